This design comes from an exercise in tuning for small area, a short achievable clock period and few clock cycles per item on the open sky130 flow, not from production work.
At most, simulation tests tie the RTL to the original design; equivalence was not proved.
Runs are listed by start time; runs that overlapped did not see each other's results, and the first one shown may already differ from the original design.
The series may have gaps, and a smaller design here may also do less where the tests do not look.
The RTL of runs 3, 5 to 7, 17, 20 and 27 was laid out without a check of its function.
Power is estimated from default activity; no workload was simulated.

<file path="design.v">
`timescale 1ns / 1ps
module mux2x1 #(
	parameter size = 8)(
    input sel,
    input [size*2-1:0] inputVal,
    output reg [size-1:0] y
    );
	always @(sel, inputVal) begin
		case(sel)
			1'b0: y = inputVal[size-1:0];
			1'b1: y = inputVal[(size*2)-1:size];
		endcase
	end
endmodule
`timescale 1ns / 1ps
module DataRAM #(
    parameter width = 8,
    parameter length = 8) (
    input writeEnable, readEnable, clr, clk,
    input [length-1:0] addr, readAddr,
    input [width-1:0] writeData,
    output dataReady,
    output reg [width-1:0] readData
	);
    wire [width*(2**length)-1:0] words;
    assign dataReady = clr & ~writeEnable & readEnable;
    genvar g;
    generate
        for(g=0; g<2**length; g=g+1) begin : word
            reg [width-1:0] q;
            assign words[g*width +: width] = q;
            always @(posedge clk) begin
                if(clr == 0) q <= 0;
                else if(writeEnable == 1 && addr == g) q <= writeData;
            end
        end
    endgenerate
    always @(posedge clk) begin
        if(clr == 1 && writeEnable == 0 && readEnable == 1)
            readData <= words[readAddr*width +: width];
    end
endmodule
`timescale 1ns / 1ps
module DMCache(rst, cntrl, clk, addr, dataIn, dataOut, isHit, isClean, dataOutRAM, addrOutRAM, isDirtyWrite);
	parameter blocksize = 1;
	parameter ramWidth = 8;  
	parameter addrWidth = 8;
	parameter lineSize = 14;  
	parameter blockAddrBits = 4;
	input [1:0] cntrl;
	input clk, rst, isDirtyWrite;
	input [ramWidth-1:0] dataIn;  
	input [addrWidth-1:0] addr;
	output [ramWidth-1:0] dataOut;
	output reg isHit, isClean;
	output reg [ramWidth-1:0] dataOutRAM;
	output reg [addrWidth-1:0] addrOutRAM;
	localparam [lineSize-1:0] clearLine = {1'b1, 1'b0, {(lineSize-2){1'b1}}};
	reg [ramWidth-1:0] dataOutReg;
	wire [lineSize*(2**blockAddrBits)-1:0] lines;
	wire [lineSize-1:0] curLine = lines[addr[blockAddrBits-1:0]*lineSize +: lineSize];
	assign dataOut = (cntrl == 2'b10) ? curLine[ramWidth-1:0] : dataOutReg;
	genvar g;
	generate
		for(g=0; g<2**blockAddrBits; g=g+1) begin : line
			reg [lineSize-1:0] q;
			assign lines[g*lineSize +: lineSize] = q;
			always @(posedge clk) begin
				if(rst || cntrl == 2'b00) q <= clearLine;  
				else if(cntrl == 2'b11 && addr[blockAddrBits-1:0] == g)  
					q <= {1'b0, isDirtyWrite, addr[addrWidth-1:blockAddrBits], dataIn};
			end
		end
	endgenerate
	always @(posedge clk) begin
		dataOutReg <= dataOut;
		if(cntrl == 2'b01) begin  
			if((curLine[lineSize-3:ramWidth] == addr[addrWidth-1:blockAddrBits]) && (curLine[lineSize-1] != 1'b1) ) begin  
				isHit <= 1'b1;
			end
			else begin  
				isHit <= 1'b0;
			end
			isClean <= ~curLine[lineSize-2];
			addrOutRAM <= {curLine[lineSize-3:ramWidth], addr[blockAddrBits-1:0]};
			dataOutRAM <= curLine[ramWidth-1:0];
		end
	end
endmodule
`timescale 1ns / 1ps
module CacheController #(
	parameter ramWidth = 8,
	parameter addrSize = 8)(
    input clk, rst, isClean, isHit, indirect, dataReady,
	input [1:0] ctrl,
	input [addrSize-1:0] addr,
	input [ramWidth-1:0] dataIn,
    output reg dataInSel, RAMreadEnable, RAMwriteEnable, outputReady, addrSel,
    output reg [1:0] cacheIn,
	output reg [addrSize-1:0] cacheAddr,
	output reg [ramWidth-1:0] lockedDataIn
	);
    parameter start            = 19'b1000000000000000000,
              clrState         = 19'b0100000000000000000,
              read             = 19'b0010000000000000000,
              checkReadStatus  = 19'b0001000000000000000,
              r_writeRAM       = 19'b0000100000000000000,
              r_fetchRAM       = 19'b0000010000000000000,
              r_cacheWrite     = 19'b0000001000000000000,
              cacheRead        = 19'b0000000100000000000,
              write            = 19'b0000000010000000000,
              checkWriteStatus = 19'b0000000001000000000,
              w_writeRAM       = 19'b0000000000100000000,
              cacheWrite       = 19'b0000000000010000000,
              indCheckStatus   = 19'b0000000000001000000,
              indWriteCache    = 19'b0000000000000100000,
              indWriteRAM      = 19'b0000000000000010000,
              indReadRAM       = 19'b0000000000000001000,
              indRead          = 19'b0000000000000000100,
			  indirectAddr	   = 19'b0000000000000000010,
              indirectCheck    = 19'b0000000000000000001;
    reg [18:0] currState, nextState;
    always @(currState, isClean, isHit, indirect, ctrl, dataReady) begin
        case(currState)
            start: begin
                case(ctrl)
                    2'b00: nextState = clrState;
					2'b01: nextState = start;
                    2'b10: nextState = indirectCheck;
                    2'b11: nextState = indirectCheck;
					default: nextState = start;
                endcase
			end
            indirectCheck:
                if(indirect == 1) nextState = indCheckStatus;
                else
                    case(ctrl)
                        2'b00: nextState = clrState;
                        2'b01: nextState = start;
                        2'b10: nextState = read;
                        2'b11: nextState = write;
						default: nextState = start;
                    endcase
            indCheckStatus:
                case({isHit,isClean})
                    2'b00: nextState = indWriteRAM;
                    2'b01: nextState = indReadRAM;
                    2'b10: nextState = indRead;
                    2'b11: nextState = indRead;
					default: nextState = start;
                endcase
            indWriteRAM: nextState = indReadRAM;
            indReadRAM: nextState = indWriteCache;
            indWriteCache: nextState = indRead;
            indRead: nextState = indirectAddr;
			indirectAddr:
                case(ctrl)
                    2'b00: nextState = clrState;
                    2'b01: nextState = start;
                    2'b10: nextState = read;
                    2'b11: nextState = write;
					default: nextState = start;
                endcase
            clrState: nextState = start;
            read: nextState = checkReadStatus;
            checkReadStatus:
                case({isHit,isClean})
                    2'b00: nextState = r_writeRAM;
                    2'b01: nextState = r_fetchRAM;
                    2'b10: nextState = cacheRead;
                    2'b11: nextState = cacheRead;
					default: nextState = start;
                endcase
            r_writeRAM: nextState = r_fetchRAM;
            r_fetchRAM:
                if(dataReady == 0) nextState = r_fetchRAM;
			    else nextState = r_cacheWrite;
            r_cacheWrite: nextState = cacheRead;
            cacheRead: nextState = start;
            write: nextState = checkWriteStatus;
            checkWriteStatus:begin
                case({isHit,isClean})
                    2'b00: nextState = w_writeRAM;
                    2'b01: nextState = cacheWrite;
                    2'b10: nextState = cacheWrite;
                    2'b11: nextState = cacheWrite;
					default: nextState = start;
                endcase
			end
            w_writeRAM: nextState = cacheWrite;
            cacheWrite: nextState = start;
			default: nextState = start;
        endcase
    end
    always @(posedge clk) begin
		if(currState == start || currState == indirectAddr) 	cacheAddr <= addr;
		else	cacheAddr <= cacheAddr;
		if(currState == start) lockedDataIn <= dataIn;
		else lockedDataIn <= lockedDataIn;
        if(rst) currState <= start;
        else currState <= nextState;
    end
    always @(currState, addr, ctrl) begin
        case(currState)
            start: begin
                cacheIn = 2'b10;
                dataInSel = ctrl[0];
                RAMreadEnable = 1'b0;
                RAMwriteEnable = 1'b0;
				outputReady = 1'b0;
				addrSel = 1'b0;
            end
            clrState: begin
                cacheIn = 2'b00;
                dataInSel = ctrl[0];
                RAMreadEnable = 1'b0;
                RAMwriteEnable = 1'b0;
				outputReady = 1'b0;
				addrSel = 1'b0;
            end
            indirectCheck: begin
                cacheIn = 2'b01;
                dataInSel = ctrl[0];
                RAMreadEnable = 1'b0;
                RAMwriteEnable = 1'b0;
				outputReady = 1'b0;
				addrSel = 1'b0;
            end
            read: begin
                cacheIn = 2'b01;
                dataInSel = ctrl[0];
                RAMreadEnable = 1'b0;
                RAMwriteEnable = 1'b0;
				outputReady = 1'b0;
				addrSel = 1'b0;
            end
            checkReadStatus: begin
                cacheIn = 2'b10;
                dataInSel = ctrl[0];
                RAMreadEnable = 1'b0;
                RAMwriteEnable = 1'b0;
				outputReady = 1'b0;
				addrSel = 1'b0;
            end
            r_writeRAM: begin
                cacheIn = 2'b10;
                dataInSel = ctrl[0];
                RAMreadEnable = 1'b0;
                RAMwriteEnable = 1'b1;
				outputReady = 1'b0;
				addrSel = 1'b0;
            end
            r_fetchRAM: begin
                cacheIn = 2'b10;
                dataInSel = ctrl[0];
                RAMreadEnable = 1'b1;
                RAMwriteEnable = 1'b0;
				outputReady = 1'b0;
				addrSel = 1'b0;
            end
            r_cacheWrite: begin
                cacheIn = 2'b11;
                dataInSel = ctrl[0];
                RAMreadEnable = 1'b0;
                RAMwriteEnable = 1'b0;
                outputReady = 1'b0;
				addrSel = 1'b0;
            end
            cacheRead: begin
                cacheIn = 2'b10;
                dataInSel = ctrl[0];
                RAMreadEnable = 1'b0;
                RAMwriteEnable = 1'b0;
				outputReady = 1'b1;
				addrSel = 1'b0;
            end
            write: begin
                cacheIn = 2'b01;
                dataInSel = ctrl[0];
                RAMreadEnable = 1'b0;
                RAMwriteEnable = 1'b0;
				outputReady = 1'b0;
				addrSel = 1'b0;
            end
            checkWriteStatus: begin
                cacheIn = 2'b10;
                dataInSel = ctrl[0];
                RAMreadEnable = 1'b0;
                RAMwriteEnable = 1'b0;
				outputReady = 1'b0;
				addrSel = 1'b0;
            end
            w_writeRAM: begin
                cacheIn = 2'b10;
                dataInSel = ctrl[0];
                RAMreadEnable = 1'b0;
                RAMwriteEnable = 1'b1;
				outputReady = 1'b0;
				addrSel = 1'b0;
            end
            cacheWrite: begin
                cacheIn = 2'b11;
                dataInSel = ctrl[0];
                RAMreadEnable = 1'b0;
                RAMwriteEnable = 1'b0;
				outputReady = 1'b1;
				addrSel = 1'b0;
            end
            indCheckStatus: begin
                cacheIn = 2'b10;
                dataInSel = ctrl[0];
                RAMreadEnable = 1'b0;
                RAMwriteEnable = 1'b0;
				outputReady = 1'b0;
				addrSel = 1'b0;
            end
            indWriteRAM: begin
                cacheIn = 2'b10;
                dataInSel = ctrl[0];
                RAMreadEnable = 1'b0;
                RAMwriteEnable = 1'b1;
				outputReady = 1'b0;
				addrSel = 1'b0;
            end
            indReadRAM: begin
                cacheIn = 2'b10;
                dataInSel = ctrl[0];
                RAMreadEnable = 1'b1;
                RAMwriteEnable = 1'b0;
				outputReady = 1'b0;
				addrSel = 1'b0;
            end
            indWriteCache: begin
                cacheIn = 2'b11;
                dataInSel = 1'b0;  
                RAMreadEnable = 1'b0;
                RAMwriteEnable = 1'b0;
                outputReady = 1'b0;
				addrSel = 1'b0;
            end
            indRead: begin
                cacheIn = 2'b10;
                dataInSel = ctrl[0];
                RAMreadEnable = 1'b0;
                RAMwriteEnable = 1'b0;
				outputReady = 1'b0;
				addrSel = 1'b1;
            end
			indirectAddr: begin
				cacheIn = 2'b01;
                dataInSel = ctrl[0];
                RAMreadEnable = 1'b0;
                RAMwriteEnable = 1'b0;
				outputReady = 1'b0;
				addrSel = 1'b1;
			end
            default: begin
                cacheIn = 2'b10;
                dataInSel = ctrl[0];
                RAMreadEnable = 1'b0;
                RAMwriteEnable = 1'b0;
				outputReady = 1'b0;
				addrSel = 1'b0;
            end
        endcase
    end
endmodule
`timescale 1ns / 1ps
module memoryModule #(
	parameter ramWidth = 8,
	parameter addrSize = 8) (
	input clk, rst, isIndirect,
	input [1:0] cntrl,
	input [addrSize-1:0] addr,
	input [ramWidth-1:0] dataIn,
	output [ramWidth-1:0] dataOut,
	output dataReady
    );
	wire [ramWidth-1:0] wDataRAM;
	wire [addrSize-1:0] wAddrRAM, wCacheToRAMaddr,  wAddr;
	wire [ramWidth-1:0] wRAMOut; 
	wire [ramWidth-1:0] wCacheDataIn;
	wire [ramWidth-1:0] wLockedDataIn;
	wire wRAMDataReady;
	wire wIsHit, wIsClean;
	wire [1:0] wCacheCntrl;
	wire wWriteEnRAM, wReadEnRAM;
	wire wDataInSel;
	wire [addrSize-1:0] wCacheAddr;
	wire wAddrInSel, wRAMAddrInSel;
	DMCache #(.blocksize(1), .ramWidth(ramWidth), .addrWidth(addrSize), .lineSize(ramWidth+6), .blockAddrBits(4)) cache(  
		.rst(rst),
		.cntrl(wCacheCntrl),
		.clk(clk), 
		.addr(wCacheAddr), 
		.dataIn(wCacheDataIn), 
		.dataOut(dataOut), 
		.isHit(wIsHit), 
		.isClean(wIsClean), 
		.dataOutRAM(wDataRAM), 
		.addrOutRAM(wAddrRAM),
		.isDirtyWrite(~wAddrInSel)
	);
	DataRAM #(.width(ramWidth), .length(addrSize)) RAM(
		.writeEnable(wWriteEnRAM), 
		.readEnable(wReadEnRAM), 
		.clr(~rst), 
		.clk(clk), 
		.addr(wAddrRAM),
		.readAddr(wCacheAddr),
		.writeData(wDataRAM), 
		.dataReady(wRAMDataReady), 
		.readData(wRAMOut)
	);
	CacheController #(.ramWidth(ramWidth), .addrSize(addrSize)) controller(	
		.rst(rst),
		.dataIn(dataIn),
		.dataReady(wRAMDataReady),
		.ctrl(cntrl),
		.clk(clk),
		.isClean(wIsClean),
		.isHit(wIsHit),
		.indirect(isIndirect),
		.addr(wAddr),
		.dataInSel(wDataInSel),
		.RAMreadEnable(wReadEnRAM),
		.RAMwriteEnable(wWriteEnRAM),
		.cacheIn(wCacheCntrl),
		.outputReady(dataReady),
		.cacheAddr(wCacheAddr),
		.addrSel(wAddrInSel),
		.lockedDataIn(wLockedDataIn)
	);
	mux2x1 #(.size(ramWidth)) dataInSelector (
		.sel(wDataInSel),
		.inputVal({wLockedDataIn, wRAMOut}),
		.y(wCacheDataIn)
	);
	mux2x1 #(.size(addrSize)) addrSelector (
		.sel(wAddrInSel),
		.inputVal({dataOut[addrSize-1:0], addr}),
		.y(wAddr)
	);
endmodule
</file>
<file path="run.sh">
#!/bin/bash
# synth_recipe.tcl (not shown) runs the flow's synth.tcl, then flattens the netlist and writes it again
# the make line also repeats each setting of config.mk as NAME=value (left out here)
make -C /OpenROAD-flow-scripts/flow DESIGN_CONFIG=/design/flow/config.mk WORK_HOME=/design/flow/orfs CLKGATE_MAP_FILE= SYNTH_SCRIPT=/design/flow/synth_recipe.tcl finish
</file>
<file path="config.mk">
export PLATFORM = sky130hd
export DESIGN_NAME = memoryModule
export DESIGN_NICKNAME = memoryModule
export VERILOG_FILES = /design/flow/design.v
export SDC_FILE = /design/flow/constraint.sdc
export NUM_CORES = 4
export LEC_CHECK = 0
export CAP_MARGIN = 20
export CORE_MARGIN = 2
export CORE_UTILIZATION = 40
export SLEW_MARGIN = 20
</file>
<file path="constraint.sdc">
create_clock -name core_clock -period 6.0 [get_ports {clk}]
set_input_delay 1.2000 -clock core_clock [delete_from_list [all_inputs] [get_ports {clk}]]
set_output_delay 1.2000 -clock core_clock [all_outputs]
set_load 0.01 [all_outputs]
</file>
==> flow_summary.ini, run 1 <==
[run_status]
status = timing/DRC/antenna clean

[sta]
clock_skew_ns = 0.06430
finalHoldViolCount = 0
slew_viol_final = 0
rsz0062_at_grt = false
fin_setup_tns_ns = 0
fmax_ghz = 0.1880
relSlewSlack = 0.1811
period_share = 0.8865
min_period_ns = 5.319
fin_ws_ns = 0.6812
tightest_slew_ns = 1.197
setup_violations = 0

[placement]
placed_area_um2 = 110800
dp_cells = 12811
place_ws_ns = 1.229
io_buffers = 29
dp_hpwl_mm = 207.3
gp_congestion = 0.8669

[setup_path]
cp_cell_sequence = nor3_1, nand4_1, or4_1, nand4_1, nor2_1, mux2_2, clkdlybuf4s50_1
r2r_cells = 8
r2r_start = controller.cacheAddr[1]$_DFFE_PP_
slowest_delay_ns = 0.66
timing.rr.end = RAM.readData[6]$_DFFE_PP_
arrival_ns = 4.12
timing.critical_path.mode_cell = nand4_1
critical_path_class = flop to primary output
critPathMaxFanout = 9
cp.required_ns = 4.80
crit_path_start_kind = flop
reg2reg_slack_ns = 1.10
critPathSlowestCell = nor3_1
cp-end-kind = primary output

[routing]
wl_per_cell_um = 25.23
drt-pass1-iter-count = 6
final_antenna_net_count = 0
via_per_inst = 5.732
drc = 0
wl_mm = 334.6
vias = 76026
drt_iter0_drc = 7893

[power_and_ir_drop]
worst_ir_drop_vdd_mv = 0.2860
power_leakage_nw = 55.46
p_per_area_nw_per_um2 = 286.5

[global_routing]
track_usage = 0.2397
overflow = 0
grt_start_max_net_pins = 251
grt_pass1_wl_mm = 496.6
antenna_found_initial = 15
grt_pass1_vias = 73606

[final_layout]
fin_nets = 9528
design_area_um2 = 119400
layout.cells.non_filler = 13263
drive_gt1_frac = 0.1475
area_growth_pct = 11.21

[synth]
synth.top_cell.area_share = 0.4289
synth_cells = 9862
avgSynthCellArea_um2 = 10.88
ys_seq_area_frac = 0.4406
synthArstFlopShare = 0
synth_area_um2 = 107300
synth.net_count = 9883
yosys_register_bits = 2341
yosysTopAreaCell = dfxtp_1
synth_area_leaders = dfxtp_1 43%, mux2i_1 23%, mux4_2 9.9%, nor2_1 8.2%, o31ai_4 4.1%
synth_edf_count = 42
ys.warnings.count = 4
yosysUniqueCellTypes = 79
synth_flop_cell = dfxtp_1

[floorplan]
dieHeight_um = 522.0
io_pins = 30
die_x_um = 522.0
rows = 190
core_area_um2 = 267400
initial_core_util = 0.4013
die-area_um2 = 272500

[clock_network]
clock_latency_ns = 0.90
cts_root_buffer = clkbuf_16
path_clk_slew_ns = 0.06
hold_buffers = 0
cts_tree = done
htreeDepth = 4
clock_sinks = 2341
cts_buffers = 241
cts_setup_buffers = 0
clockBufferDepth = 3
ctsResizeCount = 0

[worst_hold_path]
hp-start = RAM.word[226].q[7]$_SDFFE_PP0P_
hold_path_class = flop to flop
hold_depth = 2
hold_end = RAM.word[226].q[7]$_SDFFE_PP0P_

[job]
max-cap-violations = 0
-- layout by cell type (no fill, tap or decap), drive strengths merged, types with 14 or more instances in the layout --
cell type	count
o31ai	259
nand3	56
buf	236
mux4	472
inv	27
edfxtp	42
bufinv	23
nand2b	14
clkbuf	362
clkinv	52
o211ai	19
a221oi	25
a21oi	59
dfxtp	2299
nor2b	27
nor2	2345
o221ai	51
mux2i	2507
nand2	339
nor3	26
o21a	19
clkdlybuf4s50	28
o22ai	50
a2111oi	14
nand4	26
o21ai	88
a22oi	25
mux2	43
a211oi	31
-- worst max-delay path by stage --
stage / cells past startpoint / startpoint / slack, ns / endpoint
after floorplan: 8 / controller.cacheAddr[1]$_DFFE_PP_ / 2.15 / dataOut[0]
after global placement: 8 / controller.cacheAddr[1]$_DFFE_PP_ / 1.14 / RAM.readData[6]$_DFFE_PP_
after detailed placement: 8 / controller.cacheAddr[1]$_DFFE_PP_ / 1.23 / RAM.readData[6]$_DFFE_PP_
after CTS: 7 / controller.currState[0]$_SDFF_PP0_ / 0.71 / dataOut[5]
after global routing: 7 / controller.currState[7]$_SDFF_PP0_ / 0.49 / dataOut[5]
final: 7 / controller.currState[7]$_SDFF_PP0_ / 0.68 / dataOut[5]
-- critical path: cells and delay by family (launching register included) --
kind	cells	cell delay [ns]
buffers and inverters	1	0.57
DFF	1	0.36
muxes	1	0.29
and+or+nand+nor	5	2.04
-- registers in the layout, summed over array words and instances, names as in the netlist, 8 cells and up --
name	flops
cache.dataOutReg	8
RAM.readData	8
cache.dataOutRAM	8
controller.currState	19
controller.cacheAddr	8
RAM.word.q	2048
cache.addrOutRAM	8
controller.lockedDataIn	8
cache.line.q	224
-- cell type report --
cell class,instances,area [um2]
Clock buffer,362,7141
Fill cell,24528,148100
Sequential cell,2341,47290
Tap cell,3552,4444
Inverter,25,101.3
Timing Repair Buffer,264,2809
Antenna cell,4,10.01
Multi-Input combinational cell,6634,56410
Clock inverter,81,1159
-- Yosys cell counts, drive strengths merged (19+ instances only) --
| cell type | number |
|---|---|
| mux2i | 2507 |
| nor2 | 2345 |
| dfxtp | 2299 |
| clkbuf | 587 |
| mux4 | 472 |
| nand2 | 339 |
| buf | 275 |
| o31ai | 259 |
| o21ai | 88 |
| a21oi | 59 |
| nand3 | 56 |
| o221ai | 51 |
| o22ai | 50 |
| mux2 | 43 |
| edfxtp | 42 |
| a211oi | 31 |
| nor2b | 27 |
| nand4 | 26 |
| nor3 | 26 |
| a221oi | 25 |
| a22oi | 25 |
| inv | 24 |
| o211ai | 19 |
| o21a | 19 |
-- power breakdown --
part | total [mW] | internal, mW | switching, mW
combinational | 2.87 | 0.816 | 2.05
sequential | 15.7 | 15.6 | 0.0371
clock | 15.7 | 9.17 | 6.51
-- through the flow --
step	power, mW	utilization	hold WS, ns
floorplan	17.66	-	0.4206
global placement	18.81	0.4136	0.4359
detailed placement	18.82	0.4145	0.4453
CTS	34.35	0.4455	0.4535
global route	35.08	0.4463	0.4683
finish	34.20	0.4463	0.4543
-- kinds of logic (layout without fill, tap and decap cells) --
group | count (synthesis) | after routing | synth area share
AOI/OAI and AO/OA | 712 | 712 | 0.07835
and+or+nand+nor | 2892 | 2892 | 0.1060
buffers and inverters | 887 | 732 | 0.03696
muxes | 3022 | 3022 | 0.3374
DFF | 2341 | 2341 | 0.4406
other | 0 | 4 | 0
xor gates and xnor gates | 8 | 8 | 0.0006529
-- layer usage --
layer / global-route usage / routed length, um / vias to the layer above
met4: 0.08742 / 12830 / 6
met5: 0 / 30 / -
li1: - / - / 34235
met2: 0.3800 / 152700 / 2767
met1: 0.3289 / 144700 / 38402
met3: 0.03772 / 24370 / 616
Testbench counts, summed over its fixed seeds: cycles 49,551, items 6,400.
==> run 2: changes to the inputs <==
==> design.v (replaced) <==
`timescale 1ns / 1ps
module memoryModule #(
	parameter ramWidth = 8,
	parameter addrSize = 8) (
	input clk, rst, isIndirect,
	input [1:0] cntrl,
	input [addrSize-1:0] addr,
	input [ramWidth-1:0] dataIn,
	output [ramWidth-1:0] dataOut,
	output dataReady
	);
	reg ph;                        
	reg [addrSize-1:0] ptr;        
	wire [addrSize-1:0] eff = ph ? ptr : addr;
	wire [ramWidth-1:0] rdata;
	assign dataReady = cntrl[1] & (ph | ~isIndirect);
	assign dataOut = rdata;
	wire we = rst | (cntrl == 2'b11 && (ph || !isIndirect));
	wire [ramWidth-1:0] wdata = rst ? {ramWidth{1'b0}} : dataIn;
	wire [ramWidth*(2**addrSize)-1:0] words;
	genvar g;
	generate
		for (g = 0; g < 2**addrSize; g = g + 1) begin : word
			reg [ramWidth-1:0] q;
			assign words[g*ramWidth +: ramWidth] = q;
			always @(posedge clk)
				if (rst || (we && eff == g)) q <= wdata;
		end
	endgenerate
	assign rdata = words[eff*ramWidth +: ramWidth];
	always @(posedge clk) begin
		if (rst) ph <= 1'b0;
		else ph <= cntrl[1] & isIndirect & ~ph;
		if (!ph) ptr <= rdata;
	end
endmodule
==> run 2 against run 1 <==
Effect of this change: now fails the layout checks on negative setup slack; global-route usage down 3.9 points; routed wire length down 38%; utilization up 2.4 points; maximum frequency down 12%; combinational power up about 20%; largest power group unchanged; highest routed layer is now met4.
==> flow_summary.ini, run 2 <==
[run_status]
status = failed layout checks
so_faults = negative setup slack

[power_and_ir_drop]
p_per_area_nw_per_um2 = 345.4
combPwrFrac = 0.106
p_int_mw = 24.83
worst_ir_drop_vdd_mv = 0.2894
power_leakage_nw = 33.17
p_clk_frac = 0.369
p_switching_mw = 7.590
netSwitchingFraction = 0.2341
seq_power_share = 0.525

[global_routing]
antenna_found_initial = 3
grt_start_max_net_pins = 216
overflow = 0
grt_pass1_wl_mm = 295.1
grt_pass1_vias = 40526
track_usage = 0.2002

[clock_network]
cts_root_buffer = clkbuf_16
clock_sinks = 2057
htreeDepth = 4
path_clk_slew_ns = 0.06
cts_buffers = 203
clock_latency_ns = 0.84
clockBufferDepth = 3
cts_tree = done

[setup_path]
crit_path_start_kind = primary input
crit_cells = 12
crit_buf_inv = 5
critPathMaxFanout = 17
critPathLaunch = addr[5]
cp.required_ns = 4.80
r2r_start = ph$_SDFF_PP0_
slowest_delay_ns = 0.73
critical_path_class = primary input to primary output
arrival_ns = 4.85
cp_top_family = compound AO/OA/AOI/OAI gates
reg2reg_slack_ns = 2.05
cp-end-kind = primary output
r2r_cells = 11
critPathSlowestCell = a221oi_1
timing.critical_path.mode_cell = buf_4
cp_cell_sequence = clkdlybuf4s50_1, buf_4, or3b_1, and2_1, or2_1, buf_12, a221oi_1, a22oi_1, a41oi_1, buf_4, or4_4, dlygate4sd2_1

[floorplan]
dieHeight_um = 452.0
core_area_um2 = 199700
rows = 164
io_pins = 30
initial_core_util = 0.4021
die_x_um = 452.0
die-area_um2 = 204300

[final_layout]
final_common_cell = edfxtp_1
fin_nets = 4198
area_growth_pct = 16.94
drive_gt1_frac = 0.2853
largest_reg_flops = 2048
fin_util = 0.4702
largestRegisters = word.q x2048, ptr x8, ph x1
final_cell_mix = 2056 x edfxtp_1, 432 x mux4_2, 319 x buf_4
regMostFlops = word.q

[sta]
fmax_ghz = 0.1652
slew_viol_final = 0
clock_skew_ns = 0.03678
fin_setup_tns_ns = -0.07489
finalHoldViolCount = 0
setup_violations = 2
relSlewSlack = 0.1635
tightest_slew_ns = 1.255
min_period_ns = 6.052
period_share = 1.009
fin_ws_ns = -0.05189

[synth]
synth_area_leaders = edfxtp_1 77%, mux4_2 12%, mux2i_1 2.0%, a21o_1 2.0%, a22oi_1 1.9%
synthArstFlopShare = 0
ys.warnings.count = 1
synth_commonest_cells = 2056 x edfxtp_1, 432 x mux4_2, 209 x a21o_1
synth_area_um2 = 80270
synth.net_count = 3794
synth_flop_cell = edfxtp_1
avgSynthCellArea_um2 = 21.28
synth_edf_count = 2056
synth.top_cell.area_share = 0.7691
yosysUniqueCellTypes = 43
ys_seq_area_frac = 0.7694
yosysMostFrequentCell = edfxtp_1
yosys_register_bits = 2057
synth_cells = 3773
yosysTopAreaCell = edfxtp_1

[job]
max-cap-violations = 0

[placement]
dp_hpwl_mm = 128.0
gp_congestion = 0.8630
place_ws_ns = -1.047
io_buffers = 29

[routing]
drt_iter0_drc = 4556
wl_per_cell_um = 29.56
wl_mm = 206.5
via_per_inst = 5.770
drc = 0
final_antenna_net_count = 0
drt-pass1-iter-count = 5
vias = 40305

[worst_hold_path]
hold_depth = 2
hp-start = ph$_SDFF_PP0_
hold_path_class = flop to flop
==> run 2: cell count changes after synthesis, moves of 205 or more <==
cell / change
edfxtp_1: +2014
clkbuf_1: -470
mux2i_1: -2343
dfxtp_1: -2298
a21o_1: +207
nor2_1: -2316
o31ai_4: -205
nand2_1: -245
==> run 2: cells by family (layout without fill, tap and decap cells) <==
logic type / count (synthesis) / count (layout) / synth area share
other: 0 / 3 / 0
buffers and inverters: 249 / 802 / 0.01414
AO/OA/AOI/OAI: 605 / 605 / 0.05775
AND/OR/NAND/NOR: 262 / 262 / 0.01652
flip-flops: 2057 / 2057 / 0.7694
multiplexers: 600 / 600 / 0.1422
==> run 2: power by group through the flow <==
stage / combinational [mW] / sequential [mW] / clock, mW
finish: 3.43 / 17.0 / 12.0
global route: 3.60 / 17.1 / 12.7
CTS: 3.44 / 17.0 / 12.2
detailed placement: 3.35 / 17.3 / 0
global placement: 3.31 / 17.3 / 0
floorplan: 1.91 / 17.3 / 0
==> run 2: metrics by stage <==
step / power, mW / instance area [um2] / instances / hold slack (ns)
2_1_floorplan: 19.17 / 80290 / 3773 / 1.013
3_3_place_gp: 20.59 / 86930 / 6604 / 0.8107
3_5_place_dp: 20.67 / 86990 / 6606 / 0.8112
4_1_cts: 32.63 / 93700 / 6972 / 0.6822
5_1_grt: 33.40 / 93870 / 6984 / 0.7302
6_report: 32.42 / 93870 / 6985 / 0.6780
==> run 2: final cells by class <==
cell class | instances | area, um2
clock buffer | 254 | 5293
inverter | 4 | 15.01
antenna | 3 | 7.507
tap | 2656 | 3323
clock inverter | 100 | 882.1
multi-input combinational | 1467 | 17960
fill | 16349 | 105800
sequential | 2057 | 61760
timing repair buffer | 444 | 4632
==> run 2: path summary, 6_finish.rpt <==
check	to
max	dataOut[3]
min	ph$_SDFF_PP0_
max reg2reg	ptr[4]$_DFFE_PN_
min reg2reg	ph$_SDFF_PP0_
==> run 2: tightest hold or removal path: stages, from the launching register on <==
cell and delay [ns]:
dfxtp_2 0.44, nand2b_1 0.15, nor3b_1 0.05
==> run 2: repair_timing <==
item / in CTS / in global routing
setup buffers: 9 / 9
endpoints found under the setup margin: 8 / 3
gates cloned: 3 / 0
hold buffers: 0 / 0
resized for setup: 84 / 10
pin swaps: 15 / 3
==> run 2: per-layer routing <==
metal / global-route usage / share of wire / routed length, um / vias up
met5: 0 / 0 / 0 / -
met4: 0.06543 / 0.031 / 6406 / 0
met3: 0.03327 / 0.066 / 13730 / 282
met2: 0.3196 / 0.48 / 100100 / 1552
met1: 0.2812 / 0.42 / 86260 / 21542
li1: - / - / - / 16929
Testbench counts for the RTL of run 2, summed over its fixed seeds: cycles 7,680, items 6,400.
==> run 3: changes to the inputs <==
--- a/design.v
+++ b/design.v
@@ -25,8 +25,22 @@
 			assign words[g*ramWidth +: ramWidth] = q;
 			always @(posedge clk)
-				if (rst || (we && eff == g)) q <= wdata;
+				if (rst || (we && row[g])) q <= wdata;
 		end
 	endgenerate
-	assign rdata = words[eff*ramWidth +: ramWidth];
+	wire [2**addrSize-1:0] row;
+	wire [ramWidth*(2**addrSize)-1:0] masked;
+	generate
+		for (g = 0; g < 2**addrSize; g = g + 1) begin : sel
+			assign row[g] = (eff == g);
+			assign masked[g*ramWidth +: ramWidth] = words[g*ramWidth +: ramWidth] & {ramWidth{row[g]}};
+		end
+	endgenerate
+	integer k;
+	reg [ramWidth-1:0] acc;
+	always @* begin
+		acc = {ramWidth{1'b0}};
+		for (k = 0; k < 2**addrSize; k = k + 1) acc = acc | masked[k*ramWidth +: ramWidth];
+	end
+	assign rdata = acc;
 	always @(posedge clk) begin
 		if (rst) ph <= 1'b0;
--- a/config.mk
+++ b/config.mk
@@ -6,6 +6,8 @@
 export NUM_CORES = 4
 export LEC_CHECK = 0
+export ABC_CLOCK_PERIOD_IN_PS = 4000
 export CAP_MARGIN = 20
 export CORE_MARGIN = 2
-export CORE_UTILIZATION = 40
+export CORE_UTILIZATION = 60
+export SETUP_SLACK_MARGIN = 1.5
 export SLEW_MARGIN = 20
==> run 3 against run 2 <==
Effect of this change: still fails the layout checks on negative setup slack; flip-flop and latch count unchanged; utilization grew 30 points; sequential share of layout area shrank 4.4 points; critical endpoint unchanged; total power is 0.54% higher.
==> flow_summary.ini, run 3 <==
[routing]
wl_per_cell_um = 47.70
drt_iter0_drc = 14276
highest_layer = met5
drt-pass1-iter-count = 10
final_antenna_net_count = 0
drt-met1-wl_mm = 119.5
met2_length_mm = 143.0
via_per_inst = 7.911
drc = 0
vias = 61087
wl_mm = 368.4
dr_wl_met3_mm = 73.33

[synth]
synth-xor-area-share = 0
avgSynthCellArea_um2 = 17.05
yosysUniqueCellTypes = 61
yosysMostFrequentCell = edfxtp_1
synth_edf_count = 2056
ys_seq_area_frac = 0.7765
yosys_register_bits = 2057
synth_commonest_cells = 2056 x edfxtp_1, 433 x a22oi_1, 304 x a32oi_1
synth_area_um2 = 79540
synth_compound_area_frac = 0.1273
synth_flop_cell = edfxtp_1
synth_area_leaders = edfxtp_1 78%, a22oi_1 4.1%, a32oi_1 3.3%, a21o_1 1.6%, nand3_1 1.6%
synth_mux_area_frac = 0
synthArstFlopShare = 0
synth_cells = 4665
ys.warnings.count = 1
synth_top_family_by_area = compound AO/OA/AOI/OAI gates
yosysTopAreaCell = edfxtp_1
synth.top_cell.area_share = 0.7763
synth.net_count = 4686
synthSimpleGateAreaFrac = 0.07683
synthAdderAreaFrac = 0

[setup_path]
r2r_start = ph$_SDFF_PP0_
timing.rr.end = ptr[3]$_DFFE_PN_
cp.required_ns = 4.80
critical_path_class = flop to primary output
crit_path_start_kind = flop
reg2reg_slack_ns = 1.78
r2r_cells = 14
cp-end-kind = primary output
critPathMaxFanout = 10
slowest_delay_ns = 0.74
critPathSlowestCell = nor4_4
arrival_ns = 4.94
cp_cell_sequence = buf_8, or3b_4, buf_16, buf_4, a22oi_2, buf_12, and2_4, buf_4, a22oi_1, nand4_1, nor4_4, buf_6, nand4_1, buf_4, buf_6
cp_top_family = simple AND/OR/NAND/NOR gates
crit_buf_inv = 8
timing.critical_path.mode_cell = buf_4

[final_layout]
design_area_um2 = 100700
fin_util = 0.7659
fin_nets = 5787
regMostFlops = word.q
largestRegisters = word.q x2048, ptr x8, ph x1
final_cell_mix = 2056 x edfxtp_1, 983 x buf_4, 369 x a22oi_1
area_growth_pct = 26.59
layout.cells.non_filler = 7722
drive_gt1_frac = 0.3316
largest_reg_flops = 2048
final_common_cell = edfxtp_1

[sta]
period_share = 1.023
fin_ws_ns = -0.1360
fin_setup_tns_ns = -0.2778
tightest_slew_ns = 1.252
finalHoldViolCount = 0
holdWs_ns = 0.9279
clock_skew_ns = 0.05421
setup_violations = 4
slew_viol_final = 0
min_period_ns = 6.136
fmax_ghz = 0.1630
rsz0062_at_grt = true
relSlewSlack = 0.1652

[run_status]
so_faults = negative setup slack
status = failed layout checks

[floorplan]
io_pins = 30
rows = 133
die-area_um2 = 135500
initial_core_util = 0.6050
die_x_um = 368.1
core_area_um2 = 131500
dieHeight_um = 368.1

[placement]
dp_cells = 7198
dp_hpwl_mm = 257.3
place_ws_ns = -1.810
placed_area_um2 = 91240
io_buffers = 29
gp_congestion = 1.079

[power_and_ir_drop]
p_total_mw = 32.60
p_per_area_nw_per_um2 = 323.8
worst_ir_drop_vdd_mv = 0.4015
power_leakage_nw = 38.08

[job]
max-cap-violations = 0

[clock_network]
clockBufferDepth = 3
htreeDepth = 4
clock_latency_ns = 0.90
cts_buffers = 202
cts_root_buffer = clkbuf_16
path_clk_slew_ns = 0.06
cts_tree = done
clock_sinks = 2057

[global_routing]
antenna_found_initial = 23
overflow = 0
grt_pass1_wl_mm = 482.0
grt_pass1_vias = 55234
grt_start_max_net_pins = 178
track_usage = 0.5385

[worst_hold_path]
hold_path_class = primary input to flop
hold_end = ph$_SDFF_PP0_
hp-start = rst
hold_depth = 2
==> run 3: cell families (layout without fill, tap and decap cells) <==
logic type	count (synthesis)	in the layout
compound gates	1236	1236
buf+inv	354	1629
flops	2057	2057
other cells	0	26
simple gates	1018	1019
==> run 3: how the worst max path moves through the flow <==
stage / from / depth (start not counted) / end
floorplan: rst / 2 / word[0].q[0]$_DFFE_PP_
global placement: addr[7] / 16 / dataOut[0]
detailed placement: addr[7] / 16 / dataOut[0]
CTS: ph$_SDFF_PP0_ / 17 / dataOut[0]
global route: ph$_SDFF_PP0_ / 15 / dataOut[3]
finish: ph$_SDFF_PP0_ / 15 / dataOut[3]
==> run 3: layout make-up <==
cell class,count,area [um2]
antenna,26,65.06
clock buffer,245,5238
clock inverter,134,1267
fill,7606,30780
inverter,2,7.507
multi-input combinational,2255,18200
sequential,2057,61760
tap,1755,2196
timing repair buffer,1248,11950
==> run 3: timing repair <==
item / in CTS / in global routing
setup endpoints to repair: 16 / 8
hold buffers: 0 / 0
gates resized for setup: 402 / 86
pin swaps: 97 / 40
gates cloned: 3 / 1
buffers inserted: 93 / 22
==> run 3: routing by layer <==
layer	track usage	vias to the layer above
li1	-	22125
met1	0.6963	30023
met2	0.6989	7330
met3	0.2943	1585
met4	0.3407	24
met5	0.03348	-
==> run 3: power by group <==
| group | switching, mW | internal [mW] |
|---|---|---|
| Combinational | 1.97 | 0.802 |
| Sequential | 0.325 | 16.8 |
| Clock | 5.67 | 7.02 |
==> run 4: changes to the inputs <==
--- a/design.v
+++ b/design.v
@@ -25,22 +25,8 @@
 			assign words[g*ramWidth +: ramWidth] = q;
 			always @(posedge clk)
-				if (rst || (we && row[g])) q <= wdata;
+				if (rst || (we && eff == g)) q <= wdata;
 		end
 	endgenerate
-	wire [2**addrSize-1:0] row;
-	wire [ramWidth*(2**addrSize)-1:0] masked;
-	generate
-		for (g = 0; g < 2**addrSize; g = g + 1) begin : sel
-			assign row[g] = (eff == g);
-			assign masked[g*ramWidth +: ramWidth] = words[g*ramWidth +: ramWidth] & {ramWidth{row[g]}};
-		end
-	endgenerate
-	integer k;
-	reg [ramWidth-1:0] acc;
-	always @* begin
-		acc = {ramWidth{1'b0}};
-		for (k = 0; k < 2**addrSize; k = k + 1) acc = acc | masked[k*ramWidth +: ramWidth];
-	end
-	assign rdata = acc;
+	assign rdata = words[eff*ramWidth +: ramWidth];
 	always @(posedge clk) begin
 		if (rst) ph <= 1'b0;
==> run 4 against run 3 <==
Effect of this change: the run now finishes clean; utilization down 5.9 points; non-clock buffer count down 791; maximum frequency up 10%; clock power down 5%; area after synthesis up 0.93%; die area up 0.92%; sequential share of layout area up 4.3 points; critical path depth down 1; synthesized cell count down 19%; critical path type is now primary input to primary output.
==> flow_summary.ini, run 4 <==
[sta]
relSlewSlack = 0.1043
period_share = 0.9259
fmax_ghz = 0.1800
finalHoldViolCount = 0
fin_ws_ns = 0.4448
slew_viol_final = 0
rsz0062_at_grt = true
min_period_ns = 5.555
clock_skew_ns = 0.02189
tightest_slew_ns = 1.344
setup_violations = 0
holdWs_ns = 0.5963

[final_layout]
final_cell_mix = 2056 x edfxtp_1, 432 x mux4_2, 299 x buf_4
largest_reg_flops = 2048
area_growth_pct = 17.27
fin_nets = 4208
largestRegisters = word.q x2048, ptr x8, ph x1
fin_util = 0.7071
regMostFlops = word.q
layout.cells.non_filler = 6108
final_common_cell = edfxtp_1
drive_gt1_frac = 0.3164
diodes = 0
fillers = 8012

[placement]
place_ws_ns = -0.8410
io_buffers = 29
dp_hpwl_mm = 127.3
gp_congestion = 0.9118
dp_cells = 5678

[power_and_ir_drop]
worst_ir_drop_vdd_mv = 0.2829
p_per_area_nw_per_um2 = 349.3
netSwitchingFraction = 0.2282
combPwrFrac = 0.112
p_switching_mw = 7.502
p_clk_frac = 0.369
power_leakage_nw = 33.58
p_int_mw = 25.38
seq_power_share = 0.519

[routing]
drt-met1-wl_mm = 83.68
highest_layer = met5
wl_mm = 208.7
wl_per_cell_um = 34.17
dr_wl_met3_mm = 18.46
final_antenna_net_count = 0
via_per_inst = 6.775
vias = 41380
drc = 0
met2_length_mm = 100.6
drt_iter0_drc = 5166
drt-pass1-iter-count = 5

[job]
max-cap-violations = 0

[run_status]
status = timing/DRC/antenna clean

[global_routing]
track_usage = 0.3100
overflow = 0
antenna_found_initial = 3
grt_pass1_wl_mm = 299.5
grt_start_max_net_pins = 206
grt_pass1_vias = 41529

[clock_network]
cts_root_buffer = clkbuf_16
htreeDepth = 4
path_clk_slew_ns = 0.06
clock_latency_ns = 0.81
cts_tree = done
clockBufferDepth = 3
clock_sinks = 2057
cts_buffers = 198

[setup_path]
critical_path_class = primary input to primary output
r2r_start = ptr[0]$_DFFE_PN_
cp.required_ns = 4.80
crit_path_start_kind = primary input
reg2reg_slack_ns = 2.16
cp-end-kind = primary output
critPathMaxFanout = 9
critPathLaunch = addr[4]
arrival_ns = 4.36

[synth]
yosys_register_bits = 2057
synth_commonest_cells = 2056 x edfxtp_1, 432 x mux4_2, 209 x a21o_1
synth_cells = 3773
ys_seq_area_frac = 0.7694
ys.warnings.count = 1
yosysUniqueCellTypes = 43
synth_edf_count = 2056
synth.top_cell.area_share = 0.7691
synth.net_count = 3794
avgSynthCellArea_um2 = 21.28
synth_area_um2 = 80270
yosysMostFrequentCell = edfxtp_1
synthArstFlopShare = 0
synth_area_leaders = edfxtp_1 77%, mux4_2 12%, mux2i_1 2.0%, a21o_1 2.0%, a22oi_1 1.9%
synth_flop_cell = edfxtp_1
yosysTopAreaCell = edfxtp_1

[worst_hold_path]
hold_path_class = flop to flop
hp-start = ph$_SDFF_PP0_

[floorplan]
die_x_um = 369.8
io_pins = 30
core_area_um2 = 133100
rows = 134
initial_core_util = 0.6030
dieHeight_um = 369.8
die-area_um2 = 136700
[run 4: changes by cell type in the layout (fill, tap and decap cells not counted), sizes merged, moves of 92 or more]
| cell | before | now |
|---|---|---|
| nand4 | 149 | 16 |
| a22oi | 439 | 200 |
| and3 | 170 | 1 |
| mux2i | 0 | 164 |
| mux4 | 0 | 432 |
| and2 | 99 | 7 |
| buf | 1229 | 432 |
| a32oi | 304 | 1 |
| nand3 | 258 | 58 |
[run 4: layer usage]
metal / up-vias / GRT usage
li1: 16984 / -
met1: 22007 / 0.4581
met2: 2052 / 0.4824
met3: 333 / 0.05575
met4: 4 / 0.09365
met5: - / 0
[run 4: power groups by stage]
stage / clock network, mW / registers (mW) / logic [mW]
6_report: 12.1 / 17.1 / 3.67
5_1_grt: 12.8 / 17.1 / 3.85
4_1_cts: 12.3 / 17.0 / 3.62
3_5_place_dp: 0 / 17.3 / 3.24
2_1_floorplan: 0 / 17.2 / 1.91
3_3_place_gp: 0 / 17.3 / 3.18
[run 4: worst max-delay path, stage by stage]
cell	delay [ns]
clkdlybuf4s50_1	0.41
buf_4	0.18
or3_1	0.48
buf_4	0.19
nand2_1	0.09
nand2_1	0.11
buf_12	0.18
buf_4	0.19
a221oi_1	0.49
buf_4	0.20
a22oi_1	0.09
a41oi_1	0.23
or4_4	0.20
buf_6	0.11
[run 4: path summary, 6_finish.rpt]
check,to,cells after the start
max,dataOut[6],14
min,ph$_SDFF_PP0_,2
max reg2reg,word[72].q[2]$_DFFE_PP_,8
min reg2reg,ph$_SDFF_PP0_,2
[run 4: layout make-up]
class	count	area (um2)	share of cell area
Tap cell	1768	2212	0.02350
Inverter	4	15.01	0.0001595
Sequential cell	2057	61760	0.6561
Clock inverter	110	1026	0.01090
Clock buffer	243	5230	0.05556
Timing Repair Buffer	457	5066	0.05382
Multi-Input combinational cell	1469	18820	0.2000
[run 4: cell families after synthesis]
| family | count (synthesis) | synth area share |
|---|---|---|
| AO/OA/AOI/OAI | 605 | 0.05775 |
| multiplexers | 600 | 0.1422 |
| AND/OR/NAND/NOR | 262 | 0.01652 |
| flip-flops | 2057 | 0.7694 |
| buffers and inverters | 249 | 0.01414 |
[run 4: stage by stage]
step | power (mW) | setup TNS, ns | instance area (um2)
after global routing | 33.78 | 0 | 94140
after global placement | 20.45 | -4.935 | 85370
final | 32.88 | 0 | 94140
after floorplan | 19.15 | -126.11 | 80290
after CTS | 32.94 | 0 | 93800
after detailed placement | 20.58 | -4.913 | 85370
[run 4: repair_timing]
item	in CTS	in global routing
setup buffers	54	6
hold endpoints to repair	0	0
endpoints found under the setup margin	9	8
pin swaps	62	19
gates cloned	13	1
hold buffers	0	0
resized for setup	302	40
Testbench counts for the RTL of run 4, summed over its fixed seeds: cycles 7,680, items 6,400.
==> run 5: changes to the inputs <==
==> design.v (replaced) <==
`timescale 1ns / 1ps
module memoryModule #(
	parameter ramWidth = 8,
	parameter addrSize = 8) (
	input clk, rst, isIndirect,
	input [1:0] cntrl,
	input [addrSize-1:0] addr,
	input [ramWidth-1:0] dataIn,
	output [ramWidth-1:0] dataOut,
	output dataReady
	);
	reg ph;                  
	reg [15:0] ptrH, ptrL;   
	wire [7:0] rdata;
	wire startInd = cntrl[1] & isIndirect & ~ph;
	assign dataReady = cntrl[1] & (ph | ~isIndirect);
	assign dataOut = rdata;
	wire we = cntrl == 2'b11 && (ph || !isIndirect);
	wire [7:0] wdata = rst ? 8'd0 : we ? dataIn : rdata;
	wire [7:0] lt = addr & {8{~ph}};
	wire [7:0] lf = ~addr & {8{~ph}};
	wire [15:0] Hn, Ln;
	genvar g, b;
	generate
		for (g = 0; g < 16; g = g + 1) begin : dec
			g_a41oi uh (.a1(g[3] ? lt[7] : lf[7]), .a2(g[2] ? lt[6] : lf[6]),
			            .a3(g[1] ? lt[5] : lf[5]), .a4(g[0] ? lt[4] : lf[4]),
			            .b1(ptrH[g] | rst), .y(Hn[g]));
			g_a41oi ul (.a1(g[3] ? lt[3] : lf[3]), .a2(g[2] ? lt[2] : lf[2]),
			            .a3(g[1] ? lt[1] : lf[1]), .a4(g[0] ? lt[0] : lf[0]),
			            .b1(ptrL[g] | rst), .y(Ln[g]));
		end
	endgenerate
	wire [255:0] row;
	wire [2047:0] words;
	generate
		for (g = 0; g < 256; g = g + 1) begin : word
			reg [7:0] q;
			g_nor2 ur (.a(Hn[g/16]), .b(Ln[g%16]), .y(row[g]));
			assign words[g*8 +: 8] = q;
			always @(posedge clk)
				if (row[g]) q <= wdata;
		end
	endgenerate
	generate
		for (b = 0; b < 8; b = b + 1) begin : rbit
			wire [85:0] grp;
			wire [21:0] s1;
			wire [10:0] s2;
			wire [3:0] s3;
			wire [1:0] s4;
			for (g = 0; g < 84; g = g + 1) begin : ga
				g_aoi222 u (.a0(row[3*g]), .b0(words[(3*g)*8+b]),
				            .a1(row[3*g+1]), .b1(words[(3*g+1)*8+b]),
				            .a2(row[3*g+2]), .b2(words[(3*g+2)*8+b]),
				            .y(grp[g]));
			end
			for (g = 0; g < 2; g = g + 1) begin : gb
				g_aoi22 u (.a0(row[252+2*g]), .b0(words[(252+2*g)*8+b]),
				           .a1(row[253+2*g]), .b1(words[(253+2*g)*8+b]),
				           .y(grp[84+g]));
			end
			for (g = 0; g < 21; g = g + 1) begin : t1
				g_nand4 u (.a(grp[4*g]), .b(grp[4*g+1]), .c(grp[4*g+2]), .d(grp[4*g+3]), .y(s1[g]));
			end
			g_nand2 t1x (.a(grp[84]), .b(grp[85]), .y(s1[21]));
			for (g = 0; g < 11; g = g + 1) begin : t2
				g_nor2 u (.a(s1[2*g]), .b(s1[2*g+1]), .y(s2[g]));
			end
			g_nand3 t3a (.a(s2[0]), .b(s2[1]), .c(s2[2]), .y(s3[0]));
			g_nand3 t3b (.a(s2[3]), .b(s2[4]), .c(s2[5]), .y(s3[1]));
			g_nand3 t3c (.a(s2[6]), .b(s2[7]), .c(s2[8]), .y(s3[2]));
			g_nand2 t3d (.a(s2[9]), .b(s2[10]), .y(s3[3]));
			g_nor2 t4a (.a(s3[0]), .b(s3[1]), .y(s4[0]));
			g_nor2 t4b (.a(s3[2]), .b(s3[3]), .y(s4[1]));
			g_nand2 t5 (.a(s4[0]), .b(s4[1]), .y(rdata[b]));
		end
	endgenerate
	integer m;
	always @(posedge clk) begin
		if (rst) ph <= 1'b0;
		else ph <= startInd;
		for (m = 0; m < 16; m = m + 1) begin
			ptrH[m] <= ~rst & startInd & (rdata[7:4] == m);
			ptrL[m] <= ~rst & startInd & (rdata[3:0] == m);
		end
	end
endmodule
module g_a41oi (input a1, a2, a3, a4, b1, output y);
	assign y = ~((a1 & a2 & a3 & a4) | b1);
endmodule
module g_aoi222 (input a0, b0, a1, b1, a2, b2, output y);
	assign y = ~((a0 & b0) | (a1 & b1) | (a2 & b2));
endmodule
module g_aoi22 (input a0, b0, a1, b1, output y);
	assign y = ~((a0 & b0) | (a1 & b1));
endmodule
module g_nand4 (input a, b, c, d, output y);
	assign y = ~(a & b & c & d);
endmodule
module g_nand3 (input a, b, c, output y);
	assign y = ~(a & b & c);
endmodule
module g_nand2 (input a, b, output y);
	assign y = ~(a & b);
endmodule
module g_nor2 (input a, b, output y);
	assign y = ~(a | b);
endmodule
--- a/config.mk
+++ b/config.mk
@@ -6,8 +6,10 @@
 export NUM_CORES = 4
 export LEC_CHECK = 0
-export ABC_CLOCK_PERIOD_IN_PS = 4000
 export CAP_MARGIN = 20
 export CORE_MARGIN = 2
 export CORE_UTILIZATION = 60
-export SETUP_SLACK_MARGIN = 1.5
+export SETUP_SLACK_MARGIN = 1.0
 export SLEW_MARGIN = 20
+export SYNTH_HIERARCHICAL = 1
+export SYNTH_MINIMUM_KEEP_SIZE = 0
+export TNS_END_PERCENT = 5
==> run 5 against run 4 <==
Effect of this change: register-to-register slack got worse by 1.1 ns; first-iteration DRC count rose by 52%; critical endpoint unchanged; via count rose by 8.4%; count of clock-buffer cells in the layout rose by 3; combinational power fell by 12%; final area rose by 1.1%; utilization rose by 8.4 points; highest routed layer is now met4; non-clock buffer count rose by 926; sequential share of layout area fell by 0.30 points.
==> flow_summary.ini, run 5 <==
[final_layout]
largest_reg_flops = 2048
layout.cells.non_filler = 6853
fin_util = 0.7912
fillers = 6451
largestRegisters = word.q x2048, ptrH x16, ptrL x16
fin_nets = 5101
seqCellArea_um2 = 62160
diodes = 0
final_common_cell = edfxtp_1
final_cell_mix = 2048 x edfxtp_1, 1131 x buf_4, 672 x a222oi_1
area_growth_pct = 30.39
multi_input_area_um2 = 12020
design_area_um2 = 95180
drive_gt1_frac = 0.3591
regMostFlops = word.q

[power_and_ir_drop]
p_clk_frac = 0.372
netSwitchingFraction = 0.2234
p_int_mw = 25.12
combPwrFrac = 0.100
seq_power_share = 0.528
worst_ir_drop_vdd_mv = 0.3738
power_leakage_nw = 33.36
p_switching_mw = 7.225
p_per_area_nw_per_um2 = 339.8

[sta]
fin_ws_ns = 0.3727
fmax_ghz = 0.1777
finalHoldViolCount = 0
min_period_ns = 5.627
clock_skew_ns = 0.03229
tightest_slew_ns = 1.181
slew_viol_final = 0
period_share = 0.9379
setup_violations = 0
rsz0062_at_grt = true
relSlewSlack = 0.2129

[synth]
synth_area_um2 = 72990
synth.net_count = 3528
synthAdderAreaFrac = 0
yosys_register_bits = 2081
synth_compound_area_frac = 0.1020
yosysTopAreaCell = edfxtp_1
yosysUniqueCellTypes = 25
synth_top_family_by_area = compound AO/OA/AOI/OAI gates
synth-xor-area-share = 0
ys.warnings.count = 7
synth_commonest_cells = 2048 x edfxtp_1, 672 x a222oi_1, 392 x nor2_1
synth_cells = 3507
yosysMostFrequentCell = edfxtp_1
synth_area_leaders = edfxtp_1 84%, a222oi_1 9.2%, nor2_1 2.0%, nand4_1 1.4%, dfxtp_1 0.91%
synthSimpleGateAreaFrac = 0.04472
synth.top_cell.area_share = 0.8426
synthArstFlopShare = 0
synth_flop_cell = edfxtp_1
avgSynthCellArea_um2 = 20.81
synth_mux_area_frac = 0.001097
ys_seq_area_frac = 0.8516
synth_edf_count = 2048

[floorplan]
die-area_um2 = 124500
die_x_um = 352.8
dieHeight_um = 352.8
io_pins = 30
initial_core_util = 0.6068
core_area_um2 = 120300
rows = 127

[setup_path]
arrival_ns = 4.43
critPathMaxFanout = 12
cp.required_ns = 4.80
crit_path_start_kind = primary input
critical_path_class = primary input to primary output
cp-end-kind = primary output

[routing]
vias = 44866
via_per_inst = 6.547
drt-pass1-iter-count = 10
drc = 0
wl_mm = 194.9
final_antenna_net_count = 0
wl_per_cell_um = 28.44
drt_iter0_drc = 7848

[clock_network]
hold_buffers = 0
htreeDepth = 4
cts_tree = done
clock_sinks = 2081
clockBufferDepth = 3
cts_buffers = 196
path_clk_slew_ns = 0.06
cts_root_buffer = clkbuf_16
clock_latency_ns = 0.82

[job]
max-cap-violations = 0

[global_routing]
overflow = 0
antenna_found_initial = 1
grt_pass1_wl_mm = 286.5
grt_pass1_vias = 44844
track_usage = 0.3121
grt_start_max_net_pins = 97

[worst_hold_path]
hold_path_class = flop to flop

[placement]
gp_congestion = 0.8838
dp_cells = 6379
place_ws_ns = -0.9923
dp_hpwl_mm = 124.5
io_buffers = 29
placed_area_um2 = 86440

[run_status]
status = timing/DRC/antenna clean
==> run 5: repair_timing <==
item | in CTS | in global routing
endpoints found under the setup margin | 2068 | 265
resized for setup | 334 | 76
pin swaps | 168 | 93
cloned | 6 | 0
buffers inserted | 80 | 29
==> run 5: per-stage QoR <==
| step | power, mW | TNS, ns | hold slack [ns] |
|---|---|---|---|
| 4_1_cts | 32.41 | 0 | 0.9779 |
| 2_1_floorplan | 18.49 | -2235.89 | 0.7460 |
| 3_3_place_gp | 20.21 | -432.99 | 0.9604 |
| 3_5_place_dp | 20.35 | -625.28 | 0.9588 |
| 6_report | 32.34 | 0 | 1.005 |
| 5_1_grt | 33.26 | 0 | 1.022 |
==> run 5: modules after synthesis, one instance, submodules excluded <==
module / times used / cells / cell area [um2]
g_a41oi: 32 / 1 / 16.27
g_aoi22: 16 / 1 / 12.51
g_aoi222: 672 / 1 / 10.01
g_nand2: 24 / 1 / 3.754
g_nand3: 24 / 1 / 5.005
g_nand4: 168 / 1 / 6.256
g_nor2: 360 / 1 / 3.754
memoryModule: 1 / 2211 / 62930
==> run 5: logic make-up (layout without fill, tap and decap cells) <==
logic type / Yosys count / count (layout)
multiplexers: 8 / 8
AO/OA/AOI/OAI: 720 / 720
AND/OR/NAND/NOR: 690 / 690
buffers and inverters: 8 / 1742
flip-flops: 2081 / 2081
==> run 5: power by group through the flow <==
stage | Sequential (mW) | Clock (mW) | Combinational [mW]
2_1_floorplan | 17.4 | 0 | 1.14
3_3_place_gp | 17.3 | 0 | 2.88
3_5_place_dp | 17.4 | 0 | 2.98
4_1_cts | 17.1 | 12.2 | 3.15
5_1_grt | 17.1 | 12.7 | 3.40
6_report | 17.1 | 12.0 | 3.22
==> run 5: area by class of cell <==
cell class	count	share of cell area
clock buffer	246	0.05483
timing repair buffer	1383	0.1337
clock inverter	113	0.01077
multi-input combinational	1418	0.1263
sequential	2081	0.6531
tap	1612	0.02119
==> run 5: worst paths after layout <==
| path | end | slack [ns] | from | depth (start not counted) |
|---|---|---|---|---|
| max | dataOut[6] | 0.37 | rst | 19 |
| min | word[120].q[3]$_DFFE_PP_ | 1.01 | ptrH[7]$_DFF_P_ | 5 |
| max reg2reg | word[150].q[0]$_DFFE_PP_ | 1.08 | ph$_SDFF_PP0_ | 22 |
| min reg2reg | word[120].q[3]$_DFFE_PP_ | 1.01 | ptrH[7]$_DFF_P_ | 5 |
==> run 5: routing by layer <==
metal | GRT usage | routed length (um) | vias to the layer above
met1 | 0.4378 | 76580 | 22900
li1 | - | - | 19230
met2 | 0.4837 | 91710 | 2429
met5 | 0 | 0 | -
met3 | 0.08408 | 20760 | 307
met4 | 0.1009 | 5869 | 0
==> run 5: worst max-delay path: stages <==
cell and delay, ns:
buf_16 0.14, buf_16 0.14, or2_2 0.31, a41oi_4 0.22, buf_12 0.17, buf_12 0.10, buf_4 0.11, nor2_1 0.05
buf_4 0.15, buf_12 0.14, a222oi_1 0.51, nand4_1 0.20, nor2_2 0.24, nand2_4 0.16, nor2_4 0.14, buf_6 0.12
nand2_2 0.06, buf_6 0.13, buf_6 0.11
==> run 6: changes to the inputs <==
--- a/config.mk
+++ b/config.mk
@@ -9,4 +9,7 @@
 export CORE_MARGIN = 2
 export CORE_UTILIZATION = 60
+export CTS_BUF_LIST = sky130_fd_sc_hd__clkbuf_4 sky130_fd_sc_hd__clkbuf_8
+export CTS_CLUSTER_SIZE = 20
+export GPL_TIMING_DRIVEN = 0
 export SETUP_SLACK_MARGIN = 1.0
 export SLEW_MARGIN = 20
==> run 6 against run 5 <==
Effect of this change: highest routed layer unchanged; global-route usage shrank 3.0 points; total power fell by 4.3%; critical path type unchanged; via count down 7.6%; combinational power decreased by 16%; clock power down 7%.
==> flow_summary.ini, run 6 <==
[setup_path]
slowest_delay_ns = 0.56
r2r_start = ph$_SDFF_PP0_
critPathSlowestCell = a222oi_1
crit_path_start_kind = primary input
timing.rr.end = word[5].q[1]$_DFFE_PP_
critical_path_class = primary input to primary output
cp_top_family = simple AND/OR/NAND/NOR gates
critPathMaxFanout = 13
r2r_cells = 20
critPathLaunch = addr[4]
crit_buf_inv = 7
cp-end-kind = primary output
reg2reg_slack_ns = 1.16
cp.required_ns = 4.80
arrival_ns = 4.36
crit_cells = 16
cp_cell_sequence = dlygate4sd2_1, nor2b_4, buf_12, a41oi_4, buf_12, buf_12, buf_16, buf_4, nor2_4, a222oi_1, nand4_1, nor2_4, nand3_4, nor2_4, nand2_4, buf_6

[synth]
synth.top_cell.area_share = 0.8426
yosysTopAreaCell = edfxtp_1
avgSynthCellArea_um2 = 20.81
synth_mux_area_frac = 0.001097
synth_top_family_by_area = compound AO/OA/AOI/OAI gates
synthAdderAreaFrac = 0
yosys_register_bits = 2081
synth-xor-area-share = 0
yosysMostFrequentCell = edfxtp_1
synthSimpleGateAreaFrac = 0.04472
yosysUniqueCellTypes = 25
ys_seq_area_frac = 0.8516
synth.net_count = 3528
synth_area_um2 = 72990
synth_commonest_cells = 2048 x edfxtp_1, 672 x a222oi_1, 392 x nor2_1
synth_compound_area_frac = 0.1020
synth_cells = 3507
synth_flop_cell = edfxtp_1
ys.warnings.count = 7
synth_edf_count = 2048
synthArstFlopShare = 0
synth_area_leaders = edfxtp_1 84%, a222oi_1 9.2%, nor2_1 2.0%, nand4_1 1.4%, dfxtp_1 0.91%

[power_and_ir_drop]
worst_ir_drop_vdd_mv = 0.2761
p_per_area_nw_per_um2 = 344.5
power_leakage_nw = 29.11

[final_layout]
final_common_cell = edfxtp_1
layout.cells.non_filler = 6096
largestRegisters = word.q x2048, ptrH x16, ptrL x16
regMostFlops = word.q
fin_nets = 4274
largest_reg_flops = 2048
final_cell_mix = 2048 x edfxtp_1, 672 x a222oi_1, 338 x clkbuf_8
drive_gt1_frac = 0.2973
area_growth_pct = 23.08

[worst_hold_path]
hold_end = ph$_SDFF_PP0_
hp-start = rst
hold_depth = 3
hold_path_class = primary input to flop

[clock_network]
cts_tree = done
cts_root_buffer = clkbuf_8
clock_sinks = 2081
cts_buffers = 331
path_clk_slew_ns = 0.07
clock_latency_ns = 0.98
clockBufferDepth = 4
htreeDepth = 5
hold_buffers = 0

[routing]
wl_mm = 178.0
final_antenna_net_count = 0
wl_per_cell_um = 29.20
vias = 41439
drc = 0
drt_iter0_drc = 6751
via_per_inst = 6.798
drt-pass1-iter-count = 9

[placement]
dp_cells = 5269
io_buffers = 29
dp_hpwl_mm = 108.1
gp_congestion = 0.8137
place_ws_ns = -2.279

[sta]
tightest_slew_ns = 0.8671
clock_skew_ns = 0.04996
fmax_ghz = 0.1799
fin_ws_ns = 0.4422
finalHoldViolCount = 0
min_period_ns = 5.558
setup_violations = 0
rsz0062_at_grt = true
relSlewSlack = 0.4213
slew_viol_final = 0
period_share = 0.9263

[floorplan]
die-area_um2 = 124500
rows = 127
core_area_um2 = 120300
initial_core_util = 0.6068
io_pins = 30
die_x_um = 352.8
dieHeight_um = 352.8

[run_status]
status = timing/DRC/antenna clean

[global_routing]
overflow = 0
grt_start_max_net_pins = 33
grt_pass1_wl_mm = 258.5
grt_pass1_vias = 40142
track_usage = 0.2818
antenna_found_initial = 2

[job]
max-cap-violations = 0
run 6: cell counts after synthesis:
Identical to the previous run, type by type.
run 6: cell families (layout without fill, tap and decap cells):
logic type             count (synthesis)  in the layout
other                                  0              1
buffers and inverters                  8            980
AO/OA/AOI/OAI                        720            720
AND/OR/NAND/NOR                      690            693
flip-flops                          2081           2081
multiplexers                           8              9
run 6: layout make-up:
cell class	instances	area [um2]
Antenna cell	1	2.502
Sequential cell	2081	62160
Multi-Input combinational cell	1422	13650
Tap cell	1612	2017
Clock inverter	124	666.9
Fill cell	6767	30450
Buffer	8	103.9
Timing Repair Buffer	409	5823
Clock buffer	439	5404
run 6: worst register-to-register path: stages (launching register included):
cell      delay [ns]
dfxtp_4         0.38
buf_12          0.17
nor2_4          0.44
a41oi_4         0.18
buf_12          0.18
buf_16          0.16
nor2_2          0.57
a222oi_1        0.25
nand4_1         0.29
nor2_4          0.10
nand3_4         0.14
nor2_4          0.06
nand2_4         0.09
buf_4           0.19
nand2b_1        0.12
mux2i_4         0.31
buf_8           0.25
buf_16          0.20
buf_16          0.17
buf_8           0.19
buf_8           0.22
run 6: worst max path at each step:
stage                               to  slack (ns)
2_1_floorplan   word[0].q[0]$_DFFE_PP_       -1.13
3_3_place_gp   word[18].q[0]$_DFFE_PP_       -7.45
3_5_place_dp                dataOut[7]       -2.28
4_1_cts                     dataOut[4]        0.56
5_1_grt                     dataOut[4]        0.45
6_report                    dataOut[0]        0.44
run 6: per-layer routing:
layer / track usage / vias to the layer above / routed length, um / share of wire
met5: 0 / - / 0 / 0
met4: 0.1128 / 0 / 6369 / 0.036
met3: 0.05618 / 377 / 15640 / 0.088
met2: 0.4205 / 2215 / 82460 / 0.46
met1: 0.4161 / 21202 / 73560 / 0.41
li1: - / 17645 / - / -
run 6: per-module statistics from Yosys (local to each module, per instance), excerpt:
module        copies in the design  area [um2]
g_nand2                         24       3.754
g_nand4                        168       6.256
g_aoi22                         16       12.51
g_aoi222                       672       10.01
g_nand3                         24       5.005
memoryModule                     1       62930
g_nor2                         360       3.754
run 6: power by group:
part / switching [mW] / internal (mW) / total [mW]
Combinational: 1.78 / 0.930 / 2.71
Sequential: 0.178 / 16.9 / 17.1
Clock: 5.10 / 6.07 / 11.2
run 6: through the flow:
| stage | cell area [um2] | setup TNS [ns] | hold WS, ns | util | total power, mW |
|---|---|---|---|---|---|
| floorplan | 73140 | -2235.89 | 0.7460 | - | 18.49 |
| detailed placement | 78650 | -3119.77 | 0.8913 | 0.6538 | 19.62 |
| global route | 89830 | 0 | 0.6995 | 0.7468 | 32.00 |
| global placement | 75450 | - | 0.8567 | 0.6272 | 19.24 |
| CTS | 89310 | 0 | 0.6536 | 0.7424 | 31.09 |
| finish | 89830 | 0 | 0.7518 | 0.7468 | 30.95 |
run 6: timing repair:
action                                  in CTS  in global routing
pin swaps                                  191                 72
setup buffers                              227                 29
gates cloned                                 5                  2
resized for setup                          636                 65
endpoints found under the setup margin    2088                196
==> run 7: changes to the inputs <==
--- a/config.mk
+++ b/config.mk
@@ -8,5 +8,5 @@
 export CAP_MARGIN = 20
 export CORE_MARGIN = 2
-export CORE_UTILIZATION = 60
+export CORE_UTILIZATION = 75
 export CTS_BUF_LIST = sky130_fd_sc_hd__clkbuf_4 sky130_fd_sc_hd__clkbuf_8
 export CTS_CLUSTER_SIZE = 20
==> run 7 against run 6 <==
Effect of this change: the layout now fails its checks (negative setup slack); area after synthesis unchanged; final area down 0.37%; combinational power up about 10%; flip-flop and latch count unchanged; clock power about the same; utilization up 18 points; critical endpoint unchanged; largest cell class unchanged; largest power group unchanged.
==> flow_summary.ini, run 7 <==
[run_status]
status = failed layout checks
so_faults = negative setup slack

[floorplan]
dieHeight_um = 316.0
initial_core_util = 0.7559
io_pins = 30
rows = 114
die_x_um = 316.0
die-area_um2 = 99830
core_area_um2 = 96570

[sta]
rsz0062_at_grt = true
fmax_ghz = 0.1501
slew_viol_final = 0
finalHoldViolCount = 0
clock_skew_ns = 0.09421
period_share = 1.110
holdWs_ns = 0.8046
tightest_slew_ns = 1.200
relSlewSlack = 0.2002
min_period_ns = 6.660
fin_ws_ns = -0.6603
setup_violations = 38

[final_layout]
seqCellArea_um2 = 62160
drive_gt1_frac = 0.3012
layout.cells.non_filler = 5784
fillers = 2445
final_common_cell = edfxtp_1
area_growth_pct = 22.62
regMostFlops = word.q
largestRegisters = word.q x2048, ptrH x16, ptrL x16
final_cell_mix = 2048 x edfxtp_1, 672 x a222oi_1, 324 x clkbuf_8
largest_reg_flops = 2048
multi_input_area_um2 = 13830
fin_nets = 4314

[synth]
synth_cells = 3507
synth_area_leaders = edfxtp_1 84%, a222oi_1 9.2%, nor2_1 2.0%, nand4_1 1.4%, dfxtp_1 0.91%
yosysUniqueCellTypes = 25
synth_edf_count = 2048
synth.top_cell.area_share = 0.8426
ys.warnings.count = 7
yosysTopAreaCell = edfxtp_1
yosysMostFrequentCell = edfxtp_1
avgSynthCellArea_um2 = 20.81
synth_area_um2 = 72990
yosys_register_bits = 2081
synth_flop_cell = edfxtp_1
synth_commonest_cells = 2048 x edfxtp_1, 672 x a222oi_1, 392 x nor2_1
synth.net_count = 3528
ys_seq_area_frac = 0.8516
synthArstFlopShare = 0

[placement]
dp_hpwl_mm = 104.9
io_buffers = 29
gp_congestion = 0.8341
dp_cells = 4926

[job]
max-cap-violations = 0

[setup_path]
cp.required_ns = 4.80
cp_cell_sequence = buf_8, buf_2, or2_2, a41oi_4, buf_6, nor2_2, a222oi_1, nand4_1, nor2_2, nand3_1, nor2_4, nand2_4, dlymetal6s2s_1
critical_path_class = primary input to primary output
critPathSlowestCell = a222oi_1
timing.critical_path.mode_cell = nor2_2
crit_path_start_kind = primary input
arrival_ns = 5.46
r2r_cells = 22
cp-end-kind = primary output
slowest_delay_ns = 0.55
critPathMaxFanout = 16
cp_top_family = simple AND/OR/NAND/NOR gates
crit_cells = 13
crit_buf_inv = 4

[routing]
drc = 0
wl_mm = 229.8
final_antenna_net_count = 0
wl_per_cell_um = 39.74
vias = 47687
via_per_inst = 8.245
drt-pass1-iter-count = 22
drt_iter0_drc = 13674

[power_and_ir_drop]
worst_ir_drop_vdd_mv = 0.3264
p_per_area_nw_per_um2 = 350.6
power_leakage_nw = 29.11

[clock_network]
cts_tree = done
htreeDepth = 5
path_clk_slew_ns = 0.06
hold_buffers = 0
clock_latency_ns = 1.03
cts_buffers = 320
cts_root_buffer = clkbuf_8
clockBufferDepth = 4
clock_sinks = 2081

[global_routing]
grt_pass1_wl_mm = 278.3
overflow = 0
grt_pass1_vias = 42404
track_usage = 0.3886
grt_start_max_net_pins = 36
antenna_found_initial = 4

[worst_hold_path]
hold_depth = 3
hold_path_class = primary input to flop
## run 7: cell counts after synthesis
No cell type changed its count.
## run 7: cell families after synthesis
family,Yosys count,share of synthesized area
and+or+nand+nor,690,0.04472
muxes,8,0.001097
DFF,2081,0.8516
buffers and inverters,8,0.0005486
AOI/OAI and AO/OA,720,0.1020
## run 7: through the flow
stage / instance area, um2 / TNS [ns] / power (mW) / setup WS, ns / utilization
after detailed placement: 78230 / -2819.99 / 19.59 / -2.018 / 0.8101
after floorplan: 73140 / -2235.89 / 18.49 / -1.134 / -
after global routing: 89490 / -1.004 / 31.90 / -0.3508 / 0.9267
after CTS: 86960 / -1.156 / 30.27 / -0.3120 / 0.9006
after global placement: 75030 / - / 19.18 / -6.852 / 0.7770
final: 89500 / -3.743 / 31.38 / -0.6603 / 0.9268
## run 7: per-layer routing
layer  vias up  global-route usage  share of wire
li1      17716                   -              -
met1     22934              0.5463           0.30
met2      5770              0.5803           0.45
met3      1261              0.1001           0.17
met4         6              0.1961          0.079
met5         -                   0        0.00064
## run 7: modules after synthesis (local to each module, per instance)
module        cell area (um2)  cells inside  flip-flops and latches
g_a41oi                 16.27             1                       0
g_nand3                 5.005             1                       0
memoryModule            62930          2211                    2081
g_nand4                 6.256             1                       0
g_nand2                 3.754             1                       0
g_aoi22                 12.51             1                       0
g_nor2                  3.754             1                       0
g_aoi222                10.01             1                       0
## run 7: report_power, final
| group | total [mW] | switching, mW | internal [mW] | leakage [nW] |
|---|---|---|---|---|
| logic | 2.99 | 2.04 | 0.951 | 6.39 |
| registers | 17.2 | 0.276 | 16.9 | 19.8 |
| clock network | 11.2 | 5.68 | 5.54 | 2.97 |
## run 7: timing repair
action,in CTS,in global routing
resized for setup,482,232
cloned,2,7
setup endpoints to repair,2088,1307
pin swaps,54,178
buffers inserted,123,189
## run 7: area by class of cell
type / instances / area share
antenna: 6 / 0.0001678
buffer: 8 / 0.001118
clock buffer: 412 / 0.05714
clock inverter: 119 / 0.005885
multi-input combinational: 1423 / 0.1545
sequential: 2081 / 0.6946
tap: 1276 / 0.01784
timing repair buffer: 459 / 0.06878
## run 7: worst paths after layout
kind | start | end | slack [ns]
max | rst | dataOut[0] | -0.66
min | rst | ph$_SDFF_PP0_ | 0.80
max reg2reg | ph$_SDFF_PP0_ | word[49].q[7]$_DFFE_PP_ | 0.09
min reg2reg | ph$_SDFF_PP0_ | ph$_SDFF_PP0_ | 0.91
## run 7: worst min-delay path, cell delays in order
cell	delay, ns
buf_8	0.13
and4bb_1	0.26
buf_6	0.16
==> run 8: changes to the inputs <==
==> design.v (replaced) <==
`timescale 1ns / 1ps
module memoryModule #(
	parameter ramWidth = 8,
	parameter addrSize = 8) (
	input clk, rst, isIndirect,
	input [1:0] cntrl,
	input [addrSize-1:0] addr,
	input [ramWidth-1:0] dataIn,
	output [ramWidth-1:0] dataOut,
	output dataReady
	);
	reg ph;                  
	reg [15:0] ptrH, ptrL;   
	wire [7:0] rdata;
	wire startInd = cntrl[1] & isIndirect & ~ph;
	assign dataReady = cntrl[1] & (ph | ~isIndirect);
	assign dataOut = rdata;
	wire we = cntrl == 2'b11 && (ph || !isIndirect);
	wire [7:0] wdata = rst ? 8'd0 : we ? dataIn : rdata;
	wire [7:0] lt = addr & {8{~ph}};
	wire [7:0] lf = ~addr & {8{~ph}};
	wire [15:0] Hn, Ln;
	genvar g, b;
	generate
		for (g = 0; g < 16; g = g + 1) begin : dec
			g_a41oi uh (.a1(g[3] ? lt[7] : lf[7]), .a2(g[2] ? lt[6] : lf[6]),
			            .a3(g[1] ? lt[5] : lf[5]), .a4(g[0] ? lt[4] : lf[4]),
			            .b1(ptrH[g]), .y(Hn[g]));
			g_a41oi ul (.a1(g[3] ? lt[3] : lf[3]), .a2(g[2] ? lt[2] : lf[2]),
			            .a3(g[1] ? lt[1] : lf[1]), .a4(g[0] ? lt[0] : lf[0]),
			            .b1(ptrL[g]), .y(Ln[g]));
		end
	endgenerate
	wire [255:0] row;
	wire [2047:0] words;
	generate
		for (g = 0; g < 256; g = g + 1) begin : word
			reg [7:0] q;
			g_o21ai ur (.a1(Hn[g/16]), .a2(Ln[g%16]), .b1(~rst), .y(row[g]));
			assign words[g*8 +: 8] = q;
			always @(posedge clk)
				if (row[g]) q <= wdata;
		end
	endgenerate
	generate
		for (b = 0; b < 8; b = b + 1) begin : rbit
			wire [31:0] s1;
			wire [15:0] s2;
			wire [3:0] s3;
			wire [1:0] s4;
			for (g = 0; g < 32; g = g + 1) begin : t1
				g_ao8 u (.r(row[8*g +: 8]),
				         .q({words[(8*g+7)*8+b], words[(8*g+6)*8+b], words[(8*g+5)*8+b], words[(8*g+4)*8+b],
				             words[(8*g+3)*8+b], words[(8*g+2)*8+b], words[(8*g+1)*8+b], words[(8*g)*8+b]}),
				         .y(s1[g]));
			end
			for (g = 0; g < 16; g = g + 1) begin : t2
				g_nor2 u (.a(s1[2*g]), .b(s1[2*g+1]), .y(s2[g]));
			end
			for (g = 0; g < 4; g = g + 1) begin : t3
				g_nand4 u (.a(s2[4*g]), .b(s2[4*g+1]), .c(s2[4*g+2]), .d(s2[4*g+3]), .y(s3[g]));
			end
			g_nor2 t4a (.a(s3[0]), .b(s3[1]), .y(s4[0]));
			g_nor2 t4b (.a(s3[2]), .b(s3[3]), .y(s4[1]));
			g_nand2 t5 (.a(s4[0]), .b(s4[1]), .y(rdata[b]));
		end
	endgenerate
	integer m;
	always @(posedge clk) begin
		if (rst) ph <= 1'b0;
		else ph <= startInd;
		for (m = 0; m < 16; m = m + 1) begin
			ptrH[m] <= ~rst & startInd & (rdata[7:4] == m);
			ptrL[m] <= ~rst & startInd & (rdata[3:0] == m);
		end
	end
endmodule
module g_a41oi (input a1, a2, a3, a4, b1, output y);
	assign y = ~((a1 & a2 & a3 & a4) | b1);
endmodule
module g_ao8 (input [7:0] r, input [7:0] q, output y);
	assign y = ~(~((r[0] & q[0]) | (r[1] & q[1])) & ~((r[2] & q[2]) | (r[3] & q[3])) &
	             ~((r[4] & q[4]) | (r[5] & q[5])) & ~((r[6] & q[6]) | (r[7] & q[7])));
endmodule
module g_o21ai (input a1, a2, b1, output y);
	assign y = ~((a1 | a2) & b1);
endmodule
module g_nand4 (input a, b, c, d, output y);
	assign y = ~(a & b & c & d);
endmodule
module g_nand2 (input a, b, output y);
	assign y = ~(a & b);
endmodule
module g_nor2 (input a, b, output y);
	assign y = ~(a | b);
endmodule
==> flow/run.sh (new file) <==
#!/bin/bash
# Standard layout, with the ports buffered by plain buffers (buf_4, which the
# resizer may size up or down within the buf footprint) instead of the delay
# cells buffer_ports picks by default.
set -euo pipefail
bash standard.sh "BUFFER_PORTS_ARGS=-buffer_cell sky130_fd_sc_hd__buf_4" finish > standard.log 2>&1
==> standard.sh (new file) <==
#!/bin/bash
# synth_recipe.tcl (not shown) runs the flow's synth.tcl, then flattens the netlist and writes it again
# the make line also repeats each setting of config.mk as NAME=value (left out here)
make -C /OpenROAD-flow-scripts/flow DESIGN_CONFIG=/design/flow/config.mk WORK_HOME=/design/flow/orfs CLKGATE_MAP_FILE= SYNTH_SCRIPT=/design/flow/synth_recipe.tcl "${@:-finish}"
--- a/config.mk
+++ b/config.mk
@@ -8,9 +8,9 @@
 export CAP_MARGIN = 20
 export CORE_MARGIN = 2
-export CORE_UTILIZATION = 75
-export CTS_BUF_LIST = sky130_fd_sc_hd__clkbuf_4 sky130_fd_sc_hd__clkbuf_8
-export CTS_CLUSTER_SIZE = 20
+export CORE_UTILIZATION = 60
+export CTS_CLUSTER_DIAMETER = 80
+export CTS_CLUSTER_SIZE = 28
 export GPL_TIMING_DRIVEN = 0
-export SETUP_SLACK_MARGIN = 1.0
+export SETUP_SLACK_MARGIN = 0.5
 export SLEW_MARGIN = 20
 export SYNTH_HIERARCHICAL = 1
removed: run.sh
==> run 8 against run 7 <==
Effect of this change: now clean on timing, DRC and antenna; flip-flop and latch count unchanged; clock skew down 0.061 ns; clock power down 36%; global-route usage down 11 points; setup slack better by 0.94 ns; total power down 15%; sequential share of layout area up 3.0 points; register-to-register slack better by 0.56 ns; critical endpoint is now dataOut[4].
==> flow_summary.ini, run 8 <==
[clock_network]
path_clk_slew_ns = 0.11
htreeDepth = 3
clock_latency_ns = 0.72
cts_root_buffer = clkbuf_16
hold_buffers = 0
cts_tree = done
clock_sinks = 2081
cts_buffers = 88
clockBufferDepth = 3

[sta]
clock_skew_ns = 0.03294
min_period_ns = 5.725
finalHoldViolCount = 0
relSlewSlack = 0.4025
slew_viol_final = 0
fmax_ghz = 0.1747
period_share = 0.9541
setup_violations = 0
rsz0062_at_grt = true
fin_ws_ns = 0.2751
tightest_slew_ns = 0.8775

[run_status]
status = timing/DRC/antenna clean

[floorplan]
die_x_um = 356.5
rows = 129
initial_core_util = 0.6038
dieHeight_um = 356.5
io_pins = 30
core_area_um2 = 123500
die-area_um2 = 127100

[setup_path]
crit_path_start_kind = flop
cp-end-kind = primary output
arrival_ns = 4.52
cp.required_ns = 4.80
critPathSlowestCell = o21ai_2
critPathMaxFanout = 16
critical_path_class = flop to primary output
slowest_delay_ns = 0.70
cp_cell_sequence = buf_6, nor2_4, a41oi_4, buf_12, buf_8, o21ai_2, a22oi_1, nand4_1, nor2_1, nand4_1, nor2_1, nand2_2, buf_4
timing.rr.end = word[81].q[5]$_DFFE_PP_
r2r_start = ph$_SDFF_PP0_
reg2reg_slack_ns = 0.65
r2r_cells = 20

[synth]
synth_commonest_cells = 2048 x edfxtp_1, 1024 x a22oi_1, 288 x nand4_1
synth.top_cell.area_share = 0.8249
synth_flop_cell = edfxtp_1
ys.warnings.count = 7
avgSynthCellArea_um2 = 18.97
synth_area_um2 = 74550
yosysTopAreaCell = edfxtp_1
yosysMostFrequentCell = edfxtp_1
yosys_register_bits = 2081
synth_edf_count = 2048
synth_cells = 3930
ys_seq_area_frac = 0.8338
synth.net_count = 3951
synthArstFlopShare = 0
synth_area_leaders = edfxtp_1 82%, a22oi_1 10%, nand4_1 2.4%, o21ai_1 1.7%, dfxtp_1 0.89%
yosysUniqueCellTypes = 25

[placement]
dp_cells = 5720
place_ws_ns = -1.801
dp_hpwl_mm = 113.0
io_buffers = 29
gp_congestion = 0.8061

[final_layout]
final_cell_mix = 2048 x edfxtp_1, 1021 x a22oi_1, 288 x nand4_1
fin_nets = 4270
final_common_cell = edfxtp_1
largestRegisters = word.q x2048, ptrH x16, ptrL x16
regMostFlops = word.q
diodes = 0
area_growth_pct = 15.15
fillers = 7672
drive_gt1_frac = 0.1638
fin_util = 0.6953
layout.cells.non_filler = 5928
multi_input_area_um2 = 14740
largest_reg_flops = 2048
seqCellArea_um2 = 62160

[global_routing]
gr-usage-met2 = 0.4376
use_met1 = 0.4144
grt_pass1_wl_mm = 258.7
antenna_found_initial = 1
overflow = 0
met3_usage = 0.03831
grt_start_max_net_pins = 52
busiest_layer = met2
grt_pass1_vias = 39251
track_usage = 0.2768

[worst_hold_path]
hp-start = dataIn[2]
hold_end = word[37].q[2]$_DFFE_PP_
hold_path_class = primary input to flop
hold_depth = 3

[routing]
drt-pass1-iter-count = 6
wl_per_cell_um = 29.71
drc = 0
drt_iter0_drc = 5446
final_antenna_net_count = 0
vias = 40713
via_per_inst = 6.868
wl_mm = 176.1

[power_and_ir_drop]
power_leakage_nw = 27.76
p_per_area_nw_per_um2 = 310.3
p_total_mw = 26.64
worst_ir_drop_vdd_mv = 0.2900

[job]
max-cap-violations = 0
==> run 8: cell types whose count changed in the layout (fill, tap and decap cells not counted), sizes merged, moves of 205 or more <==
cell	change
a222oi	-672
o21ai	+256
nor2	-220
buf	-205
clkbuf	-313
a22oi	+1008
==> run 8: area by class of cell <==
class,count,share of cell area
Sequential cell,2081,0.7241
Multi-Input combinational cell,1842,0.1717
Timing Repair Buffer,229,0.04896
Clock buffer,107,0.02673
Tap cell,1637,0.02386
Clock inverter,25,0.003833
Buffer,6,0.0006996
Inverter,1,0.00005830
==> run 8: timing repair <==
action / 4_1_cts / 5_1_grt
pin swaps: 50 / 0
buffers inserted: 69 / 1
setup endpoints to repair: 2087 / 94
cloned: 6 / 0
hold endpoints to repair: 0 / 0
resized for setup: 315 / 1
==> run 8: kinds of logic after synthesis <==
family,after synthesis,synth area share
multiplexers,8,0.001074
buffers and inverters,7,0.0004867
AO/OA/AOI/OAI,1312,0.1273
AND/OR/NAND/NOR,522,0.03734
flip-flops,2081,0.8338
==> run 8: modules after synthesis (local to each module, per instance) <==
module	cells inside	area [um2]	times used
memoryModule	2178	62690	1
g_ao8	5	36.28	256
g_a41oi	1	16.27	32
g_nand4	1	6.256	32
g_o21ai	1	5.005	256
g_nand2	1	3.754	8
g_nor2	1	3.754	144
==> run 8: worst max path at each step <==
| stage | from | end | slack, ns | depth (start not counted) |
|---|---|---|---|---|
| 6_report | ph$_SDFF_PP0_ | dataOut[4] | 0.28 | 13 |
| 5_1_grt | ph$_SDFF_PP0_ | dataOut[4] | 0.18 | 13 |
| 4_1_cts | ph$_SDFF_PP0_ | dataOut[4] | 0.36 | 13 |
| 3_5_place_dp | addr[5] | word[103].q[5]$_DFFE_PP_ | -1.80 | 17 |
| 3_3_place_gp | addr[3] | word[226].q[1]$_DFFE_PP_ | -7.59 | 13 |
| 2_1_floorplan | addr[5] | word[0].q[1]$_DFFE_PP_ | -1.33 | 12 |
==> run 8: worst max-delay path, delay by kind of cell, from the launching register on <==
family	cells	cell delay [ns]
compound gates	3	1.13
buf+inv	4	0.77
flops	1	0.44
simple gates	6	1.44
==> run 8: through the flow <==
| stage | hold slack (ns) | instance area (um2) | TNS (ns) |
|---|---|---|---|
| global route | 0.9633 | 85850 | 0 |
| CTS | 0.9954 | 85840 | 0 |
| floorplan | 0.7460 | 74660 | -2455.45 |
| detailed placement | 1.091 | 80650 | -2152.32 |
| finish | 0.9950 | 85850 | 0 |
| global placement | 1.070 | 76930 | - |
==> run 8: layer usage <==
metal	wire [um]	part of all wire
met2	85060	0.48
met4	4207	0.024
met3	13440	0.076
met5	0	0
met1	73420	0.42
==> run 8: power by group <==
part	total, mW	switching, mW	internal [mW]
logic	2.13	1.44	0.688
clock network	7.12	4.20	2.93
registers	17.4	0.266	17.1
total	26.6	5.91	20.7
Testbench counts for the RTL of run 8, summed over its fixed seeds: cycles 7,680, items 6,400.
==> run 9: changes to the inputs <==
--- a/config.mk
+++ b/config.mk
@@ -12,5 +12,5 @@
 export CTS_CLUSTER_SIZE = 28
 export GPL_TIMING_DRIVEN = 0
-export SETUP_SLACK_MARGIN = 0.5
+export SETUP_SLACK_MARGIN = 1.0
 export SLEW_MARGIN = 20
 export SYNTH_HIERARCHICAL = 1
==> run 9 against run 8 <==
Effect of this change: clock skew grew 0.0011 ns; cell count grew 5.7%; routed wire length grew 5.1%; area after synthesis is the same; largest cell class unchanged; highest routed layer is now met5.
==> flow_summary.ini, run 9 <==
[run_status]
status = timing/DRC/antenna clean

[sta]
clock_skew_ns = 0.03399
min_period_ns = 5.367
holdWs_ns = 1.008
setup_violations = 0
tightest_slew_ns = 0.8834
slew_viol_final = 0
rsz0062_at_grt = true
period_share = 0.8945
fmax_ghz = 0.1863
relSlewSlack = 0.3985
finalHoldViolCount = 0

[placement]
dp_hpwl_mm = 113.0
placed_area_um2 = 80650
io_buffers = 29
gp_congestion = 0.8061
dp_cells = 5720

[job]
max-cap-violations = 0

[setup_path]
cp_cell_sequence = buf_6, and2b_4, a41oi_4, buf_12, o21ai_4, clkbuf_4, a22oi_1, nand4_1, nor2_2, nand4_1, nor2_4, nand2_4, buf_4
timing.critical_path.mode_cell = nand4_1
r2r_cells = 18
cp-endpoint = dataOut[7]
critPathLaunch = addr[0]
slowest_delay_ns = 0.35
cp_top_family = simple AND/OR/NAND/NOR gates
critPathMaxFanout = 8
crit_cells = 13
cp-end-kind = primary output
critical_path_class = primary input to primary output
cp.required_ns = 4.80
critPathSlowestCell = a41oi_4
timing.rr.end = word[81].q[5]$_DFFE_PP_
crit_path_start_kind = primary input
r2r_start = ph$_SDFF_PP0_
arrival_ns = 4.17
reg2reg_slack_ns = 0.84
crit_buf_inv = 4

[floorplan]
io_pins = 30
core_area_um2 = 123500
die_x_um = 356.5
initial_core_util = 0.6038
die-area_um2 = 127100
rows = 129
dieHeight_um = 356.5

[final_layout]
area_growth_pct = 21.25
layout.cells.non_filler = 6263
drive_gt1_frac = 0.2429
regMostFlops = word.q
fin_nets = 4603
largest_reg_flops = 2048
design_area_um2 = 90390
largestRegisters = word.q x2048, ptrH x16, ptrL x16
final_cell_mix = 2048 x edfxtp_1, 976 x a22oi_1, 349 x buf_4
final_common_cell = edfxtp_1

[clock_network]
path_clk_slew_ns = 0.11
clockBufferDepth = 3
clock_latency_ns = 0.73
htreeDepth = 3
cts_tree = done
cts_buffers = 88
cts_root_buffer = clkbuf_16
clock_sinks = 2081
hold_buffers = 0

[worst_hold_path]
hold_path_class = flop to flop

[routing]
vias = 42513
drc = 0
via_per_inst = 6.788
wl_per_cell_um = 29.56
final_antenna_net_count = 0
wl_mm = 185.1
drt-pass1-iter-count = 6
drt_iter0_drc = 5618

[power_and_ir_drop]
power_leakage_nw = 29.79
p_switching_mw = 6.068
p_int_mw = 20.93
netSwitchingFraction = 0.2248
worst_ir_drop_vdd_mv = 0.2950
p_clk_frac = 0.265
p_per_area_nw_per_um2 = 298.7
seq_power_share = 0.644
combPwrFrac = 0.091

[global_routing]
track_usage = 0.2868
grt_start_max_net_pins = 33
overflow = 0
antenna_found_initial = 3
grt_pass1_vias = 40675
grt_pass1_wl_mm = 267.3

[synth]
synth_area_leaders = edfxtp_1 82%, a22oi_1 10%, nand4_1 2.4%, o21ai_1 1.7%, dfxtp_1 0.89%
synth_area_um2 = 74550
synth_commonest_cells = 2048 x edfxtp_1, 1024 x a22oi_1, 288 x nand4_1
ys.warnings.count = 7
yosysTopAreaCell = edfxtp_1
synth.top_cell.area_share = 0.8249
synth.net_count = 3951
yosysMostFrequentCell = edfxtp_1
ys_seq_area_frac = 0.8338
yosys_register_bits = 2081
synth_flop_cell = edfxtp_1
yosysUniqueCellTypes = 25
synth_edf_count = 2048
avgSynthCellArea_um2 = 18.97
synth_cells = 3930
synthArstFlopShare = 0
## run 9: cell counts after synthesis
Identical to the previous run, type by type.
## run 9: worst register-to-register path: stages, from the launching register on
cell     delay, ns
dfxtp_4       0.41
buf_12        0.18
nor2b_4       0.49
a41oi_4       0.20
buf_12        0.22
o21ai_2       0.65
a22oi_1       0.21
nand4_1       0.16
nor2_2        0.08
nand4_1       0.32
nor2_2        0.13
nand2_1       0.15
buf_1         0.53
nand2_1       0.20
mux2i_4       0.29
buf_16        0.20
buf_16        0.18
buf_16        0.18
buf_8         0.19
## run 9: how the worst min path moves through the flow
stage / depth (start not counted) / slack, ns / to / start
floorplan: 2 / 0.75 / ph$_SDFF_PP0_ / ph$_SDFF_PP0_
global placement: 7 / 1.07 / ptrL[0]$_DFF_P_ / word[148].q[0]$_DFFE_PP_
detailed placement: 7 / 1.09 / ptrL[0]$_DFF_P_ / word[148].q[0]$_DFFE_PP_
CTS: 3 / 0.99 / word[244].q[6]$_DFFE_PP_ / ptrH[15]$_DFF_P_
global route: 3 / 1.03 / word[242].q[4]$_DFFE_PP_ / ptrH[15]$_DFF_P_
finish: 7 / 1.01 / ptrH[0]$_DFF_P_ / word[145].q[4]$_DFFE_PP_
## run 9: area by class of cell
type	count	area, um2
Multi-Input combinational cell	1848	16310
Clock buffer	107	2295
Fill cell	7187	33080
Clock inverter	25	329.1
Sequential cell	2081	62160
Buffer	6	68.82
Antenna cell	2	5.005
Inverter	1	8.758
Tap cell	1637	2048
Timing Repair Buffer	556	7168
## run 9: stage by stage
stage / util / setup slack (ns) / power, mW / setup TNS, ns
after detailed placement: 0.6532 / -1.801 / 19.71 / -2152.32
after CTS: 0.7195 / 0.7390 / 26.98 / 0
final: 0.7321 / 0.6328 / 27.00 / 0
after floorplan: - / -1.334 / 18.71 / -2455.45
after global placement: 0.6230 / -7.595 / 19.35 / -
after global routing: 0.7320 / 0.5723 / 27.87 / 0
## run 9: layer usage
metal	track usage	wire, um	part of all wire
met5	0	12	0.000065
met4	0.07907	4893	0.026
met3	0.03724	14640	0.079
met2	0.4536	88950	0.48
met1	0.4283	76630	0.41
## run 9: cell families after synthesis
family | synth area share
DFF | 0.8338
AOI/OAI and AO/OA | 0.1273
and+or+nand+nor | 0.03734
muxes | 0.001074
buffers and inverters | 0.0004867
## run 9: power by group through the flow
stage	clock network [mW]	logic [mW]	registers [mW]
floorplan	0	1.04	17.7
global placement	0	1.57	17.8
detailed placement	0	1.99	17.7
CTS	7.27	2.33	17.4
global route	7.80	2.61	17.5
finish	7.16	2.45	17.4
## run 9: repair_timing
| action | 4_1_cts | 5_1_grt |
|---|---|---|
| pin swaps | 145 | 73 |
| endpoints found under the setup margin | 2088 | 575 |
| hold endpoints to repair | 0 | 0 |
| gates resized for setup | 556 | 53 |
| cloned | 13 | 3 |
| buffers inserted | 238 | 155 |
## run 9: per-module statistics from Yosys, one instance, submodules excluded
| module | copies in the design | cell area (um2) | flip-flops and latches |
|---|---|---|---|
| g_nor2 | 144 | 3.754 | 0 |
| g_o21ai | 256 | 5.005 | 0 |
| memoryModule | 1 | 62690 | 2081 |
| g_nand4 | 32 | 6.256 | 0 |
| g_a41oi | 32 | 16.27 | 0 |
| g_nand2 | 8 | 3.754 | 0 |
| g_ao8 | 256 | 36.28 | 0 |
==> run 10: changes to the inputs <==
--- a/config.mk
+++ b/config.mk
@@ -12,5 +12,5 @@
 export CTS_CLUSTER_SIZE = 28
 export GPL_TIMING_DRIVEN = 0
-export SETUP_SLACK_MARGIN = 1.0
+export SETUP_SLACK_MARGIN = 1.5
 export SLEW_MARGIN = 20
 export SYNTH_HIERARCHICAL = 1
==> run 10 against run 9 <==
Effect of this change: cell count is 2.9% higher; register-to-register slack improved by 0.23 ns; sequential power barely moved; critical path depth rose by 1; routed wire length is 3.6% higher; clock skew is 0.0016 ns lower; clock power about the same; largest power group unchanged.
==> flow_summary.ini, run 10 <==
[power_and_ir_drop]
p_switching_mw = 6.164
p_int_mw = 21.03
seq_power_share = 0.640
p_total_mw = 27.19
combPwrFrac = 0.095
power_leakage_nw = 30.76
p_per_area_nw_per_um2 = 294.3
worst_ir_drop_vdd_mv = 0.2925
p_clk_frac = 0.264
netSwitchingFraction = 0.2267

[run_status]
status = timing/DRC/antenna clean

[setup_path]
crit_path_start_kind = primary input
critical_path_class = primary input to primary output
r2r_start = ph$_SDFF_PP0_
critPathMaxFanout = 11
arrival_ns = 4.15
r2r_cells = 19
reg2reg_slack_ns = 1.07
timing.rr.end = word[84].q[6]$_DFFE_PP_
cp-end-kind = primary output
cp.required_ns = 4.80

[final_layout]
area_growth_pct = 23.92
fin_nets = 4784
fin_util = 0.7482
final_common_cell = edfxtp_1
fillers = 6995
layout.cells.non_filler = 6442
diodes = 0
drive_gt1_frac = 0.2853
final_cell_mix = 2048 x edfxtp_1, 920 x a22oi_1, 506 x buf_4
largest_reg_flops = 2048
regMostFlops = word.q
largestRegisters = word.q x2048, ptrH x16, ptrL x16

[placement]
gp_congestion = 0.8061
io_buffers = 29
dp_cells = 5720
dp_hpwl_mm = 113.0

[routing]
wl_per_cell_um = 29.77
wl_mm = 191.8
drt-pass1-iter-count = 6
vias = 43540
final_antenna_net_count = 0
via_per_inst = 6.759
drt_iter0_drc = 6021
drc = 0

[worst_hold_path]
hold_depth = 3
hold_end = word[78].q[6]$_DFFE_PP_
hold_path_class = flop to flop
hp-start = ptrH[4]$_DFF_P_

[clock_network]
cts_buffers = 88
clock_latency_ns = 0.73
cts_root_buffer = clkbuf_16
clock_sinks = 2081
clockBufferDepth = 3
htreeDepth = 3
path_clk_slew_ns = 0.11
hold_buffers = 0
cts_tree = done

[sta]
holdWs_ns = 1.001
fmax_ghz = 0.1868
rsz0062_at_grt = true
fin_setup_tns_ns = 0
finalHoldViolCount = 0
period_share = 0.8921
tightest_slew_ns = 0.8233
clock_skew_ns = 0.03237
min_period_ns = 5.353
relSlewSlack = 0.4394
setup_violations = 0
slew_viol_final = 0

[global_routing]
grt_pass1_vias = 41064
overflow = 0
track_usage = 0.2879
antenna_found_initial = 5
grt_pass1_wl_mm = 268.6
grt_start_max_net_pins = 33

[floorplan]
die-area_um2 = 127100
io_pins = 30
core_area_um2 = 123500
rows = 129
dieHeight_um = 356.5
initial_core_util = 0.6038
die_x_um = 356.5

[synth]
synth_commonest_cells = 2048 x edfxtp_1, 1024 x a22oi_1, 288 x nand4_1
synth_area_leaders = edfxtp_1 82%, a22oi_1 10%, nand4_1 2.4%, o21ai_1 1.7%, dfxtp_1 0.89%
ys_seq_area_frac = 0.8338
yosysMostFrequentCell = edfxtp_1
synth_cells = 3930
synth_flop_cell = edfxtp_1
yosys_register_bits = 2081
yosysTopAreaCell = edfxtp_1
synth_area_um2 = 74550
synthArstFlopShare = 0
ys.warnings.count = 7
synth.top_cell.area_share = 0.8249
yosysUniqueCellTypes = 25
synth.net_count = 3951
avgSynthCellArea_um2 = 18.97
synth_edf_count = 2048

[job]
max-cap-violations = 0
[run 10: critical path, stage by stage]
cell     delay, ns
buf_4         0.16
nor2_4        0.06
buf_12        0.15
a41oi_4       0.38
buf_12        0.18
buf_4         0.17
o21ai_4       0.13
a22oi_1       0.23
nand4_1       0.19
nor2_2        0.25
nand4_1       0.38
nor2_2        0.32
nand2_4       0.14
buf_4         0.18
[run 10: power by group through the flow]
| stage | clock [mW] | sequential (mW) | combinational [mW] |
|---|---|---|---|
| 6_report | 7.19 | 17.4 | 2.59 |
| 5_1_grt | 7.81 | 17.5 | 2.75 |
| 4_1_cts | 7.27 | 17.4 | 2.35 |
| 3_5_place_dp | 0 | 17.7 | 1.99 |
| 3_3_place_gp | 0 | 17.8 | 1.57 |
| 2_1_floorplan | 0 | 17.7 | 1.04 |
[run 10: Yosys stat by module (local to each module, per instance), a selection]
module        cell area [um2]  cells inside  flops+latches
g_a41oi                 16.27             1              0
g_ao8                   36.28             5              0
g_nand2                 3.754             1              0
g_nand4                 6.256             1              0
g_o21ai                 5.005             1              0
memoryModule            62690          2178           2081
[run 10: worst max path at each step]
stage | start | endpoint | slack [ns] | depth (start not counted)
after floorplan | addr[5] | word[0].q[1]$_DFFE_PP_ | -1.33 | 12
after detailed placement | addr[5] | word[103].q[5]$_DFFE_PP_ | -1.80 | 17
after global routing | ph$_SDFF_PP0_ | dataOut[5] | 0.62 | 14
after CTS | addr[0] | dataOut[4] | 0.74 | 12
after global placement | addr[3] | word[226].q[1]$_DFFE_PP_ | -7.59 | 13
final | addr[0] | dataOut[6] | 0.65 | 14
[run 10: final cells by class]
type,instances,area [um2],share of cell area
Buffer,6,70.07,0.0007584
Clock inverter,25,329.1,0.003562
Multi-Input combinational cell,1849,16690,0.1807
Tap cell,1637,2048,0.02217
Timing Repair Buffer,736,8778,0.09502
Inverter,1,8.758,0.00009481
Sequential cell,2081,62160,0.6729
Clock buffer,107,2295,0.02484
[run 10: timing repair]
action	CTS	global route
gates resized for setup	544	156
setup endpoints to repair	2088	1782
cloned	11	10
setup buffers	295	274
pin swaps	141	171
[run 10: metrics by stage]
| stage | worst slack, ns | area (um2) |
|---|---|---|
| after detailed placement | -1.801 | 80650 |
| after global placement | -7.595 | 76930 |
| after CTS | 0.7392 | 89240 |
| after global routing | 0.6217 | 92380 |
| final | 0.6474 | 92380 |
| after floorplan | -1.334 | 74660 |
[run 10: logic make-up (layout without fill, tap and decap cells)]
logic type             after synthesis  count (layout)  share of synthesized area
DFF                               2081            2081                     0.8338
AOI/OAI and AO/OA                 1312            1319                     0.1273
and+or+nand+nor                    522             522                    0.03734
muxes                                8               8                   0.001074
buffers and inverters                7             875                  0.0004867
[run 10: metal layers]
| metal | vias to the layer above | share of wire | global-route usage |
|---|---|---|---|
| met1 | 22561 | 0.41 | 0.4280 |
| met4 | 6 | 0.029 | 0.08886 |
| met2 | 1989 | 0.48 | 0.4536 |
| met5 | - | 0.00019 | 0 |
| met3 | 278 | 0.082 | 0.03688 |
| li1 | 18706 | - | - |
==> run 11: changes to the inputs <==
--- a/config.mk
+++ b/config.mk
@@ -12,5 +12,5 @@
 export CTS_CLUSTER_SIZE = 28
 export GPL_TIMING_DRIVEN = 0
-export SETUP_SLACK_MARGIN = 1.5
+export SETUP_SLACK_MARGIN = 0.75
 export SLEW_MARGIN = 20
 export SYNTH_HIERARCHICAL = 1
==> run 11 against run 10 <==
Effect of this change: routed wire length is 2.5% lower; global-route usage fell by 0.32 points; clock skew is 0.0039 ns higher; synthesized cell count unchanged; combinational power decreased by 5%; highest routed layer is now met4.
==> flow_summary.ini, run 11 <==
[run_status]
status = timing/DRC/antenna clean

[routing]
vias = 42614
wl_per_cell_um = 29.81
via_per_inst = 6.794
final_antenna_net_count = 0
drt_iter0_drc = 5949
drt-pass1-iter-count = 8
wl_mm = 187.0
drc = 0

[floorplan]
core_area_um2 = 123500
dieHeight_um = 356.5
io_pins = 30
rows = 129
die-area_um2 = 127100
initial_core_util = 0.6038
die_x_um = 356.5

[final_layout]
final_cell_mix = 2048 x edfxtp_1, 975 x a22oi_1, 357 x buf_4
largestRegisters = word.q x2048, ptrH x16, ptrL x16
drive_gt1_frac = 0.2440
largest_reg_flops = 2048
regMostFlops = word.q
layout.cells.non_filler = 6272
area_growth_pct = 21.39
fin_nets = 4614
diodes = 0
final_common_cell = edfxtp_1
fin_util = 0.7329

[worst_hold_path]
hold_depth = 7
hold_path_class = flop to flop

[placement]
dp_cells = 5720
place_ws_ns = -1.801
dp_hpwl_mm = 113.0
gp_congestion = 0.8061
io_buffers = 29

[setup_path]
critPathSlowestCell = a41oi_4
cp-end-kind = primary output
crit_path_start_kind = primary input
critPathMaxFanout = 16
crit_cells = 12
crit_buf_inv = 3
arrival_ns = 4.22
r2r_cells = 19
critical_path_class = primary input to primary output
cp_top_family = simple AND/OR/NAND/NOR gates
slowest_delay_ns = 0.37
cp.required_ns = 4.80
cp_cell_sequence = buf_4, nor2b_4, a41oi_4, buf_8, o21ai_4, a22oi_1, nand4_1, nor2_1, nand4_1, nor2_4, nand2_4, buf_4

[clock_network]
path_clk_slew_ns = 0.11
cts_tree = done
clock_latency_ns = 0.73
cts_root_buffer = clkbuf_16
cts_buffers = 88
clock_sinks = 2081
clockBufferDepth = 3
htreeDepth = 3

[global_routing]
track_usage = 0.2847
grt_pass1_wl_mm = 265.7
overflow = 0
antenna_found_initial = 2
grt_start_max_net_pins = 33
grt_pass1_vias = 40384

[sta]
clock_skew_ns = 0.03625
tightest_slew_ns = 0.8761
relSlewSlack = 0.4034
fin_setup_tns_ns = 0
period_share = 0.9027
fin_ws_ns = 0.5840
min_period_ns = 5.416
rsz0062_at_grt = true
setup_violations = 0
finalHoldViolCount = 0
fmax_ghz = 0.1846
slew_viol_final = 0

[power_and_ir_drop]
worst_ir_drop_vdd_mv = 0.2927
p_per_area_nw_per_um2 = 298.7
p_total_mw = 27.03
power_leakage_nw = 29.82

[synth]
yosysUniqueCellTypes = 25
synthArstFlopShare = 0
yosys_register_bits = 2081
synth_flop_cell = edfxtp_1
synth_cells = 3930
synth_area_um2 = 74550
synth.top_cell.area_share = 0.8249
ys.warnings.count = 7
ys_seq_area_frac = 0.8338
avgSynthCellArea_um2 = 18.97
yosysTopAreaCell = edfxtp_1
synth.net_count = 3951
synth_commonest_cells = 2048 x edfxtp_1, 1024 x a22oi_1, 288 x nand4_1
synth_area_leaders = edfxtp_1 82%, a22oi_1 10%, nand4_1 2.4%, o21ai_1 1.7%, dfxtp_1 0.89%
yosysMostFrequentCell = edfxtp_1
synth_edf_count = 2048

[job]
max-cap-violations = 0
-- run 11: final timing paths --
kind / start / to / slack, ns
hold / removal: word[148].q[0]$_DFFE_PP_ / ptrL[0]$_DFF_P_ / 0.95
hold reg to reg: word[148].q[0]$_DFFE_PP_ / ptrL[0]$_DFF_P_ / 0.95
setup reg to reg: ph$_SDFF_PP0_ / word[99].q[5]$_DFFE_PP_ / 0.89
setup / recovery: addr[1] / dataOut[0] / 0.58
-- run 11: where the power goes --
group          leakage [nW]  internal [mW]  switching (mW)
registers              20.5           17.1           0.277
clock network          1.27           2.93            4.24
logic                  8.07          0.890            1.57
-- run 11: cell type report --
type	instances	area, um2
Buffer	6	68.82
Clock buffer	107	2295
Clock inverter	25	329.1
Fill cell	7188	32980
Inverter	1	8.758
Multi-Input combinational cell	1849	16320
Sequential cell	2081	62160
Tap cell	1637	2048
Timing Repair Buffer	566	7259
-- run 11: per-layer routing --
layer | share of wire | vias to the layer above | global-route usage
li1 | - | 18380 | -
met1 | 0.41 | 22045 | 0.4265
met2 | 0.48 | 1927 | 0.4485
met3 | 0.080 | 262 | 0.03714
met4 | 0.029 | 0 | 0.07932
met5 | 0 | - | 0
-- run 11: per-module statistics from Yosys, one instance, submodules excluded --
module        times used  flops+latches  area [um2]
g_ao8                256              0       36.28
g_o21ai              256              0       5.005
g_nor2               144              0       3.754
g_nand4               32              0       6.256
g_a41oi               32              0       16.27
g_nand2                8              0       3.754
memoryModule           1           2081       62690
-- run 11: kinds of logic (layout without fill, tap and decap cells) --
logic type,Yosys count,in the layout,synth area share
AND/OR/NAND/NOR,522,522,0.03734
AO/OA/AOI/OAI,1312,1319,0.1273
flip-flops,2081,2081,0.8338
multiplexers,8,8,0.001074
buffers and inverters,7,705,0.0004867
-- run 11: tightest hold or removal path: stages, from the launching register on --
cell and delay, ns:
edfxtp_1 0.34, a22oi_1 0.06, nand4_1 0.09, nor2_1 0.06
nand4_1 0.13, nor2_4 0.08, nand2_4 0.11, nor3_2 0.05
-- run 11: timing repair --
| action | 4_1_cts | 5_1_grt |
|---|---|---|
| pin swaps | 128 | 88 |
| buffers inserted | 197 | 206 |
| resized for setup | 527 | 68 |
| cloned | 11 | 6 |
| hold buffers | 0 | 0 |
| setup endpoints to repair | 2088 | 129 |
| hold endpoints to repair | 0 | 0 |
-- run 11: per-stage QoR --
step | area, um2 | hold WS (ns)
after CTS | 88280 | 0.9445
after global placement | 76930 | 1.070
after floorplan | 74660 | 0.7460
after detailed placement | 80650 | 1.091
after global routing | 90490 | 0.9747
final | 90490 | 0.9506
==> run 12: changes to the inputs <==
--- a/config.mk
+++ b/config.mk
@@ -8,9 +8,9 @@
 export CAP_MARGIN = 20
 export CORE_MARGIN = 2
-export CORE_UTILIZATION = 60
+export CORE_UTILIZATION = 66
 export CTS_CLUSTER_DIAMETER = 80
 export CTS_CLUSTER_SIZE = 28
 export GPL_TIMING_DRIVEN = 0
-export SETUP_SLACK_MARGIN = 0.75
+export SETUP_SLACK_MARGIN = 1.0
 export SLEW_MARGIN = 20
 export SYNTH_HIERARCHICAL = 1
==> run 12 against run 11 <==
Effect of this change: routed wire length is 3.8% higher; setup slack improved by 0.028 ns; utilization up 9.0 points.
==> flow_summary.ini, run 12 <==
[clock_network]
hold_buffers = 0
cts_tree = done
clock_sinks = 2081
clockBufferDepth = 3
cts_buffers = 85
cts_root_buffer = clkbuf_16
clock_latency_ns = 0.72
htreeDepth = 3
path_clk_slew_ns = 0.11

[synth]
synth_area_leaders = edfxtp_1 82%, a22oi_1 10%, nand4_1 2.4%, o21ai_1 1.7%, dfxtp_1 0.89%
yosys_register_bits = 2081
synth.net_count = 3951
synth_commonest_cells = 2048 x edfxtp_1, 1024 x a22oi_1, 288 x nand4_1
synthArstFlopShare = 0
yosysUniqueCellTypes = 25
synth_cells = 3930
synth.top_cell.area_share = 0.8249
synth_edf_count = 2048
yosysMostFrequentCell = edfxtp_1
ys_seq_area_frac = 0.8338
ys.warnings.count = 7
synth_flop_cell = edfxtp_1
avgSynthCellArea_um2 = 18.97
yosysTopAreaCell = edfxtp_1
synth_area_um2 = 74550

[sta]
setup_violations = 0
tightest_slew_ns = 0.8212
min_period_ns = 5.388
relSlewSlack = 0.4525
fmax_ghz = 0.1856
rsz0062_at_grt = true
clock_skew_ns = 0.03382
slew_viol_final = 0
finalHoldViolCount = 0
period_share = 0.8980
fin_setup_tns_ns = 0
fin_ws_ns = 0.6123

[global_routing]
antenna_found_initial = 3
grt_start_max_net_pins = 71
track_usage = 0.3176
grt_pass1_wl_mm = 270.4
grt_pass1_vias = 41289
overflow = 0

[setup_path]
cp_cell_sequence = buf_6, nor2b_4, a41oi_4, clkbuf_16, buf_16, buf_4, o21ai_4, buf_6, a22oi_2, nand4_1, nor2_2, nand4_1, nor2_4, nand2_4, buf_6
crit_path_start_kind = primary input
critPathLaunch = addr[1]
r2r_start = ph$_SDFF_PP0_
crit_buf_inv = 6
crit_cells = 15
timing.rr.end = word[80].q[6]$_DFFE_PP_
cp.required_ns = 4.80
critical_path_class = primary input to primary output
critPathSlowestCell = nand4_1
arrival_ns = 4.19
critPathMaxFanout = 10
timing.critical_path.mode_cell = buf_6
reg2reg_slack_ns = 0.78
slowest_delay_ns = 0.39
cp-end-kind = primary output
cp_top_family = simple AND/OR/NAND/NOR gates
cp-endpoint = dataOut[6]
r2r_cells = 21

[floorplan]
rows = 123
die_x_um = 340.1
dieHeight_um = 340.1
initial_core_util = 0.6645
die-area_um2 = 115700
io_pins = 30
core_area_um2 = 112200

[placement]
place_ws_ns = -1.645
io_buffers = 29
gp_congestion = 0.8262
dp_cells = 5577
dp_hpwl_mm = 109.5

[routing]
vias = 44582
drt-met1-wl_mm = 74.65
wl_per_cell_um = 30.58
via_per_inst = 7.025
wl_mm = 194.1
drt-pass1-iter-count = 8
met2_length_mm = 93.72
final_antenna_net_count = 0
highest_layer = met5
drc = 0
drt_iter0_drc = 6404
dr_wl_met3_mm = 18.05

[power_and_ir_drop]
worst_ir_drop_vdd_mv = 0.2782
p_total_mw = 26.98
power_leakage_nw = 30.90
p_per_area_nw_per_um2 = 292.1

[final_layout]
area_growth_pct = 23.90
fin_util = 0.8233
largestRegisters = word.q x2048, ptrH x16, ptrL x16
drive_gt1_frac = 0.2871
fillers = 5116
largest_reg_flops = 2048
final_cell_mix = 2048 x edfxtp_1, 927 x a22oi_1, 544 x buf_4
layout.cells.non_filler = 6346
final_common_cell = edfxtp_1
fin_nets = 4831
regMostFlops = word.q
multi_input_area_um2 = 16670
seqCellArea_um2 = 62160

[job]
max-cap-violations = 0

[worst_hold_path]
hold_path_class = flop to flop

[run_status]
status = timing/DRC/antenna clean
==> run 12: cell types whose count changed in the layout (fill, tap and decap cells not counted), sizes merged, moves of 3 or more <==
cell    change
buf       +220
inv         -5
clkinv      -5
o21ai       +3
==> run 12: area by class of cell <==
cell class | instances | area share
antenna | 1 | 0.00002709
buffer | 6 | 0.0007586
clock buffer | 109 | 0.02446
clock inverter | 13 | 0.001910
inverter | 1 | 0.0001761
multi-input combinational | 1854 | 0.1805
sequential | 2081 | 0.6730
tap | 1500 | 0.02032
timing repair buffer | 781 | 0.09883
==> run 12: cells by family (layout without fill, tap and decap cells) <==
family / after synthesis / after routing / synth area share
AOI/OAI and AO/OA: 1312 / 1322 / 0.1273
and+or+nand+nor: 522 / 522 / 0.03734
DFF: 2081 / 2081 / 0.8338
buffers and inverters: 7 / 910 / 0.0004867
other: 0 / 1 / 0
muxes: 8 / 10 / 0.001074
==> run 12: routing by layer <==
metal  global-route usage  vias up
met2               0.5025     2591
met4              0.09919        6
li1                     -    18803
met1               0.4655    22763
met3              0.05066      419
met5                    0        -
==> run 12: how the worst min path moves through the flow <==
stage | from | end | cells after the start
after global placement | ph$_SDFF_PP0_ | ph$_SDFF_PP0_ | 2
after global routing | isIndirect | ph$_SDFF_PP0_ | 3
after detailed placement | word[153].q[0]$_DFFE_PP_ | ptrL[0]$_DFF_P_ | 7
after floorplan | ph$_SDFF_PP0_ | ph$_SDFF_PP0_ | 2
final | ptrL[1]$_DFF_P_ | word[81].q[1]$_DFFE_PP_ | 3
after CTS | dataIn[5] | word[163].q[5]$_DFFE_PP_ | 3
==> run 12: worst min-delay path, delay by kind of cell, from the launching register on <==
family / cells / cell delay, ns
AO/OA/AOI/OAI: 2 / 0.30
buffers and inverters: 1 / 0.17
flip-flops: 1 / 0.40
==> run 12: modules after synthesis, one instance, submodules excluded <==
module / cell area (um2) / flops+latches
g_a41oi: 16.27 / 0
g_nand2: 3.754 / 0
g_nand4: 6.256 / 0
g_o21ai: 5.005 / 0
g_nor2: 3.754 / 0
g_ao8: 36.28 / 0
memoryModule: 62690 / 2081
==> run 12: metrics by stage <==
step	instance area (um2)	hold WS [ns]
after floorplan	74660	0.7460
after global placement	76750	1.104
after detailed placement	80400	1.104
after CTS	89010	0.9773
after global routing	92360	1.034
final	92360	1.034
==> run 12: power by group <==
group          switching, mW  internal [mW]  leakage, nW  total, mW
Sequential             0.307           17.1         20.5       17.4
Combinational           1.63          0.992         9.24       2.62
Clock                   4.10           2.83         1.19       6.93
==> run 12: timing repair <==
item / CTS / global route
cloned: 22 / 5
endpoints found under the setup margin: 2088 / 598
resized for setup: 591 / 103
pin swaps: 188 / 166
buffers inserted: 282 / 337
hold endpoints to repair: 0 / 0
==> run 13: changes to the inputs <==
--- a/design.v
+++ b/design.v
@@ -20,14 +20,14 @@
 	wire [7:0] lt = addr & {8{~ph}};
 	wire [7:0] lf = ~addr & {8{~ph}};
-	wire [15:0] Hn, Ln;
+	wire [15:0] H, L;
 	genvar g, b;
 	generate
 		for (g = 0; g < 16; g = g + 1) begin : dec
-			g_a41oi uh (.a1(g[3] ? lt[7] : lf[7]), .a2(g[2] ? lt[6] : lf[6]),
-			            .a3(g[1] ? lt[5] : lf[5]), .a4(g[0] ? lt[4] : lf[4]),
-			            .b1(ptrH[g]), .y(Hn[g]));
-			g_a41oi ul (.a1(g[3] ? lt[3] : lf[3]), .a2(g[2] ? lt[2] : lf[2]),
-			            .a3(g[1] ? lt[1] : lf[1]), .a4(g[0] ? lt[0] : lf[0]),
-			            .b1(ptrL[g]), .y(Ln[g]));
+			g_a41o uh (.a1(g[3] ? lt[7] : lf[7]), .a2(g[2] ? lt[6] : lf[6]),
+			           .a3(g[1] ? lt[5] : lf[5]), .a4(g[0] ? lt[4] : lf[4]),
+			           .b1(ptrH[g]), .y(H[g]));
+			g_a41o ul (.a1(g[3] ? lt[3] : lf[3]), .a2(g[2] ? lt[2] : lf[2]),
+			           .a3(g[1] ? lt[1] : lf[1]), .a4(g[0] ? lt[0] : lf[0]),
+			           .b1(ptrL[g]), .y(L[g]));
 		end
 	endgenerate
@@ -37,5 +37,5 @@
 		for (g = 0; g < 256; g = g + 1) begin : word
 			reg [7:0] q;
-			g_o21ai ur (.a1(Hn[g/16]), .a2(Ln[g%16]), .b1(~rst), .y(row[g]));
+			g_a21o ur (.a1(H[g/16]), .a2(L[g%16]), .b1(rst), .y(row[g]));
 			assign words[g*8 +: 8] = q;
 			always @(posedge clk)
@@ -45,19 +45,20 @@
 	generate
 		for (b = 0; b < 8; b = b + 1) begin : rbit
-			wire [31:0] s1;
-			wire [15:0] s2;
+			wire [15:0] sa, sb, t;
 			wire [3:0] s3;
 			wire [1:0] s4;
-			for (g = 0; g < 32; g = g + 1) begin : t1
-				g_ao8 u (.r(row[8*g +: 8]),
-				         .q({words[(8*g+7)*8+b], words[(8*g+6)*8+b], words[(8*g+5)*8+b], words[(8*g+4)*8+b],
-				             words[(8*g+3)*8+b], words[(8*g+2)*8+b], words[(8*g+1)*8+b], words[(8*g)*8+b]}),
-				         .y(s1[g]));
-			end
-			for (g = 0; g < 16; g = g + 1) begin : t2
-				g_nor2 u (.a(s1[2*g]), .b(s1[2*g+1]), .y(s2[g]));
+			for (g = 0; g < 16; g = g + 1) begin : grp
+				g_ao8 ua (.r(L[7:0]),
+				          .q({words[(16*g+7)*8+b], words[(16*g+6)*8+b], words[(16*g+5)*8+b], words[(16*g+4)*8+b],
+				              words[(16*g+3)*8+b], words[(16*g+2)*8+b], words[(16*g+1)*8+b], words[(16*g)*8+b]}),
+				          .y(sa[g]));
+				g_ao8 ub (.r(L[15:8]),
+				          .q({words[(16*g+15)*8+b], words[(16*g+14)*8+b], words[(16*g+13)*8+b], words[(16*g+12)*8+b],
+				              words[(16*g+11)*8+b], words[(16*g+10)*8+b], words[(16*g+9)*8+b], words[(16*g+8)*8+b]}),
+				          .y(sb[g]));
+				g_o21ai uo (.a1(sa[g]), .a2(sb[g]), .b1(H[g]), .y(t[g]));
 			end
 			for (g = 0; g < 4; g = g + 1) begin : t3
-				g_nand4 u (.a(s2[4*g]), .b(s2[4*g+1]), .c(s2[4*g+2]), .d(s2[4*g+3]), .y(s3[g]));
+				g_nand4 u (.a(t[4*g]), .b(t[4*g+1]), .c(t[4*g+2]), .d(t[4*g+3]), .y(s3[g]));
 			end
 			g_nor2 t4a (.a(s3[0]), .b(s3[1]), .y(s4[0]));
@@ -76,6 +77,9 @@
 	end
 endmodule
-module g_a41oi (input a1, a2, a3, a4, b1, output y);
-	assign y = ~((a1 & a2 & a3 & a4) | b1);
+module g_a41o (input a1, a2, a3, a4, b1, output y);
+	assign y = (a1 & a2 & a3 & a4) | b1;
+endmodule
+module g_a21o (input a1, a2, b1, output y);
+	assign y = (a1 & a2) | b1;
 endmodule
 module g_ao8 (input [7:0] r, input [7:0] q, output y);
--- a/config.mk
+++ b/config.mk
@@ -8,9 +8,9 @@
 export CAP_MARGIN = 20
 export CORE_MARGIN = 2
-export CORE_UTILIZATION = 66
+export CORE_UTILIZATION = 60
 export CTS_CLUSTER_DIAMETER = 80
 export CTS_CLUSTER_SIZE = 28
 export GPL_TIMING_DRIVEN = 0
-export SETUP_SLACK_MARGIN = 1.0
+export SETUP_SLACK_MARGIN = 0.6
 export SLEW_MARGIN = 20
 export SYNTH_HIERARCHICAL = 1
==> run 13 against run 12 <==
Effect of this change: via count shrank 6.6%; first-iteration DRC count shrank 1.0%; routed wire length shrank 4.1%; setup slack lost 0.13 ns; register-to-register slack lost 0.05 ns; total power grew 5.7%; sequential power grew 6%; critical path depth shrank 4; synthesized cell count is essentially flat; combinational power grew 6%; highest routed layer unchanged.
==> flow_summary.ini, run 13 <==
[run_status]
status = timing/DRC/antenna clean

[setup_path]
critPathLaunch = addr[1]
critical_path_class = primary input to primary output
crit_path_start_kind = primary input
r2r_start = ph$_SDFF_PP0_
cp.required_ns = 4.80
cp-end-kind = primary output
critPathMaxFanout = 63
arrival_ns = 4.32
timing.rr.end = word[71].q[0]$_DFFE_PP_
reg2reg_slack_ns = 0.73
r2r_cells = 17

[sta]
slew_viol_final = 0
clock_skew_ns = 0.03474
fin_ws_ns = 0.4834
fmax_ghz = 0.1813
tightest_slew_ns = 1.233
min_period_ns = 5.517
setup_violations = 0
holdWs_ns = 0.9171
rsz0062_at_grt = true
relSlewSlack = 0.1780
finalHoldViolCount = 0
period_share = 0.9194

[clock_network]
cts_tree = done
hold_buffers = 0
clockBufferDepth = 3
path_clk_slew_ns = 0.10
clock_latency_ns = 0.72
cts_root_buffer = clkbuf_16
cts_buffers = 89
htreeDepth = 3
clock_sinks = 2081

[floorplan]
initial_core_util = 0.6065
io_pins = 30
die-area_um2 = 128100
dieHeight_um = 358.0
rows = 129
die_x_um = 358.0
core_area_um2 = 124000

[synth]
synth_flop_cell = edfxtp_1
synth.top_cell.area_share = 0.8181
yosysUniqueCellTypes = 24
synth.net_count = 3948
ys.warnings.count = 7
synthArstFlopShare = 0
synth_area_um2 = 75180
synth_cells = 3927
synth_edf_count = 2048
synth_commonest_cells = 2048 x edfxtp_1, 1024 x a22oi_1, 288 x nand4_1
avgSynthCellArea_um2 = 19.14
synth_area_leaders = edfxtp_1 82%, a22oi_1 10%, a21o_1 2.6%, nand4_1 2.4%, dfxtp_1 0.88%
yosys_register_bits = 2081
yosysTopAreaCell = edfxtp_1
yosysMostFrequentCell = edfxtp_1
ys_seq_area_frac = 0.8268

[placement]
dp_hpwl_mm = 116.7
io_buffers = 29
place_ws_ns = -0.4814
gp_congestion = 0.8195

[final_layout]
final_common_cell = edfxtp_1
regMostFlops = word.q
final_cell_mix = 2048 x edfxtp_1, 1011 x a22oi_1, 288 x nand4_1
fin_nets = 4238
drive_gt1_frac = 0.09821
area_growth_pct = 12.20
largestRegisters = word.q x2048, ptrH x16, ptrL x16
largest_reg_flops = 2048

[job]
max-cap-violations = 0

[worst_hold_path]
hold_end = ph$_SDFF_PP0_
hold_path_class = flop to flop
hp-start = ph$_SDFF_PP0_
hold_depth = 3

[power_and_ir_drop]
p_total_mw = 28.51
power_leakage_nw = 29.04
p_per_area_nw_per_um2 = 338.0
p_int_mw = 21.93
netSwitchingFraction = 0.2309
combPwrFrac = 0.098
worst_ir_drop_vdd_mv = 0.2785
p_clk_frac = 0.253
p_switching_mw = 6.584
seq_power_share = 0.649

[routing]
drt_iter0_drc = 6337
drc = 0
final_antenna_net_count = 0
vias = 41652
drt-pass1-iter-count = 9
wl_mm = 186.2
via_per_inst = 7.067
wl_per_cell_um = 31.59

[global_routing]
grt_start_max_net_pins = 97
overflow = 0
antenna_found_initial = 3
grt_pass1_vias = 40033
grt_pass1_wl_mm = 268.4
track_usage = 0.2892
-- run 13: cell count changes after synthesis --
cell	before	now
a21o_1	0	256
nor2_1	176	48
o21ai_1	256	128
a41o_1	0	32
a41oi_2	32	0
nand2_1	26	10
nand2b_1	5	21
buf_1	2	0
buf_2	2	1
clkbuf_1	1	2
clkinv_1	1	0
-- run 13: logic make-up (layout without fill, tap and decap cells) --
logic type / count (synthesis) / in the layout / synth area share
compound gates: 1440 / 1454 / 0.1406
buf+inv: 4 / 319 / 0.0003162
flops: 2081 / 2081 / 0.8268
mux: 8 / 8 / 0.001065
other cells: 0 / 1 / 0
simple gates: 394 / 394 / 0.03117
-- run 13: critical path, stage by stage --
cell     delay, ns
buf_4         0.14
and2b_4       0.28
a41o_4        0.36
buf_16        0.23
a22oi_1       0.33
nand4_1       0.15
o21ai_1       0.28
nand4_1       0.54
nor2_4        0.37
nand2_4       0.15
buf_4         0.18
-- run 13: how the worst max path moves through the flow --
stage,endpoint,slack (ns),depth (start not counted)
finish,dataOut[0],0.48,11
global route,dataOut[0],0.45,11
CTS,dataOut[5],0.55,11
detailed placement,word[64].q[6]$_DFFE_PP_,-0.48,19
global placement,word[64].q[6]$_DFFE_PP_,-5.99,11
floorplan,word[0].q[0]$_DFFE_PP_,-0.51,10
-- run 13: repair_timing --
item,CTS,global route
setup buffers,13,10
pin swaps,27,25
gates resized for setup,50,20
setup endpoints to repair,1821,68
cloned,13,1
-- run 13: power by group through the flow --
stage / Combinational, mW / Sequential [mW] / Clock, mW
floorplan: 1.15 / 18.8 / 0
global placement: 2.03 / 19.0 / 0
detailed placement: 2.69 / 18.8 / 0
CTS: 2.76 / 18.5 / 7.33
global route: 2.94 / 18.6 / 7.85
finish: 2.78 / 18.5 / 7.22
-- run 13: metal layers --
layer / vias to the layer above / wire length (um) / global-route usage
met5: - / 41 / 0
met4: 6 / 5113 / 0.08008
met3: 273 / 15850 / 0.04000
met2: 2066 / 89000 / 0.4583
met1: 21519 / 76160 / 0.4292
li1: 17788 / - / -
-- run 13: final cells by class --
type	count	area, um2
antenna	1	2.502
buffer	4	35.03
clock buffer	102	2297
clock inverter	28	379.1
fill	7829	39610
multi-input combinational	1856	13750
sequential	2081	62160
tap	1637	2048
timing repair buffer	185	3671
-- run 13: stage by stage --
step | instances | utilization | setup TNS, ns | instance area (um2)
2_1_floorplan | 3927 | - | -1016.88 | 75520
3_3_place_gp | 5593 | 0.6275 | - | 77790
3_5_place_dp | 5726 | 0.6539 | -64.13 | 81060
4_1_cts | 5882 | 0.6790 | 0 | 84160
5_1_grt | 5893 | 0.6804 | 0 | 84350
6_report | 5894 | 0.6805 | 0 | 84350
-- run 13: modules after synthesis, one instance, submodules excluded --
module,cell area [um2],cells inside
memoryModule,62720,2175
g_ao8,36.28,5
g_a41o,10.01,1
g_a21o,7.507,1
g_nand4,6.256,1
g_o21ai,5.005,1
g_nand2,3.754,1
g_nor2,3.754,1
Testbench counts for the RTL of run 13, summed over its fixed seeds: cycles 7,680, items 6,400.
==> run 14: changes to the inputs <==
--- a/config.mk
+++ b/config.mk
@@ -12,5 +12,5 @@
 export CTS_CLUSTER_SIZE = 28
 export GPL_TIMING_DRIVEN = 0
-export SETUP_SLACK_MARGIN = 0.6
+export SETUP_SLACK_MARGIN = 1.0
 export SLEW_MARGIN = 20
 export SYNTH_HIERARCHICAL = 1
==> run 14 against run 13 <==
Effect of this change: largest cell class unchanged; sequential share of layout area decreased by 1.8 points; first-iteration DRC count increased by 8.8%; clock power increased by 0.7%; routed wire length increased by 9.8%; final area increased by 2.5%; die area unchanged; still clean on timing, DRC and antenna; largest power group unchanged; sequential power about the same.
==> flow_summary.ini, run 14 <==
[run_status]
status = timing/DRC/antenna clean

[floorplan]
die_x_um = 358.0
dieHeight_um = 358.0
rows = 129
core_area_um2 = 124000
io_pins = 30
initial_core_util = 0.6065
die-area_um2 = 128100

[worst_hold_path]
hold_end = ph$_SDFF_PP0_
hold_path_class = primary input to flop
hold_depth = 3
hp-start = isIndirect

[global_routing]
antenna_found_initial = 4
grt_pass1_vias = 40930
track_usage = 0.3071
overflow = 0
grt_pass1_wl_mm = 282.0
grt_start_max_net_pins = 97

[final_layout]
largest_reg_flops = 2048
design_area_um2 = 86460
largestRegisters = word.q x2048, ptrH x16, ptrL x16
regMostFlops = word.q
drive_gt1_frac = 0.1411
final_cell_mix = 2048 x edfxtp_1, 936 x a22oi_1, 288 x nand4_1
final_common_cell = edfxtp_1
area_growth_pct = 15.01
fin_nets = 4334
fillers = 7594

[sta]
relSlewSlack = 0.2810
clock_skew_ns = 0.03706
fmax_ghz = 0.1895
finalHoldViolCount = 0
fin_ws_ns = 0.7227
min_period_ns = 5.277
tightest_slew_ns = 1.079
period_share = 0.8796
slew_viol_final = 0
holdWs_ns = 0.9472
setup_violations = 0
rsz0062_at_grt = true

[routing]
drt-pass1-iter-count = 6
wl_per_cell_um = 34.13
vias = 43319
wl_mm = 204.5
drt_iter0_drc = 6894
via_per_inst = 7.231
final_antenna_net_count = 0
drc = 0

[power_and_ir_drop]
worst_ir_drop_vdd_mv = 0.2852
p_per_area_nw_per_um2 = 333.3
power_leakage_nw = 29.87

[clock_network]
htreeDepth = 3
hold_buffers = 0
clockBufferDepth = 3
cts_buffers = 89
clock_latency_ns = 0.73
clock_sinks = 2081
path_clk_slew_ns = 0.11
cts_root_buffer = clkbuf_16
cts_tree = done

[synth]
synth_area_leaders = edfxtp_1 82%, a22oi_1 10%, a21o_1 2.6%, nand4_1 2.4%, dfxtp_1 0.88%
synth_area_um2 = 75180
synth_cells = 3927
synth_flop_cell = edfxtp_1
yosysTopAreaCell = edfxtp_1
ys_seq_area_frac = 0.8268
synth_commonest_cells = 2048 x edfxtp_1, 1024 x a22oi_1, 288 x nand4_1
synth.top_cell.area_share = 0.8181
avgSynthCellArea_um2 = 19.14
yosys_register_bits = 2081
yosysUniqueCellTypes = 24
synth_edf_count = 2048
synth.net_count = 3948
ys.warnings.count = 7
yosysMostFrequentCell = edfxtp_1
synthArstFlopShare = 0

[placement]
io_buffers = 29
placed_area_um2 = 81060
dp_hpwl_mm = 116.7
gp_congestion = 0.8195
place_ws_ns = -0.4814

[job]
max-cap-violations = 0

[setup_path]
critical_path_class = primary input to primary output
arrival_ns = 4.08
cp-end-kind = primary output
cp.required_ns = 4.80
critPathMaxFanout = 6
timing.rr.end = word[71].q[0]$_DFFE_PP_
r2r_cells = 19
r2r_start = ph$_SDFF_PP0_
reg2reg_slack_ns = 0.99
crit_path_start_kind = primary input
==> run 14: cell counts after synthesis <==
Identical to the previous run, type by type.
==> run 14: area by class of cell <==
cell class                 instances  area (um2)  share of cell area
tap                             1637        2048             0.02369
multi-input combinational       1863       14380              0.1663
timing repair buffer             274        5139             0.05944
antenna                            2       5.005          0.00005789
clock buffer                     102        2297             0.02657
buffer                             4       45.04           0.0005210
clock inverter                    28       379.1            0.004385
sequential                      2081       62160              0.7190
==> run 14: metal layers <==
metal | wire (um) | global-route usage | vias up
met5 | 44 | 0 | -
met3 | 22380 | 0.04824 | 305
li1 | - | - | 18015
met4 | 5475 | 0.08577 | 6
met2 | 96350 | 0.4829 | 2604
met1 | 80210 | 0.4551 | 22389
==> run 14: worst max-delay path by stage <==
stage	from	to	slack (ns)	depth (start not counted)
floorplan	addr[3]	word[0].q[0]$_DFFE_PP_	-0.51	10
CTS	addr[1]	dataOut[3]	0.89	11
finish	addr[2]	dataOut[2]	0.72	12
global placement	addr[1]	word[64].q[6]$_DFFE_PP_	-5.99	11
global route	ph$_SDFF_PP0_	dataOut[0]	0.73	11
detailed placement	addr[0]	word[64].q[6]$_DFFE_PP_	-0.48	19
==> run 14: cells by family (layout without fill, tap and decap cells) <==
kind of cell,after synthesis,after routing,share of synthesized area
other,0,2,0
muxes,8,9,0.001065
DFF,2081,2081,0.8268
AOI/OAI and AO/OA,1440,1457,0.1406
buffers and inverters,4,408,0.0003162
and+or+nand+nor,394,397,0.03117
==> run 14: where the power goes <==
group,internal (mW),switching [mW]
combinational,0.981,2.04
sequential,18.1,0.472
clock,3.00,4.27
==> run 14: repair_timing <==
| item | CTS | global route |
|---|---|---|
| resized for setup | 165 | 40 |
| setup endpoints to repair | 2071 | 141 |
| setup buffers | 60 | 20 |
| pin swaps | 105 | 47 |
| gates cloned | 34 | 18 |
==> run 14: worst max-delay path, stage by stage <==
cell	delay (ns)
buf_6	0.11
and2b_4	0.20
a41o_4	0.34
buf_12	0.17
clkbuf_16	0.16
a22oi_1	0.24
nand4_1	0.22
o21ai_2	0.22
nand4_1	0.52
nor2_4	0.38
nand2_4	0.13
buf_4	0.17
==> run 14: per-stage QoR <==
stage	util	TNS, ns	cells	power (mW)
global route	0.6974	0	5989	29.65
floorplan	-	-1016.88	3927	19.91
CTS	0.6912	0	5950	28.76
finish	0.6975	0	5991	28.81
detailed placement	0.6539	-64.13	5726	21.51
global placement	0.6275	-	5593	21.00
==> run 14: per-module statistics from Yosys, one instance, submodules excluded <==
module	copies in the design	flops+latches	cell area, um2
memoryModule	1	2081	62720
g_ao8	256	0	36.28
g_a41o	32	0	10.01
g_a21o	256	0	7.507
g_nand4	32	0	6.256
g_o21ai	128	0	5.005
g_nand2	8	0	3.754
g_nor2	16	0	3.754
==> run 15: changes to the inputs <==
--- a/config.mk
+++ b/config.mk
@@ -12,7 +12,7 @@
 export CTS_CLUSTER_SIZE = 28
 export GPL_TIMING_DRIVEN = 0
-export SETUP_SLACK_MARGIN = 1.0
+export SETUP_SLACK_MARGIN = 1.3
 export SLEW_MARGIN = 20
 export SYNTH_HIERARCHICAL = 1
 export SYNTH_MINIMUM_KEEP_SIZE = 0
-export TNS_END_PERCENT = 5
+export TNS_END_PERCENT = 2
==> run 15 against run 14 <==
Effect of this change: critical path type unchanged; largest cell class unchanged; largest power group unchanged; area after synthesis unchanged; clock power about the same; total power up 0.19%; utilization up 0.28 points; via count up 0.40%; setup slack worse by 0.015 ns; critical endpoint is now dataOut[4]; sequential power about the same; flip-flop and latch count unchanged; cell count up 0.40%; synthesized cell count unchanged; die area unchanged.
==> flow_summary.ini, run 15 <==
[job]
max-cap-violations = 0

[clock_network]
htreeDepth = 3
clock_sinks = 2081
cts_tree = done
cts_root_buffer = clkbuf_16
hold_buffers = 0
cts_buffers = 89
path_clk_slew_ns = 0.11
clockBufferDepth = 3
clock_latency_ns = 0.73

[setup_path]
r2r_start = ph$_SDFF_PP0_
critical_path_class = primary input to primary output
cp-end-kind = primary output
cp.required_ns = 4.80
critPathLaunch = addr[0]
arrival_ns = 4.09
critPathMaxFanout = 8
r2r_cells = 18
crit_path_start_kind = primary input

[power_and_ir_drop]
power_leakage_nw = 30.00
p_per_area_nw_per_um2 = 332.6
worst_ir_drop_vdd_mv = 0.2810

[synth]
synth_cells = 3927
synth_compound_area_frac = 0.1406
synth_commonest_cells = 2048 x edfxtp_1, 1024 x a22oi_1, 288 x nand4_1
synth_flop_cell = edfxtp_1
synthSimpleGateAreaFrac = 0.03117
yosysUniqueCellTypes = 24
synth_area_leaders = edfxtp_1 82%, a22oi_1 10%, a21o_1 2.6%, nand4_1 2.4%, dfxtp_1 0.88%
ys_seq_area_frac = 0.8268
ys.warnings.count = 7
avgSynthCellArea_um2 = 19.14
synth.top_cell.area_share = 0.8181
yosys_register_bits = 2081
synthAdderAreaFrac = 0
synth_edf_count = 2048
synth-xor-area-share = 0
synth.net_count = 3948
synth_mux_area_frac = 0.001065
yosysTopAreaCell = edfxtp_1
synth_top_family_by_area = compound AO/OA/AOI/OAI gates
yosysMostFrequentCell = edfxtp_1
synthArstFlopShare = 0
synth_area_um2 = 75180

[routing]
wl_per_cell_um = 34.22
drt_iter0_drc = 7617
drc = 0
final_antenna_net_count = 0
wl_mm = 205.8
drt-pass1-iter-count = 6
via_per_inst = 7.231
vias = 43493

[run_status]
status = timing/DRC/antenna clean

[sta]
slew_viol_final = 0
min_period_ns = 5.292
rsz0062_at_grt = true
tightest_slew_ns = 1.055
period_share = 0.8820
clock_skew_ns = 0.03336
finalHoldViolCount = 0
fmax_ghz = 0.1890
setup_violations = 0
holdWs_ns = 0.9497
relSlewSlack = 0.2965

[floorplan]
die-area_um2 = 128100
core_area_um2 = 124000
dieHeight_um = 358.0
initial_core_util = 0.6065
io_pins = 30
rows = 129
die_x_um = 358.0

[global_routing]
track_usage = 0.3073
grt_pass1_vias = 40949
overflow = 0
grt_pass1_wl_mm = 282.0
antenna_found_initial = 5
grt_start_max_net_pins = 97

[final_layout]
final_cell_mix = 2048 x edfxtp_1, 917 x a22oi_1, 288 x nand4_1
final_common_cell = edfxtp_1
drive_gt1_frac = 0.1529
design_area_um2 = 86800
largestRegisters = word.q x2048, ptrH x16, ptrL x16
largest_reg_flops = 2048
fin_nets = 4358
area_growth_pct = 15.46
layout.cells.non_filler = 6015
fin_util = 0.7002
regMostFlops = word.q

[worst_hold_path]
hold_path_class = primary input to flop
hp-start = isIndirect
hold_depth = 3

[placement]
gp_congestion = 0.8195
dp_hpwl_mm = 116.7
placed_area_um2 = 81060
dp_cells = 5726
io_buffers = 29
-- run 15: worst paths after layout --
check	end	slack, ns
max	dataOut[4]	0.71
max reg2reg	word[185].q[2]$_DFFE_PP_	0.97
min reg2reg	ptrH[4]$_DFF_P_	0.98
min	ph$_SDFF_PP0_	0.95
-- run 15: cell type report --
type | instances | area (um2)
buffer | 4 | 45.04
multi-input combinational | 1865 | 14540
fill | 7552 | 37160
tap | 1637 | 2048
timing repair buffer | 296 | 5324
clock buffer | 102 | 2297
sequential | 2081 | 62160
clock inverter | 28 | 379.1
antenna | 2 | 5.005
-- run 15: where the power goes --
| part | switching (mW) | internal (mW) | leakage [nW] |
|---|---|---|---|
| Clock | 4.26 | 3.00 | 1.29 |
| Sequential | 0.477 | 18.1 | 21.3 |
| Combinational | 2.06 | 1.01 | 7.36 |
-- run 15: kinds of logic after synthesis --
group,after synthesis
flip-flops,2081
AO/OA/AOI/OAI,1440
multiplexers,8
AND/OR/NAND/NOR,394
buffers and inverters,4
-- run 15: modules after synthesis (local to each module, per instance) --
module | cells | area [um2] | times used
g_ao8 | 5 | 36.28 | 256
g_nand4 | 1 | 6.256 | 32
g_nor2 | 1 | 3.754 | 16
g_a21o | 1 | 7.507 | 256
g_nand2 | 1 | 3.754 | 8
g_o21ai | 1 | 5.005 | 128
g_a41o | 1 | 10.01 | 32
memoryModule | 2175 | 62720 | 1
-- run 15: metrics by stage --
stage          setup WS, ns   TNS, ns  power (mW)
2_1_floorplan       -0.5126  -1016.88       19.91
3_5_place_dp        -0.4814    -64.13       21.51
3_3_place_gp         -5.986         -       21.00
5_1_grt              0.6732         0       29.71
6_report             0.7079         0       28.87
4_1_cts              0.8948         0       28.76
-- run 15: worst max-delay path, stage by stage --
cell and delay [ns]:
buf_4 0.14, and2b_2 0.26, a41o_4 0.36, buf_12 0.18, clkbuf_16 0.17, buf_4 0.14, a22oi_2 0.19, nand4_1 0.19
o21ai_1 0.18, nand4_1 0.40, nor2_4 0.32, nand2_4 0.15, buf_4 0.18
-- run 15: repair_timing --
item	4_1_cts	5_1_grt
setup buffers	63	40
resized for setup	166	70
pin swaps	105	88
gates cloned	34	19
endpoints found under the setup margin	2088	510
-- run 15: routing by layer --
layer / routed length (um) / up-vias / GRT usage
li1: - / 18061 / -
met1: 80090 / 22367 / 0.4538
met2: 96910 / 2709 / 0.4843
met3: 22660 / 346 / 0.04921
met4: 5995 / 10 / 0.08519
met5: 188 / - / 0
==> run 16: changes to the inputs <==
--- a/config.mk
+++ b/config.mk
@@ -8,11 +8,11 @@
 export CAP_MARGIN = 20
 export CORE_MARGIN = 2
-export CORE_UTILIZATION = 60
+export CORE_UTILIZATION = 55
 export CTS_CLUSTER_DIAMETER = 80
 export CTS_CLUSTER_SIZE = 28
 export GPL_TIMING_DRIVEN = 0
-export SETUP_SLACK_MARGIN = 1.3
+export SETUP_SLACK_MARGIN = 1.0
 export SLEW_MARGIN = 20
 export SYNTH_HIERARCHICAL = 1
 export SYNTH_MINIMUM_KEEP_SIZE = 0
-export TNS_END_PERCENT = 2
+export TNS_END_PERCENT = 5
==> run 16 against run 15 <==
Effect of this change: still clean on timing, DRC and antenna; first-iteration DRC count down 7.4%; global-route usage down 0.57 points; synthesized cell count unchanged; worst hold slack worse by 0.026 ns; final area up 1.8%; via count up 1.2%; total power up 0.81%; largest power group unchanged; highest routed layer unchanged.
==> flow_summary.ini, run 16 <==
[sta]
period_share = 0.8995
finalHoldViolCount = 0
fmax_ghz = 0.1853
rsz0062_at_grt = true
min_period_ns = 5.397
slew_viol_final = 0
setup_violations = 0
clock_skew_ns = 0.05790
holdWs_ns = 0.9237
tightest_slew_ns = 1.006
fin_setup_tns_ns = 0
relSlewSlack = 0.3290

[routing]
via_per_inst = 7.068
wl_mm = 223.5
vias = 43994
final_antenna_net_count = 0
drt_iter0_drc = 7054
drt-pass1-iter-count = 6
drc = 0
wl_per_cell_um = 35.91

[worst_hold_path]
hold_path_class = primary input to flop
hp-start = dataIn[5]
hold_end = word[33].q[5]$_DFFE_PP_
hold_depth = 3

[power_and_ir_drop]
power_leakage_nw = 30.65
worst_ir_drop_vdd_mv = 0.2670
p_per_area_nw_per_um2 = 329.4

[synth]
synth_commonest_cells = 2048 x edfxtp_1, 1024 x a22oi_1, 288 x nand4_1
ys.warnings.count = 7
synth_cells = 3927
synth.top_cell.area_share = 0.8181
synth.net_count = 3948
synthArstFlopShare = 0
synth_edf_count = 2048
synth_flop_cell = edfxtp_1
synth_area_um2 = 75180
yosysUniqueCellTypes = 24
ys_seq_area_frac = 0.8268
yosysTopAreaCell = edfxtp_1
yosysMostFrequentCell = edfxtp_1
avgSynthCellArea_um2 = 19.14
synth_area_leaders = edfxtp_1 82%, a22oi_1 10%, a21o_1 2.6%, nand4_1 2.4%, dfxtp_1 0.88%
yosys_register_bits = 2081

[global_routing]
antenna_found_initial = 10
track_usage = 0.3016
grt_start_max_net_pins = 89
overflow = 0
grt_pass1_wl_mm = 300.5
grt_pass1_vias = 40856

[floorplan]
rows = 135
die_x_um = 373.7
core_area_um2 = 135600
die-area_um2 = 139700
initial_core_util = 0.5543
dieHeight_um = 373.7
io_pins = 30

[final_layout]
regMostFlops = word.q
final_common_cell = edfxtp_1
drive_gt1_frac = 0.1606
layout.cells.non_filler = 6224
final_cell_mix = 2048 x edfxtp_1, 934 x a22oi_1, 288 x nand4_1
fin_nets = 4422
fillers = 9063
largest_reg_flops = 2048
largestRegisters = word.q x2048, ptrH x16, ptrL x16
design_area_um2 = 88360
area_growth_pct = 17.54

[clock_network]
cts_buffers = 90
hold_buffers = 0
path_clk_slew_ns = 0.10
clock_sinks = 2081
cts_tree = done
cts_root_buffer = clkbuf_16
clock_latency_ns = 0.76
clockBufferDepth = 3
htreeDepth = 3

[setup_path]
critPathMaxFanout = 11
timing.rr.end = word[251].q[3]$_DFFE_PP_
crit_path_start_kind = primary input
cp-end-kind = primary output
r2r_start = ph$_SDFF_PP0_
r2r_cells = 22
arrival_ns = 4.20
reg2reg_slack_ns = 0.96
critical_path_class = primary input to primary output
cp.required_ns = 4.80

[placement]
io_buffers = 29
gp_congestion = 0.7342
placed_area_um2 = 81600
dp_cells = 5885
dp_hpwl_mm = 117.7

[run_status]
status = timing/DRC/antenna clean

[job]
max-cap-violations = 0
-- run 16: cell counts after synthesis --
No cell type changed its count.
-- run 16: worst max path at each step --
stage             startpoint                      end  cells after the start
2_1_floorplan        addr[3]   word[0].q[0]$_DFFE_PP_                     10
6_report             addr[0]               dataOut[2]                     14
3_5_place_dp         addr[2]  word[67].q[4]$_DFFE_PP_                     19
5_1_grt        ph$_SDFF_PP0_               dataOut[2]                     13
4_1_cts              addr[2]               dataOut[3]                     12
3_3_place_gp         addr[3]  word[67].q[0]$_DFFE_PP_                     11
-- run 16: report_power, final --
| group | switching, mW | internal (mW) | total, mW | leakage, nW |
|---|---|---|---|---|
| Clock | 4.41 | 2.96 | 7.37 | 1.29 |
| Sequential | 0.430 | 18.1 | 18.5 | 21.3 |
| Combinational | 2.14 | 1.11 | 3.25 | 8.01 |
-- run 16: metrics by stage --
stage	utilization	worst slack, ns	power (mW)
CTS	0.6418	0.7816	28.96
detailed placement	0.6016	-0.3169	21.54
finish	0.6515	0.6030	29.10
floorplan	-	-0.5126	19.91
global placement	0.5748	-6.220	21.06
global route	0.6514	0.6798	29.89
-- run 16: logic make-up after synthesis --
| logic type | after synthesis | synth area share |
|---|---|---|
| AOI/OAI and AO/OA | 1440 | 0.1406 |
| buffers and inverters | 4 | 0.0003162 |
| DFF | 2081 | 0.8268 |
| muxes | 8 | 0.001065 |
| and+or+nand+nor | 394 | 0.03117 |
-- run 16: what timing repair did --
action | 4_1_cts | 5_1_grt
endpoints found under the setup margin | 2088 | 248
gates resized for setup | 165 | 66
pin swaps | 99 | 83
gates cloned | 54 | 26
buffers inserted | 79 | 46
endpoints found under the hold margin | 0 | 0
-- run 16: per-module statistics from Yosys (local to each module, per instance) --
module,flip-flops and latches,cells inside
g_ao8,0,5
g_nor2,0,1
memoryModule,2081,2175
g_nand2,0,1
g_a41o,0,1
g_o21ai,0,1
g_nand4,0,1
g_a21o,0,1
-- run 16: cell type report --
cell class                      count  area (um2)  area share
Buffer                              4       45.04   0.0005098
Clock inverter                     28       316.6    0.003582
Clock buffer                      103        2344     0.02652
Sequential cell                  2081       62160      0.7035
Tap cell                         1781        2228     0.02522
Timing Repair Buffer              367        6870     0.07775
Antenna cell                        3       7.507  0.00008496
Multi-Input combinational cell   1857       14390      0.1628
-- run 16: metal layers --
layer,GRT usage,share of wire
met1,0.4560,0.40
met2,0.4596,0.46
met3,0.05302,0.11
met4,0.07731,0.028
met5,0,0.00030
-- run 16: critical path, stage by stage --
cell       delay [ns]
buf_4            0.14
and2b_4          0.20
a41o_4           0.29
buf_16           0.15
buf_16           0.16
buf_12           0.15
clkbuf_16        0.17
a22oi_1          0.19
nand4_1          0.13
o21ai_2          0.26
nand4_1          0.46
nor2_4           0.36
nand2_4          0.13
buf_4            0.16
==> run 17: changes to the inputs <==
--- a/design.v
+++ b/design.v
@@ -20,5 +20,6 @@
 	wire [7:0] lt = addr & {8{~ph}};
 	wire [7:0] lf = ~addr & {8{~ph}};
-	wire [15:0] H, L;
+	wire [15:0] H;
+	wire [31:0] L;    
 	genvar g, b;
 	generate
@@ -27,7 +28,10 @@
 			           .a3(g[1] ? lt[5] : lf[5]), .a4(g[0] ? lt[4] : lf[4]),
 			           .b1(ptrH[g]), .y(H[g]));
-			g_a41o ul (.a1(g[3] ? lt[3] : lf[3]), .a2(g[2] ? lt[2] : lf[2]),
-			           .a3(g[1] ? lt[1] : lf[1]), .a4(g[0] ? lt[0] : lf[0]),
-			           .b1(ptrL[g]), .y(L[g]));
+			g_a41o ul0 (.a1(g[3] ? lt[3] : lf[3]), .a2(g[2] ? lt[2] : lf[2]),
+			            .a3(g[1] ? lt[1] : lf[1]), .a4(g[0] ? lt[0] : lf[0]),
+			            .b1(ptrL[g]), .y(L[g]));
+			g_a41o ul1 (.a1(g[3] ? lt[3] : lf[3]), .a2(g[2] ? lt[2] : lf[2]),
+			            .a3(g[1] ? lt[1] : lf[1]), .a4(g[0] ? lt[0] : lf[0]),
+			            .b1(ptrL[g]), .y(L[16+g]));
 		end
 	endgenerate
@@ -37,5 +41,5 @@
 		for (g = 0; g < 256; g = g + 1) begin : word
 			reg [7:0] q;
-			g_a21o ur (.a1(H[g/16]), .a2(L[g%16]), .b1(rst), .y(row[g]));
+			g_a21o ur (.a1(H[g/16]), .a2(L[16*(g/128) + g%16]), .b1(rst), .y(row[g]));
 			assign words[g*8 +: 8] = q;
 			always @(posedge clk)
@@ -49,9 +53,9 @@
 			wire [1:0] s4;
 			for (g = 0; g < 16; g = g + 1) begin : grp
-				g_ao8 ua (.r(L[7:0]),
+				g_ao8 ua (.r(L[16*(g/8) +: 8]),
 				          .q({words[(16*g+7)*8+b], words[(16*g+6)*8+b], words[(16*g+5)*8+b], words[(16*g+4)*8+b],
 				              words[(16*g+3)*8+b], words[(16*g+2)*8+b], words[(16*g+1)*8+b], words[(16*g)*8+b]}),
 				          .y(sa[g]));
-				g_ao8 ub (.r(L[15:8]),
+				g_ao8 ub (.r(L[16*(g/8) + 8 +: 8]),
 				          .q({words[(16*g+15)*8+b], words[(16*g+14)*8+b], words[(16*g+13)*8+b], words[(16*g+12)*8+b],
 				              words[(16*g+11)*8+b], words[(16*g+10)*8+b], words[(16*g+9)*8+b], words[(16*g+8)*8+b]}),
--- a/config.mk
+++ b/config.mk
@@ -8,5 +8,5 @@
 export CAP_MARGIN = 20
 export CORE_MARGIN = 2
-export CORE_UTILIZATION = 55
+export CORE_UTILIZATION = 60
 export CTS_CLUSTER_DIAMETER = 80
 export CTS_CLUSTER_SIZE = 28
==> run 17 against run 16 <==
Effect of this change: now fails the layout checks on max-capacitance violations, max-slew violations; routed wire length is 23% higher; die area is 8.1% lower; global-route usage is 2.1 points lower; worst hold slack better by 0.094 ns; cell count is 0.39% higher; critical path type is now flop to primary output; non-clock buffer count is 1 lower; first-iteration DRC count is 55% higher; count of clock-buffer cells in the layout is 3 higher.
==> flow_summary.ini, run 17 <==
[run_status]
status = failed layout checks
so_faults = max-capacitance violations, max-slew violations

[final_layout]
fin_nets = 4574
design_area_um2 = 89130
area_growth_pct = 18.31
layout.cells.non_filler = 6248
fin_util = 0.7126
drive_gt1_frac = 0.1835
largestRegisters = word.q x2048, ptrH x16, ptrL x16
fillers = 7440
regMostFlops = word.q
final_cell_mix = 2048 x edfxtp_1, 966 x a22oi_1, 288 x nand4_1
final_common_cell = edfxtp_1
largest_reg_flops = 2048

[synth]
avgSynthCellArea_um2 = 19.11
yosysMostFrequentCell = edfxtp_1
synth_edf_count = 2048
synth.net_count = 3964
yosysUniqueCellTypes = 24
synthArstFlopShare = 0
yosys_register_bits = 2081
synth_area_um2 = 75340
ys_seq_area_frac = 0.8251
ys.warnings.count = 7
synth.top_cell.area_share = 0.8163
synth_flop_cell = edfxtp_1
synth_cells = 3943
yosysTopAreaCell = edfxtp_1
synth_area_leaders = edfxtp_1 82%, a22oi_1 10%, a21o_1 2.6%, nand4_1 2.4%, dfxtp_1 0.88%
synth_commonest_cells = 2048 x edfxtp_1, 1024 x a22oi_1, 288 x nand4_1

[sta]
fin_setup_tns_ns = 0
fmax_ghz = 0.1798
relSlewSlack = -0.1089
fin_ws_ns = 0.4370
period_share = 0.9272
tightest_slew_ns = 1.661
holdWs_ns = 1.018
min_period_ns = 5.563
clock_skew_ns = 0.03817
finalHoldViolCount = 0
rsz0062_at_grt = true
setup_violations = 0
slew_viol_final = 21

[setup_path]
critPathLaunch = ph$_SDFF_PP0_
r2r_start = ptrL[15]$_DFF_P_
timing.rr.end = word[132].q[2]$_DFFE_PP_
slowest_delay_ns = 0.46
r2r_cells = 15
critPathMaxFanout = 11
cp_cell_sequence = buf_12, nor2_4, clkbuf_4, buf_4, a41o_4, a22oi_1, nand4_1, o21ai_1, nand4_1, nor2_1, nand2_2, buf_4
cp-endpoint = dataOut[7]
cp-end-kind = primary output
reg2reg_slack_ns = 0.94
critPathSlowestCell = dfxtp_4
critical_path_class = flop to primary output
crit_path_start_kind = flop
cp.required_ns = 4.80
arrival_ns = 4.36

[power_and_ir_drop]
power_leakage_nw = 31.14
worst_ir_drop_vdd_mv = 0.2680
p_total_mw = 29.43
p_per_area_nw_per_um2 = 330.2

[global_routing]
track_usage = 0.2810
antenna_found_initial = 15
grt_pass1_vias = 39303
overflow = 0
grt_start_max_net_pins = 88
grt_pass1_wl_mm = 260.9

[floorplan]
dieHeight_um = 358.3
initial_core_util = 0.6023
die_x_um = 358.3
io_pins = 30
rows = 130
core_area_um2 = 125100
die-area_um2 = 128400

[placement]
dp_hpwl_mm = 115.7
placed_area_um2 = 80630
gp_congestion = 0.8021
dp_cells = 5724
io_buffers = 29
place_ws_ns = -0.2487

[clock_network]
clock_sinks = 2081
clock_latency_ns = 0.74
path_clk_slew_ns = 0.11
hold_buffers = 0
cts_tree = done
clockBufferDepth = 3
cts_buffers = 87
cts_root_buffer = clkbuf_16
htreeDepth = 3

[routing]
final_antenna_net_count = 0
via_per_inst = 8.021
vias = 50113
drt-pass1-iter-count = 9
drc = 0
drt_iter0_drc = 10940
wl_mm = 273.9
wl_per_cell_um = 43.84

[worst_hold_path]
hold_path_class = flop to flop

[job]
max-cap-violations = 2
==> run 17: cell type report <==
cell class,instances,area (um2),share of cell area
Sequential cell,2081,62170,0.6976
Timing Repair Buffer,366,5205,0.05840
Clock inverter,19,206.4,0.002316
Tap cell,1650,2064,0.02316
Multi-Input combinational cell,2013,17060,0.1915
Buffer,4,40.04,0.0004492
Clock buffer,106,2354,0.02641
Antenna cell,9,22.52,0.0002527
==> run 17: cell families after synthesis <==
kind of cell | after synthesis | share of synthesized area
flip-flops | 2081 | 0.8251
buffers and inverters | 4 | 0.0003155
multiplexers | 8 | 0.001063
AND/OR/NAND/NOR | 394 | 0.03111
AO/OA/AOI/OAI | 1456 | 0.1424
==> run 17: routing by layer <==
metal,vias up,GRT usage,wire [um]
li1,19022,-,-
met1,25104,0.4187,92680
met2,4917,0.4504,116900
met4,27,0.05498,16900
met3,1043,0.04305,46640
met5,-,0,813
==> run 17: modules after synthesis (local to each module, per instance) <==
module | copies in the design | area [um2]
g_nand4 | 32 | 6.256
g_a41o | 48 | 10.01
g_ao8 | 256 | 36.28
g_nor2 | 16 | 3.754
g_o21ai | 128 | 5.005
memoryModule | 1 | 62720
g_nand2 | 8 | 3.754
g_a21o | 256 | 7.507
==> run 17: worst min-delay path by stage <==
| stage | startpoint | to | depth (start not counted) |
|---|---|---|---|
| 6_report | word[230].q[4]$_DFFE_PP_ | ptrH[0]$_DFF_P_ | 7 |
| 5_1_grt | word[230].q[4]$_DFFE_PP_ | ptrH[0]$_DFF_P_ | 7 |
| 4_1_cts | dataIn[2] | word[51].q[2]$_DFFE_PP_ | 3 |
| 3_5_place_dp | word[246].q[5]$_DFFE_PP_ | ptrH[0]$_DFF_P_ | 7 |
| 3_3_place_gp | word[246].q[4]$_DFFE_PP_ | ptrH[0]$_DFF_P_ | 7 |
| 2_1_floorplan | ph$_SDFF_PP0_ | ph$_SDFF_PP0_ | 2 |
==> run 17: worst max-delay path: cells and delay by family (launching register included) <==
kind,cells,cell delay (ns)
buf+inv,4,0.81
flops,1,0.46
compound gates,3,1.06
simple gates,5,1.27
==> run 17: where the power goes <==
part / total [mW] / leakage (nW) / internal (mW) / switching (mW)
Clock: 7.22 / 1.24 / 2.92 / 4.30
Combinational: 3.65 / 8.55 / 1.11 / 2.54
Sequential: 18.6 / 21.4 / 18.1 / 0.498
==> run 17: repair_timing <==
item,4_1_cts,5_1_grt
pin swaps,0,181
resized for setup,9,320
gates cloned,0,156
buffers inserted,0,233
endpoints found under the setup margin,2003,1565
==> run 18: changes to the inputs <==
--- a/design.v
+++ b/design.v
@@ -20,6 +20,5 @@
 	wire [7:0] lt = addr & {8{~ph}};
 	wire [7:0] lf = ~addr & {8{~ph}};
-	wire [15:0] H;
-	wire [31:0] L;    
+	wire [15:0] H, L;
 	genvar g, b;
 	generate
@@ -28,10 +27,7 @@
 			           .a3(g[1] ? lt[5] : lf[5]), .a4(g[0] ? lt[4] : lf[4]),
 			           .b1(ptrH[g]), .y(H[g]));
-			g_a41o ul0 (.a1(g[3] ? lt[3] : lf[3]), .a2(g[2] ? lt[2] : lf[2]),
-			            .a3(g[1] ? lt[1] : lf[1]), .a4(g[0] ? lt[0] : lf[0]),
-			            .b1(ptrL[g]), .y(L[g]));
-			g_a41o ul1 (.a1(g[3] ? lt[3] : lf[3]), .a2(g[2] ? lt[2] : lf[2]),
-			            .a3(g[1] ? lt[1] : lf[1]), .a4(g[0] ? lt[0] : lf[0]),
-			            .b1(ptrL[g]), .y(L[16+g]));
+			g_a41o ul (.a1(g[3] ? lt[3] : lf[3]), .a2(g[2] ? lt[2] : lf[2]),
+			           .a3(g[1] ? lt[1] : lf[1]), .a4(g[0] ? lt[0] : lf[0]),
+			           .b1(ptrL[g]), .y(L[g]));
 		end
 	endgenerate
@@ -41,5 +37,5 @@
 		for (g = 0; g < 256; g = g + 1) begin : word
 			reg [7:0] q;
-			g_a21o ur (.a1(H[g/16]), .a2(L[16*(g/128) + g%16]), .b1(rst), .y(row[g]));
+			g_a21o ur (.a1(H[g/16]), .a2(L[g%16]), .b1(rst), .y(row[g]));
 			assign words[g*8 +: 8] = q;
 			always @(posedge clk)
@@ -53,9 +49,9 @@
 			wire [1:0] s4;
 			for (g = 0; g < 16; g = g + 1) begin : grp
-				g_ao8 ua (.r(L[16*(g/8) +: 8]),
+				g_ao8 ua (.r(L[7:0]),
 				          .q({words[(16*g+7)*8+b], words[(16*g+6)*8+b], words[(16*g+5)*8+b], words[(16*g+4)*8+b],
 				              words[(16*g+3)*8+b], words[(16*g+2)*8+b], words[(16*g+1)*8+b], words[(16*g)*8+b]}),
 				          .y(sa[g]));
-				g_ao8 ub (.r(L[16*(g/8) + 8 +: 8]),
+				g_ao8 ub (.r(L[15:8]),
 				          .q({words[(16*g+15)*8+b], words[(16*g+14)*8+b], words[(16*g+13)*8+b], words[(16*g+12)*8+b],
 				              words[(16*g+11)*8+b], words[(16*g+10)*8+b], words[(16*g+9)*8+b], words[(16*g+8)*8+b]}),
--- a/config.mk
+++ b/config.mk
@@ -9,6 +9,7 @@
 export CORE_MARGIN = 2
 export CORE_UTILIZATION = 60
-export CTS_CLUSTER_DIAMETER = 80
-export CTS_CLUSTER_SIZE = 28
+export CTS_BUF_LIST = sky130_fd_sc_hd__clkbuf_8
+export CTS_CLUSTER_DIAMETER = 60
+export CTS_CLUSTER_SIZE = 16
 export GPL_TIMING_DRIVEN = 0
 export SETUP_SLACK_MARGIN = 1.0
==> run 18 against run 17 <==
Effect of this change: combinational power down 17%; sequential power about the same; flip-flop and latch count unchanged; sequential share of layout area up 2.6 points; the run now finishes clean; global-route usage up 2.9 points; cell count down 3.1%; register-to-register slack worse by 0.12 ns; highest routed layer unchanged; first-iteration DRC count down 34%.
==> flow_summary.ini, run 18 <==
[final_layout]
design_area_um2 = 85870
multi_input_area_um2 = 14390
final_common_cell = edfxtp_1
fillers = 7674
layout.cells.non_filler = 6054
largest_reg_flops = 2048
final_cell_mix = 2048 x edfxtp_1, 941 x a22oi_1, 288 x nand4_1
area_growth_pct = 14.23
drive_gt1_frac = 0.1500
seqCellArea_um2 = 62160
fin_nets = 4381
regMostFlops = word.q
largestRegisters = word.q x2048, ptrH x16, ptrL x16

[setup_path]
arrival_ns = 4.22
crit_path_start_kind = flop
critPathSlowestCell = nand4_1
cp.required_ns = 4.80
cp-end-kind = primary output
cp_cell_sequence = clkbuf_16, nor2_2, a41o_4, buf_16, a22oi_1, nand4_1, o21ai_2, nand4_1, nor2_4, nand2_4, buf_4
r2r_start = ph$_SDFF_PP0_
critPathLaunch = ph$_SDFF_PP0_
timing.critical_path.mode_cell = nand4_1
slowest_delay_ns = 0.48
critPathMaxFanout = 54
critical_path_class = flop to primary output

[placement]
dp_cells = 5726
gp_congestion = 0.8195
io_buffers = 29
placed_area_um2 = 81060
dp_hpwl_mm = 116.7

[job]
max-cap-violations = 0

[clock_network]
htreeDepth = 4
cts_tree = done
clock_sinks = 2081
cts_buffers = 152
hold_buffers = 0
cts_root_buffer = clkbuf_8
path_clk_slew_ns = 0.10
clockBufferDepth = 3
clock_latency_ns = 0.92

[power_and_ir_drop]
power_leakage_nw = 29.73
p_per_area_nw_per_um2 = 329.3
worst_ir_drop_vdd_mv = 0.2915

[synth]
synth_commonest_cells = 2048 x edfxtp_1, 1024 x a22oi_1, 288 x nand4_1
synth_edf_count = 2048
ys_seq_area_frac = 0.8268
avgSynthCellArea_um2 = 19.14
synth.net_count = 3948
synth_cells = 3927
synth.top_cell.area_share = 0.8181
yosysMostFrequentCell = edfxtp_1
synth_area_leaders = edfxtp_1 82%, a22oi_1 10%, a21o_1 2.6%, nand4_1 2.4%, dfxtp_1 0.88%
synthArstFlopShare = 0
yosys_register_bits = 2081
yosysTopAreaCell = edfxtp_1
yosysUniqueCellTypes = 24
synth_area_um2 = 75180
synth_flop_cell = edfxtp_1
ys.warnings.count = 7

[floorplan]
initial_core_util = 0.6065
rows = 129
core_area_um2 = 124000
dieHeight_um = 358.0
io_pins = 30
die-area_um2 = 128100
die_x_um = 358.0

[worst_hold_path]
hp-start = isIndirect
hold_path_class = primary input to flop

[routing]
drt_iter0_drc = 7185
wl_mm = 201.2
wl_per_cell_um = 33.24
drt-pass1-iter-count = 6
final_antenna_net_count = 0
drc = 0
via_per_inst = 7.125
vias = 43132

[sta]
fin_setup_tns_ns = 0
rsz0062_at_grt = true
holdWs_ns = 0.7534
fmax_ghz = 0.1846
tightest_slew_ns = 1.160
period_share = 0.9027
min_period_ns = 5.416
setup_violations = 0
finalHoldViolCount = 0
clock_skew_ns = 0.04156
slew_viol_final = 0
relSlewSlack = 0.2267

[global_routing]
grt_pass1_wl_mm = 283.1
antenna_found_initial = 5
grt_start_max_net_pins = 97
overflow = 0
track_usage = 0.3096
grt_pass1_vias = 41375

[run_status]
status = timing/DRC/antenna clean
run 18: changes by cell type in the layout (fill, tap and decap cells not counted), sizes merged, moves of 7 or more:
cell / before / now
nor2: 58 / 51
clkinv: 3 / 13
and2b: 21 / 4
inv: 10 / 25
a41o: 174 / 50
bufbuf: 0 / 13
clkbuf: 111 / 166
buf: 365 / 241
run 18: final cells by class:
type	instances	share of cell area
multi-input combinational	1864	0.1675
timing repair buffer	257	0.05538
antenna	4	0.0001166
tap	1637	0.02385
buffer	4	0.0005245
clock buffer	159	0.02548
sequential	2081	0.7239
clock inverter	48	0.003176
run 18: stage by stage:
step | total power [mW] | utilization | setup slack (ns)
2_1_floorplan | 19.91 | - | -0.5126
3_3_place_gp | 21.00 | 0.6275 | -5.986
3_5_place_dp | 21.51 | 0.6539 | -0.4814
4_1_cts | 28.30 | 0.6901 | 0.7175
5_1_grt | 29.18 | 0.6927 | 0.5674
6_report | 28.27 | 0.6927 | 0.5836
run 18: where the power goes:
group | leakage (nW) | internal [mW] | switching, mW
sequential | 21.3 | 18.1 | 0.469
combinational | 7.06 | 0.991 | 2.05
clock | 1.33 | 2.48 | 4.22
total | 29.7 | 21.5 | 6.74
run 18: path summary, 6_finish.rpt:
check | slack, ns | depth (start not counted) | to
min | 0.75 | 3 | ph$_SDFF_PP0_
max | 0.58 | 11 | dataOut[3]
max reg2reg | 0.82 | 19 | word[188].q[2]$_DFFE_PP_
min reg2reg | 0.94 | 3 | ph$_SDFF_PP0_
run 18: Yosys stat by module, one instance, submodules excluded, excerpt:
module	flip-flops and latches	times used
memoryModule	2081	1
g_ao8	0	256
g_a41o	0	32
g_a21o	0	256
g_o21ai	0	128
g_nand2	0	8
g_nor2	0	16
run 18: logic make-up (layout without fill, tap and decap cells):
| kind of cell | Yosys count | count (layout) | synth area share |
|---|---|---|---|
| other | 0 | 4 | 0 |
| AND/OR/NAND/NOR | 394 | 397 | 0.03117 |
| buffers and inverters | 4 | 468 | 0.0003162 |
| flip-flops | 2081 | 2081 | 0.8268 |
| AO/OA/AOI/OAI | 1440 | 1458 | 0.1406 |
| multiplexers | 8 | 9 | 0.001065 |
run 18: timing repair:
item | CTS | global route
setup buffers | 66 | 6
gates resized for setup | 172 | 28
pin swaps | 121 | 56
gates cloned | 37 | 8
endpoints found under the setup margin | 2069 | 297
run 18: critical path: cells and delay by family, from the launching register on:
family / cells / cell delay, ns
simple gates: 5 / 1.24
buf+inv: 3 / 0.59
compound gates: 3 / 0.93
flops: 1 / 0.44
run 18: per-layer routing:
layer	GRT usage	part of all wire
met5	0	0.00016
met4	0.09163	0.029
met3	0.05791	0.11
met2	0.4802	0.47
met1	0.4561	0.40
Testbench counts for the RTL of run 18, summed over its fixed seeds: cycles 7,680, items 6,400.
==> run 19: changes to the inputs <==
--- a/design.v
+++ b/design.v
@@ -46,6 +46,6 @@
 		for (b = 0; b < 8; b = b + 1) begin : rbit
 			wire [15:0] sa, sb, t;
-			wire [3:0] s3;
-			wire [1:0] s4;
+			wire [7:0] s3;
+			wire [3:0] s4;
 			for (g = 0; g < 16; g = g + 1) begin : grp
 				g_ao8 ua (.r(L[7:0]),
@@ -59,10 +59,11 @@
 				g_o21ai uo (.a1(sa[g]), .a2(sb[g]), .b1(H[g]), .y(t[g]));
 			end
-			for (g = 0; g < 4; g = g + 1) begin : t3
-				g_nand4 u (.a(t[4*g]), .b(t[4*g+1]), .c(t[4*g+2]), .d(t[4*g+3]), .y(s3[g]));
+			for (g = 0; g < 8; g = g + 1) begin : t3
+				g_nand2 u (.a(t[2*g]), .b(t[2*g+1]), .y(s3[g]));
 			end
-			g_nor2 t4a (.a(s3[0]), .b(s3[1]), .y(s4[0]));
-			g_nor2 t4b (.a(s3[2]), .b(s3[3]), .y(s4[1]));
-			g_nand2 t5 (.a(s4[0]), .b(s4[1]), .y(rdata[b]));
+			for (g = 0; g < 4; g = g + 1) begin : t4
+				g_nor2 u (.a(s3[2*g]), .b(s3[2*g+1]), .y(s4[g]));
+			end
+			g_nand4 t5 (.a(s4[0]), .b(s4[1]), .c(s4[2]), .d(s4[3]), .y(rdata[b]));
 		end
 	endgenerate
--- a/config.mk
+++ b/config.mk
@@ -9,7 +9,6 @@
 export CORE_MARGIN = 2
 export CORE_UTILIZATION = 60
-export CTS_BUF_LIST = sky130_fd_sc_hd__clkbuf_8
-export CTS_CLUSTER_DIAMETER = 60
-export CTS_CLUSTER_SIZE = 16
+export CTS_CLUSTER_DIAMETER = 80
+export CTS_CLUSTER_SIZE = 28
 export GPL_TIMING_DRIVEN = 0
 export SETUP_SLACK_MARGIN = 1.0
==> run 19 against run 18 <==
Effect of this change: still clean; via count hardly changed; register-to-register slack better by 0.26 ns; total power is 1.9% higher; combinational power hardly changed; setup slack better by 0.30 ns; global-route usage is 0.29 points higher; worst hold slack better by 0.27 ns; synthesized cell count is 1.2% higher; highest routed layer is now met4.
==> flow_summary.ini, run 19 <==
[placement]
io_buffers = 29
place_ws_ns = -0.7688
dp_hpwl_mm = 117.8
dp_cells = 5776
gp_congestion = 0.8069

[floorplan]
initial_core_util = 0.6066
io_pins = 30
dieHeight_um = 358.3
rows = 129
die_x_um = 358.3
die-area_um2 = 128300
core_area_um2 = 124100

[routing]
drc = 0
wl_per_cell_um = 33.38
final_antenna_net_count = 0
drt-pass1-iter-count = 6
vias = 43114
wl_mm = 201.4
via_per_inst = 7.148
drt_iter0_drc = 6852

[sta]
fin_ws_ns = 0.8851
fmax_ghz = 0.1955
min_period_ns = 5.115
period_share = 0.8525
relSlewSlack = 0.4559
finalHoldViolCount = 0
setup_violations = 0
tightest_slew_ns = 0.8162
slew_viol_final = 0
rsz0062_at_grt = true
clock_skew_ns = 0.04761

[clock_network]
hold_buffers = 0
cts_tree = done
cts_buffers = 91
clock_latency_ns = 0.74
htreeDepth = 3
cts_root_buffer = clkbuf_16
clock_sinks = 2081
path_clk_slew_ns = 0.10
clockBufferDepth = 3

[synth]
yosys_register_bits = 2081
synth-xor-area-share = 0
synth_edf_count = 2048
yosysMostFrequentCell = edfxtp_1
ys_seq_area_frac = 0.8255
yosysTopAreaCell = edfxtp_1
ys.warnings.count = 7
synth_compound_area_frac = 0.1404
synthArstFlopShare = 0
synthSimpleGateAreaFrac = 0.03272
synthAdderAreaFrac = 0
yosysUniqueCellTypes = 24
synth_commonest_cells = 2048 x edfxtp_1, 1024 x a22oi_1, 264 x nand4_1
synth_flop_cell = edfxtp_1
synth.net_count = 3996
synth_cells = 3975
synth_top_family_by_area = compound AO/OA/AOI/OAI gates
synth.top_cell.area_share = 0.8167
avgSynthCellArea_um2 = 18.94
synth_mux_area_frac = 0.001063
synth_area_um2 = 75300
synth_area_leaders = edfxtp_1 82%, a22oi_1 10%, a21o_1 2.6%, nand4_1 2.2%, dfxtp_1 0.88%

[setup_path]
critPathSlowestCell = a41o_4
slowest_delay_ns = 0.38
crit_path_start_kind = primary input
critPathMaxFanout = 32
cp.required_ns = 4.80
cp-end-kind = primary output
cp_cell_sequence = buf_12, and2b_4, buf_12, a41o_4, buf_16, a22oi_1, nand4_1, o21ai_1, nand2_1, nor2_1, nand4_1, buf_4, buf_4
arrival_ns = 3.91
critical_path_class = primary input to primary output

[global_routing]
grt_pass1_wl_mm = 286.5
grt_pass1_vias = 41435
track_usage = 0.3125
antenna_found_initial = 2
overflow = 0
grt_start_max_net_pins = 95

[final_layout]
fin_nets = 4372
largest_reg_flops = 2048
area_growth_pct = 14.63
largestRegisters = word.q x2048, ptrH x16, ptrL x16
final_common_cell = edfxtp_1
drive_gt1_frac = 0.1479
final_cell_mix = 2048 x edfxtp_1, 942 x a22oi_1, 264 x nand4_1
layout.cells.non_filler = 6032
regMostFlops = word.q

[power_and_ir_drop]
seq_power_share = 0.643
p_per_area_nw_per_um2 = 333.7
p_switching_mw = 6.802
p_int_mw = 22.00
worst_ir_drop_vdd_mv = 0.2965
p_clk_frac = 0.251
power_leakage_nw = 29.95
netSwitchingFraction = 0.2362
combPwrFrac = 0.106

[worst_hold_path]
hold_path_class = flop to flop

[run_status]
status = timing/DRC/antenna clean

[job]
max-cap-violations = 0
run 19: changes by cell type after synthesis:
cell | before | now
nor2_1 | 48 | 64
nand4_1 | 288 | 264
nand2_1 | 10 | 66
run 19: final timing paths:
check / slack (ns) / start / cells past startpoint / to
hold reg to reg: 1.02 / word[212].q[5]$_DFFE_PP_ / 8 / ptrH[0]$_DFF_P_
setup reg to reg: 1.08 / ph$_SDFF_PP0_ / 20 / word[52].q[7]$_DFFE_PP_
hold / removal: 1.02 / word[212].q[5]$_DFFE_PP_ / 8 / ptrH[0]$_DFF_P_
setup / recovery: 0.89 / addr[1] / 13 / dataOut[2]
run 19: modules after synthesis, one instance, submodules excluded:
module | cells | area (um2)
g_nor2 | 1 | 3.754
g_a21o | 1 | 7.507
g_ao8 | 5 | 36.28
g_a41o | 1 | 10.01
g_nand4 | 1 | 6.256
g_nand2 | 1 | 3.754
g_o21ai | 1 | 5.005
memoryModule | 2175 | 62720
run 19: stage by stage:
step	power, mW	area (um2)	hold WS [ns]	setup TNS, ns	utilization
4_1_cts	28.82	85990	0.9995	0	0.6928
6_report	28.80	86320	1.022	0	0.6954
2_1_floorplan	19.91	75620	0.7791	-1249.39	-
3_3_place_gp	21.02	77890	1.159	-	0.6275
3_5_place_dp	21.54	81130	1.124	-178.15	0.6537
5_1_grt	29.66	86310	1.019	0	0.6954
run 19: power groups by stage:
stage / clock network (mW) / logic, mW / registers, mW
floorplan: 0 / 1.14 / 18.8
global placement: 0 / 2.04 / 19.0
detailed placement: 0 / 2.71 / 18.8
CTS: 7.32 / 2.99 / 18.5
global route: 7.83 / 3.18 / 18.6
finish: 7.23 / 3.04 / 18.5
run 19: final cells by class:
| class | count | area, um2 |
|---|---|---|
| multi-input cells | 1910 | 14730 |
| clock buffers | 108 | 2405 |
| diodes | 1 | 2.502 |
| repair buffers | 263 | 4643 |
| flip-flops and latches | 2081 | 62160 |
| well taps | 1637 | 2048 |
| fillers | 7626 | 37810 |
| clock inverters | 28 | 282.8 |
| plain buffers | 4 | 45.04 |
run 19: metal layers:
layer | GRT usage | vias up | part of all wire | wire length (um)
li1 | - | 18091 | - | -
met3 | 0.05442 | 278 | 0.11 | 21230
met5 | 0 | - | 0 | 0
met1 | 0.4678 | 22229 | 0.40 | 80120
met4 | 0.08084 | 0 | 0.027 | 5440
met2 | 0.4852 | 2516 | 0.47 | 94560
run 19: kinds of logic (layout without fill, tap and decap cells):
group | Yosys count | in the layout
buf+inv | 4 | 403
simple gates | 442 | 442
other cells | 0 | 1
mux | 8 | 8
compound gates | 1440 | 1460
flops | 2081 | 2081
run 19: critical path, delay by kind of cell:
family          cells  cell delay (ns)
compound gates      3             0.95
simple gates        5             0.91
buf+inv             5             0.80
run 19: what timing repair did:
item / CTS / global route
resized for setup: 213 / 59
endpoints found under the setup margin: 2088 / 177
pin swaps: 103 / 49
cloned: 32 / 2
buffers inserted: 84 / 1
Testbench counts for the RTL of run 19, summed over its fixed seeds: cycles 7,680, items 6,400.
==> run 20: changes to the inputs <==
--- a/design.v
+++ b/design.v
@@ -15,5 +15,4 @@
 	wire startInd = cntrl[1] & isIndirect & ~ph;
 	assign dataReady = cntrl[1] & (ph | ~isIndirect);
-	assign dataOut = rdata;
 	wire we = cntrl == 2'b11 && (ph || !isIndirect);
 	wire [7:0] wdata = rst ? 8'd0 : we ? dataIn : rdata;
@@ -66,4 +65,5 @@
 			end
 			g_nand4 t5 (.a(s4[0]), .b(s4[1]), .c(s4[2]), .d(s4[3]), .y(rdata[b]));
+			g_nand4 t5o (.a(s4[0]), .b(s4[1]), .c(s4[2]), .d(s4[3]), .y(dataOut[b]));
 		end
 	endgenerate
==> run 20 against run 19 <==
Effect of this change: critical path depth up 2; via count up 2.4%; highest routed layer is now met5; worst hold slack worse by 0.0043 ns; still clean.
==> flow_summary.ini, run 20 <==
[sta]
slew_viol_final = 0
fmax_ghz = 0.1902
fin_ws_ns = 0.7413
min_period_ns = 5.259
setup_violations = 0
rsz0062_at_grt = true
tightest_slew_ns = 1.111
period_share = 0.8764
finalHoldViolCount = 0
clock_skew_ns = 0.03640
relSlewSlack = 0.2591

[setup_path]
cp_top_family = buffers and inverters
critical_path_class = flop to primary output
cp.required_ns = 4.80
reg2reg_slack_ns = 1.10
crit_buf_inv = 7
r2r_start = ph$_SDFF_PP0_
timing.critical_path.mode_cell = buf_4
arrival_ns = 4.06
cp-end-kind = primary output
critPathMaxFanout = 8
r2r_cells = 19
critPathSlowestCell = dfxtp_4
cp_cell_sequence = clkbuf_16, nor2_4, buf_4, a41o_4, buf_16, buf_16, buf_6, buf_4, a22oi_2, nand4_1, o21ai_1, nand2_2, nor2_4, nand4_1, buf_4
crit_path_start_kind = flop
slowest_delay_ns = 0.43
timing.rr.end = word[11].q[3]$_DFFE_PP_

[clock_network]
path_clk_slew_ns = 0.11
cts_root_buffer = clkbuf_16
clockBufferDepth = 3
cts_tree = done
clock_latency_ns = 0.74
clock_sinks = 2081
htreeDepth = 3
cts_buffers = 90

[routing]
final_antenna_net_count = 0
drt-pass1-iter-count = 6
drc = 0
wl_per_cell_um = 35.85
wl_mm = 219.0
via_per_inst = 7.223
vias = 44130
drt_iter0_drc = 7427

[job]
max-cap-violations = 0

[final_layout]
seqCellArea_um2 = 62160
design_area_um2 = 87560
fillers = 7836
multi_input_area_um2 = 14370
final_common_cell = edfxtp_1
final_cell_mix = 2048 x edfxtp_1, 967 x a22oi_1, 272 x nand4_1
area_growth_pct = 16.21
largestRegisters = word.q x2048, ptrH x16, ptrL x16
regMostFlops = word.q
fin_nets = 4436
drive_gt1_frac = 0.1445
largest_reg_flops = 2048

[synth]
synth_area_leaders = edfxtp_1 82%, a22oi_1 10%, a21o_1 2.6%, nand4_1 2.3%, dfxtp_1 0.88%
synthAdderAreaFrac = 0
synth_area_um2 = 75350
synth-xor-area-share = 0
synth_compound_area_frac = 0.1403
synth_commonest_cells = 2048 x edfxtp_1, 1024 x a22oi_1, 272 x nand4_1
synthSimpleGateAreaFrac = 0.03336
yosysUniqueCellTypes = 24
ys_seq_area_frac = 0.8250
yosys_register_bits = 2081
synth_cells = 3983
yosysMostFrequentCell = edfxtp_1
avgSynthCellArea_um2 = 18.92
synth_edf_count = 2048
synth_flop_cell = edfxtp_1
synthArstFlopShare = 0
synth.top_cell.area_share = 0.8162
synth.net_count = 4004
synth_top_family_by_area = compound AO/OA/AOI/OAI gates
ys.warnings.count = 7
synth_mux_area_frac = 0.001063
yosysTopAreaCell = edfxtp_1

[run_status]
status = timing/DRC/antenna clean

[floorplan]
io_pins = 30
dieHeight_um = 358.4
core_area_um2 = 125100
die_x_um = 358.4
initial_core_util = 0.6024
rows = 130
die-area_um2 = 128400

[power_and_ir_drop]
p_total_mw = 29.05
seq_power_share = 0.636
power_leakage_nw = 30.67
worst_ir_drop_vdd_mv = 0.2968
p_switching_mw = 6.950
p_per_area_nw_per_um2 = 331.8
p_clk_frac = 0.256
combPwrFrac = 0.108
p_int_mw = 22.10
netSwitchingFraction = 0.2392

[global_routing]
track_usage = 0.3316
overflow = 0
grt_start_max_net_pins = 96
antenna_found_initial = 5
grt_pass1_vias = 41500
grt_pass1_wl_mm = 300.2

[placement]
dp_hpwl_mm = 116.1
io_buffers = 29
gp_congestion = 0.7490
placed_area_um2 = 81520
place_ws_ns = -0.3043

[worst_hold_path]
hp-start = isIndirect
hold_path_class = primary input to flop
hold_end = ph$_SDFF_PP0_
hold_depth = 3
==> run 20: cell types whose count changed after synthesis <==
cell,change
nand4_1,+8
==> run 20: worst max-delay path by stage <==
| stage | from | to | slack (ns) | cells past startpoint |
|---|---|---|---|---|
| final | ph$_SDFF_PP0_ | dataOut[1] | 0.74 | 15 |
| after global routing | addr[3] | dataOut[0] | 0.81 | 14 |
| after CTS | addr[0] | dataOut[0] | 0.87 | 12 |
| after detailed placement | ph$_SDFF_PP0_ | word[193].q[2]$_DFFE_PP_ | -0.30 | 17 |
| after global placement | addr[3] | word[15].q[1]$_DFFE_PP_ | -6.30 | 11 |
| after floorplan | addr[3] | word[0].q[0]$_DFFE_PP_ | -0.57 | 10 |
==> run 20: power by group through the flow <==
stage | clock [mW] | combinational, mW | sequential (mW)
2_1_floorplan | 0 | 1.15 | 18.8
3_3_place_gp | 0 | 2.11 | 18.9
3_5_place_dp | 0 | 2.77 | 18.8
4_1_cts | 7.46 | 3.05 | 18.5
5_1_grt | 7.93 | 3.27 | 18.6
6_report | 7.43 | 3.13 | 18.5
==> run 20: per-module statistics from Yosys, one instance, submodules excluded <==
module / flip-flops and latches / area (um2) / cells inside
g_a21o: 0 / 7.507 / 1
g_a41o: 0 / 10.01 / 1
g_ao8: 0 / 36.28 / 5
g_nand2: 0 / 3.754 / 1
g_nand4: 0 / 6.256 / 1
g_nor2: 0 / 3.754 / 1
g_o21ai: 0 / 5.005 / 1
memoryModule: 2081 / 62720 / 2175
==> run 20: metal layers <==
| layer | routed length (um) | GRT usage | part of all wire | vias up |
|---|---|---|---|---|
| met4 | 6173 | 0.09188 | 0.028 | 2 |
| li1 | - | - | - | 18260 |
| met1 | 86660 | 0.4927 | 0.40 | 23001 |
| met2 | 102100 | 0.5106 | 0.47 | 2581 |
| met3 | 24090 | 0.06350 | 0.11 | 286 |
| met5 | 28 | 0 | 0.00013 | - |
==> run 20: stage by stage <==
stage	utilization	cells	setup TNS, ns	hold WS (ns)
2_1_floorplan	-	3983	-1074.36	0.7791
3_3_place_gp	0.6232	5662	-	1.010
3_5_place_dp	0.6517	5805	-41.40	1.035
4_1_cts	0.6951	6070	0	0.9514
5_1_grt	0.6999	6106	0	1.007
6_report	0.7000	6110	0	1.017
==> run 20: repair_timing <==
item | in CTS | in global routing
resized for setup | 173 | 26
hold buffers | 0 | 0
cloned | 52 | 11
pin swaps | 81 | 26
endpoints found under the setup margin | 2066 | 72
setup buffers | 80 | 25
==> run 20: layout make-up <==
class / count / area share
clock inverter: 27 / 0.003915
multi-input combinational: 1915 / 0.1641
buffer: 4 / 0.0005144
tap: 1650 / 0.02358
antenna: 4 / 0.0001143
timing repair buffer: 323 / 0.07082
clock buffer: 106 / 0.02701
sequential: 2081 / 0.7100
==> run 20: worst reg2reg max path, stage by stage, from the launching register on <==
cell       delay, ns
dfxtp_4         0.43
clkbuf_16       0.18
nor2_4          0.08
buf_4           0.17
a41o_4          0.32
buf_16          0.19
buf_4           0.21
clkbuf_16       0.19
a22oi_1         0.21
nand4_1         0.15
o21ai_1         0.31
nand2_1         0.28
nor2_4          0.22
nand4_1         0.41
nand2b_1        0.28
mux2i_4         0.23
buf_16          0.26
buf_16          0.16
buf_16          0.17
buf_16          0.18
==> run 20: cells by family (layout without fill, tap and decap cells) <==
kind of cell | Yosys count | in the layout
flip-flops | 2081 | 2081
multiplexers | 8 | 8
buffers and inverters | 4 | 460
AND/OR/NAND/NOR | 450 | 450
AO/OA/AOI/OAI | 1440 | 1457
other | 0 | 4
==> run 21: changes to the inputs <==
--- a/design.v
+++ b/design.v
@@ -15,4 +15,5 @@
 	wire startInd = cntrl[1] & isIndirect & ~ph;
 	assign dataReady = cntrl[1] & (ph | ~isIndirect);
+	assign dataOut = rdata;
 	wire we = cntrl == 2'b11 && (ph || !isIndirect);
 	wire [7:0] wdata = rst ? 8'd0 : we ? dataIn : rdata;
@@ -65,5 +66,4 @@
 			end
 			g_nand4 t5 (.a(s4[0]), .b(s4[1]), .c(s4[2]), .d(s4[3]), .y(rdata[b]));
-			g_nand4 t5o (.a(s4[0]), .b(s4[1]), .c(s4[2]), .d(s4[3]), .y(dataOut[b]));
 		end
 	endgenerate
--- a/config.mk
+++ b/config.mk
@@ -12,5 +12,5 @@
 export CTS_CLUSTER_SIZE = 28
 export GPL_TIMING_DRIVEN = 0
-export SETUP_SLACK_MARGIN = 1.0
+export SETUP_SLACK_MARGIN = 1.4
 export SLEW_MARGIN = 20
 export SYNTH_HIERARCHICAL = 1
==> run 21 against run 20 <==
Effect of this change: still clean on timing, DRC and antenna; clock power down 3%; maximum frequency grew 2.7%; utilization is 0.13 points lower; global-route usage down 1.6 points.
==> flow_summary.ini, run 21 <==
[clock_network]
cts_tree = done
path_clk_slew_ns = 0.11
hold_buffers = 0
clockBufferDepth = 3
cts_buffers = 91
clock_latency_ns = 0.75
htreeDepth = 3
clock_sinks = 2081
cts_root_buffer = clkbuf_16

[final_layout]
multi_input_area_um2 = 14780
seqCellArea_um2 = 62160
final_common_cell = edfxtp_1
regMostFlops = word.q
area_growth_pct = 15.18
design_area_um2 = 86730
final_cell_mix = 2048 x edfxtp_1, 945 x a22oi_1, 264 x nand4_1
drive_gt1_frac = 0.1557
largestRegisters = word.q x2048, ptrH x16, ptrL x16
fillers = 7574
largest_reg_flops = 2048
diodes = 0
fin_util = 0.6988
fin_nets = 4402

[floorplan]
die-area_um2 = 128300
rows = 129
initial_core_util = 0.6066
io_pins = 30
die_x_um = 358.3
dieHeight_um = 358.3
core_area_um2 = 124100

[power_and_ir_drop]
worst_ir_drop_vdd_mv = 0.2774
p_clk_frac = 0.251
netSwitchingFraction = 0.2370
p_per_area_nw_per_um2 = 333.3
p_switching_mw = 6.852
seq_power_share = 0.641
p_int_mw = 22.06
p_total_mw = 28.91
power_leakage_nw = 30.15
combPwrFrac = 0.108

[global_routing]
overflow = 0
grt_start_max_net_pins = 95
grt_pass1_wl_mm = 289.4
antenna_found_initial = 5
track_usage = 0.3161
grt_pass1_vias = 41588

[sta]
fmax_ghz = 0.1952
rsz0062_at_grt = true
clock_skew_ns = 0.05330
fin_ws_ns = 0.8772
period_share = 0.8538
min_period_ns = 5.123
setup_violations = 0
tightest_slew_ns = 0.7793
slew_viol_final = 0
relSlewSlack = 0.4805
finalHoldViolCount = 0

[synth]
synth.net_count = 3996
synth.top_cell.area_share = 0.8167
ys.warnings.count = 7
synth_area_um2 = 75300
avgSynthCellArea_um2 = 18.94
yosysMostFrequentCell = edfxtp_1
synth_commonest_cells = 2048 x edfxtp_1, 1024 x a22oi_1, 264 x nand4_1
synthArstFlopShare = 0
synth_cells = 3975
yosys_register_bits = 2081
synth_edf_count = 2048
ys_seq_area_frac = 0.8255
yosysUniqueCellTypes = 24
synth_flop_cell = edfxtp_1
yosysTopAreaCell = edfxtp_1
synth_area_leaders = edfxtp_1 82%, a22oi_1 10%, a21o_1 2.6%, nand4_1 2.2%, dfxtp_1 0.88%

[routing]
vias = 43452
wl_mm = 203.5
final_antenna_net_count = 0
drt_iter0_drc = 7208
via_per_inst = 7.169
drc = 0
drt-pass1-iter-count = 7
wl_per_cell_um = 33.58

[run_status]
status = timing/DRC/antenna clean

[setup_path]
critPathLaunch = addr[1]
cp-end-kind = primary output
cp.required_ns = 4.80
critical_path_class = primary input to primary output
crit_path_start_kind = primary input
critPathMaxFanout = 7
arrival_ns = 3.92
r2r_start = ph$_SDFF_PP0_

[job]
max-cap-violations = 0

[placement]
place_ws_ns = -0.7688
placed_area_um2 = 81130
dp_hpwl_mm = 117.8
io_buffers = 29
gp_congestion = 0.8069

[worst_hold_path]
hp-start = dataIn[2]
hold_path_class = primary input to flop
-- run 21: timing repair --
action,CTS,global route
pin swaps,121,40
cloned,37,1
setup buffers,101,10
gates resized for setup,250,44
setup endpoints to repair,2088,734
-- run 21: power groups by stage --
stage / registers [mW] / logic [mW] / clock network, mW
after global routing: 18.6 / 3.28 / 7.83
after CTS: 18.5 / 3.07 / 7.32
final: 18.5 / 3.14 / 7.24
after floorplan: 18.8 / 1.14 / 0
after detailed placement: 18.8 / 2.71 / 0
after global placement: 19.0 / 2.04 / 0
-- run 21: worst paths after layout --
kind / end / slack (ns) / depth (start not counted)
max: dataOut[7] / 0.88 / 14
min: word[133].q[2]$_DFFE_PP_ / 0.96 / 3
max reg2reg: word[54].q[3]$_DFFE_PP_ / 1.23 / 21
min reg2reg: ptrH[0]$_DFF_P_ / 1.05 / 8
-- run 21: cell type report --
type                       count  area share
multi-input combinational   1910      0.1704
buffer                         4   0.0005193
timing repair buffer         293     0.05773
clock inverter                28    0.003260
clock buffer                 108     0.02773
sequential                  2081      0.7167
tap                         1637     0.02362
-- run 21: Yosys stat by module (local to each module, per instance) --
module        cell area (um2)  times used  cells inside  flops+latches
g_o21ai                 5.005         128             1              0
g_nand4                 6.256           8             1              0
g_a41o                  10.01          32             1              0
memoryModule            62720           1          2175           2081
g_ao8                   36.28         256             5              0
g_nand2                 3.754          64             1              0
g_nor2                  3.754          32             1              0
g_a21o                  7.507         256             1              0
-- run 21: through the flow --
step	hold slack, ns	instances	setup TNS [ns]
detailed placement	1.124	5776	-178.15
finish	0.9593	6061	0
global placement	1.159	5641	-
global route	0.9470	6061	0
floorplan	0.7791	3975	-1249.39
CTS	0.9995	6050	0
-- run 21: worst max-delay path, cell delays in order --
cell and delay, ns:
buf_12 0.11, and2b_4 0.19, buf_12 0.14, a41o_4 0.38, buf_12 0.18, buf_16 0.14
a22oi_2 0.21, nand4_1 0.21, o21ai_2 0.29, nand2_2 0.13, nor2_4 0.21, nand4_1 0.18
buf_6 0.19, buf_6 0.12
-- run 21: kinds of logic after synthesis --
| kind of cell | after synthesis | share of synthesized area |
|---|---|---|
| flops | 2081 | 0.8255 |
| simple gates | 442 | 0.03272 |
| compound gates | 1440 | 0.1404 |
| buf+inv | 4 | 0.0003157 |
| mux | 8 | 0.001064 |
-- run 21: routing by layer --
layer  routed length, um  up-vias  global-route usage  share of wire
met4                5629        4             0.08619          0.028
met1               80860    22454              0.4723           0.40
met5                  22        -                   0        0.00011
met3               21980      278             0.05822           0.11
met2               95060     2550              0.4872           0.47
li1                    -    18166                   -              -
Testbench counts for the RTL of run 21, summed over its fixed seeds: cycles 7,680, items 6,400.
==> run 22: changes to the inputs <==
--- a/config.mk
+++ b/config.mk
@@ -12,5 +12,5 @@
 export CTS_CLUSTER_SIZE = 28
 export GPL_TIMING_DRIVEN = 0
-export SETUP_SLACK_MARGIN = 1.4
+export SETUP_SLACK_MARGIN = 0.7
 export SLEW_MARGIN = 20
 export SYNTH_HIERARCHICAL = 1
==> run 22 against run 21 <==
Effect of this change: clock power about the same; cell count decreased by 1.0%; final area decreased by 2.0%; utilization decreased by 1.4 points; flip-flop and latch count unchanged; worst hold slack improved by 0.068 ns; synthesized cell count unchanged; non-clock buffer count decreased by 63; critical path depth decreased by 1; area after synthesis unchanged; critical endpoint is now dataOut[5]; highest routed layer unchanged.
==> flow_summary.ini, run 22 <==
[power_and_ir_drop]
p_switching_mw = 6.730
p_total_mw = 28.67
p_per_area_nw_per_um2 = 337.3
seq_power_share = 0.646
combPwrFrac = 0.102
netSwitchingFraction = 0.2348
power_leakage_nw = 29.62
p_int_mw = 21.94
worst_ir_drop_vdd_mv = 0.2914
p_clk_frac = 0.252

[sta]
slew_viol_final = 0
tightest_slew_ns = 1.169
finalHoldViolCount = 0
min_period_ns = 5.394
clock_skew_ns = 0.05116
fin_setup_tns_ns = 0
relSlewSlack = 0.2209
rsz0062_at_grt = true
fmax_ghz = 0.1854
period_share = 0.8990
setup_violations = 0

[final_layout]
drive_gt1_frac = 0.1133
fin_nets = 4339
design_area_um2 = 84990
largest_reg_flops = 2048
layout.cells.non_filler = 5999
final_cell_mix = 2048 x edfxtp_1, 1009 x a22oi_1, 264 x nand4_1
final_common_cell = edfxtp_1
regMostFlops = word.q
largestRegisters = word.q x2048, ptrH x16, ptrL x16
area_growth_pct = 12.87

[routing]
vias = 42673
drt_iter0_drc = 6588
wl_mm = 195.6
drt-pass1-iter-count = 6
via_per_inst = 7.113
final_antenna_net_count = 0
drc = 0
wl_per_cell_um = 32.60

[setup_path]
cp-endpoint = dataOut[5]
timing.rr.end = word[52].q[7]$_DFFE_PP_
r2r_cells = 19
critical_path_class = primary input to primary output
r2r_start = ph$_SDFF_PP0_
critPathSlowestCell = a41o_4
crit_path_start_kind = primary input
arrival_ns = 4.19
slowest_delay_ns = 0.39
cp_cell_sequence = buf_4, and2b_4, buf_4, a41o_4, buf_16, a22oi_1, nand4_1, o21ai_1, nand2_1, nor2_2, nand4_1, buf_4, buf_4
cp.required_ns = 4.80
reg2reg_slack_ns = 0.85
cp-end-kind = primary output
timing.critical_path.mode_cell = buf_4
critPathLaunch = addr[1]
critPathMaxFanout = 63

[synth]
synth_flop_cell = edfxtp_1
synth_commonest_cells = 2048 x edfxtp_1, 1024 x a22oi_1, 264 x nand4_1
ys_seq_area_frac = 0.8255
synth.net_count = 3996
avgSynthCellArea_um2 = 18.94
yosys_register_bits = 2081
yosysTopAreaCell = edfxtp_1
synth_cells = 3975
ys.warnings.count = 7
synth.top_cell.area_share = 0.8167
synth_area_um2 = 75300
synth_area_leaders = edfxtp_1 82%, a22oi_1 10%, a21o_1 2.6%, nand4_1 2.2%, dfxtp_1 0.88%
yosysUniqueCellTypes = 24
synthArstFlopShare = 0
yosysMostFrequentCell = edfxtp_1
synth_edf_count = 2048

[floorplan]
die-area_um2 = 128300
dieHeight_um = 358.3
die_x_um = 358.3
initial_core_util = 0.6066
io_pins = 30
core_area_um2 = 124100
rows = 129

[global_routing]
track_usage = 0.2996
overflow = 0
grt_start_max_net_pins = 95
antenna_found_initial = 1
grt_pass1_wl_mm = 277.0
grt_pass1_vias = 40807

[placement]
io_buffers = 29
dp_cells = 5776
placed_area_um2 = 81130
gp_congestion = 0.8069
dp_hpwl_mm = 117.8

[clock_network]
clock_sinks = 2081
cts_buffers = 91
path_clk_slew_ns = 0.08
clock_latency_ns = 0.74
htreeDepth = 3
clockBufferDepth = 3
cts_tree = done
cts_root_buffer = clkbuf_16

[job]
max-cap-violations = 0

[worst_hold_path]
hold_path_class = primary input to flop

[run_status]
status = timing/DRC/antenna clean
==> run 22: worst min-delay path by stage <==
stage                                start                       end  depth (start not counted)
after floorplan              ph$_SDFF_PP0_             ph$_SDFF_PP0_                          2
after CTS                    ph$_SDFF_PP0_             ph$_SDFF_PP0_                          2
after detailed placement  ptrL[11]$_DFF_P_   word[75].q[6]$_DFFE_PP_                          2
after global routing            isIndirect             ph$_SDFF_PP0_                          3
after global placement       ph$_SDFF_PP0_             ph$_SDFF_PP0_                          2
final                            dataIn[3]  word[131].q[3]$_DFFE_PP_                          3
==> run 22: critical path, delay by kind of cell <==
family | cells | cell delay [ns]
AO/OA/AOI/OAI | 3 | 1.02
buffers and inverters | 5 | 0.87
AND/OR/NAND/NOR | 5 | 0.94
==> run 22: cell type report <==
| cell class | count | area, um2 |
|---|---|---|
| Buffer | 4 | 33.78 |
| Clock inverter | 28 | 282.8 |
| Clock buffer | 108 | 2405 |
| Tap cell | 1637 | 2048 |
| Antenna cell | 1 | 2.502 |
| Multi-Input combinational cell | 1910 | 14050 |
| Timing Repair Buffer | 230 | 4003 |
| Fill cell | 7801 | 39130 |
| Sequential cell | 2081 | 62160 |
==> run 22: routing by layer <==
metal	GRT usage	wire length, um	vias to the layer above
li1	-	-	18043
met1	0.4456	78570	22078
met2	0.4738	92790	2313
met3	0.05198	19740	237
met4	0.06586	4450	2
met5	0	13	-
==> run 22: cells by family after synthesis <==
| logic type | synth area share |
|---|---|
| flops | 0.8255 |
| buf+inv | 0.0003157 |
| simple gates | 0.03272 |
| compound gates | 0.1404 |
| mux | 0.001064 |
==> run 22: modules after synthesis, one instance, submodules excluded <==
module | copies in the design | cell area [um2] | cells | flip-flops and latches
g_a21o | 256 | 7.507 | 1 | 0
g_a41o | 32 | 10.01 | 1 | 0
g_nor2 | 32 | 3.754 | 1 | 0
g_ao8 | 256 | 36.28 | 5 | 0
memoryModule | 1 | 62720 | 2175 | 2081
g_nand4 | 8 | 6.256 | 1 | 0
g_nand2 | 64 | 3.754 | 1 | 0
g_o21ai | 128 | 5.005 | 1 | 0
==> run 22: power groups by stage <==
stage          sequential [mW]  clock [mW]  combinational (mW)
2_1_floorplan             18.8           0                1.14
3_3_place_gp              19.0           0                2.04
3_5_place_dp              18.8           0                2.71
4_1_cts                   18.5        7.32                2.88
5_1_grt                   18.6        7.82                3.08
6_report                  18.5        7.23                2.93
==> run 22: stage by stage <==
step | util | hold slack [ns] | worst slack [ns]
floorplan | - | 0.7791 | -0.6502
global placement | 0.6275 | 1.159 | -6.309
detailed placement | 0.6537 | 1.124 | -0.7688
CTS | 0.6823 | 0.9620 | 0.6814
global route | 0.6847 | 1.018 | 0.6685
finish | 0.6847 | 1.027 | 0.6058
==> run 22: what timing repair did <==
| action | CTS | global route |
|---|---|---|
| pin swaps | 34 | 19 |
| endpoints found under the setup margin | 2036 | 62 |
| hold buffers | 0 | 0 |
| gates cloned | 17 | 4 |
| setup buffers | 51 | 14 |
| gates resized for setup | 75 | 29 |
==> run 23: changes to the inputs <==
--- a/config.mk
+++ b/config.mk
@@ -8,9 +8,9 @@
 export CAP_MARGIN = 20
 export CORE_MARGIN = 2
-export CORE_UTILIZATION = 60
+export CORE_UTILIZATION = 63
 export CTS_CLUSTER_DIAMETER = 80
 export CTS_CLUSTER_SIZE = 28
 export GPL_TIMING_DRIVEN = 0
-export SETUP_SLACK_MARGIN = 0.7
+export SETUP_SLACK_MARGIN = 1.0
 export SLEW_MARGIN = 20
 export SYNTH_HIERARCHICAL = 1
==> run 23 against run 22 <==
Effect of this change: flip-flop and latch count stayed put; global-route usage is 2.5 points higher; count of clock-buffer cells in the layout is 4 lower; still clean; routed wire length is 2.0% higher; non-clock buffer count is 25 higher; area after synthesis stayed put; sequential share of layout area is 0.28 points lower; die area is 4.7% lower; via count is 1.4% higher; critical path type unchanged; clock skew is 0.014 ns lower; final area is 0.39% higher; worst hold slack better by 0.036 ns.
==> flow_summary.ini, run 23 <==
[routing]
wl_per_cell_um = 33.81
wl_mm = 199.5
drc = 0
vias = 43291
drt_iter0_drc = 7298
final_antenna_net_count = 0
drt-pass1-iter-count = 6
via_per_inst = 7.335

[synth]
ys.warnings.count = 7
synth_flop_cell = edfxtp_1
synth_area_um2 = 75300
yosys_register_bits = 2081
yosysMostFrequentCell = edfxtp_1
synth_compound_area_frac = 0.1404
synth_cells = 3975
synth_area_leaders = edfxtp_1 82%, a22oi_1 10%, a21o_1 2.6%, nand4_1 2.2%, dfxtp_1 0.88%
synth_mux_area_frac = 0.001063
synth_commonest_cells = 2048 x edfxtp_1, 1024 x a22oi_1, 264 x nand4_1
synth.top_cell.area_share = 0.8167
yosysUniqueCellTypes = 24
synth.net_count = 3996
synthArstFlopShare = 0
ys_seq_area_frac = 0.8255
avgSynthCellArea_um2 = 18.94
synthSimpleGateAreaFrac = 0.03272
synth-xor-area-share = 0
synthAdderAreaFrac = 0
synth_edf_count = 2048
synth_top_family_by_area = compound AO/OA/AOI/OAI gates
yosysTopAreaCell = edfxtp_1

[setup_path]
arrival_ns = 3.97
crit_buf_inv = 6
cp_cell_sequence = buf_4, nor2b_4, buf_12, a41o_4, buf_16, buf_4, a22oi_1, nand4_1, o21ai_1, nand2_1, nor2_2, nand4_1, buf_4, buf_4
r2r_cells = 19
timing.rr.end = word[244].q[2]$_DFFE_PP_
critical_path_class = primary input to primary output
reg2reg_slack_ns = 0.95
cp_top_family = buffers and inverters
timing.critical_path.mode_cell = buf_4
slowest_delay_ns = 0.33
cp-endpoint = dataOut[7]
critPathSlowestCell = a22oi_1
r2r_start = ph$_SDFF_PP0_
cp-end-kind = primary output
cp.required_ns = 4.80
crit_cells = 14
critPathMaxFanout = 10
crit_path_start_kind = primary input
critPathLaunch = addr[3]

[final_layout]
layout.cells.non_filler = 5902
largest_reg_flops = 2048
seqCellArea_um2 = 62160
fin_util = 0.7216
regMostFlops = word.q
drive_gt1_frac = 0.1217
area_growth_pct = 13.31
multi_input_area_um2 = 14220
final_cell_mix = 2048 x edfxtp_1, 995 x a22oi_1, 264 x nand4_1
largestRegisters = word.q x2048, ptrH x16, ptrL x16
fillers = 7008
final_common_cell = edfxtp_1
fin_nets = 4356

[floorplan]
io_pins = 30
die-area_um2 = 122300
rows = 126
dieHeight_um = 349.7
initial_core_util = 0.6368
die_x_um = 349.7
core_area_um2 = 118200

[sta]
holdWs_ns = 1.063
finalHoldViolCount = 0
clock_skew_ns = 0.03718
slew_viol_final = 0
setup_violations = 0
rsz0062_at_grt = true
fin_ws_ns = 0.8302
period_share = 0.8616
min_period_ns = 5.170
relSlewSlack = 0.2616
fmax_ghz = 0.1934
tightest_slew_ns = 1.108

[global_routing]
track_usage = 0.3244
grt_pass1_vias = 41268
overflow = 0
grt_pass1_wl_mm = 283.3
antenna_found_initial = 10
grt_start_max_net_pins = 90

[clock_network]
clock_latency_ns = 0.73
cts_buffers = 85
htreeDepth = 3
clock_sinks = 2081
path_clk_slew_ns = 0.11
clockBufferDepth = 3
hold_buffers = 0
cts_tree = done
cts_root_buffer = clkbuf_16

[power_and_ir_drop]
p_per_area_nw_per_um2 = 333.1
worst_ir_drop_vdd_mv = 0.2554
power_leakage_nw = 29.77
p_total_mw = 28.42

[placement]
dp_cells = 5675
gp_congestion = 0.8191
place_ws_ns = -0.4524
io_buffers = 29
dp_hpwl_mm = 118.1

[job]
max-cap-violations = 0

[worst_hold_path]
hp-start = isIndirect
hold_path_class = primary input to flop

[run_status]
status = timing/DRC/antenna clean
==> run 23: how the worst min path moves through the flow <==
stage,endpoint,slack [ns],depth (start not counted)
after CTS,ph$_SDFF_PP0_,1.03,3
after global placement,ptrL[0]$_DFF_P_,1.18,7
final,ph$_SDFF_PP0_,1.06,3
after detailed placement,word[167].q[5]$_DFFE_PP_,1.17,2
after floorplan,ph$_SDFF_PP0_,0.78,2
after global routing,ph$_SDFF_PP0_,1.04,3
==> run 23: logic make-up after synthesis <==
family,after synthesis
multiplexers,8
AO/OA/AOI/OAI,1440
flip-flops,2081
AND/OR/NAND/NOR,442
buffers and inverters,4
==> run 23: cell type report <==
cell class / instances / area share
sequential: 2081 / 0.7286
multi-input combinational: 1908 / 0.1666
timing repair buffer: 255 / 0.05329
clock buffer: 104 / 0.02651
tap: 1536 / 0.02252
clock inverter: 10 / 0.001804
buffer: 4 / 0.0005279
antenna: 4 / 0.0001173
==> run 23: stage by stage <==
step | setup TNS, ns | instance area (um2)
3_5_place_dp | -90.05 | 81060
6_report | 0 | 85320
3_3_place_gp | - | 77760
4_1_cts | 0 | 85290
2_1_floorplan | -1249.39 | 75620
5_1_grt | 0 | 85310
==> run 23: worst min-delay path: cells and delay by family <==
| family | cells | cell delay, ns |
|---|---|---|
| buffers and inverters | 2 | 0.28 |
| and+or+nand+nor | 1 | 0.26 |
==> run 23: timing repair <==
action	4_1_cts	5_1_grt
resized for setup	159	0
gates cloned	30	0
setup endpoints to repair	2088	151
setup buffers	77	1
pin swaps	52	0
==> run 23: modules after synthesis (local to each module, per instance) <==
module        flip-flops and latches  copies in the design  cell area (um2)  cells inside
g_a21o                             0                   256            7.507             1
g_a41o                             0                    32            10.01             1
g_ao8                              0                   256            36.28             5
g_nand2                            0                    64            3.754             1
g_nand4                            0                     8            6.256             1
g_nor2                             0                    32            3.754             1
g_o21ai                            0                   128            5.005             1
memoryModule                    2081                     1            62720          2175
==> run 23: power by group <==
part | internal (mW) | switching [mW] | leakage [nW]
logic | 0.966 | 2.03 | 7.25
clock network | 2.79 | 4.10 | 1.17
registers | 18.1 | 0.463 | 21.3
==> run 23: layer usage <==
metal  GRT usage  part of all wire  vias to the layer above
met5           0           0.00030                        -
met2      0.5115              0.47                     2682
met1      0.4826              0.39                    22232
met3     0.05060              0.11                      321
li1            -                 -                    18046
met4     0.08656             0.029                       10
==> run 24: changes to the inputs <==
--- a/design.v
+++ b/design.v
@@ -32,4 +32,11 @@
 		end
 	endgenerate
+	wire [15:0] Hwn, Lwn;
+	generate
+		for (g = 0; g < 16; g = g + 1) begin : wdec
+			g_nor2 uh (.a(H[g]), .b(rst), .y(Hwn[g]));
+			g_nor2 ul (.a(L[g]), .b(rst), .y(Lwn[g]));
+		end
+	endgenerate
 	wire [255:0] row;
 	wire [2047:0] words;
@@ -37,5 +44,5 @@
 		for (g = 0; g < 256; g = g + 1) begin : word
 			reg [7:0] q;
-			g_a21o ur (.a1(H[g/16]), .a2(L[g%16]), .b1(rst), .y(row[g]));
+			g_nor2 ur (.a(Hwn[g/16]), .b(Lwn[g%16]), .y(row[g]));
 			assign words[g*8 +: 8] = q;
 			always @(posedge clk)
@@ -81,7 +88,4 @@
 	assign y = (a1 & a2 & a3 & a4) | b1;
 endmodule
-module g_a21o (input a1, a2, b1, output y);
-	assign y = (a1 & a2) | b1;
-endmodule
 module g_ao8 (input [7:0] r, input [7:0] q, output y);
 	assign y = ~(~((r[0] & q[0]) | (r[1] & q[1])) & ~((r[2] & q[2]) | (r[3] & q[3])) &
--- a/config.mk
+++ b/config.mk
@@ -8,5 +8,5 @@
 export CAP_MARGIN = 20
 export CORE_MARGIN = 2
-export CORE_UTILIZATION = 63
+export CORE_UTILIZATION = 60
 export CTS_CLUSTER_DIAMETER = 80
 export CTS_CLUSTER_SIZE = 28
==> run 24 against run 23 <==
Effect of this change: combinational power up 17%; via count about the same; worst hold slack worse by 0.055 ns; setup slack improved by 0.052 ns; critical path depth shrank 1; area after synthesis shrank 1.1%; critical path type unchanged; highest routed layer is now met4.
==> flow_summary.ini, run 24 <==
[run_status]
status = timing/DRC/antenna clean

[placement]
placed_area_um2 = 80950
io_buffers = 29
gp_congestion = 0.8153
dp_hpwl_mm = 128.9

[clock_network]
clockBufferDepth = 3
clock_latency_ns = 0.72
cts_tree = done
path_clk_slew_ns = 0.09
htreeDepth = 3
cts_root_buffer = clkbuf_16
clock_sinks = 2081
cts_buffers = 89

[global_routing]
grt_start_max_net_pins = 57
track_usage = 0.3387
grt_pass1_vias = 40660
grt_pass1_wl_mm = 300.8
antenna_found_initial = 2
overflow = 0

[sta]
tightest_slew_ns = 1.248
min_period_ns = 5.118
fmax_ghz = 0.1954
clock_skew_ns = 0.02360
rsz0062_at_grt = true
period_share = 0.8530
slew_viol_final = 0
finalHoldViolCount = 0
relSlewSlack = 0.1678
setup_violations = 0

[synth]
ys.warnings.count = 7
yosysUniqueCellTypes = 23
synth_cells = 4007
yosysMostFrequentCell = edfxtp_1
synth.net_count = 4028
avgSynthCellArea_um2 = 18.58
yosysTopAreaCell = edfxtp_1
synth_area_leaders = edfxtp_1 83%, a22oi_1 10%, nand4_1 2.2%, nor2_1 1.8%, dfxtp_1 0.89%
synth_edf_count = 2048
ys_seq_area_frac = 0.8348
yosys_register_bits = 2081
synth_area_um2 = 74460
synth_flop_cell = edfxtp_1
synth_commonest_cells = 2048 x edfxtp_1, 1024 x a22oi_1, 352 x nor2_1
synthArstFlopShare = 0
synth.top_cell.area_share = 0.8260

[final_layout]
fin_nets = 4427
area_growth_pct = 15.31
final_common_cell = edfxtp_1
largest_reg_flops = 2048
design_area_um2 = 85850
final_cell_mix = 2048 x edfxtp_1, 970 x a22oi_1, 292 x nor2_1
largestRegisters = word.q x2048, ptrH x16, ptrL x16
fillers = 7893
drive_gt1_frac = 0.1437
regMostFlops = word.q

[setup_path]
cp.required_ns = 4.80
cp_top_family = simple AND/OR/NAND/NOR gates
critPathMaxFanout = 45
timing.critical_path.mode_cell = buf_4
crit_path_start_kind = primary input
cp_cell_sequence = buf_4, and2b_4, buf_4, a41o_4, buf_16, a22oi_1, nand4_1, o21ai_2, nand2_2, nor2_4, nand4_1, buf_4, buf_4
crit_buf_inv = 5
critPathSlowestCell = a41o_4
timing.rr.end = word[241].q[4]$_DFFE_PP_
r2r_start = ph$_SDFF_PP0_
reg2reg_slack_ns = 0.98
slowest_delay_ns = 0.31
critical_path_class = primary input to primary output
arrival_ns = 3.92
cp-end-kind = primary output
r2r_cells = 20

[power_and_ir_drop]
p_per_area_nw_per_um2 = 338.9
power_leakage_nw = 27.94
p_total_mw = 29.10
worst_ir_drop_vdd_mv = 0.2725

[routing]
final_antenna_net_count = 0
drt-pass1-iter-count = 6
drc = 0
wl_mm = 217.6
via_per_inst = 7.101
wl_per_cell_um = 35.73
vias = 43248
drt_iter0_drc = 7042

[job]
max-cap-violations = 0

[floorplan]
dieHeight_um = 356.3
initial_core_util = 0.6030
io_pins = 30
rows = 129
core_area_um2 = 123500
die_x_um = 356.3
die-area_um2 = 126900

[worst_hold_path]
hold_path_class = flop to flop
hp-start = word[175].q[4]$_DFFE_PP_
hold_depth = 8
hold_end = ptrH[4]$_DFF_P_
[run 24: cell types whose count changed after synthesis]
cell,previous run,this run
nor2_1,64,352
a21o_1,256,0
[run 24: cells by family after synthesis]
logic type | share of synthesized area
and+or+nand+nor | 0.04761
DFF | 0.8348
muxes | 0.001076
AOI/OAI and AO/OA | 0.1162
buffers and inverters | 0.0003192
[run 24: worst max-delay path by stage]
stage,start,to,slack (ns),cells past startpoint
global placement,addr[1],word[48].q[1]$_DFFE_PP_,-6.20,11
global route,ph$_SDFF_PP0_,dataOut[0],0.90,14
detailed placement,ph$_SDFF_PP0_,word[240].q[0]$_DFFE_PP_,-0.95,18
floorplan,addr[3],word[0].q[0]$_DFFE_PP_,-0.55,10
finish,addr[1],dataOut[3],0.88,13
CTS,ph$_SDFF_PP0_,dataOut[6],0.99,14
[run 24: area by class of cell]
type	count	area, um2	area share
diodes	5	12.51	0.0001457
flip-flops and latches	2081	62160	0.7241
clock inverters	23	270.3	0.003148
well taps	1637	2048	0.02386
clock buffers	110	2401	0.02797
repair buffers	289	5303	0.06176
plain buffers	4	45.04	0.0005247
multi-input cells	1941	13610	0.1585
[run 24: modules after synthesis (local to each module, per instance)]
module,flops+latches,cells,times used
memoryModule,2081,2175,1
g_ao8,0,5,256
g_a41o,0,1,32
g_nand4,0,1,8
g_o21ai,0,1,128
g_nand2,0,1,64
g_nor2,0,1,320
[run 24: layer usage]
metal	up-vias	global-route usage	wire length (um)
li1	17971	-	-
met1	22269	0.4856	83090
met5	-	0	0
met3	385	0.05586	22020
met4	0	0.1443	10150
met2	2623	0.5242	102300
[run 24: power by group]
part	total (mW)	switching (mW)	leakage, nW	internal, mW
Sequential	18.3	0.350	20.2	17.9
Clock	7.32	4.32	1.29	3.00
Combinational	3.51	2.45	6.40	1.07
Total	29.1	7.12	27.9	22.0
[run 24: repair_timing]
action                                   CTS  global route
gates resized for setup                  133            48
endpoints found under the hold margin      0             0
hold buffers                               0             0
gates cloned                              33             6
endpoints found under the setup margin  2088            67
buffers inserted                          77             7
pin swaps                                 53            37
[run 24: worst reg2reg max path, cell delays in order, from the launching register on]
cell       delay (ns)
dfxtp_4          0.42
clkbuf_16        0.20
nor2_4           0.35
buf_4            0.34
a41o_4           0.37
buf_16           0.27
a22oi_1          0.22
nand4_1          0.14
o21ai_2          0.11
nand2_2          0.19
nor2_4           0.07
nand4_1          0.10
buf_4            0.18
buf_4            0.20
nand2b_1         0.11
mux2i_4          0.54
buf_8            0.25
buf_16           0.20
buf_16           0.18
buf_8            0.22
buf_16           0.19
[run 24: per-stage QoR]
| stage | hold WS, ns | setup TNS (ns) | setup slack (ns) | utilization | std cells |
|---|---|---|---|---|---|
| 2_1_floorplan | 0.7791 | -1045.43 | -0.5509 | - | 4007 |
| 3_3_place_gp | 1.170 | - | -6.202 | 0.6240 | 5673 |
| 3_5_place_dp | 1.212 | -468.61 | -0.9478 | 0.6556 | 5829 |
| 4_1_cts | 0.9648 | 0 | 0.9899 | 0.6920 | 6072 |
| 5_1_grt | 1.040 | 0 | 0.9026 | 0.6952 | 6085 |
| 6_report | 1.008 | 0 | 0.8823 | 0.6953 | 6090 |
Testbench counts for the RTL of run 24, summed over its fixed seeds: cycles 7,680, items 6,400.
==> run 25: changes to the inputs <==
--- a/config.mk
+++ b/config.mk
@@ -9,6 +9,6 @@
 export CORE_MARGIN = 2
 export CORE_UTILIZATION = 60
-export CTS_CLUSTER_DIAMETER = 80
-export CTS_CLUSTER_SIZE = 28
+export CTS_CLUSTER_DIAMETER = 90
+export CTS_CLUSTER_SIZE = 32
 export GPL_TIMING_DRIVEN = 0
 export SETUP_SLACK_MARGIN = 1.0
==> run 25 against run 24 <==
Effect of this change: first-iteration DRC count decreased by 1.0%; routed wire length is essentially flat; die area stayed put; setup slack lost 0.043 ns; clock skew increased by 0.025 ns; sequential share of layout area increased by 0.48 points; maximum frequency is 0.84% lower; final area shrank 0.66%; register-to-register slack improved by 0.02 ns; count of clock-buffer cells in the layout decreased by 18; critical path type unchanged; largest cell class unchanged; largest power group unchanged.
==> flow_summary.ini, run 25 <==
[synth]
ys.warnings.count = 7
yosysTopAreaCell = edfxtp_1
yosys_register_bits = 2081
synth_cells = 4007
ys_seq_area_frac = 0.8348
synth_commonest_cells = 2048 x edfxtp_1, 1024 x a22oi_1, 352 x nor2_1
yosysMostFrequentCell = edfxtp_1
synth_area_um2 = 74460
yosysUniqueCellTypes = 23
synth_flop_cell = edfxtp_1
synth.net_count = 4028
synthArstFlopShare = 0
avgSynthCellArea_um2 = 18.58
synth_edf_count = 2048
synth.top_cell.area_share = 0.8260
synth_area_leaders = edfxtp_1 83%, a22oi_1 10%, nand4_1 2.2%, nor2_1 1.8%, dfxtp_1 0.89%

[clock_network]
path_clk_slew_ns = 0.11
hold_buffers = 0
clock_latency_ns = 0.72
clockBufferDepth = 3
cts_tree = done
cts_buffers = 75
clock_sinks = 2081
cts_root_buffer = clkbuf_16
htreeDepth = 3

[final_layout]
regMostFlops = word.q
drive_gt1_frac = 0.1354
fillers = 7909
layout.cells.non_filler = 6054
design_area_um2 = 85290
fin_nets = 4414
largestRegisters = word.q x2048, ptrH x16, ptrL x16
final_cell_mix = 2048 x edfxtp_1, 982 x a22oi_1, 293 x nor2_1
final_common_cell = edfxtp_1
area_growth_pct = 14.55
largest_reg_flops = 2048
fin_util = 0.6907

[sta]
holdWs_ns = 0.9907
slew_viol_final = 0
period_share = 0.8601
setup_violations = 0
fin_setup_tns_ns = 0
tightest_slew_ns = 1.178
min_period_ns = 5.161
finalHoldViolCount = 0
fin_ws_ns = 0.8392
fmax_ghz = 0.1938
clock_skew_ns = 0.04903
relSlewSlack = 0.2147
rsz0062_at_grt = true

[floorplan]
io_pins = 30
dieHeight_um = 356.3
rows = 129
die_x_um = 356.3
die-area_um2 = 126900
core_area_um2 = 123500
initial_core_util = 0.6030

[job]
max-cap-violations = 0

[global_routing]
overflow = 0
busiest_layer = met2
met3_usage = 0.05483
grt_start_max_net_pins = 57
grt_pass1_vias = 40658
grt_pass1_wl_mm = 302.3
antenna_found_initial = 6
use_met1 = 0.4890
gr-usage-met2 = 0.5357
track_usage = 0.3413

[routing]
drt-pass1-iter-count = 6
vias = 43105
wl_mm = 217.6
via_per_inst = 7.120
final_antenna_net_count = 0
drt_iter0_drc = 6969
wl_per_cell_um = 35.93
drc = 0

[power_and_ir_drop]
worst_ir_drop_vdd_mv = 0.2956
p_total_mw = 28.34
power_leakage_nw = 27.68
p_per_area_nw_per_um2 = 332.3

[setup_path]
cp-end-kind = primary output
critPathMaxFanout = 6
timing.critical_path.mode_cell = buf_4
cp.required_ns = 4.80
critPathSlowestCell = o21ai_1
crit_buf_inv = 6
critical_path_class = primary input to primary output
arrival_ns = 3.96
cp_cell_sequence = buf_4, nor2b_4, buf_6, a41o_4, buf_16, buf_4, a22oi_1, nand4_1, o21ai_1, nand2_1, nor2_1, nand4_1, buf_4, buf_4
crit_path_start_kind = primary input
slowest_delay_ns = 0.31
cp_top_family = buffers and inverters

[placement]
dp_cells = 5829
place_ws_ns = -0.9478
placed_area_um2 = 80950
dp_hpwl_mm = 128.9
io_buffers = 29
gp_congestion = 0.8153

[worst_hold_path]
hold_path_class = primary input to flop

[run_status]
status = timing/DRC/antenna clean
[run 25: cell counts after synthesis]
Identical to the previous run, type by type.
[run 25: cell families after synthesis]
family                 share of synthesized area
multiplexers                            0.001076
buffers and inverters                  0.0003192
AO/OA/AOI/OAI                             0.1162
flip-flops                                0.8348
AND/OR/NAND/NOR                          0.04761
[run 25: tightest hold or removal path: stages]
cell and delay [ns]:
buf_4 0.11, nand2b_1 0.10, mux2i_4 0.12
[run 25: repair_timing]
action / CTS / global route
gates resized for setup: 153 / 25
pin swaps: 65 / 20
endpoints found under the hold margin: 0 / 0
gates cloned: 36 / 1
setup endpoints to repair: 2088 / 81
setup buffers: 86 / 1
[run 25: metal layers]
layer  part of all wire  wire length (um)  up-vias
li1                   -                 -    17906
met1               0.38             83350    22207
met2               0.47            103000     2586
met3              0.099             21510      400
met4              0.045              9692        6
met5            0.00016                35        -
[run 25: modules after synthesis (local to each module, per instance)]
module	flops+latches	area [um2]	copies in the design	cells
g_ao8	0	36.28	256	5
memoryModule	2081	62720	1	2175
g_nor2	0	3.754	320	1
g_o21ai	0	5.005	128	1
g_a41o	0	10.01	32	1
g_nand2	0	3.754	64	1
g_nand4	0	6.256	8	1
[run 25: final timing paths]
| check | start | to | slack, ns | cells past startpoint |
|---|---|---|---|---|
| worst max-delay path | addr[3] | dataOut[7] | 0.84 | 14 |
| worst min-delay path | dataIn[4] | word[137].q[4]$_DFFE_PP_ | 0.99 | 3 |
| worst max register to register | ph$_SDFF_PP0_ | word[50].q[2]$_DFFE_PP_ | 1.00 | 20 |
| worst min register to register | word[175].q[4]$_DFFE_PP_ | ptrH[4]$_DFF_P_ | 1.03 | 8 |
[run 25: final cells by class]
cell class / instances / area, um2 / share of cell area
antenna: 7 / 17.52 / 0.0002054
buffer: 4 / 45.04 / 0.0005281
clock buffer: 92 / 2047 / 0.02400
clock inverter: 2 / 38.79 / 0.0004548
multi-input combinational: 1940 / 13600 / 0.1594
sequential: 2081 / 62160 / 0.7289
tap: 1637 / 2048 / 0.02402
timing repair buffer: 291 / 5331 / 0.06251
[run 25: power by group]
group	total (mW)	switching, mW	leakage [nW]	internal [mW]
registers	18.3	0.344	20.2	17.9
logic	3.51	2.45	6.42	1.07
clock network	6.57	4.11	1.02	2.46
==> run 26: changes to the inputs <==
--- a/design.v
+++ b/design.v
@@ -18,10 +18,19 @@
 	wire we = cntrl == 2'b11 && (ph || !isIndirect);
 	wire [7:0] wdata = rst ? 8'd0 : we ? dataIn : rdata;
-	wire [7:0] lt = addr & {8{~ph}};
-	wire [7:0] lf = ~addr & {8{~ph}};
-	wire [15:0] H, L;
+	wire [7:0] lt0, lf0, lt1, lf1;
 	genvar g, b;
 	generate
+		for (b = 0; b < 8; b = b + 1) begin : lit
+			g_lit u0 (.a(addr[b]), .p(ph), .t(lt0[b]), .f(lf0[b]));
+			g_lit u1 (.a(addr[b]), .p(ph), .t(lt1[b]), .f(lf1[b]));
+		end
+	endgenerate
+	wire [15:0] H, L;
+	generate
 		for (g = 0; g < 16; g = g + 1) begin : dec
+			wire [7:0] lt = {g[0] ? lt1[7:5] : lt0[7:5], g[3] ? lt1[4] : lt0[4],
+			                 g[0] ? lt1[3:1] : lt0[3:1], g[3] ? lt1[0] : lt0[0]};
+			wire [7:0] lf = {g[0] ? lf1[7:5] : lf0[7:5], g[3] ? lf1[4] : lf0[4],
+			                 g[0] ? lf1[3:1] : lf0[3:1], g[3] ? lf1[0] : lf0[0]};
 			g_a41o uh (.a1(g[3] ? lt[7] : lf[7]), .a2(g[2] ? lt[6] : lf[6]),
 			           .a3(g[1] ? lt[5] : lf[5]), .a4(g[0] ? lt[4] : lf[4]),
@@ -85,4 +94,8 @@
 	end
 endmodule
+module g_lit (input a, p, output t, f);
+	assign t = a & ~p;
+	assign f = ~a & ~p;
+endmodule
 module g_a41o (input a1, a2, a3, a4, b1, output y);
 	assign y = (a1 & a2 & a3 & a4) | b1;
--- a/config.mk
+++ b/config.mk
@@ -9,6 +9,6 @@
 export CORE_MARGIN = 2
 export CORE_UTILIZATION = 60
-export CTS_CLUSTER_DIAMETER = 90
-export CTS_CLUSTER_SIZE = 32
+export CTS_CLUSTER_DIAMETER = 80
+export CTS_CLUSTER_SIZE = 28
 export GPL_TIMING_DRIVEN = 0
 export SETUP_SLACK_MARGIN = 1.0
==> run 26 against run 25 <==
Effect of this change: area after synthesis up 0.28%; cell count about the same; flip-flop and latch count stayed put; synthesized cell count increased by 0.52%; largest cell class unchanged; critical path depth is the same; first-iteration DRC count up 0.55%; final area fell by 0.58%; sequential power about the same.
==> flow_summary.ini, run 26 <==
[power_and_ir_drop]
power_leakage_nw = 27.58
p_switching_mw = 6.933
combPwrFrac = 0.119
p_clk_frac = 0.243
p_int_mw = 21.65
p_per_area_nw_per_um2 = 337.1
seq_power_share = 0.638
worst_ir_drop_vdd_mv = 0.3126
netSwitchingFraction = 0.2426

[final_layout]
final_common_cell = edfxtp_1
largest_reg_flops = 2048
drive_gt1_frac = 0.1237
fin_nets = 4407
multi_input_area_um2 = 13660
final_cell_mix = 2048 x edfxtp_1, 1008 x a22oi_1, 301 x nor2_1
largestRegisters = word.q x2048, ptrH x16, ptrL x16
regMostFlops = word.q
area_growth_pct = 13.57
fillers = 8074
seqCellArea_um2 = 62160

[clock_network]
cts_buffers = 86
cts_tree = done
htreeDepth = 3
clockBufferDepth = 3
path_clk_slew_ns = 0.10
clock_latency_ns = 0.73
cts_root_buffer = clkbuf_16
clock_sinks = 2081

[setup_path]
cp.required_ns = 4.80
critPathSlowestCell = o21ai_2
slowest_delay_ns = 0.26
cp_cell_sequence = buf_4, nor2b_4, buf_4, a41o_4, buf_16, buf_16, a22oi_2, nand4_1, o21ai_2, nand2_2, nor2_4, nand4_1, buf_4, buf_4
timing.critical_path.mode_cell = buf_4
crit_path_start_kind = primary input
critPathMaxFanout = 42
arrival_ns = 3.92
critical_path_class = primary input to primary output
cp-end-kind = primary output

[synth]
ys.warnings.count = 7
yosysTopAreaCell = edfxtp_1
synth_area_leaders = edfxtp_1 82%, a22oi_1 10%, nand4_1 2.2%, nor2_1 1.8%, dfxtp_1 0.88%
synth_flop_cell = edfxtp_1
yosysMostFrequentCell = edfxtp_1
yosysUniqueCellTypes = 20
synthArstFlopShare = 0
synth_commonest_cells = 2048 x edfxtp_1, 1024 x a22oi_1, 362 x nor2_1
yosys_register_bits = 2081
synth.top_cell.area_share = 0.8237
synth.net_count = 4049
synth_edf_count = 2048
avgSynthCellArea_um2 = 18.54
synth_area_um2 = 74660
ys_seq_area_frac = 0.8325
synth_cells = 4028

[routing]
wl_mm = 213.0
wl_per_cell_um = 35.20
drt-pass1-iter-count = 8
vias = 43267
final_antenna_net_count = 0
drt_iter0_drc = 7007
drc = 0
via_per_inst = 7.149

[floorplan]
die_x_um = 356.8
die-area_um2 = 127300
core_area_um2 = 123600
rows = 129
initial_core_util = 0.6039
dieHeight_um = 356.8
io_pins = 30

[run_status]
status = timing/DRC/antenna clean

[sta]
tightest_slew_ns = 1.093
holdWs_ns = 0.7673
setup_violations = 0
fmax_ghz = 0.1953
rsz0062_at_grt = true
fin_setup_tns_ns = 0
clock_skew_ns = 0.03631
slew_viol_final = 0
period_share = 0.8535
min_period_ns = 5.121
relSlewSlack = 0.2687
finalHoldViolCount = 0

[placement]
io_buffers = 29
gp_congestion = 0.7794
dp_hpwl_mm = 126.3

[global_routing]
grt_pass1_vias = 40833
overflow = 0
track_usage = 0.3347
grt_start_max_net_pins = 121
grt_pass1_wl_mm = 298.7
antenna_found_initial = 14

[worst_hold_path]
hold_path_class = primary input to flop

[job]
max-cap-violations = 0
## run 26: cell count changes after synthesis, moves of 2 or more
cell,previous run,this run
mux2_4,0,2
mux2i_1,8,6
nor2_1,352,362
or3b_4,2,0
nand2b_1,21,17
nand2_1,66,75
nand3_1,2,0
nor2b_4,0,16
nand3b_1,4,0
and4b_2,0,2
and4bb_2,0,2
and2b_1,4,0
nor3_1,6,9
nor3_2,2,0
## run 26: area by class of cell
type / instances / share of cell area
clock inverters: 18 / 0.001608
clock buffers: 97 / 0.02662
well taps: 1637 / 0.02415
multi-input cells: 1968 / 0.1611
flip-flops and latches: 2081 / 0.7331
plain buffers: 2 / 0.0001771
diodes: 2 / 0.00005902
repair buffers: 247 / 0.05315
## run 26: worst paths after layout
path	start	slack, ns	endpoint	depth (start not counted)
max	addr[0]	0.88	dataOut[6]	14
min	isIndirect	0.77	ph$_SDFF_PP0_	3
max reg2reg	ph$_SDFF_PP0_	1.09	word[51].q[4]$_DFFE_PP_	21
min reg2reg	ph$_SDFF_PP0_	0.86	ph$_SDFF_PP0_	3
## run 26: timing repair
item	CTS	global route
buffers inserted	69	2
cloned	28	1
endpoints found under the setup margin	1962	187
hold endpoints to repair	0	0
hold buffers	0	0
resized for setup	127	4
pin swaps	64	0
## run 26: power by group through the flow
stage	Clock, mW	Sequential [mW]	Combinational [mW]
floorplan	0	18.6	1.30
global placement	0	18.7	2.41
detailed placement	0	18.6	3.10
CTS	7.01	18.2	3.33
global route	7.49	18.4	3.54
finish	6.94	18.2	3.40
## run 26: metrics by stage
stage | cells | cell area [um2] | worst slack (ns) | total power, mW | util
2_1_floorplan | 4028 | 74920 | -0.6020 | 19.86 | -
3_3_place_gp | 5694 | 77180 | -6.295 | 21.15 | 0.6243
3_5_place_dp | 5833 | 80740 | -0.3959 | 21.67 | 0.6531
4_1_cts | 6045 | 84700 | 1.001 | 28.58 | 0.6851
5_1_grt | 6050 | 84790 | 0.8796 | 29.38 | 0.6858
6_report | 6052 | 84800 | 0.8791 | 28.58 | 0.6858
## run 26: cells by family after synthesis
logic type,share of synthesized area
simple gates,0.05022
compound gates,0.1158
buf+inv,0.0002010
mux,0.001207
flops,0.8325
## run 26: per-module statistics from Yosys (local to each module, per instance)
| module | flops+latches | area [um2] |
|---|---|---|
| g_o21ai | 0 | 5.005 |
| g_nand4 | 0 | 6.256 |
| g_a41o | 0 | 10.01 |
| g_nand2 | 0 | 3.754 |
| g_ao8 | 0 | 36.28 |
| memoryModule | 2081 | 62640 |
| g_lit | 0 | 17.52 |
| g_nor2 | 0 | 3.754 |
## run 26: layer usage
layer | vias up | part of all wire | global-route usage
li1 | 17926 | - | -
met2 | 2749 | 0.45 | 0.5006
met1 | 22261 | 0.40 | 0.5062
met5 | - | 0.00047 | 0
met4 | 16 | 0.033 | 0.1045
met3 | 315 | 0.12 | 0.06512
## run 26: critical path, delay by kind of cell
kind | cells | cell delay (ns)
AOI/OAI and AO/OA | 3 | 0.71
and+or+nand+nor | 5 | 0.84
buffers and inverters | 6 | 1.03
Testbench counts for the RTL of run 26, summed over its fixed seeds: cycles 7,680, items 6,400.
==> run 27: changes to the inputs <==
--- a/design.v
+++ b/design.v
@@ -15,5 +15,4 @@
 	wire startInd = cntrl[1] & isIndirect & ~ph;
 	assign dataReady = cntrl[1] & (ph | ~isIndirect);
-	assign dataOut = rdata;
 	wire we = cntrl == 2'b11 && (ph || !isIndirect);
 	wire [7:0] wdata = rst ? 8'd0 : we ? dataIn : rdata;
@@ -82,4 +81,5 @@
 			end
 			g_nand4 t5 (.a(s4[0]), .b(s4[1]), .c(s4[2]), .d(s4[3]), .y(rdata[b]));
+			g_nand4 t5o (.a(s4[0]), .b(s4[1]), .c(s4[2]), .d(s4[3]), .y(dataOut[b]));
 		end
 	endgenerate
==> run 27 against run 26 <==
Effect of this change: sequential share of layout area decreased by 1.7 points; via count increased by 4.3%; first-iteration DRC count increased by 31%; sequential power is essentially flat; register-to-register slack got worse by 0.08 ns; total power increased by 1.6%; cell count is 1.2% higher; combinational power increased by 5%; largest power group unchanged.
==> flow_summary.ini, run 27 <==
[run_status]
status = timing/DRC/antenna clean

[global_routing]
overflow = 0
grt_start_max_net_pins = 113
grt_pass1_vias = 41297
grt_pass1_wl_mm = 320.3
track_usage = 0.3664
antenna_found_initial = 14

[synth]
synthArstFlopShare = 0
synth_edf_count = 2048
yosysMostFrequentCell = edfxtp_1
yosysTopAreaCell = edfxtp_1
synth.net_count = 4057
ys.warnings.count = 7
synth_cells = 4036
yosysUniqueCellTypes = 20
synth.top_cell.area_share = 0.8231
synth_commonest_cells = 2048 x edfxtp_1, 1024 x a22oi_1, 362 x nor2_1
yosys_register_bits = 2081
avgSynthCellArea_um2 = 18.51
synth_flop_cell = edfxtp_1
synth_area_leaders = edfxtp_1 82%, a22oi_1 10%, nand4_1 2.3%, nor2_1 1.8%, dfxtp_1 0.88%
synth_area_um2 = 74710
ys_seq_area_frac = 0.8320

[final_layout]
fin_nets = 4466
largestRegisters = word.q x2048, ptrH x16, ptrL x16
seqCellArea_um2 = 62160
multi_input_area_um2 = 14320
drive_gt1_frac = 0.1572
area_growth_pct = 16.20
largest_reg_flops = 2048
layout.cells.non_filler = 6126
final_cell_mix = 2048 x edfxtp_1, 926 x a22oi_1, 295 x nor2_1
fillers = 7882
regMostFlops = word.q
final_common_cell = edfxtp_1

[routing]
met2_length_mm = 106.6
vias = 45125
final_antenna_net_count = 0
drt-met1-wl_mm = 90.52
dr_wl_met3_mm = 33.02
highest_layer = met5
drc = 0
via_per_inst = 7.366
wl_per_cell_um = 38.94
wl_mm = 238.5
drt_iter0_drc = 9149
drt-pass1-iter-count = 6

[setup_path]
critPathMaxFanout = 6
cp.required_ns = 4.80
cp-end-kind = primary output
r2r_start = ph$_SDFF_PP0_
r2r_cells = 19
crit_path_start_kind = primary input
timing.rr.end = word[48].q[3]$_DFFE_PP_
arrival_ns = 4.01
critical_path_class = primary input to primary output
reg2reg_slack_ns = 1.01

[floorplan]
io_pins = 30
initial_core_util = 0.6043
rows = 129
core_area_um2 = 123600
dieHeight_um = 356.9
die_x_um = 356.9
die-area_um2 = 127400

[job]
max-cap-violations = 0

[sta]
relSlewSlack = 0.3457
rsz0062_at_grt = true
tightest_slew_ns = 0.9779
clock_skew_ns = 0.02821
setup_violations = 0
finalHoldViolCount = 0
period_share = 0.8682
slew_viol_final = 0
min_period_ns = 5.209
fmax_ghz = 0.1920
holdWs_ns = 0.7827

[power_and_ir_drop]
power_leakage_nw = 28.27
p_per_area_nw_per_um2 = 334.6
p_total_mw = 29.05
worst_ir_drop_vdd_mv = 0.2850

[clock_network]
cts_tree = done
htreeDepth = 3
hold_buffers = 0
clockBufferDepth = 3
path_clk_slew_ns = 0.10
cts_root_buffer = clkbuf_16
cts_buffers = 86
clock_latency_ns = 0.73
clock_sinks = 2081

[placement]
io_buffers = 29
dp_cells = 5835
gp_congestion = 0.8118
dp_hpwl_mm = 126.4

[worst_hold_path]
hold_depth = 3
hp-start = isIndirect
hold_end = ph$_SDFF_PP0_
hold_path_class = primary input to flop
run 27: changes by cell type in the layout (fill, tap and decap cells not counted), moves of 9 or more:
| cell | change |
|---|---|
| a22oi_1 | -82 |
| a22oi_2 | +82 |
| clkbuf_1 | +14 |
| bufbuf_16 | +12 |
| clkbuf_16 | +12 |
| nand2_1 | -11 |
| a41o_4 | +10 |
| buf_16 | +10 |
| o21ai_1 | -10 |
| o21ai_2 | +10 |
| nand2_2 | +9 |
run 27: cell type report:
type	count	share of cell area
clock buffers	111	0.02660
well taps	1637	0.02359
multi-input cells	1977	0.1650
flip-flops and latches	2081	0.7160
clock inverters	18	0.002378
diodes	3	0.00008647
plain buffers	2	0.0001729
repair buffers	297	0.06614
run 27: worst max path at each step:
stage,slack (ns),startpoint,to,cells past startpoint
after global routing,0.88,ph$_SDFF_PP0_,dataOut[7],13
after CTS,0.99,ph$_SDFF_PP0_,dataOut[3],14
final,0.79,addr[1],dataOut[6],11
after global placement,-6.20,ph$_SDFF_PP0_,word[58].q[3]$_DFFE_PP_,10
after detailed placement,-0.23,addr[1],word[62].q[3]$_DFFE_PP_,17
after floorplan,-0.52,addr[1],word[0].q[6]$_DFFE_PP_,10
run 27: cells by family (layout without fill, tap and decap cells):
family,Yosys count,in the layout,synth area share
buffers and inverters,2,428,0.0002009
AND/OR/NAND/NOR,761,761,0.05086
other,0,3,0
multiplexers,8,8,0.001206
AO/OA/AOI/OAI,1184,1208,0.1158
flip-flops,2081,2081,0.8320
run 27: critical path, cell delays in order:
cell and delay (ns):
buf_6 0.12, nor2b_4 0.17, a41o_2 0.47, clkbuf_16 0.27, a22oi_2 0.29, nand4_1 0.25, o21ai_1 0.22, nand2_2 0.12
nor2_4 0.21, nand4_1 0.38, buf_4 0.30
run 27: per-layer routing:
layer / up-vias / global-route usage
li1: 18106 / -
met1: 23183 / 0.5485
met2: 3407 / 0.5357
met3: 409 / 0.09122
met4: 20 / 0.1224
met5: - / 0
run 27: timing repair:
| action | 4_1_cts | 5_1_grt |
|---|---|---|
| gates cloned | 58 | 14 |
| resized for setup | 201 | 80 |
| pin swaps | 87 | 74 |
| buffers inserted | 76 | 10 |
| endpoints found under the setup margin | 1779 | 159 |
run 27: per-module statistics from Yosys (local to each module, per instance), excerpt:
module,flip-flops and latches,area [um2],times used
g_a41o,0,10.01,32
g_lit,0,17.52,16
memoryModule,2081,62640,1
g_nand2,0,3.754,64
g_ao8,0,36.28,256
g_nor2,0,3.754,320
run 27: metrics by stage:
step / util / setup WS, ns / TNS [ns] / area (um2)
after global routing: 0.7021 / 0.8792 / 0 / 86810
after floorplan: - / -0.5186 / -727.53 / 74970
after CTS: 0.6954 / 0.9929 / 0 / 85970
after detailed placement: 0.6517 / -0.2349 / -19.11 / 80580
final: 0.7022 / 0.7907 / 0 / 86820
after global placement: 0.6247 / -6.203 / - / 77230
run 27: power breakdown:
| part | switching [mW] | internal (mW) |
|---|---|---|
| combinational | 2.55 | 1.03 |
| clock | 4.30 | 2.90 |
| sequential | 0.357 | 17.9 |
| total | 7.21 | 21.8 |
==> run 28: changes to the inputs <==
--- a/design.v
+++ b/design.v
@@ -15,4 +15,5 @@
 	wire startInd = cntrl[1] & isIndirect & ~ph;
 	assign dataReady = cntrl[1] & (ph | ~isIndirect);
+	assign dataOut = rdata;
 	wire we = cntrl == 2'b11 && (ph || !isIndirect);
 	wire [7:0] wdata = rst ? 8'd0 : we ? dataIn : rdata;
@@ -81,5 +82,4 @@
 			end
 			g_nand4 t5 (.a(s4[0]), .b(s4[1]), .c(s4[2]), .d(s4[3]), .y(rdata[b]));
-			g_nand4 t5o (.a(s4[0]), .b(s4[1]), .c(s4[2]), .d(s4[3]), .y(dataOut[b]));
 		end
 	endgenerate
--- a/config.mk
+++ b/config.mk
@@ -12,4 +12,5 @@
 export CTS_CLUSTER_SIZE = 28
 export GPL_TIMING_DRIVEN = 0
+export PLACE_DENSITY = 0.66
 export SETUP_SLACK_MARGIN = 1.0
 export SLEW_MARGIN = 20
==> run 28 against run 27 <==
Effect of this change: still clean; total power is 0.45% lower; largest cell class unchanged; non-clock buffer count fell by 21; sequential share of layout area rose by 0.87 points; synthesized cell count shrank 0.20%; utilization decreased by 0.84 points.
==> flow_summary.ini, run 28 <==
[run_status]
status = timing/DRC/antenna clean

[synth]
avgSynthCellArea_um2 = 18.54
synth_edf_count = 2048
yosys_register_bits = 2081
yosysTopAreaCell = edfxtp_1
synth_flop_cell = edfxtp_1
ys.warnings.count = 7
synth_commonest_cells = 2048 x edfxtp_1, 1024 x a22oi_1, 362 x nor2_1
synth_area_leaders = edfxtp_1 82%, a22oi_1 10%, nand4_1 2.2%, nor2_1 1.8%, dfxtp_1 0.88%
yosysUniqueCellTypes = 20
synthArstFlopShare = 0
ys_seq_area_frac = 0.8325
synth_cells = 4028
yosysMostFrequentCell = edfxtp_1
synth_area_um2 = 74660
synth.top_cell.area_share = 0.8237
synth.net_count = 4049

[floorplan]
dieHeight_um = 356.8
initial_core_util = 0.6039
core_area_um2 = 123600
io_pins = 30
die-area_um2 = 127300
rows = 129
die_x_um = 356.8

[setup_path]
r2r_start = ph$_SDFF_PP0_
cp_cell_sequence = buf_4, nor2b_4, buf_6, a41o_4, buf_16, a22oi_2, nand4_1, o21ai_2, nand2_2, nor2_4, nand4_1, buf_4
slowest_delay_ns = 0.40
cp_top_family = simple AND/OR/NAND/NOR gates
cp.required_ns = 4.80
critPathSlowestCell = a41o_4
arrival_ns = 3.97
cp-end-kind = primary output
critPathMaxFanout = 7
reg2reg_slack_ns = 0.88
critical_path_class = primary input to primary output
crit_buf_inv = 4
crit_path_start_kind = primary input
r2r_cells = 16
timing.rr.end = word[62].q[5]$_DFFE_PP_

[global_routing]
track_usage = 0.3439
grt_start_max_net_pins = 117
grt_pass1_wl_mm = 305.8
grt_pass1_vias = 41275
overflow = 0
antenna_found_initial = 7

[final_layout]
regMostFlops = word.q
largestRegisters = word.q x2048, ptrH x16, ptrL x16
area_growth_pct = 14.88
largest_reg_flops = 2048
final_cell_mix = 2048 x edfxtp_1, 967 x a22oi_1, 297 x nor2_1
fillers = 7860
multi_input_area_um2 = 14000
design_area_um2 = 85770
final_common_cell = edfxtp_1
fin_nets = 4439
drive_gt1_frac = 0.1424
seqCellArea_um2 = 62160

[clock_network]
clock_sinks = 2081
path_clk_slew_ns = 0.11
cts_tree = done
clock_latency_ns = 0.73
cts_root_buffer = clkbuf_16
cts_buffers = 87
clockBufferDepth = 3
hold_buffers = 0
htreeDepth = 3

[worst_hold_path]
hp-start = isIndirect
hold_end = ph$_SDFF_PP0_
hold_path_class = primary input to flop
hold_depth = 3

[placement]
gp_congestion = 0.8045
placed_area_um2 = 80370
io_buffers = 29
place_ws_ns = -0.1348
dp_hpwl_mm = 122.4

[sta]
holdWs_ns = 0.7504
period_share = 0.8622
fmax_ghz = 0.1933
min_period_ns = 5.173
slew_viol_final = 0
clock_skew_ns = 0.04397
fin_setup_tns_ns = 0
fin_ws_ns = 0.8266
relSlewSlack = 0.2636
tightest_slew_ns = 1.100
setup_violations = 0
finalHoldViolCount = 0
rsz0062_at_grt = true

[power_and_ir_drop]
p_per_area_nw_per_um2 = 337.2
power_leakage_nw = 27.90
worst_ir_drop_vdd_mv = 0.3958

[routing]
drc = 0
via_per_inst = 7.275
vias = 44440
drt_iter0_drc = 7869
wl_per_cell_um = 37.23
final_antenna_net_count = 0
wl_mm = 227.4
drt-pass1-iter-count = 6

[job]
max-cap-violations = 0
## run 28: cell count changes after synthesis, sizes merged
cell,before,now
nand4,272,264
## run 28: cell type report
type | instances | area share
antenna | 6 | 0.0001750
buffer | 2 | 0.0001750
clock buffer | 121 | 0.02785
clock inverter | 16 | 0.002101
multi-input combinational | 1970 | 0.1632
sequential | 2081 | 0.7247
tap | 1637 | 0.02388
timing repair buffer | 276 | 0.05790
## run 28: what timing repair did
item	4_1_cts	5_1_grt
resized for setup	130	77
pin swaps	67	57
endpoints found under the setup margin	2003	122
cloned	34	18
setup buffers	81	14
## run 28: cells by family (layout without fill, tap and decap cells)
family / count (synthesis) / after routing / share of synthesized area
mux: 8 / 8 / 0.001207
simple gates: 753 / 753 / 0.05022
flops: 2081 / 2081 / 0.8325
compound gates: 1184 / 1209 / 0.1158
buf+inv: 2 / 415 / 0.0002010
other cells: 0 / 6 / 0
## run 28: power by group
| part | total (mW) | switching [mW] | internal [mW] |
|---|---|---|---|
| sequential | 18.3 | 0.359 | 17.9 |
| combinational | 3.46 | 2.47 | 0.990 |
| clock | 7.18 | 4.28 | 2.90 |
## run 28: worst max path at each step
stage / start / to / slack [ns] / cells past startpoint
after floorplan: addr[1] / word[0].q[6]$_DFFE_PP_ / -0.60 / 10
final: addr[3] / dataOut[5] / 0.83 / 12
after CTS: ph$_SDFF_PP0_ / dataOut[5] / 0.98 / 13
after global placement: ph$_SDFF_PP0_ / word[58].q[3]$_DFFE_PP_ / -5.88 / 10
after global routing: ph$_SDFF_PP0_ / dataOut[5] / 0.89 / 14
after detailed placement: addr[1] / word[114].q[6]$_DFFE_PP_ / -0.13 / 17
## run 28: per-stage QoR
stage	std cells	util	power (mW)
detailed placement	5818	0.6501	21.58
global route	6103	0.6936	29.61
finish	6109	0.6938	28.92
global placement	5694	0.6243	21.11
floorplan	4028	-	19.86
CTS	6070	0.6857	28.72
## run 28: per-module statistics from Yosys (local to each module, per instance)
| module | cells | flip-flops and latches | copies in the design | cell area (um2) |
|---|---|---|---|---|
| g_a41o | 1 | 0 | 32 | 10.01 |
| g_ao8 | 5 | 0 | 256 | 36.28 |
| g_lit | 2 | 0 | 16 | 17.52 |
| g_nand2 | 1 | 0 | 64 | 3.754 |
| g_nand4 | 1 | 0 | 8 | 6.256 |
| g_nor2 | 1 | 0 | 320 | 3.754 |
| g_o21ai | 1 | 0 | 128 | 5.005 |
| memoryModule | 2164 | 2081 | 1 | 62640 |
## run 28: worst reg2reg max path, cell delays in order, from the launching register on
cell	delay (ns)
dfxtp_4	0.41
buf_12	0.18
nor2_4	0.37
a41o_4	0.56
buf_12	0.31
a22oi_1	0.20
nand4_1	0.12
o21ai_2	0.10
nand2_2	0.21
nor2_4	0.09
nand4_1	0.30
buf_4	0.18
buf_4	0.10
buf_4	0.10
nor2b_1	0.50
mux2_8	0.54
buf_16	0.45
## run 28: per-layer routing
layer,vias up,track usage,share of wire
met1,22557,0.4938,0.36
met5,-,0,0.00029
li1,18031,-,-
met2,3360,0.5175,0.46
met3,482,0.07402,0.13
met4,10,0.1488,0.052
Testbench counts for the RTL of run 28, summed over its fixed seeds: cycles 7,680, items 6,400.
==> run 29: changes to the inputs <==
--- a/config.mk
+++ b/config.mk
@@ -12,5 +12,5 @@
 export CTS_CLUSTER_SIZE = 28
 export GPL_TIMING_DRIVEN = 0
-export PLACE_DENSITY = 0.66
+export PLACE_DENSITY = 0.72
 export SETUP_SLACK_MARGIN = 1.0
 export SLEW_MARGIN = 20
==> run 29 against run 28 <==
Effect of this change: still clean on timing, DRC and antenna; count of clock-buffer cells in the layout grew 1; first-iteration DRC count increased by 9.1%; setup slack gained 0.036 ns; combinational power fell by 3%; flip-flop and latch count unchanged; clock skew rose by 0.0049 ns; worst hold slack better by 0.013 ns; critical endpoint unchanged; largest power group unchanged.
==> flow_summary.ini, run 29 <==
[run_status]
status = timing/DRC/antenna clean

[clock_network]
cts_buffers = 85
htreeDepth = 3
cts_root_buffer = clkbuf_16
clock_latency_ns = 0.72
path_clk_slew_ns = 0.10
clockBufferDepth = 3
clock_sinks = 2081
cts_tree = done

[setup_path]
critPathMaxFanout = 27
cp_top_family = simple AND/OR/NAND/NOR gates
timing.critical_path.mode_cell = buf_4
arrival_ns = 3.94
cp_cell_sequence = buf_4, nor2b_4, a41o_4, buf_12, buf_12, a22oi_1, nand4_1, o21ai_1, nand2_1, nor2_2, nand4_1, buf_4, buf_4
crit_path_start_kind = primary input
critPathSlowestCell = o21ai_1
cp.required_ns = 4.80
slowest_delay_ns = 0.37
crit_buf_inv = 5
cp-end-kind = primary output
critical_path_class = primary input to primary output

[final_layout]
regMostFlops = word.q
largestRegisters = word.q x2048, ptrH x16, ptrL x16
fillers = 7743
final_cell_mix = 2048 x edfxtp_1, 1016 x a22oi_1, 306 x nor2_1
fin_util = 0.6809
multi_input_area_um2 = 13560
drive_gt1_frac = 0.1111
largest_reg_flops = 2048
seqCellArea_um2 = 62160
final_common_cell = edfxtp_1
area_growth_pct = 12.75
fin_nets = 4394
layout.cells.non_filler = 6051

[routing]
vias = 44060
wl_mm = 212.3
drt_iter0_drc = 8586
drt-pass1-iter-count = 6
final_antenna_net_count = 0
drc = 0
wl_per_cell_um = 35.08
via_per_inst = 7.281

[global_routing]
track_usage = 0.3311
overflow = 0
busiest_layer = met2
met3_usage = 0.09207
gr-usage-met2 = 0.4991
antenna_found_initial = 10
use_met1 = 0.4528
grt_pass1_vias = 41616
grt_pass1_wl_mm = 296.8
grt_start_max_net_pins = 127

[placement]
io_buffers = 29
dp_cells = 5818
gp_congestion = 0.8161
dp_hpwl_mm = 120.1

[sta]
relSlewSlack = 0.2206
fmax_ghz = 0.1946
setup_violations = 0
min_period_ns = 5.138
tightest_slew_ns = 1.169
finalHoldViolCount = 0
rsz0062_at_grt = true
clock_skew_ns = 0.04887
slew_viol_final = 0
period_share = 0.8563

[synth]
synth_area_leaders = edfxtp_1 82%, a22oi_1 10%, nand4_1 2.2%, nor2_1 1.8%, dfxtp_1 0.88%
yosys_register_bits = 2081
synth_commonest_cells = 2048 x edfxtp_1, 1024 x a22oi_1, 362 x nor2_1
synth_area_um2 = 74660
synth_edf_count = 2048
synthArstFlopShare = 0
synth.net_count = 4049
synth.top_cell.area_share = 0.8237
yosysUniqueCellTypes = 20
synth_flop_cell = edfxtp_1
yosysTopAreaCell = edfxtp_1
ys.warnings.count = 7
avgSynthCellArea_um2 = 18.54
yosysMostFrequentCell = edfxtp_1
synth_cells = 4028
ys_seq_area_frac = 0.8325

[power_and_ir_drop]
p_total_mw = 28.51
p_switching_mw = 6.920
p_int_mw = 21.59
seq_power_share = 0.641
combPwrFrac = 0.117
power_leakage_nw = 27.34
worst_ir_drop_vdd_mv = 0.2852
p_clk_frac = 0.242
netSwitchingFraction = 0.2428
p_per_area_nw_per_um2 = 338.6

[floorplan]
die_x_um = 356.8
die-area_um2 = 127300
io_pins = 30
rows = 129
initial_core_util = 0.6039
core_area_um2 = 123600
dieHeight_um = 356.8

[job]
max-cap-violations = 0

[worst_hold_path]
hold_path_class = primary input to flop
==> run 29: cell counts after synthesis <==
No cell type changed its count.
==> run 29: path summary, 6_finish.rpt <==
kind / start / to / slack, ns / depth (start not counted)
max: addr[1] / dataOut[5] / 0.86 / 13
min: isIndirect / ph$_SDFF_PP0_ / 0.76 / 3
max reg2reg: ph$_SDFF_PP0_ / word[58].q[4]$_DFFE_PP_ / 0.97 / 21
min reg2reg: ph$_SDFF_PP0_ / ph$_SDFF_PP0_ / 0.89 / 3
==> run 29: kinds of logic after synthesis <==
family	share of synthesized area
compound gates	0.1158
simple gates	0.05022
flops	0.8325
buf+inv	0.0002010
mux	0.001207
==> run 29: power groups by stage <==
stage | Combinational [mW] | Clock (mW) | Sequential [mW]
2_1_floorplan | 1.30 | 0 | 18.6
3_3_place_gp | 2.34 | 0 | 18.7
3_5_place_dp | 2.99 | 0 | 18.6
4_1_cts | 3.21 | 6.89 | 18.3
5_1_grt | 3.45 | 7.37 | 18.4
6_report | 3.34 | 6.89 | 18.3
==> run 29: worst reg2reg max path, stage by stage (launching register included) <==
cell      delay [ns]
dfxtp_4         0.39
buf_8           0.17
buf_4           0.15
nor2b_4         0.30
a41o_4          0.31
buf_16          0.24
buf_16          0.32
a22oi_1         0.22
nand4_1         0.14
o21ai_2         0.08
nand2_1         0.27
nor2_4          0.11
nand4_1         0.11
buf_4           0.17
buf_4           0.17
nand2b_1        0.11
mux2i_4         0.61
buf_16          0.24
buf_16          0.19
buf_8           0.19
buf_8           0.18
buf_16          0.19
==> run 29: timing repair <==
action,in CTS,in global routing
hold buffers,0,0
gates cloned,26,2
gates resized for setup,77,12
buffers inserted,70,7
endpoints found under the setup margin,1876,191
pin swaps,39,1
==> run 29: per-stage QoR <==
| step | setup TNS (ns) | setup WS, ns | area, um2 | hold WS [ns] |
|---|---|---|---|---|
| 2_1_floorplan | -858.49 | -0.6020 | 74920 | 0.9050 |
| 3_3_place_gp | - | -5.756 | 77180 | 1.160 |
| 3_5_place_dp | -62.85 | -0.3866 | 80390 | 0.8235 |
| 4_1_cts | 0 | 0.9867 | 83990 | 0.7231 |
| 5_1_grt | 0 | 0.8963 | 84180 | 0.7590 |
| 6_report | 0 | 0.8624 | 84180 | 0.7639 |
==> run 29: layer usage <==
metal / wire (um) / up-vias
met2: 97530 / 3356
li1: - / 17935
met5: 140 / -
met3: 29060 / 532
met1: 74400 / 22217
met4: 11120 / 20
==> run 29: per-module statistics from Yosys, one instance, submodules excluded <==
module	flops+latches	area (um2)	cells inside
g_a41o	0	10.01	1
g_ao8	0	36.28	5
g_lit	0	17.52	2
g_nand2	0	3.754	1
g_nand4	0	6.256	1
g_nor2	0	3.754	1
g_o21ai	0	5.005	1
memoryModule	2081	62640	2164
==> run 29: area by class of cell <==
type | instances | share of cell area
antenna | 2 | 0.00005945
buffer | 2 | 0.0001784
clock buffer | 122 | 0.02742
clock inverter | 4 | 0.0007580
multi-input combinational | 1971 | 0.1611
sequential | 2081 | 0.7384
tap | 1637 | 0.02433
timing repair buffer | 232 | 0.04774
==> run 30: changes to the inputs <==
--- a/config.mk
+++ b/config.mk
@@ -12,5 +12,5 @@
 export CTS_CLUSTER_SIZE = 28
 export GPL_TIMING_DRIVEN = 0
-export PLACE_DENSITY = 0.72
+export PLACE_DENSITY = 0.8
 export SETUP_SLACK_MARGIN = 1.0
 export SLEW_MARGIN = 20
==> run 30 against run 29 <==
Effect of this change: still clean; utilization is 0.87 points higher; worst hold slack worse by 0.010 ns; final area is 1.3% higher; non-clock buffer count is 32 higher; count of clock-buffer cells in the layout is 18 lower; cell count is 0.26% higher; maximum frequency is 3.0% lower; register-to-register slack worse by 0.09 ns; total power is 0.52% higher; critical path type unchanged; critical endpoint is now dataOut[7]; largest cell class unchanged.
==> flow_summary.ini, run 30 <==
[routing]
wl_mm = 226.3
drc = 0
wl_per_cell_um = 37.29
vias = 46450
final_antenna_net_count = 0
drt_iter0_drc = 9595
drt-pass1-iter-count = 12
via_per_inst = 7.656

[floorplan]
initial_core_util = 0.6039
rows = 129
die-area_um2 = 127300
io_pins = 30
core_area_um2 = 123600
dieHeight_um = 356.8
die_x_um = 356.8

[run_status]
status = timing/DRC/antenna clean

[synth]
synth_area_leaders = edfxtp_1 82%, a22oi_1 10%, nand4_1 2.2%, nor2_1 1.8%, dfxtp_1 0.88%
yosys_register_bits = 2081
synth.top_cell.area_share = 0.8237
ys.warnings.count = 7
ys_seq_area_frac = 0.8325
synth_area_um2 = 74660
synth_edf_count = 2048
synthArstFlopShare = 0
synth_commonest_cells = 2048 x edfxtp_1, 1024 x a22oi_1, 362 x nor2_1
synth_flop_cell = edfxtp_1
synth.net_count = 4049
yosysTopAreaCell = edfxtp_1
yosysUniqueCellTypes = 20
avgSynthCellArea_um2 = 18.54
yosysMostFrequentCell = edfxtp_1
synth_cells = 4028

[placement]
placed_area_um2 = 80400
dp_cells = 5820
gp_congestion = 0.8200
io_buffers = 29
dp_hpwl_mm = 122.3
place_ws_ns = -0.5380

[global_routing]
overflow = 0
grt_pass1_vias = 43845
grt_pass1_wl_mm = 311.3
antenna_found_initial = 13
track_usage = 0.3472
grt_start_max_net_pins = 119

[worst_hold_path]
hold_path_class = primary input to flop

[sta]
rsz0062_at_grt = true
fmax_ghz = 0.1888
tightest_slew_ns = 1.111
setup_violations = 0
fin_ws_ns = 0.7028
slew_viol_final = 0
holdWs_ns = 0.7538
clock_skew_ns = 0.04974
finalHoldViolCount = 0
period_share = 0.8829
min_period_ns = 5.297
relSlewSlack = 0.2567

[power_and_ir_drop]
power_leakage_nw = 27.65
worst_ir_drop_vdd_mv = 0.3301
p_int_mw = 21.59
combPwrFrac = 0.123
p_clk_frac = 0.237
p_per_area_nw_per_um2 = 336.1
seq_power_share = 0.640
netSwitchingFraction = 0.2466
p_total_mw = 28.66
p_switching_mw = 7.067

[setup_path]
cp-endpoint = dataOut[7]
critical_path_class = primary input to primary output
reg2reg_slack_ns = 0.88
critPathLaunch = addr[1]
crit_path_start_kind = primary input
cp.required_ns = 4.80
r2r_cells = 18
arrival_ns = 4.10
cp-end-kind = primary output
timing.rr.end = word[130].q[5]$_DFFE_PP_
critPathMaxFanout = 19
r2r_start = ph$_SDFF_PP0_

[clock_network]
clock_sinks = 2081
cts_buffers = 84
cts_root_buffer = clkbuf_16
path_clk_slew_ns = 0.11
hold_buffers = 0
htreeDepth = 3
cts_tree = done
clockBufferDepth = 3
clock_latency_ns = 0.74

[final_layout]
design_area_um2 = 85260
layout.cells.non_filler = 6067
regMostFlops = word.q
final_common_cell = edfxtp_1
drive_gt1_frac = 0.1365
largestRegisters = word.q x2048, ptrH x16, ptrL x16
area_growth_pct = 14.19
fin_nets = 4417
largest_reg_flops = 2048
final_cell_mix = 2048 x edfxtp_1, 966 x a22oi_1, 296 x nor2_1

[job]
max-cap-violations = 0
-- run 30: cell counts after synthesis --
Identical to the previous run, type by type.
-- run 30: worst max-delay path, stage by stage --
cell	delay [ns]
buf_4	0.15
nor2b_4	0.17
a41o_4	0.31
buf_16	0.14
buf_4	0.19
bufbuf_16	0.33
a22oi_1	0.33
nand4_1	0.15
o21ai_1	0.21
nand2_1	0.08
nor2_1	0.33
nand4_1	0.18
buf_6	0.18
buf_4	0.14
-- run 30: layout make-up --
cell class | count | area [um2]
Sequential cell | 2081 | 62160
Fill cell | 7038 | 38380
Multi-Input combinational cell | 1963 | 13880
Timing Repair Buffer | 264 | 4846
Clock buffer | 104 | 2241
Tap cell | 1637 | 2048
Antenna cell | 13 | 32.53
Clock inverter | 3 | 30.03
Buffer | 2 | 15.01
-- run 30: how the worst min path moves through the flow --
stage	start	endpoint	slack [ns]	cells past startpoint
after detailed placement	ph$_SDFF_PP0_	ph$_SDFF_PP0_	0.81	1
final	isIndirect	ph$_SDFF_PP0_	0.75	3
after CTS	isIndirect	ph$_SDFF_PP0_	0.73	3
after global placement	word[174].q[7]$_DFFE_PP_	ptrH[0]$_DFF_P_	1.13	7
after global routing	isIndirect	ph$_SDFF_PP0_	0.77	3
after floorplan	word[86].q[7]$_DFFE_PP_	ptrH[1]$_DFF_P_	0.90	7
-- run 30: Yosys stat by module (local to each module, per instance) --
module	cells inside	flops+latches	copies in the design	cell area, um2
memoryModule	2164	2081	1	62640
g_nand4	1	0	8	6.256
g_lit	2	0	16	17.52
g_nor2	1	0	320	3.754
g_a41o	1	0	32	10.01
g_ao8	5	0	256	36.28
g_nand2	1	0	64	3.754
g_o21ai	1	0	128	5.005
-- run 30: per-layer routing --
layer | track usage | part of all wire | routed length (um)
met5 | 0 | 0.00028 | 64
met4 | 0.2359 | 0.086 | 19570
met3 | 0.09744 | 0.14 | 32750
met2 | 0.5332 | 0.46 | 104200
met1 | 0.4346 | 0.31 | 69670
-- run 30: stage by stage --
stage	utilization	setup TNS, ns
after floorplan	-	-858.49
after global placement	0.6243	-
after detailed placement	0.6503	-178.34
after CTS	0.6835	0
after global routing	0.6894	0
final	0.6896	0
-- run 30: timing repair --
| item | CTS | global route |
|---|---|---|
| buffers inserted | 65 | 16 |
| pin swaps | 61 | 64 |
| gates cloned | 39 | 7 |
| endpoints found under the setup margin | 2023 | 274 |
| gates resized for setup | 114 | 96 |
-- run 30: cell families after synthesis --
group / Yosys count / synth area share
AOI/OAI and AO/OA: 1184 / 0.1158
buffers and inverters: 2 / 0.0002010
DFF: 2081 / 0.8325
muxes: 8 / 0.001207
and+or+nand+nor: 753 / 0.05022
-- run 30: power groups by stage --
stage	combinational [mW]	sequential [mW]	clock (mW)
after floorplan	1.30	18.6	0
after global placement	2.29	18.7	0
after detailed placement	2.99	18.6	0
after CTS	3.25	18.3	6.70
after global routing	3.57	18.4	7.19
final	3.51	18.3	6.80
==> run 31: changes to the inputs <==
--- a/config.mk
+++ b/config.mk
@@ -8,9 +8,9 @@
 export CAP_MARGIN = 20
 export CORE_MARGIN = 2
-export CORE_UTILIZATION = 60
+export CORE_UTILIZATION = 63
 export CTS_CLUSTER_DIAMETER = 80
 export CTS_CLUSTER_SIZE = 28
 export GPL_TIMING_DRIVEN = 0
-export PLACE_DENSITY = 0.8
+export PLACE_DENSITY = 0.72
 export SETUP_SLACK_MARGIN = 1.0
 export SLEW_MARGIN = 20
==> run 31 against run 30 <==
Effect of this change: non-clock buffer count is 39 lower; sequential share of layout area is 1.1 points higher; routed wire length is 11% lower; total power is 1.2% lower; global-route usage is 1.8 points lower; clock power hardly changed; sequential power hardly changed; clock skew is 0.0012 ns lower; critical path type is now flop to primary output; critical endpoint is now dataOut[2].
==> flow_summary.ini, run 31 <==
[floorplan]
dieHeight_um = 348.3
die-area_um2 = 121300
core_area_um2 = 117800
io_pins = 30
die_x_um = 348.3
rows = 126
initial_core_util = 0.6340

[worst_hold_path]
hold_end = ph$_SDFF_PP0_
hold_depth = 3
hold_path_class = primary input to flop
hp-start = isIndirect

[routing]
final_antenna_net_count = 0
drc = 0
vias = 43383
via_per_inst = 7.317
drt-pass1-iter-count = 8
drt_iter0_drc = 7472
wl_per_cell_um = 34.09
wl_mm = 202.1

[synth]
synth_top_family_by_area = compound AO/OA/AOI/OAI gates
synth_area_um2 = 74660
synthSimpleGateAreaFrac = 0.05022
synth_flop_cell = edfxtp_1
synth_mux_area_frac = 0.001207
synth-xor-area-share = 0
synth_compound_area_frac = 0.1158
synth.net_count = 4049
synthArstFlopShare = 0
ys.warnings.count = 7
synthAdderAreaFrac = 0
yosysTopAreaCell = edfxtp_1
synth_commonest_cells = 2048 x edfxtp_1, 1024 x a22oi_1, 362 x nor2_1
synth.top_cell.area_share = 0.8237
synth_edf_count = 2048
ys_seq_area_frac = 0.8325
yosys_register_bits = 2081
avgSynthCellArea_um2 = 18.54
synth_area_leaders = edfxtp_1 82%, a22oi_1 10%, nand4_1 2.2%, nor2_1 1.8%, dfxtp_1 0.88%
yosysMostFrequentCell = edfxtp_1
synth_cells = 4028
yosysUniqueCellTypes = 20

[final_layout]
final_cell_mix = 2048 x edfxtp_1, 991 x a22oi_1, 306 x nor2_1
fin_nets = 4379
largestRegisters = word.q x2048, ptrH x16, ptrL x16
drive_gt1_frac = 0.1182
final_common_cell = edfxtp_1
largest_reg_flops = 2048
area_growth_pct = 12.50
regMostFlops = word.q
design_area_um2 = 84000

[sta]
rsz0062_at_grt = true
setup_violations = 0
fmax_ghz = 0.1956
period_share = 0.8522
slew_viol_final = 0
tightest_slew_ns = 1.131
holdWs_ns = 0.7732
min_period_ns = 5.113
clock_skew_ns = 0.04855
finalHoldViolCount = 0
relSlewSlack = 0.2435

[power_and_ir_drop]
power_leakage_nw = 27.23
worst_ir_drop_vdd_mv = 0.3025
p_per_area_nw_per_um2 = 337.1
p_total_mw = 28.31

[global_routing]
track_usage = 0.3291
overflow = 0
antenna_found_initial = 8
grt_pass1_vias = 40932
grt_start_max_net_pins = 111
grt_pass1_wl_mm = 285.0

[setup_path]
timing.rr.end = word[58].q[6]$_DFFE_PP_
reg2reg_slack_ns = 1.07
critPathMaxFanout = 22
critical_path_class = flop to primary output
r2r_cells = 18
cp-end-kind = primary output
arrival_ns = 3.91
r2r_start = ph$_SDFF_PP0_
crit_path_start_kind = flop
cp.required_ns = 4.80

[clock_network]
path_clk_slew_ns = 0.10
clock_sinks = 2081
cts_buffers = 84
hold_buffers = 0
clock_latency_ns = 0.73
cts_root_buffer = clkbuf_16
htreeDepth = 3
cts_tree = done
clockBufferDepth = 3

[job]
max-cap-violations = 0

[placement]
gp_congestion = 0.8210
placed_area_um2 = 80160
io_buffers = 29
dp_hpwl_mm = 119.1

[run_status]
status = timing/DRC/antenna clean
[run 31: per-stage QoR]
stage | std cells | worst slack [ns] | TNS (ns) | utilization
2_1_floorplan | 4028 | -0.6020 | -858.49 | -
3_3_place_gp | 5593 | -5.532 | - | 0.6543
3_5_place_dp | 5712 | -0.1706 | -9.943 | 0.6807
4_1_cts | 5908 | 0.9788 | 0 | 0.7093
5_1_grt | 5927 | 0.9224 | 0 | 0.7132
6_report | 5929 | 0.8868 | 0 | 0.7133
[run 31: Yosys stat by module, one instance, submodules excluded, a selection]
module        cells  times used
g_a41o            1          32
g_lit             2          16
g_nand2           1          64
g_nand4           1           8
g_nor2            1         320
g_o21ai           1         128
memoryModule   2164           1
[run 31: worst max-delay path by stage]
stage          slack, ns           from                      end
2_1_floorplan      -0.60        addr[1]   word[0].q[6]$_DFFE_PP_
3_3_place_gp       -5.53  ph$_SDFF_PP0_  word[58].q[2]$_DFFE_PP_
3_5_place_dp       -0.17        addr[1]  word[66].q[3]$_DFFE_PP_
4_1_cts             0.98  ph$_SDFF_PP0_               dataOut[3]
5_1_grt             0.92  ph$_SDFF_PP0_               dataOut[7]
6_report            0.89  ph$_SDFF_PP0_               dataOut[2]
[run 31: what timing repair did]
item,CTS,global route
gates resized for setup,77,59
pin swaps,36,25
setup buffers,58,18
setup endpoints to repair,1856,157
cloned,19,1
[run 31: kinds of logic after synthesis]
group | count (synthesis)
DFF | 2081
and+or+nand+nor | 753
buffers and inverters | 2
AOI/OAI and AO/OA | 1184
muxes | 8
[run 31: final cells by class]
class | count | area (um2)
Clock buffer | 113 | 2253
Clock inverter | 6 | 71.32
Buffer | 2 | 15.01
Timing Repair Buffer | 225 | 3894
Antenna cell | 2 | 5.005
Multi-Input combinational cell | 1964 | 13670
Fill cell | 6814 | 33770
Sequential cell | 2081 | 62160
Tap cell | 1536 | 1922
[run 31: worst max-delay path, cell delays in order, from the launching register on]
cell,delay (ns)
dfxtp_4,0.50
buf_4,0.18
buf_12,0.10
nor2b_4,0.07
buf_4,0.22
a41o_2,0.49
a22oi_1,0.31
nand4_1,0.21
o21ai_2,0.31
nand2_1,0.11
nor2_2,0.18
nand4_1,0.15
buf_4,0.20
buf_4,0.14
[run 31: per-layer routing]
metal  GRT usage  share of wire  wire length, um  vias up
met5           0        0.00039               79        -
met4      0.1541          0.054            10880       12
met3     0.07296           0.12            24430      466
met2      0.5071           0.47            94250     3148
met1      0.4556           0.36            72470    21894
li1            -              -                -    17863
[run 31: power breakdown]
part	switching [mW]	internal, mW	total (mW)	leakage, nW
clock network	4.11	2.67	6.78	1.13
registers	0.366	17.9	18.3	20.2
logic	2.32	0.919	3.24	5.86
==> run 32: changes to the inputs <==
--- a/config.mk
+++ b/config.mk
@@ -8,10 +8,10 @@
 export CAP_MARGIN = 20
 export CORE_MARGIN = 2
-export CORE_UTILIZATION = 63
+export CORE_UTILIZATION = 60
 export CTS_CLUSTER_DIAMETER = 80
 export CTS_CLUSTER_SIZE = 28
 export GPL_TIMING_DRIVEN = 0
 export PLACE_DENSITY = 0.72
-export SETUP_SLACK_MARGIN = 1.0
+export SETUP_SLACK_MARGIN = 1.2
 export SLEW_MARGIN = 20
 export SYNTH_HIERARCHICAL = 1
==> run 32 against run 31 <==
Effect of this change: largest power group unchanged; final area up 2.8%; still clean on timing, DRC and antenna; utilization down 1.5 points; critical path type is now primary input to primary output; area after synthesis unchanged; critical path depth up 1.
==> flow_summary.ini, run 32 <==
[synth]
ys.warnings.count = 7
synth_area_um2 = 74660
synth_area_leaders = edfxtp_1 82%, a22oi_1 10%, nand4_1 2.2%, nor2_1 1.8%, dfxtp_1 0.88%
synthArstFlopShare = 0
yosysTopAreaCell = edfxtp_1
synth_commonest_cells = 2048 x edfxtp_1, 1024 x a22oi_1, 362 x nor2_1
synth_flop_cell = edfxtp_1
synth_cells = 4028
ys_seq_area_frac = 0.8325
avgSynthCellArea_um2 = 18.54
yosys_register_bits = 2081
synth.top_cell.area_share = 0.8237
yosysUniqueCellTypes = 20
synth_edf_count = 2048
yosysMostFrequentCell = edfxtp_1
synth.net_count = 4049

[setup_path]
reg2reg_slack_ns = 1.11
timing.rr.end = word[52].q[5]$_DFFE_PP_
slowest_delay_ns = 0.31
timing.critical_path.mode_cell = buf_4
arrival_ns = 3.83
cp.required_ns = 4.80
critPathSlowestCell = a41o_4
critical_path_class = primary input to primary output
r2r_cells = 15
crit_buf_inv = 6
cp_cell_sequence = buf_4, nor2b_4, buf_4, a41o_4, buf_12, clkbuf_16, a22oi_1, nand4_1, o21ai_2, nand2_1, nor2_2, nand4_1, buf_4, buf_4
critPathMaxFanout = 12
cp-end-kind = primary output
cp_top_family = buffers and inverters
crit_path_start_kind = primary input
r2r_start = ph$_SDFF_PP0_

[routing]
wl_mm = 231.0
drc = 0
vias = 45515
drt_iter0_drc = 9540
final_antenna_net_count = 0
drt-pass1-iter-count = 9
wl_per_cell_um = 37.80
via_per_inst = 7.448

[final_layout]
final_common_cell = edfxtp_1
multi_input_area_um2 = 14390
drive_gt1_frac = 0.1592
fin_util = 0.6981
seqCellArea_um2 = 62160
regMostFlops = word.q
largestRegisters = word.q x2048, ptrH x16, ptrL x16
largest_reg_flops = 2048
final_cell_mix = 2048 x edfxtp_1, 929 x a22oi_1, 294 x nor2_1
fillers = 7408
fin_nets = 4453
area_growth_pct = 15.60

[worst_hold_path]
hp-start = isIndirect
hold_depth = 3
hold_end = ph$_SDFF_PP0_
hold_path_class = primary input to flop

[global_routing]
grt_start_max_net_pins = 127
track_usage = 0.3514
grt_pass1_wl_mm = 311.8
grt_pass1_vias = 42698
antenna_found_initial = 12
overflow = 0

[clock_network]
cts_root_buffer = clkbuf_16
path_clk_slew_ns = 0.10
clock_sinks = 2081
cts_tree = done
htreeDepth = 3
cts_buffers = 85
clock_latency_ns = 0.73
clockBufferDepth = 3
hold_buffers = 0

[placement]
gp_congestion = 0.8161
dp_hpwl_mm = 120.1
io_buffers = 29

[sta]
slew_viol_final = 0
tightest_slew_ns = 1.196
finalHoldViolCount = 0
rsz0062_at_grt = true
relSlewSlack = 0.2028
min_period_ns = 5.029
fmax_ghz = 0.1988
clock_skew_ns = 0.05924
period_share = 0.8382
setup_violations = 0

[power_and_ir_drop]
worst_ir_drop_vdd_mv = 0.2849
p_per_area_nw_per_um2 = 333.8
p_total_mw = 28.81
power_leakage_nw = 27.98

[floorplan]
die_x_um = 356.8
rows = 129
dieHeight_um = 356.8
io_pins = 30
core_area_um2 = 123600
die-area_um2 = 127300
initial_core_util = 0.6039

[job]
max-cap-violations = 0

[run_status]
status = timing/DRC/antenna clean
[run 32: what timing repair did]
action | in CTS | in global routing
hold endpoints to repair | 0 | 0
gates cloned | 50 | 12
setup endpoints to repair | 2056 | 324
resized for setup | 207 | 101
setup buffers | 87 | 15
pin swaps | 116 | 108
[run 32: worst reg2reg max path, cell delays in order (launching register included)]
cell and delay (ns):
dfxtp_4 0.40, buf_16 0.16, buf_4 0.17, buf_16 0.17, nor2_1 0.30, a41o_1 0.80
o21ai_2 0.23, nand2_2 0.21, nor2_4 0.08, nand4_1 0.11, buf_6 0.14, buf_4 0.13
nor2b_1 0.43, mux2_8 0.46, buf_16 0.30, buf_16 0.37
[run 32: kinds of logic after synthesis]
group	count (synthesis)	synth area share
flip-flops	2081	0.8325
buffers and inverters	2	0.0002010
AO/OA/AOI/OAI	1184	0.1158
AND/OR/NAND/NOR	753	0.05022
multiplexers	8	0.001207
[run 32: layout make-up]
type                    count  share of cell area
clock inverters             4           0.0007393
flip-flops and latches   2081              0.7202
diodes                      3          0.00008698
multi-input cells        1969              0.1667
plain buffers               2           0.0001740
well taps                1637             0.02373
repair buffers            293             0.06154
clock buffers             122             0.02675
[run 32: report_power, final]
| part | leakage [nW] | switching [mW] | internal (mW) |
|---|---|---|---|
| logic | 6.59 | 2.53 | 1.04 |
| registers | 20.2 | 0.391 | 17.9 |
| clock network | 1.14 | 4.20 | 2.72 |
[run 32: worst max-delay path by stage]
| stage | depth (start not counted) | from | endpoint |
|---|---|---|---|
| floorplan | 10 | addr[1] | word[0].q[6]$_DFFE_PP_ |
| global placement | 10 | ph$_SDFF_PP0_ | word[200].q[2]$_DFFE_PP_ |
| detailed placement | 15 | addr[0] | word[62].q[5]$_DFFE_PP_ |
| CTS | 13 | ph$_SDFF_PP0_ | dataOut[0] |
| global route | 13 | addr[3] | dataOut[1] |
| finish | 14 | addr[3] | dataOut[6] |
[run 32: layer usage]
metal,share of wire,vias to the layer above,global-route usage
met4,0.066,28,0.1916
met5,0.00086,-,0
met2,0.45,4077,0.5205
met3,0.15,748,0.1116
met1,0.33,22603,0.4693
li1,-,18059,-
[run 32: stage by stage]
| stage | std cells | TNS, ns | cell area (um2) | hold WS [ns] | setup WS (ns) |
|---|---|---|---|---|---|
| floorplan | 4028 | -858.49 | 74920 | 0.9050 | -0.6020 |
| global placement | 5694 | - | 77180 | 1.160 | -5.756 |
| detailed placement | 5818 | -62.85 | 80390 | 0.8235 | -0.3866 |
| CTS | 6081 | 0 | 85460 | 0.7231 | 1.099 |
| global route | 6108 | 0 | 86300 | 0.7604 | 0.9981 |
| finish | 6111 | 0 | 86310 | 0.7573 | 0.9709 |
[run 32: per-module statistics from Yosys, one instance, submodules excluded]
module | flip-flops and latches | times used | cells inside | cell area (um2)
g_nand4 | 0 | 8 | 1 | 6.256
g_nor2 | 0 | 320 | 1 | 3.754
g_o21ai | 0 | 128 | 1 | 5.005
memoryModule | 2081 | 1 | 2164 | 62640
g_a41o | 0 | 32 | 1 | 10.01
g_ao8 | 0 | 256 | 5 | 36.28
g_nand2 | 0 | 64 | 1 | 3.754
g_lit | 0 | 16 | 2 | 17.52

==> re-timing with driven ports <==
The flow's constraints put no driver on any port. The routed layouts listed below were extracted and timed again, unchanged, in two steps. Step 1: set_driving_cell puts a clkbuf_16 on clk and a buf_2 on each other input, an assumption about the parent block. Step 2 also shifts input and output timing later by t, the mid clock arrival at the registers, as if the neighbouring blocks saw the same clock. Three values: no drivers, after step 1, after step 2; two values: the first two.
run	t (ns)	slack for setup (ns)	hold WS [ns]
run 1	0.971	0.681 / 0.581 / 1.099	0.454 / 0.454 / 0.454
run 2	0.911	-0.052 / -0.092 / -0.092	0.678 / 0.678 / 0.678
run 3	0.950	-0.136 / -0.222 / -0.154	0.928 / 0.887 / 0.948
run 4	0.885	0.445 / 0.384 / 0.417	0.596 / 0.596 / 0.596
run 5	0.877	0.373 / 0.307 / 0.131	1.005 / 1.005 / 1.005
run 6	1.021	0.442 / 0.415 / 0.092	0.752 / 0.744 / 0.796
run 7	1.051	-0.660 / -0.721 / -1.078	0.805 / 0.819 / 0.905
run 8	0.780	0.275 / 0.192 / -0.090	0.995 / 0.943 / 0.998
run 9	0.782	0.633 / 0.523 / -0.026	1.008 / 1.007 / 1.008
run 10	0.782	0.647 / 0.579 / 0.215	1.001 / 1.001 / 1.001
run 11	0.789	0.584 / 0.533 / 0.030	0.951 / 0.951 / 0.951
run 12	0.784	0.612 / 0.473 / -0.152	1.034 / 1.007 / 1.034
run 13	0.786	0.483 / 0.405 / -0.023	0.917 / 0.904 / 0.917
run 14	0.794	0.723 / 0.680 / 0.190	0.947 / 0.902 / 0.972
run 15	0.790	0.708 / 0.665 / 0.167	0.950 / 0.902 / 0.982
run 16	0.817	0.603 / 0.525 / 0.226	0.924 / 0.874 / 1.096
run 17	0.798	0.437 / 0.364 / 0.167	1.018 / 0.985 / 1.018
run 18	0.982	0.584 / 0.505 / 0.072	0.753 / 0.708 / 0.937
run 19	0.789	0.885 / 0.801 / 0.276	1.022 / 0.976 / 1.022
run 20	0.807	0.741 / 0.658 / 0.350	1.017 / 0.965 / 1.067
run 21	0.797	0.877 / 0.795 / 0.356	0.959 / 0.903 / 1.047
run 22	0.792	0.606 / 0.539 / 0.026	1.027 / 0.970 / 1.047
run 23	0.788	0.830 / 0.759 / 0.041	1.063 / 1.007 / 1.092
run 24	0.794	0.882 / 0.805 / 0.253	1.008 / 1.008 / 1.008
run 25	0.776	0.839 / 0.766 / 0.216	0.991 / 0.939 / 1.031
run 26	0.795	0.879 / 0.809 / 0.270	0.767 / 0.710 / 0.857
run 27	0.796	0.791 / 0.720 / 0.312	0.783 / 0.723 / 0.892
run 28	0.788	0.827 / 0.768 / 0.146	0.750 / 0.690 / 0.937
run 29	0.782	0.862 / 0.803 / 0.245	0.764 / 0.703 / 0.895
run 30	0.796	0.703 / 0.621 / 0.070	0.754 / 0.750 / 1.024
run 31	0.786	0.887 / 0.807 / 0.291	0.773 / 0.721 / 1.174
run 32	0.787	0.971 / 0.923 / 0.401	0.757 / 0.699 / 1.044
With both steps, setup timing fails in run 8, run 9, run 12 and run 13, where it was met with ideal ports. The setup slack of run 23, which loses most, moves by -0.071 ns with the drivers and by -0.789 ns with both steps.
